From an optimization exercise on the open Yosys and OpenROAD flow, aimed at small area; shortcuts taken in it are not production practice.
Where RTL was checked, it was by simulation tests only, not by an equivalence proof against the original.
Runs are listed by start time; runs that overlapped did not see each other's results, and the first one shown may already differ from the original design.
Some runs may be left out. An edit can pass the tests and still lose a function that they never use.
No functional check of the RTL was part of run 3.
In runs 5 to 13 the design's own scripts or RTL, not TritonCTS, make the clock network.
The clock port is modelled as an ideal driver, which makes a skipped or thinned clock tree look cheaper than it is; a real chip needs a root buffer or a tree.
No activity file was given, so power comes from the tool's default toggle rates.

**design/flow/run.sh**
```bash
#!/bin/bash
# synth_recipe.tcl (not shown) runs the flow's synth.tcl, then flattens the netlist and writes it again
# the make line also repeats each setting of config.mk as NAME=value (left out here)
make -C /OpenROAD-flow-scripts/flow DESIGN_CONFIG=/design/flow/config.mk WORK_HOME=/design/flow/orfs CLKGATE_MAP_FILE= SYNTH_SCRIPT=/design/flow/synth_recipe.tcl finish
```
**design/flow/config.mk**
```make
export PLATFORM = sky130hd
export DESIGN_NAME = top
export DESIGN_NICKNAME = top
export VERILOG_FILES = /design/flow/design.v
export SDC_FILE = /design/flow/constraint.sdc
export NUM_CORES = 4
export LEC_CHECK = 0
export CAP_MARGIN = 20
export CORE_MARGIN = 2
export CORE_UTILIZATION = 40
export SLEW_MARGIN = 20
```
**design/flow/constraint.sdc**
```tcl
create_clock -name core_clock -period 15.0 [get_ports {clk}]
set_input_delay 3.0000 -clock core_clock [delete_from_list [all_inputs] [get_ports {clk}]]
set_output_delay 3.0000 -clock core_clock [all_outputs]
set_load 0.01 [all_outputs]
```
**design/flow/design.v**
```verilog
module top(
    input clk,
    input push_switch1,
    input push_switch2,
    input push_switch3,
    input push_switch4,
    input push_switch5,
    input push_switch6,
    output [6:0] segment1,
    output [6:0] segment2,
    output [6:0] segment3,
    output [6:0] segment4,
    output [6:0] segment5,
    output [6:0] segment6,
	 input dip_switch1,
    input dip_switch2,
    input dip_switch3,
    input dip_switch4,
    input dip_switch5,
    input dip_switch6,
    input dip_switch7,
    input dip_switch8,
    input dip_switch9,
    input dip_switch10,
    output led1_red,
    output led2_yellow,	
    output led3_green,
    output led4_red,
    output led5_yellow,
    output led6_green
);
	 modeControl m1(
	 .mode(push_switch1),
    .clkBoard(clk),
	 .reset(push_switch6),
    .set(push_switch2),
    .up(push_switch3),
    .down(push_switch4),
    .d1(segment1),
    .d2(segment2),
    .d3(segment3),
    .d4(segment4),
    .d5(segment5),
    .d6(segment6),
	 .led1(led1_red),
	 .led2(led2_yellow),
	 .led3(led3_green),
	 .led4(led4_red),
	 .led5(led5_yellow),
	 .led6(led6_green)
	 );
endmodule
`timescale 1ns / 1ps
module modeControl(
	 input mode,
    input clkBoard,
	 input reset,
    input set,
    input up,
    input down,
    output reg [6:0] d1,
    output reg [6:0] d2,
    output reg [6:0] d3,
    output reg [6:0] d4,
    output reg [6:0] d5,
    output reg [6:0] d6,
	 output reg led1,
	 output reg led2,
	 output reg led3,
	 output reg led4,
	 output reg led5,
	 output reg led6
    );
	 reg [2:0] isUsing;  
	 wire is12;  
	 wire is12changed;
	 wire [5:0] sec;
	 wire [5:0] m;
	 wire [5:0] h;
	 wire alarmon;
	 wire alarmoff;
	 wire [6:0] clockd1;
	 wire [6:0] clockd2;
	 wire [6:0] clockd3;
	 wire [6:0] clockd4;
	 wire [6:0] clockd5;
	 wire [6:0] clockd6;
	 wire [6:0] calendard1;
	 wire [6:0] calendard2;
	 wire [6:0] calendard3;
	 wire [6:0] calendard4;
	 wire [6:0] calendard5;
	 wire [6:0] calendard6;
	 wire calendarled1,calendarled2,calendarled3,calendarled4,calendarled5,calendarled6;
	 wire [6:0] ad1;
	 wire [6:0] ad2;
	 wire [6:0] ad3;
	 wire [6:0] ad4;
	 wire [6:0] ad5;
	 wire [6:0] ad6;
	 wire [6:0] dcd1;
	 wire [6:0] dcd2;
	 wire [6:0] dcd3;
	 wire [6:0] dcd4;
	 wire [6:0] dcd5;
	 wire [6:0] dcd6;
	 clock c1( .alarmon(alarmon), .isUsing(isUsing), .clkBoard(clkBoard), .reset(reset), .set(set), .up(up), .down(down), .is12in(is12changed),
	 .is12out(is12),
    .d1(clockd1),
    .d2(clockd2),
    .d3(clockd3),
    .d4(clockd4),
    .d5(clockd5),
    .d6(clockd6),
	 .secout(sec),
	 .mout(m),
	 .hout(h),
	 .alarmoff(alarmoff)
	 );
	 displayControl dc1(.is12in(is12), .isUsing(isUsing), .clkBoard(clkBoard), .reset(reset), .set(set), .up(up), .down(down),
	 .is12out(is12changed),
	 .d1(dcd1),
    .d2(dcd2),
    .d3(dcd3),
    .d4(dcd4),
    .d5(dcd5),
    .d6(dcd6));
	 alarm a1(
	 .alarmoff(alarmoff),
	 .sec(sec),
	 .m(m),
	 .h(h),
	 .is12(is12changed),
	 .isUsing(isUsing),
    .clkBoard(clkBoard),
	 .reset(reset),
    .set(set),
    .up(up),
    .down(down),
    .d1(ad1),
    .d2(ad2),
    .d3(ad3),
    .d4(ad4),
    .d5(ad5),
    .d6(ad6),
	 .alarmonout(alarmon)	 
	 );
	 parameter buttonfreq = 70;
	 reg [6:0] modecounter;
	 reg [2:0] isUsingNext;
	 always @ (posedge clkBoard)
	 begin
	 isUsingNext = isUsing;
	 if(reset)
	 begin
		isUsingNext = 0;
		modecounter = 0;
	 end
		if( modecounter < buttonfreq )
		begin
				modecounter = modecounter + 1;
		end		
		else 
		begin
			modecounter = 0;
			if(mode==1)
				begin
					if(isUsingNext < 4)
						isUsingNext = isUsingNext + 2;
					else
						isUsingNext = 0;
				end
			else begin end	
		end
		case(isUsingNext)
		0:
		begin
			d1 = clockd1;
			d2 = clockd2;
			d3 = clockd3;
			d4 = clockd4;
			d5 = clockd5;
			d6 = clockd6;
			led1=0;
			led2=0;
			led3=0;
			led4=0;
			led5=0;
			led6=0;
		end
		2:
		begin
			d1 = ad1;
			d2 = ad2;
			d3 = ad3;
			d4 = ad4;
			d5 = ad5;
			d6 = ad6;
			led1=0;
			led2=0;
			led3=0;
			led4=0;
			led5=0;
			led6=0;
		end
		4:
		begin
			d1 = dcd1;
			d2 = dcd2;
			d3 = dcd3;
			d4 = dcd4;
			d5 = dcd5;
			d6 = dcd6;
			led1=0;
			led2=0;
			led3=0;
			led4=0;
			led5=0;
			led6=0;
		end
		default :
		begin
			d1 = 0;
			d2 = 0;
			d3 = 0;
			d4 = 0;
			d5 = 0;
			d6 = 0;
			led1=0;
			led2=0;
			led3=0;
			led4=0;
			led5=0;
			led6=0;
		end
		endcase
	 isUsing <= isUsingNext;
	 end
endmodule
`timescale 1ns / 1ps
module clock(
	 input alarmon,
	 input [2:0] isUsing,
    input clkBoard,
	 input reset,
    input set,
    input up,
    input down,
	 input is12in,
	 output reg is12out,
    output reg [6:0] d1,
    output reg [6:0] d2,
    output reg [6:0] d3,
    output reg [6:0] d4,
    output reg [6:0] d5,
    output reg [6:0] d6,
	 output reg [5:0] secout,
	 output reg [5:0] mout,
	 output reg [5:0] hout,
	 output reg alarmoff
    );
	 reg [5:0] blinkcounter;
	 reg blink;
	 reg[2:0] sec1;
	 reg[3:0] sec2;
	 reg[2:0] m1;
	 reg[3:0] m2;
	 reg[5:0] sec;
	 reg[5:0] m;
	 reg[5:0] h;
	 reg [8:0] counter1;  
	 reg [6:0] setcounter;
	 parameter secfreq = 500;	 
	 parameter buttonfreq = 70;
	 reg is12;
	 reg [1:0] setStatus;  
	 always @ (posedge clkBoard)
	 begin
	 if((alarmon==1)&&(up==1))
	 begin
		alarmoff<=1;
	 end
	 else
	 begin
		alarmoff<=0;
	 end
	 is12 = is12in;
	 is12out <= is12;
	 secout<=sec;
	 mout<=m;
	 hout<=h;	 
	 if(reset)
	 begin
		setcounter = 0;
		counter1 = 0;
		h=0;
		m=0;
		sec=0;
		setStatus=0;
		blinkcounter=0;
		blink=0;
	 end
	 else begin end
	 case(setStatus)
	 0:	 
	 begin
		if( setcounter < buttonfreq )
		begin
				setcounter = setcounter + 1;
		end		
		else 
		begin
				setcounter = 0;
				if( (set==1)&&(isUsing==0) )
				begin
						counter1 = 0;
						sec = 0;
						setStatus = 1;				
				end
				else begin end	
		end
		if( counter1 < secfreq )  
		begin
			counter1 = counter1 + 1;
		end
		else  
		begin
			sec = sec+1;
			counter1 = 0;
		end
	 end  
	 1:    
	 begin
	 	 if( setcounter < buttonfreq )
		 begin
					setcounter = setcounter + 1;
		 end		
		 else 
		 begin
				setcounter = 0;				
				if((set==1)&&(isUsing==0))
				begin
					setStatus = 2;
				end
				else begin end		
		 end
		 if(	counter1 < buttonfreq ) 
		 begin  
				counter1 = counter1 + 1;
		 end
		 else
		 begin
			 counter1 = 0;					  
			 if(up)
			 begin
				if(is12==0)  
				begin
					if(h<23)
						h=h+1;
					else
						h=0;
				end
				else	 
				begin 
					if( h > 11)
					begin
						h = h-12;
					end
					else
					begin
						h = h+12;
					end
				end
			 end 
			 else
			 begin
			 end	 
			 if(down)
			 begin
				if(is12==0)  
				begin
					if (h > 0) 
					begin
						h = h-1;
					end 
					else 
					begin
						h = 23;
					end
				end	 
				else	 
				begin
					if( h > 11)
					begin
						h = h-12;
					end
					else
					begin
						h = h+12;
					end		
				end	 
			 end	 
			 else begin end
		end
	 end  
	 2:    
	 begin
		 if( setcounter < buttonfreq )
			begin
					setcounter = setcounter + 1;
			end		
		 else 
		 begin
				setcounter = 0;
				if(set)
					begin
					if(isUsing==0)
					begin
							if(is12==0)  
								setStatus = 0;
							else
								setStatus = 3;  
					end
					else begin end
					end
				else begin end	
		 end			
		 if(	counter1 < buttonfreq ) 
		 begin  
				counter1 = counter1 + 1;
		 end
		 else
		 begin
			 counter1 = 0;				
			 if(up)
			 begin
				if(is12==0)  
				begin
					if(m<59)
						m=m+1;
					else
						m=0;
				end
				else	 
				begin 
					if(h<23)
						h=h+1;
					else
						h=0;
				end
			 end  
			 else
			 begin
			 end
			 if(down)
			 begin
				if(is12==0)  
				begin
					if(m>0)
					begin
						m=m-1;
					end
					else
					begin
						m=59;
					end
				end	 
				else	 
				begin
					if(h>0)
					begin
						h=h-1;
					end
					else
					begin
						h=23;
					end
				end	 
			 end	 
			 else begin end
		 end 
		 end
	 3:   
	 begin
				 if( setcounter < buttonfreq )
					begin
							setcounter = setcounter + 1;
					end		
				 else 
				 begin
						setcounter = 0;
						if(set)
							begin
							if(isUsing==0)
							begin
								setStatus = 0;
							end
							else begin end
							end
						else begin end	
				 end
		 if(	counter1 < buttonfreq ) 
		 begin  
				counter1 = counter1 + 1;
		 end
		 else
		 begin
			 counter1 = 0;				
			 if(up)	
			 begin
				if( m<59 )
					m=m+1;
				else
					m=0;
			 end
			 else
			 begin
			 end	 
			 if(down)	
			 begin
				if(m>0)
					m=m-1;
				else
					m=59;
			 end
			 else
			 begin
			 end	
		end
	 end  
	 endcase  
	 if (sec > 59) 
	 begin 
       sec = 0;
       m = m + 1;
    end 
	 else begin end
    if (m > 59) 
	 begin 
       m = 0;
       h = h + 1;
    end
	 else begin end
    if (h > 23) 
	 begin 
       h = 0;
    end
	 else begin end
	 if(m>49)
	 begin
		m1 = 5;
		m2 = m-50;
	 end
	 else if(m>39)
	 begin
		m1 = 4;
		m2 = m-40;
	 end
	 else if(m>29)
	 begin
		m1 = 3;
		m2 = m-30;
	 end
	 else if(m>19)
	 begin
		m1 = 2;
		m2 = m-20;
	 end
	 else if(m>9)
	 begin
		m1 = 1;
		m2 = m-10;
	 end
	 else  
	 begin
		m1 = 0;
		m2 = m;
	 end
	 if(sec>49)
	 begin
		sec1 = 5;
		sec2 = sec-50;
	 end
	 else if(sec>39)
	 begin
		sec1 = 4;
		sec2 = sec-40;
	 end
	 else if(sec>29)
	 begin
		sec1 = 3;
		sec2 = sec-30;
	 end
	 else if(sec>19)
	 begin
		sec1 = 2;
		sec2 = sec-20;
	 end
	 else if(sec>9)
	 begin
		sec1 = 1;
		sec2 = sec-10;
	 end
	 else  
	 begin
		sec1 = 0;
		sec2 = sec;
	 end
	 if( blinkcounter < (secfreq/10) )
	 begin
			blinkcounter = blinkcounter+1;
	 end
	 else
	 begin
			blinkcounter = 0;
			blink = ~blink;
	 end
	 if( ((setStatus==1) && (isUsing==0) && (blink==1))|| ((alarmon==1)&& (blink==1))	)
	 begin		
			d1<=0;
	 end
	 else 
	 begin
		 if(is12==0)  
		 begin
			  if(h<10)
			  begin
					d1 <= 7'b1111110;
			  end
			  else if(h<20)
			  begin
					d1 <= 7'b0110000;
			  end
			  else
			  begin
					d1 <= 7'b1101101;
			  end
		 end
		 else  
		 begin
			 if(h<12)  
			 begin
				d1<=7'b1110111;
			 end
			 else  
			 begin
			 d1<=7'b1100111;
			 end 
		 end
	 end
	 if( ((setStatus==1) && (isUsing==0) && (blink==1))  ||  ((alarmon==1)&& (blink==1)) )
	 begin		
			d2<=0;
	 end
	 else 
	 begin
	 if(is12==0)  
	 begin
		  if(h<10)
		  begin
			case(h)
				 4'b0000: d2<=7'b1111110;
				 4'b0001: d2<=7'b0110000;
				 4'b0010: d2<=7'b1101101;
				 4'b0011: d2<=7'b1111001;
				 4'b0100: d2<=7'b0110011;
				 4'b0101: d2<=7'b1011011;
				 4'b0110: d2<=7'b1011111;
				 4'b0111: d2<=7'b1110000;
				 4'b1000: d2<=7'b1111111;
				 4'b1001: d2<=7'b1111011; 
				 default: d2<=7'b0000000;
			 endcase
		  end
	  else if(h<20)
	  begin
		case(h-10)
          4'b0000: d2<=7'b1111110;
          4'b0001: d2<=7'b0110000;
          4'b0010: d2<=7'b1101101;
          4'b0011: d2<=7'b1111001;
          4'b0100: d2<=7'b0110011;
          4'b0101: d2<=7'b1011011;
          4'b0110: d2<=7'b1011111;
          4'b0111: d2<=7'b1110000;
          4'b1000: d2<=7'b1111111;
          4'b1001: d2<=7'b1111011; 
			 default: d2<=7'b0000000;
       endcase
	  end
	  else
	  begin
	  case(h-20)
          4'b0000: d2<=7'b1111110;
          4'b0001: d2<=7'b0110000;
          4'b0010: d2<=7'b1101101;
          4'b0011: d2<=7'b1111001;
			 default: d2<=7'b0000000;
       endcase
	  end 
	 end  
	 else  
	 begin 
	 d2<=0;
	 end 
	 end
	 if( ((setStatus==2) && (isUsing==0) && (blink==1))	|| ((alarmon==1)&& (blink==1))  )
	 begin		
			d3<=0;
	 end
	 else 
	 begin
	 if(is12==0)  
	 begin
      case(m1)
          4'b0000: d3<=7'b1111110;
          4'b0001: d3<=7'b0110000;
          4'b0010: d3<=7'b1101101;
          4'b0011: d3<=7'b1111001;
          4'b0100: d3<=7'b0110011;
          4'b0101: d3<=7'b1011011; 
			 default: d3<=7'b0000000;
        endcase
	 end
	 else  
	 begin
		if(h<12)
		begin
			if(h<10)
				d3 <= 7'b1111110;
			else
				d3 <= 7'b0110000;
		end
		else  
		begin
			if(h-12<10)
				d3 <= 7'b1111110;
			else
				d3 <= 7'b0110000;
		end
	 end
	 end
	 if( ((setStatus==2) && (isUsing==0) && (blink==1) )|| ((alarmon==1)&& (blink==1))	)
	 begin		
			d4<=0;
	 end
	 else 
	 begin
	 if(is12 ==0 )  
	 begin
      case(m2)
          4'b0000: d4<=7'b1111110;
          4'b0001: d4<=7'b0110000;
          4'b0010: d4<=7'b1101101;
          4'b0011: d4<=7'b1111001;
          4'b0100: d4<=7'b0110011;
          4'b0101: d4<=7'b1011011;
          4'b0110: d4<=7'b1011111;
          4'b0111: d4<=7'b1110000;
          4'b1000: d4<=7'b1111111;
          4'b1001: d4<=7'b1111011; 
			 default: d4<=7'b0000000;
        endcase
	 end
	 else  
	 begin
	 if(h<12)
	 begin
		 if(h<10)
		  begin
			case(h)
				 4'b0000: d4<=7'b1111110;
				 4'b0001: d4<=7'b0110000;
				 4'b0010: d4<=7'b1101101;
				 4'b0011: d4<=7'b1111001;
				 4'b0100: d4<=7'b0110011;
				 4'b0101: d4<=7'b1011011;
				 4'b0110: d4<=7'b1011111;
				 4'b0111: d4<=7'b1110000;
				 4'b1000: d4<=7'b1111111;
				 4'b1001: d4<=7'b1111011; 
				 default: d4<=7'b0000000;
			 endcase
		  end
		  else  
		  begin
			case(h-10)
				 4'b0000: d4<=7'b1111110;
				 4'b0001: d4<=7'b0110000; 
				 default: d4<=7'b0000000;
			 endcase
		  end
	 end
	 else	 
	 begin
		 if(h-12<10)  
		  begin
			case(h-12)
				 4'b0000: d4<=7'b1111110;
				 4'b0001: d4<=7'b0110000;
				 4'b0010: d4<=7'b1101101;
				 4'b0011: d4<=7'b1111001;
				 4'b0100: d4<=7'b0110011;
				 4'b0101: d4<=7'b1011011;
				 4'b0110: d4<=7'b1011111;
				 4'b0111: d4<=7'b1110000;
				 4'b1000: d4<=7'b1111111;
				 4'b1001: d4<=7'b1111011; 
				 default: d4<=7'b0000000;
			 endcase
		  end
		  else  
		  begin
			case(h-22)
				 4'b0000: d4<=7'b1111110;
				 4'b0001: d4<=7'b0110000; 
				 default: d4<=7'b0000000;
			 endcase
		  end
	 end
	 end
	 end
	 if( ((setStatus==3) && (isUsing==0) && (blink==1) )|| ((alarmon==1)&& (blink==1))	)
	 begin		
			d5<=0;
	 end
	 else 
	 begin
	 if(is12==0)  
	 begin
      case(sec1)
          4'b0000: d5<=7'b1111110;
          4'b0001: d5<=7'b0110000;
          4'b0010: d5<=7'b1101101;
          4'b0011: d5<=7'b1111001;
          4'b0100: d5<=7'b0110011;
          4'b0101: d5<=7'b1011011;
			 default: d5<=7'b0000000;
        endcase
	 end
	 else  
	 begin
		 case(m1)
          4'b0000: d5<=7'b1111110;
          4'b0001: d5<=7'b0110000;
          4'b0010: d5<=7'b1101101;
          4'b0011: d5<=7'b1111001;
          4'b0100: d5<=7'b0110011;
          4'b0101: d5<=7'b1011011; 
			 default: d5<=7'b0000000;
        endcase
	 end
	 end
	 if( ((setStatus==3) && (isUsing==0) && (blink==1)	)||  ((alarmon==1)&& (blink==1)) )
	 begin		
			d6<=0;
	 end
	 else 
	 begin
	 if(is12==0)  
    begin
      case(sec2)
          4'b0000: d6<=7'b1111110;
          4'b0001: d6<=7'b0110000;
          4'b0010: d6<=7'b1101101;
          4'b0011: d6<=7'b1111001;
          4'b0100: d6<=7'b0110011;
          4'b0101: d6<=7'b1011011;
          4'b0110: d6<=7'b1011111;
          4'b0111: d6<=7'b1110000;
          4'b1000: d6<=7'b1111111;
          4'b1001: d6<=7'b1111011; 
			 default: d6<=7'b0000000;
        endcase
    end
	 else  
	 begin
		 case(m2)
          4'b0000: d6<=7'b1111110;
          4'b0001: d6<=7'b0110000;
          4'b0010: d6<=7'b1101101;
          4'b0011: d6<=7'b1111001;
          4'b0100: d6<=7'b0110011;
          4'b0101: d6<=7'b1011011;
          4'b0110: d6<=7'b1011111;
          4'b0111: d6<=7'b1110000;
          4'b1000: d6<=7'b1111111;
          4'b1001: d6<=7'b1111011; 
			 default: d6<=7'b0000000;
        endcase	
	 end
	 end
	 end  
endmodule
`timescale 1ns / 1ps
module alarm(
	 input alarmoff,
	 input [5:0] sec,
	 input [5:0] m,
	 input [5:0] h,
	 input is12,
	 input [2:0] isUsing,
    input clkBoard,
	 input reset,
    input set,
    input up,
    input down,
    output reg [6:0] d1,
    output reg [6:0] d2,
    output reg [6:0] d3,
    output reg [6:0] d4,
    output reg [6:0] d5,
    output reg [6:0] d6,
	 output reg alarmonout
    );
	 reg [6:0] setcounter;
	 reg [5:0] blinkcounter;
	 reg blink;
	 reg[2:0] sec1;
	 reg[3:0] sec2;
	 reg[2:0] m1;
	 reg[3:0] m2;
	 reg [8:0] counter1;  
	 parameter secfreq = 500;	 
	 parameter buttonfreq = 70;
	 reg [1:0] setStatus;  
	 reg hasalarm;  
	 reg alarmon;  
	 reg [5:0] ah;  
	 reg [5:0] am;  
	 reg [5:0] asec;  
	 always @ (posedge clkBoard)
	 begin
		if( (hasalarm==1)&&(m==am)&&(h==ah) )
		begin
			alarmon=1;
		end
		else begin end
		if( alarmoff==1 )
		begin
			alarmon=0;
		end
		else begin end
		alarmonout <= alarmon;
		 if(reset)
		 begin
			counter1 = 0;
			setStatus = 0;
			hasalarm = 0;
			alarmon = 0;
			ah=0;
			am=0;
			asec=0;
			setcounter=0;
			blinkcounter=0;
			blink=0;
		 end
		 else begin end
		 case(setStatus)
		 0:
		 begin
		 	 if( setcounter < buttonfreq )
				begin
						setcounter = setcounter + 1;
				end		
			 else 
			 begin
					setcounter = 0;
					if(set)
						begin
						if(isUsing==2)
							begin
								counter1 = 0;
								hasalarm=1;
								setStatus = 1;
							end
						else begin end
						end
					else begin end	
			 end
			if( counter1 < secfreq ) 
				counter1 = counter1 + 1;
			else  
			begin
				counter1 = 0;
			end		
		 end  
		 1:    
			 begin
			 	 if( setcounter < buttonfreq )
					begin
							setcounter = setcounter + 1;
					end		
				 else 
				 begin
						setcounter = 0;
						if(set)
							begin
							if(isUsing==2)
							begin
								hasalarm=1;
								setStatus = 2;
							end
							else begin end
							end
						else begin end	
				 end
			 if(	counter1 < buttonfreq ) 
			 begin  
					counter1 = counter1 + 1;
			 end
			 else
			 begin
				 counter1 = 0;					  
				 if(up)
				 begin
					if(is12==0)  
					begin
						if(ah<23)
							ah=ah+1;
						else
							ah=0;
					end
					else	 
					begin 
						if( ah > 11)
						begin
							ah = ah-12;
						end
						else
						begin
							ah = ah+12;
						end
					end
				 end 
				 else
				 begin
				 end	 
				 if(down)
				 begin
					if(is12==0)  
					begin
						if (ah > 0) 
						begin
							ah = ah-1;
						end 
						else 
						begin
							ah = 23;
						end
					end	 
					else	 
					begin
						if( ah > 11)
						begin
							ah = ah-12;
						end
						else
						begin
							ah = ah+12;
						end		
					end	 
				 end	 
				 else begin end
			end			 
		 end  
		 2:    
		 begin
				 if( setcounter < buttonfreq )
					begin
							setcounter = setcounter + 1;
					end		
				 else 
				 begin
						setcounter = 0;
						if(set)
							begin
							if(isUsing==2)
							begin
									if(is12==0)  
									begin
										hasalarm = 1;
										setStatus = 0;
									end
									else begin
										setStatus = 3;  
									end
							end
							else begin end
							end
						else begin end	
				 end
		 if(	counter1 < buttonfreq ) 
		 begin  
				counter1 = counter1 + 1;
		 end
		 else
		 begin
			 counter1 = 0;				
			 if(up)
			 begin
				if(is12==0)  
				begin
					if(am<59)
						am=am+1;
					else
						am=0;
				end
				else	 
				begin 
					if(ah<23)
						ah=ah+1;
					else
						ah=0;
				end
			 end  
			 else
			 begin
			 end
			 if(down)
			 begin
				if(is12==0)  
				begin
					if(am>0)
					begin
						am=am-1;
					end
					else
					begin
						am=59;
					end
				end	 
				else	 
				begin
					if(ah>0)
					begin
						ah=ah-1;
					end
					else
					begin
						ah=23;
					end
				end	 
			 end	 
			 else begin end
		 end 
		 end
	 3:   
	 begin
		 	 if( setcounter < buttonfreq )
				begin
						setcounter = setcounter + 1;
				end		
			 else 
			 begin
					setcounter = 0;
					if(set)
						begin
						if(isUsing==2)
						begin
							hasalarm = 1;
							setStatus = 0;
						end
						else begin end
						end
					else begin end	
			 end
		 if(	counter1 < buttonfreq ) 
		 begin  
				counter1 = counter1 + 1;
		 end
		 else
		 begin
			 counter1 = 0;				
			 if(up)	
			 begin
				if( am<59 )
					am=am+1;
				else
					am=0;
			 end
			 else
			 begin
			 end	 
			 if(down)	
			 begin
				if(am>0)
					am=am-1;
				else
					am=59;
			 end
			 else
			 begin
			 end	
		end	 
		end  
		endcase
		 if (asec > 59) 
		 begin 
			 asec = 0;
		 end 
		 else begin end
		 if (am > 59) 
		 begin 
			 am = 0;			 
		 end
		 else begin end
		 if (ah > 23) 
		 begin 
			 ah = 0;
		 end
		 else begin end
	 if( (setStatus==0)&&(up==1) )
	 begin
		hasalarm = 0;
	 end
	 else begin end
	 if(am>49)
	 begin
		m1 = 5;
		m2 = am-50;
	 end
	 else if(am>39)
	 begin
		m1 = 4;
		m2 = am-40;
	 end
	 else if(am>29)
	 begin
		m1 = 3;
		m2 = am-30;
	 end
	 else if(am>19)
	 begin
		m1 = 2;
		m2 = am-20;
	 end
	 else if(am>9)
	 begin
		m1 = 1;
		m2 = am-10;
	 end
	 else  
	 begin
		m1 = 0;
		m2 = am;
	 end
	 if(asec>49)
	 begin
		sec1 = 5;
		sec2 = asec-50;
	 end
	 else if(asec>39)
	 begin
		sec1 = 4;
		sec2 = asec-40;
	 end
	 else if(asec>29)
	 begin
		sec1 = 3;
		sec2 = asec-30;
	 end
	 else if(asec>19)
	 begin
		sec1 = 2;
		sec2 = asec-20;
	 end
	 else if(asec>9)
	 begin
		sec1 = 1;
		sec2 = asec-10;
	 end
	 else  
	 begin
		sec1 = 0;
		sec2 = asec;
	 end
	 if( blinkcounter < (secfreq/10) )
	 begin
			blinkcounter = blinkcounter+1;
	 end
	 else
	 begin
			blinkcounter = 0;
			blink = ~blink;
	 end
	 if(hasalarm==1)
	 begin
		 if( (setStatus==1) && (isUsing==2) && (blink==1)	)
		 begin		
				d1<=0;
		 end
		 else 
		 begin
		 if(is12==0)  
		 begin
			  if(ah<10)
			  begin
					d1 <= 7'b1111110;
			  end
			  else if(ah<20)
			  begin
					d1 <= 7'b0110000;
			  end
			  else
			  begin
					d1 <= 7'b1101101;
			  end
		 end
		 else  
		 begin
			 if(ah<12)  
			 begin
				d1<=7'b1110111;
			 end
			 else  
			 begin
			 d1<=7'b1100111;
			 end 
		 end
		 end
	end
	else
	begin
		d1<=7'b0000001;
	end
	if(hasalarm==1)
	 begin
	 if( (setStatus==1) && (isUsing==2) && (blink==1)	)
	 begin		
			d2<=0;
	 end
	 else 
	 begin
	 if(is12==0)  
	 begin
		  if(ah<10)
		  begin
			case(ah)
				 4'b0000: d2<=7'b1111110;
				 4'b0001: d2<=7'b0110000;
				 4'b0010: d2<=7'b1101101;
				 4'b0011: d2<=7'b1111001;
				 4'b0100: d2<=7'b0110011;
				 4'b0101: d2<=7'b1011011;
				 4'b0110: d2<=7'b1011111;
				 4'b0111: d2<=7'b1110000;
				 4'b1000: d2<=7'b1111111;
				 4'b1001: d2<=7'b1111011; 
				 default: d2<=7'b0000000;
			 endcase
		  end
	  else if(ah<20)
	  begin
		case(ah-10)
          4'b0000: d2<=7'b1111110;
          4'b0001: d2<=7'b0110000;
          4'b0010: d2<=7'b1101101;
          4'b0011: d2<=7'b1111001;
          4'b0100: d2<=7'b0110011;
          4'b0101: d2<=7'b1011011;
          4'b0110: d2<=7'b1011111;
          4'b0111: d2<=7'b1110000;
          4'b1000: d2<=7'b1111111;
          4'b1001: d2<=7'b1111011; 
			 default: d2<=7'b0000000;
       endcase
	  end
	  else
	  begin
	  case(ah-20)
          4'b0000: d2<=7'b1111110;
          4'b0001: d2<=7'b0110000;
          4'b0010: d2<=7'b1101101;
          4'b0011: d2<=7'b1111001;
			 default: d2<=7'b0000000;
       endcase
	  end 
	 end  
	 else  
	 begin 
	 d2<=0;
	 end 
	 end	 
	end
	else
	begin
		d2<=7'b0000001;
	end
	if(hasalarm==1)
	 begin
	 if( (setStatus==2) && (isUsing==2) && (blink==1)	)
	 begin		
			d3<=0;
	 end
	 else 
	 begin
	 if(is12==0)  
	 begin
      case(m1)
          4'b0000: d3<=7'b1111110;
          4'b0001: d3<=7'b0110000;
          4'b0010: d3<=7'b1101101;
          4'b0011: d3<=7'b1111001;
          4'b0100: d3<=7'b0110011;
          4'b0101: d3<=7'b1011011; 
			 default: d3<=7'b0000000;
        endcase
	 end
	 else  
	 begin
		if(ah<12)
		begin
			if(ah<10)
				d3 <= 7'b1111110;
			else
				d3 <= 7'b0110000;
		end
		else  
		begin
			if(ah-12<10)
				d3 <= 7'b1111110;
			else
				d3 <= 7'b0110000;
		end
	 end
	 end
	end
	else
	begin
		d3<=7'b0000001;
	end
	if(hasalarm==1)
	 begin
	 if( (setStatus==2) && (isUsing==2) && (blink==1)	)
	 begin		
			d4<=0;
	 end
	 else 
	 begin
	 if(is12 ==0 )  
	 begin
      case(m2)
          4'b0000: d4<=7'b1111110;
          4'b0001: d4<=7'b0110000;
          4'b0010: d4<=7'b1101101;
          4'b0011: d4<=7'b1111001;
          4'b0100: d4<=7'b0110011;
          4'b0101: d4<=7'b1011011;
          4'b0110: d4<=7'b1011111;
          4'b0111: d4<=7'b1110000;
          4'b1000: d4<=7'b1111111;
          4'b1001: d4<=7'b1111011; 
			 default: d4<=7'b0000000;
        endcase
	 end
	 else  
	 begin
	 if(ah<12)
	 begin
		 if(ah<10)
		  begin
			case(ah)
				 4'b0000: d4<=7'b1111110;
				 4'b0001: d4<=7'b0110000;
				 4'b0010: d4<=7'b1101101;
				 4'b0011: d4<=7'b1111001;
				 4'b0100: d4<=7'b0110011;
				 4'b0101: d4<=7'b1011011;
				 4'b0110: d4<=7'b1011111;
				 4'b0111: d4<=7'b1110000;
				 4'b1000: d4<=7'b1111111;
				 4'b1001: d4<=7'b1111011; 
				 default: d4<=7'b0000000;
			 endcase
		  end
		  else  
		  begin
			case(ah-10)
				 4'b0000: d4<=7'b1111110;
				 4'b0001: d4<=7'b0110000; 
				 default: d4<=7'b0000000;
			 endcase
		  end
	 end
	 else	 
	 begin
		 if(ah-12<10)  
		  begin
			case(ah-12)
				 4'b0000: d4<=7'b1111110;
				 4'b0001: d4<=7'b0110000;
				 4'b0010: d4<=7'b1101101;
				 4'b0011: d4<=7'b1111001;
				 4'b0100: d4<=7'b0110011;
				 4'b0101: d4<=7'b1011011;
				 4'b0110: d4<=7'b1011111;
				 4'b0111: d4<=7'b1110000;
				 4'b1000: d4<=7'b1111111;
				 4'b1001: d4<=7'b1111011; 
				 default: d4<=7'b0000000;
			 endcase
		  end
		  else  
		  begin
			case(ah-22)
				 4'b0000: d4<=7'b1111110;
				 4'b0001: d4<=7'b0110000; 
				 default: d4<=7'b0000000;
			 endcase
		  end
	 end
	 end
	 end
	end
	else
	begin
		d4<=7'b0000001;
	end
	if(hasalarm==1)
	 begin
	 if( (setStatus==3) && (isUsing==2) && (blink==1)	)
	 begin		
			d5<=0;
	 end
	 else 
	 begin
	 if(is12==0)  
	 begin
      case(sec1)
          4'b0000: d5<=7'b1111110;
          4'b0001: d5<=7'b0110000;
          4'b0010: d5<=7'b1101101;
          4'b0011: d5<=7'b1111001;
          4'b0100: d5<=7'b0110011;
          4'b0101: d5<=7'b1011011;
			 default: d5<=7'b0000000;
        endcase
	 end
	 else  
	 begin
		 case(m1)
          4'b0000: d5<=7'b1111110;
          4'b0001: d5<=7'b0110000;
          4'b0010: d5<=7'b1101101;
          4'b0011: d5<=7'b1111001;
          4'b0100: d5<=7'b0110011;
          4'b0101: d5<=7'b1011011; 
			 default: d5<=7'b0000000;
        endcase
	 end
	 end
	end
	else
	begin
		d5<=7'b0000001;
	end
	if(hasalarm==1)
	 begin
	 if( (setStatus==3) && (isUsing==2) && (blink==1)	)
	 begin		
			d6<=0;
	 end
	 else 
	 begin
	 if(is12==0)  
    begin
      case(sec2)
          4'b0000: d6<=7'b1111110;
          4'b0001: d6<=7'b0110000;
          4'b0010: d6<=7'b1101101;
          4'b0011: d6<=7'b1111001;
          4'b0100: d6<=7'b0110011;
          4'b0101: d6<=7'b1011011;
          4'b0110: d6<=7'b1011111;
          4'b0111: d6<=7'b1110000;
          4'b1000: d6<=7'b1111111;
          4'b1001: d6<=7'b1111011; 
			 default: d6<=7'b0000000;
        endcase
    end
	 else  
	 begin
		 case(m2)
          4'b0000: d6<=7'b1111110;
          4'b0001: d6<=7'b0110000;
          4'b0010: d6<=7'b1101101;
          4'b0011: d6<=7'b1111001;
          4'b0100: d6<=7'b0110011;
          4'b0101: d6<=7'b1011011;
          4'b0110: d6<=7'b1011111;
          4'b0111: d6<=7'b1110000;
          4'b1000: d6<=7'b1111111;
          4'b1001: d6<=7'b1111011; 
			 default: d6<=7'b0000000;
        endcase	
	 end
	 end
	end
	else
	begin
		d6<=7'b0000001;
	end
	 end  
endmodule
`timescale 1ns / 1ps
module displayControl(
	 input is12in,
	 input [2:0] isUsing,
    input clkBoard,
	 input reset,
    input set,
    input up,
    input down,
	 output reg is12out,
    output reg [6:0] d1,
    output reg [6:0] d2,
    output reg [6:0] d3,
    output reg [6:0] d4,
    output reg [6:0] d5,
    output reg [6:0] d6
    );
	 reg [6:0] setcounter;
	 parameter buttonfreq = 70;
	 always @ (posedge clkBoard)
	 begin
	 if(reset)
	 begin
		setcounter = 0;
		is12out <= 0;
	 end
	 if( setcounter < buttonfreq )
		begin
				setcounter = setcounter + 1;
		end		
	 else 
	 begin
	 setcounter = 0;
		if(set)
		begin
			if(isUsing == 4)
			begin
				is12out <= ~is12in;
			end
			else
			begin
			end
		end
		else begin end	
	 end
		d1 = 7'b0111101;
		d2 = 7'b1001110;
		d3 = 7'b0000000;
		d4 = 7'b0000000;
		d5 = 7'b0000000;
		d6 = 7'b0000000;
	 end
endmodule
```
==> results of run 1 <==
[cells by family after synthesis]
kind of cell / share of synthesized area [%]
compound gates: 29.5
xor+xnor: 3.83
fa+ha+maj: 9.12
buf+inv: 5.75
flops: 25.6
mux: 2.71
other cells: 0.0201
simple gates: 23.5
[metrics by stage]
step | hold WS (ns) | util, % | area (um2) | total power, W | setup WS, ns
6_report | 0.400 | 44.3 | 20500 | 0.00146 | 4.39
5_1_grt | 0.413 | 44.3 | 20500 | 0.00151 | 3.91
4_1_cts | 0.397 | 44.3 | 20500 | 0.00148 | 4.60
3_5_place_dp | 0.388 | 42.1 | 19500 | 0.000750 | 3.95
3_3_place_gp | 0.385 | 42.1 | 19500 | 0.000748 | 4.11
2_1_floorplan | 0.329 | - | 18700 | 0.000729 | 4.59
[report_power, final]
part | switching, W | leakage [nW] | internal, W
Combinational | 0.0000532 | 6.13 | 0.0000313
Clock | 0.000302 | 0.466 | 0.000425
Sequential | 0.00000945 | 1.94 | 0.000644
Total | 0.000364 | 8.54 | 0.00110
[final cells by class]
| cell class | count | share of cell area, % |
|---|---|---|
| clock buffer | 35 | 3.79 |
| inverter | 127 | 2.33 |
| multi-input combinational | 1924 | 62.7 |
| timing repair buffer | 71 | 3.13 |
| clock inverter | 17 | 1.00 |
| tap | 607 | 3.70 |
| sequential | 239 | 23.3 |
[layout by cell type (no fill, tap or decap), types with 14 or more instances in the layout]
cell type,netlist,layout
a21o_1,21,21
ha_1,129,129
nand3_1,67,67
a21oi_1,155,155
xnor2_1,55,55
nand4_1,19,19
nor4_1,14,14
inv_1,119,119
a22o_1,40,40
or3_1,14,14
xor2_1,23,23
o22ai_1,24,24
and3_1,42,42
nand2_1,215,215
a31oi_1,57,57
nor2b_1,62,61
buf_4,12,25
a211oi_1,34,34
o21bai_1,14,14
o21a_1,23,23
o21ai_0,142,142
clkbuf_16,0,29
o31ai_1,16,16
clkdlybuf4s50_1,0,45
mux2i_1,36,36
and2_1,30,30
dfxtp_1,239,238
nand2b_1,36,36
nor2_1,217,215
nor3_1,69,68
o211ai_1,35,35
[worst max-delay path: cells and delay by family]
kind | cells | cell delay [ns]
buffers and inverters | 5 | 1.26
and+or+nand+nor | 11 | 2.68
xor gates and xnor gates | 1 | 0.51
adders and majority gates | 4 | 1.23
AOI/OAI and AO/OA | 9 | 2.37
[per-layer routing]
metal | GRT usage, % | wire [um] | vias to the layer above
met1 | 32.6 | 26900 | 8821
met5 | 0 | 13 | -
met4 | 8.34 | 2140 | 2
met2 | 40.3 | 27500 | 697
li1 | - | - | 8830
met3 | 2.66 | 3910 | 132
[worst max-delay path by stage]
stage                      start          end  cells past startpoint  slack (ns)
floorplan           push_switch6  m1.a1.d4[3]                     34        4.59
global placement    push_switch6  m1.c1.d4[2]                     30        4.11
detailed placement  push_switch6  m1.c1.d4[2]                     30        3.95
CTS                 push_switch6  m1.c1.d4[2]                     30        4.60
global route        push_switch6  m1.a1.d4[3]                     30        3.91
finish              push_switch6  m1.c1.d4[2]                     30        4.39
==> key figures, run 1 <==
Clock network
  • CTS tree: built
  • Clk buf depth: 3
  • TritonCTS Buffers: 29
  • H-tree Lvls: 1
  • Post_cts resized: 0
  • Root Driver: clkbuf_16
  • Clk sink count: 239
  • Setup Buffers After CTS: 0
  • CTS Hold Bufs: 0
  • Clock Pin Slew Worst Setup and Hold Paths: 0.06 ns
  • Clk latency of the worst-skew pair: 0.60 ns

Power and ir drop
  • VDD IR max: 0.101 mV
  • Pwr/cell area: 71.4 nW/um2
  • P_leak: 8.54 nW

Global route
  • Overall Global Routing Usage: 24.3%
  • Largest net degree at the start of global routing: 59
  • Gr ovfl total: 0
  • Vias in the first global route: 17200
  • Initial antenna violation count: 2
  • Wire length of the first global-routing pass: 94400 um

Min path
  • Hold path endpoint: m1.dc1.is12out
  • Hold Path Cell Cnt: 1
  • Worst hold start: m1.c1.is12out
  • HP Class: flip-flop to flip-flop

Setup path
  • Critical path's largest stage delay: 0.71 ns
  • Worst R2R Path Depth: 29
  • Worst reg2reg startpoint: m1.c1.m[1]
  • Most Frequent Cell on Critical Path: ha_1
  • WP data required: 15.46 ns
  • Startpoint types: input port
  • Worst Path Max Fanout: 43
  • Worst Path Arrival: 11.07 ns
  • R2R Setup Slk: 6.75 ns
  • Worst reg2reg path endpoint: m1.c1.d4[2]
  • Setup crit end kind: flip-flop
  • Crit path max-delay cell type: nand3_1
  • CP Class: input port to flip-flop

Detailed routing
  • Routed Antenna Nets: 0
  • Routed len/inst: 20.0 um
  • First-pass DRT Iterations: 5
  • Via count: 18500
  • Drt drc: 0
  • Total Wirelength: 60400 um
  • Vias per cell: 6.12
  • 1st-iter DRT viols: 1679

STA
  • Max Fclk: 94.3 MHz
  • Final hold vios: 0
  • Slew Viols, Final: 0
  • Setup TNS Final: 0 ns
  • Final period utilization: 70.7%
  • Worst rel slew slack: 28.1%
  • Setup repair after global routing missed its margin: false
  • Min Tclk post-route: 10.61 ns
  • Final number of setup-violating endpoints: 0
  • Worst-Margin Slew: 1.07 ns
  • Setup Skew: 0.0396 ns

Placed design
  • Number of I/O port buffers: 47
  • DP Cell Count: 2968
  • GPL Wtd Cong: 0.941
  • HPWL Detailed: 44800 um

Finish
  • Synth-to-Final Area Change: 9.82%
  • FILL cells: 4609
  • Non-Filler Instances: 3020
  • Post-layout nets: 2542
  • Multi-input gate area: 12900 um2
  • Register area: 4790 um2
  • Layout cells sized above 1: 6.76%
  • ANT cells: 0

Synthesis
  • Synth warnings: 4
  • EDFF count, synth: 0
  • Cell taking the most area after synthesis: dfxtp_1
  • Top-count cell post-synth: dfxtp_1
  • Post-synth cell types: 119
  • Average size of a mapped cell: 7.73 um2
  • Post-synthesis async set-or-reset flop share: 0%
  • Seq cells post-synth: 239
  • Area share of the largest cell type after synthesis: 25.6%
  • Seq/Total Area, Yosys: 25.6%
  • Post-synth top cells: dfxtp_1, nor2_1, nand2_1, a21oi_1, o21ai_0
  • Gate Count Post-Synth: 2417
  • Main area contributors after synthesis: dfxtp_1, ha_1, nor2_1
  • Post-synth top flop: dfxtp_1
  • Mapped cell area: 18700 um2

Floorplan
  • Die Ht: 220 um
  • Die area: 48500 um2
  • I/O pins: 65
  • FP Rows: 79
  • Core region area: 46400 um2
  • Initial Utilization: 40.3%
  • Die span in x: 220 um

Outcome
  • Status: finished clean

Flow run
  • Max cap viols: 0
==> run 2: changes to the inputs <==
==> design/flow/design.v (replaced) <==
module top(
    input clk,
    input push_switch1,
    input push_switch2,
    input push_switch3,
    input push_switch4,
    input push_switch5,
    input push_switch6,
    output [6:0] segment1,
    output [6:0] segment2,
    output [6:0] segment3,
    output [6:0] segment4,
    output [6:0] segment5,
    output [6:0] segment6,
    input dip_switch1,
    input dip_switch2,
    input dip_switch3,
    input dip_switch4,
    input dip_switch5,
    input dip_switch6,
    input dip_switch7,
    input dip_switch8,
    input dip_switch9,
    input dip_switch10,
    output led1_red,
    output led2_yellow,
    output led3_green,
    output led4_red,
    output led5_yellow,
    output led6_green
);
  assign led1_red = 1'b0;
  assign led2_yellow = 1'b0;
  assign led3_green = 1'b0;
  assign led4_red = 1'b0;
  assign led5_yellow = 1'b0;
  assign led6_green = 1'b0;
  reg r_rst, r_mode, r_set, r_up, r_down;
  always @(posedge clk) begin
    r_rst  <= push_switch6;
    r_mode <= push_switch1;
    r_set  <= push_switch2;
    r_up   <= push_switch3;
    r_down <= push_switch4;
  end
  reg [6:0] c;           
  reg [1:0] iu;          
  reg       is12;        
  reg [5:0] bc;          
  reg       blink;
  reg [8:0] cnt1;        
  reg [2:0] st;          
  reg [3:0] su;          
  reg [2:0] mt;          
  reg [3:0] mu;          
  reg       pm;          
  reg [3:0] hh;          
  reg [1:0] css;         
  reg       aoff;        
  reg [1:0] ass;         
  reg       has;         
  reg       aon;         
  reg       eq;          
  reg       apm;
  reg [3:0] ahh;
  reg [2:0] amt;
  reg [3:0] amu;
  reg [1:0] iu_d;        
  reg       aon_d;
  reg       is12_d;
  wire tick  = (c == 7'd70) & ~r_rst;
  wire pre   = (c == 7'd69);
  wire s_up  = pre & r_up & ~r_down;
  wire s_dn  = pre & r_down & ~r_up;
  wire btn   = tick & r_set;
  wire c_set = btn & (iu == 2'd0);
  wire a_set = btn & (iu == 2'd1);
  wire d_set = btn & (iu == 2'd2);
  reg [1:0] iu_n;
  always @* begin
    iu_n = iu;
    if (tick & r_mode) iu_n = (iu == 2'd0) ? 2'd1 : (iu == 2'd1) ? 2'd2 : 2'd0;
    if (r_rst) iu_n = 2'd0;
  end
  function [6:0] m_inc(input [6:0] v);
    if (v[3:0] == 4'd9) m_inc = {(v[6:4] == 3'd5) ? 3'd0 : v[6:4] + 3'd1, 4'd0};
    else m_inc = {v[6:4], v[3:0] + 4'd1};
  endfunction
  function [6:0] m_dec(input [6:0] v);
    if (v[3:0] == 4'd0) m_dec = {(v[6:4] == 3'd0) ? 3'd5 : v[6:4] - 3'd1, 4'd9};
    else m_dec = {v[6:4], v[3:0] - 4'd1};
  endfunction
  function [4:0] h_inc(input [4:0] v);
    if (v[3:0] == 4'd11) h_inc = {~v[4], 4'd0};
    else h_inc = {v[4], v[3:0] + 4'd1};
  endfunction
  function [4:0] h_dec(input [4:0] v);
    if (v[3:0] == 4'd0) h_dec = {~v[4], 4'd11};
    else h_dec = {v[4], v[3:0] - 4'd1};
  endfunction
  wire c_sec   = (css == 2'd0) & ~c_set & (cnt1 == 9'd500);
  wire c_mcar  = c_sec & ({st, su} == {3'd5, 4'd9});
  wire c_hcar  = c_mcar & ({mt, mu} == {3'd5, 4'd9});
  wire c_mfld  = ((css == 2'd2) & ~is12) | (css == 2'd3);
  wire c_hfld  = ((css == 2'd1) & ~is12) | ((css == 2'd2) & is12);
  wire c_hpm   = (css == 2'd1) & is12;
  wire c_minc  = c_mcar | (s_up & c_mfld);
  wire c_mdec  = s_dn & c_mfld;
  wire c_hinc  = c_hcar | (s_up & c_hfld);
  wire c_hdec  = s_dn & c_hfld;
  wire c_htog  = (s_up | s_dn) & c_hpm;
  wire a_mfld  = ((ass == 2'd2) & ~is12) | (ass == 2'd3);
  wire a_hfld  = ((ass == 2'd1) & ~is12) | ((ass == 2'd2) & is12);
  wire a_hpm   = (ass == 2'd1) & is12;
  wire a_minc  = s_up & a_mfld;
  wire a_mdec  = s_dn & a_mfld;
  wire a_hinc  = s_up & a_hfld;
  wire a_hdec  = s_dn & a_hfld;
  wire a_htog  = (s_up | s_dn) & a_hpm;
  reg [1:0] ass_n;
  always @* begin
    ass_n = ass;
    if (a_set)
      case (ass)
        2'd0: ass_n = 2'd1;
        2'd1: ass_n = 2'd2;
        2'd2: ass_n = is12 ? 2'd3 : 2'd0;
        2'd3: ass_n = 2'd0;
      endcase
    if (r_rst) ass_n = 2'd0;
  end
  reg [4:0] ah_n;
  reg [6:0] am_n;
  always @* begin
    ah_n = {apm, ahh};
    am_n = {amt, amu};
    if (a_hinc) ah_n = h_inc({apm, ahh});
    if (a_hdec) ah_n = h_dec({apm, ahh});
    if (a_htog) ah_n = {~apm, ahh};
    if (a_minc) am_n = m_inc({amt, amu});
    if (a_mdec) am_n = m_dec({amt, amu});
    if (r_rst) begin
      ah_n = 5'd0;
      am_n = 7'd0;
    end
  end
  always @(posedge clk) begin
    c <= (r_rst) ? 7'd1 : (c == 7'd70) ? 7'd0 : c + 7'd1;
    iu <= iu_n;
    is12 <= r_rst ? 1'b0 : d_set ? ~is12 : is12;
    bc <= (r_rst) ? 6'd1 : (bc == 6'd50) ? 6'd0 : bc + 6'd1;
    blink <= r_rst ? 1'b0 : (bc == 6'd50) ? ~blink : blink;
    aoff <= aon & r_up;
    cnt1 <= (r_rst | (css != 2'd0)) ? 9'd1 : (cnt1 == 9'd500) ? 9'd0 : cnt1 + 9'd1;
    if (r_rst | c_set & (css == 2'd0)) {st, su} <= 7'd0;
    else if (c_sec) {st, su} <= m_inc({st, su});
    if (r_rst) {mt, mu} <= 7'd0;
    else if (c_minc) {mt, mu} <= m_inc({mt, mu});
    else if (c_mdec) {mt, mu} <= m_dec({mt, mu});
    if (r_rst) {pm, hh} <= 5'd0;
    else if (c_hinc) {pm, hh} <= h_inc({pm, hh});
    else if (c_hdec) {pm, hh} <= h_dec({pm, hh});
    else if (c_htog) pm <= ~pm;
    if (r_rst) css <= 2'd0;
    else if (c_set)
      case (css)
        2'd0: css <= 2'd1;
        2'd1: css <= 2'd2;
        2'd2: css <= is12 ? 2'd3 : 2'd0;
        2'd3: css <= 2'd0;
      endcase
    aon <= r_rst ? 1'b0 : (aon | (has & eq)) & ~aoff;
    ass <= ass_n;
    has <= r_rst ? 1'b0 : ((has | a_set) & ~((ass_n == 2'd0) & r_up));
    {apm, ahh} <= ah_n;
    {amt, amu} <= am_n;
    eq <= ({pm, hh} == ah_n) & ({mt, mu} == am_n);
    iu_d <= iu;
    aon_d <= aon;
    is12_d <= is12;
  end
  function [6:0] seg(input [3:0] d);    
    case (d)
      4'd0: seg = 7'b1111110;
      4'd1: seg = 7'b0110000;
      4'd2: seg = 7'b1101101;
      4'd3: seg = 7'b1111001;
      4'd4: seg = 7'b0110011;
      4'd5: seg = 7'b1011011;
      4'd6: seg = 7'b1011111;
      4'd7: seg = 7'b1110000;
      4'd8: seg = 7'b1111111;
      4'd9: seg = 7'b1111011;
      default: seg = 7'b0000000;
    endcase
  endfunction
  wire       sa = (iu_n == 2'd1);
  wire       sd = (iu_n == 2'd2);
  wire       Hp = sa ? apm : pm;
  wire [3:0] Hh = sa ? ahh : hh;
  wire [2:0] Mt = sa ? amt : mt;
  wire [3:0] Mu = sa ? amu : mu;
  wire [2:0] St = sa ? 3'd0 : st;
  wire [3:0] Su = sa ? 4'd0 : su;
  wire b1 = blink & (sa ? ((ass == 2'd1) & (iu_d == 2'd1)) : (((css == 2'd1) & (iu_d == 2'd0)) | aon_d));
  wire b2 = blink & (sa ? ((ass == 2'd2) & (iu_d == 2'd1)) : (((css == 2'd2) & (iu_d == 2'd0)) | aon_d));
  wire b3 = blink & (sa ? ((ass == 2'd3) & (iu_d == 2'd1)) : (((css == 2'd3) & (iu_d == 2'd0)) | aon_d));
  wire dash = sa & ~has;
  reg [1:0] h24t;
  reg [3:0] h24u;
  always @* begin
    if (~Hp) begin
      h24t = (Hh >= 4'd10) ? 2'd1 : 2'd0;
      h24u = (Hh >= 4'd10) ? Hh - 4'd10 : Hh;
    end else begin
      h24t = (Hh >= 4'd8) ? 2'd2 : 2'd1;
      h24u = (Hh >= 4'd8) ? Hh - 4'd8 : Hh + 4'd2;
    end
  end
  wire       h12t = (Hh >= 4'd10);
  wire [3:0] h12u = h12t ? Hh - 4'd10 : Hh;
  wire [6:0] d1 = is12_d ? (Hp ? 7'b1100111 : 7'b1110111) : seg({2'b00, h24t});
  wire [6:0] d2 = is12_d ? 7'b0000000 : seg(h24u);
  wire [6:0] d3 = seg(is12_d ? {3'b000, h12t} : {1'b0, Mt});
  wire [6:0] d4 = seg(is12_d ? h12u : Mu);
  wire [6:0] d5 = seg(is12_d ? {1'b0, Mt} : {1'b0, St});
  wire [6:0] d6 = seg(is12_d ? Mu : Su);
  function [6:0] pick(input sd, input dash, input [6:0] dc, input blank, input [6:0] d);
    pick = sd ? dc : dash ? 7'b0000001 : blank ? 7'b0000000 : d;
  endfunction
  assign segment1 = pick(sd, dash, 7'b0111101, b1, d1);
  assign segment2 = pick(sd, dash, 7'b1001110, b1, d2);
  assign segment3 = pick(sd, dash, 7'b0000000, b2, d3);
  assign segment4 = pick(sd, dash, 7'b0000000, b2, d4);
  assign segment5 = pick(sd, dash, 7'b0000000, b3, d5);
  assign segment6 = pick(sd, dash, 7'b0000000, b3, d6);
endmodule
--- a/design/flow/config.mk
+++ b/design/flow/config.mk
@@ -5,6 +5,7 @@
 export SDC_FILE = /design/flow/constraint.sdc
 export NUM_CORES = 4
 export LEC_CHECK = 0
+export ABC_AREA = 1
 export CAP_MARGIN = 20
 export CORE_MARGIN = 2
 export CORE_UTILIZATION = 40
==> key figures, run 2 <==
Outcome
  • Status: finished clean

Clock network
  • Clock Pin Slew Worst Setup and Hold Paths: 0.06 ns (about the same)
  • Post_cts resized: 0 (unchanged)
  • Clk latency of the worst-skew pair: 0.34 ns (-0.26 ns)
  • CTS Hold Bufs: 0 (unchanged)
  • Root Driver: clkbuf_16
  • TritonCTS Buffers: 9 (-69%)
  • Clk sink count: 74 (-69%)
  • Setup Buffers After CTS: 0 (unchanged)
  • H-tree Lvls: 3 (+2)
  • CTS tree: built
  • Clk buf depth: 2 (-1)

Detailed routing
  • Via count: 5625 (-70%)
  • First-pass DRT Iterations: 7 (+2)
  • Routed len/inst: 12.4 um (-38%)
  • 1st-iter DRT viols: 319 (-81%)
  • Vias per cell: 4.94 (-19%)
  • Total Wirelength: 14100 um (-77%)
  • Routed Antenna Nets: 0 (unchanged)
  • Drt drc: 0 (unchanged)

Setup path
  • Worst Path Max Fanout: 29 (-33%)
  • Crit path max-delay cell type: nor2_4
  • Most Frequent Cell on Critical Path: nand2_1
  • CP Class: flip-flop to output pin
  • Startpoint types: flip-flop
  • Critical path's largest stage delay: 0.62 ns (-0.09 ns)
  • Setup crit end kind: output pin
  • Worst path cell trace: buf_4 > inv_2 > nand3_2 > nand2_1 > nand3_2 > nor2_4 > nand2_1 > o21ai_1 > inv_1 > o21ai_0 > inv_1 > ha_1 > nand2_1 > o211ai_1 > a21oi_1 > clkdlybuf4s50_1
  • WP data required: 12.00 ns (-3.46 ns)
  • Worst Path Arrival: 4.36 ns (-6.71 ns)

Synthesis
  • Main area contributors after synthesis: dfxtp_1, nand2_1, ha_1
  • Seq/Total Area, Yosys: 25.5% (-0.079 points)
  • Cell taking the most area after synthesis: dfxtp_1
  • Post-synth cell types: 46 (-61%)
  • Post-synth top cells: nand2_1, inv_1, nor2_1, dfxtp_1, nand3_1
  • Top-count cell post-synth: nand2_1
  • Area share of the largest cell type after synthesis: 25.5% (-0.079 points)
  • Mapped cell area: 5800 um2 (-69%)
  • Seq cells post-synth: 74 (-69%)
  • Post-synthesis async set-or-reset flop share: 0% (unchanged)
  • Post-synth top flop: dfxtp_1
  • EDFF count, synth: 0 (unchanged)
  • Synth warnings: 1 (-3)
  • Gate Count Post-Synth: 906 (-63%)
  • Average size of a mapped cell: 6.41 um2 (-17%)

Floorplan
  • I/O pins: 65 (unchanged)
  • Core region area: 14400 um2 (-69%)
  • Die area: 15500 um2 (-68%)
  • Die Ht: 124 um (-43%)
  • Die span in x: 124 um (-43%)
  • FP Rows: 44 (-44%)
  • Initial Utilization: 40.4% (+0.083 points)

STA
  • Max Fclk: 136 MHz (+44%)
  • Worst rel slew slack: 48.6% (+20 points)
  • Setup repair after global routing missed its margin: false
  • Worst-Margin Slew: 0.770 ns (-0.305 ns)
  • Final hold vios: 0 (unchanged)
  • Min Tclk post-route: 7.36 ns (-3.25 ns)
  • Final number of setup-violating endpoints: 0 (unchanged)
  • Slew Viols, Final: 0 (unchanged)
  • Final period utilization: 49.1% (-22 points)
  • Setup Skew: 0.00712 ns (-0.0325 ns)
  • Setup TNS Final: 0 ns (unchanged)

Global route
  • GR peak layer: met2
  • Wire length of the first global-routing pass: 23600 um (-75%)
  • Grt met3 use: 2.41% (-0.26 points)
  • Vias in the first global route: 5019 (-71%)
  • Largest net degree at the start of global routing: 30 (-49%)
  • Gr ovfl total: 0 (unchanged)
  • Initial antenna violation count: 0 (-2)
  • M2 GR Usage: 30.2% (-10 points)
  • Met1 Use GR: 24.0% (-8.5 points)
  • Overall Global Routing Usage: 18.3% (-5.9 points)

Placed design
  • GPL Wtd Cong: 0.874 (-7.1%)
  • Number of I/O port buffers: 47 (unchanged)
  • HPWL Detailed: 11200 um (-75%)
  • DP Cell Count: 1122 (-62%)

Flow run
  • Max cap viols: 0 (unchanged)

Finish
  • Non-Filler Instances: 1138 (-62%)
  • ANT cells: 0 (unchanged)
  • Largest register FFs: 9
  • Largest reg by FF count: cnt1
  • Post-layout nets: 1009 (-60%)
  • Layout cells sized above 1: 8.60% (+1.8 points)
  • Synth-to-Final Area Change: 16.0%
  • Most frequent cells in the layout: nand2_1, inv_1, nor2_1, dfxtp_1, nand3_1
  • FILL cells: 1502 (-67%)
  • Commonest non-fill, non-tap cell in the layout: nand2_1

Min path
  • HP Class: flip-flop to flip-flop

Power and ir drop
  • VDD IR max: 0.0421 mV (-58%)
  • Pwr/cell area: 66.6 nW/um2 (-6.7%)
  • P_leak: 3.13 nW (-63%)
## run 2: final timing paths
kind          from           to  slack [ns]  cells past startpoint
min          iu[0]      iu_d[0]        0.36                      0
min reg2reg  iu[0]      iu_d[0]        0.36                      0
max reg2reg   c[0]           eq       12.14                     15
max          r_rst  segment5[0]        7.64                     16
## run 2: cells by family after synthesis
logic type	after synthesis	synth area share [%]
buffers and inverters	174	11.9
other	1	0.0646
AOI/OAI and AO/OA	179	18.1
DFF	74	25.5
xor gates and xnor gates	13	1.96
adders and majority gates	43	9.27
and+or+nand+nor	422	33.1
## run 2: worst max-delay path, delay by kind of cell (launching register included)
family	cells	cell delay, ns
AOI/OAI and AO/OA	4	0.89
DFF	1	0.29
adders and majority gates	1	0.23
and+or+nand+nor	6	1.19
buffers and inverters	5	1.41
## run 2: metrics by stage
step / hold WS (ns) / utilization (%) / area (um2) / total power [W] / setup WS, ns
floorplan: 0.331 / - / 5820 / 0.000218 / 9.28
global placement: 0.335 / 44.6 / 6410 / 0.000221 / 8.00
detailed placement: 0.345 / 44.6 / 6410 / 0.000221 / 8.01
CTS: 0.355 / 46.8 / 6730 / 0.000455 / 7.63
global route: 0.359 / 46.8 / 6730 / 0.000465 / 7.26
finish: 0.355 / 46.8 / 6730 / 0.000449 / 7.64
## run 2: area by class of cell
class	count	area, um2	area share, %
clock buffers	11	243	3.61
clock inverters	5	77.6	1.15
inverters	153	574	8.53
multi-input cells	663	3650	54.2
flip-flops and latches	74	1480	22.0
well taps	184	230	3.42
repair buffers	48	478	7.10
## run 2: where the power goes
group	total [W]	switching, W	internal, W
Clock	0.000232	0.0000821	0.000150
Combinational	0.0000136	0.00000834	0.00000523
Sequential	0.000203	0.00000315	0.000200
Total	0.000449	0.0000936	0.000355
## run 2: routing by layer
metal	wire [um]	vias up	part of all wire, %
met5	0	-	0
met4	346	0	2.4
met3	647	20	4.6
met2	6360	135	45
met1	6780	2462	48
li1	-	3008	-
==> run 3: changes to the inputs <==
--- a/design/flow/design.v
+++ b/design/flow/design.v
@@ -35,9 +35,9 @@
   assign led4_red = 1'b0;
   assign led5_yellow = 1'b0;
   assign led6_green = 1'b0;
-  reg r_rst, r_mode, r_set, r_up, r_down;
+  wire rst = push_switch6;
+  reg r_mode, r_set, r_up, r_down;
   always @(posedge clk) begin
-    r_rst  <= push_switch6;
     r_mode <= push_switch1;
     r_set  <= push_switch2;
     r_up   <= push_switch3;
@@ -68,8 +68,10 @@
   reg [1:0] iu_d;        
   reg       aon_d;
   reg       is12_d;
-  wire tick  = (c == 7'd70) & ~r_rst;
-  wire pre   = (c == 7'd69);
+  wire tick  = (c == 7'b1110110);           
+  wire pre   = (c == 7'b0111011);           
+  wire bterm = (bc == 6'b010011);           
+  wire sterm = (cnt1 == 9'b001000011);      
   wire s_up  = pre & r_up & ~r_down;
   wire s_dn  = pre & r_down & ~r_up;
   wire btn   = tick & r_set;
@@ -79,28 +81,41 @@
   reg [1:0] iu_n;
   always @* begin
     iu_n = iu;
-    if (tick & r_mode) iu_n = (iu == 2'd0) ? 2'd1 : (iu == 2'd1) ? 2'd2 : 2'd0;
-    if (r_rst) iu_n = 2'd0;
-  end
+    if (tick & r_mode) iu_n = {iu == 2'd1, iu == 2'd0};
+  end
+  function [2:0] t_inc(input [2:0] t);
+    t_inc = {(t[1] & t[0]) | (t[2] & ~t[0]), (t[1] ^ t[0]) & ~t[2], ~t[0]};
+  endfunction
+  function [2:0] t_dec(input [2:0] t);
+    t_dec = {~t[1] & ~(t[0] ^ t[2]), (t[1] & t[0]) | (t[2] & ~t[0]), ~t[0]};
+  endfunction
+  function [3:0] u_inc(input [3:0] u);
+    u_inc = {(u[3] & ~u[0]) | (u[2] & u[1] & u[0]), u[2] ^ (u[1] & u[0]),
+             u[1] ^ (u[0] & ~u[3]), ~u[0]};
+  endfunction
+  function [3:0] u_dec(input [3:0] u);
+    u_dec = {(~u[3] & ~u[2] & ~u[1] & ~u[0]) | (u[3] & u[0]),
+             (u[2] & (u[1] | u[0])) | (u[3] & ~u[0]),
+             (u[1] & u[0]) | (u[2] & ~u[1] & ~u[0]) | (u[3] & ~u[0]),
+             ~u[0]};
+  endfunction
   function [6:0] m_inc(input [6:0] v);
-    if (v[3:0] == 4'd9) m_inc = {(v[6:4] == 3'd5) ? 3'd0 : v[6:4] + 3'd1, 4'd0};
-    else m_inc = {v[6:4], v[3:0] + 4'd1};
+    m_inc = {(v[3] & v[0]) ? t_inc(v[6:4]) : v[6:4], u_inc(v[3:0])};
   endfunction
   function [6:0] m_dec(input [6:0] v);
-    if (v[3:0] == 4'd0) m_dec = {(v[6:4] == 3'd0) ? 3'd5 : v[6:4] - 3'd1, 4'd9};
-    else m_dec = {v[6:4], v[3:0] - 4'd1};
+    m_dec = {(v[3:0] == 4'd0) ? t_dec(v[6:4]) : v[6:4], u_dec(v[3:0])};
   endfunction
   function [4:0] h_inc(input [4:0] v);
-    if (v[3:0] == 4'd11) h_inc = {~v[4], 4'd0};
-    else h_inc = {v[4], v[3:0] + 4'd1};
+    if (v[3] & v[1] & v[0]) h_inc = {~v[4], 4'd0};
+    else h_inc = {v[4], v[3] ^ (v[2] & v[1] & v[0]), v[2] ^ (v[1] & v[0]), v[1] ^ v[0], ~v[0]};
   endfunction
   function [4:0] h_dec(input [4:0] v);
     if (v[3:0] == 4'd0) h_dec = {~v[4], 4'd11};
-    else h_dec = {v[4], v[3:0] - 4'd1};
-  endfunction
-  wire c_sec   = (css == 2'd0) & ~c_set & (cnt1 == 9'd500);
-  wire c_mcar  = c_sec & ({st, su} == {3'd5, 4'd9});
-  wire c_hcar  = c_mcar & ({mt, mu} == {3'd5, 4'd9});
+    else h_dec = {v[4], v[3] & (v[2] | v[1] | v[0]), v[2] ^ (~v[1] & ~v[0]), ~(v[1] ^ v[0]), ~v[0]};
+  endfunction
+  wire c_sec   = (css == 2'd0) & ~c_set & sterm;
+  wire c_mcar  = c_sec & st[2] & st[0] & su[3] & su[0];
+  wire c_hcar  = c_mcar & mt[2] & mt[0] & mu[3] & mu[0];
   wire c_mfld  = ((css == 2'd2) & ~is12) | (css == 2'd3);
   wire c_hfld  = ((css == 2'd1) & ~is12) | ((css == 2'd2) & is12);
   wire c_hpm   = (css == 2'd1) & is12;
@@ -127,7 +142,6 @@
         2'd2: ass_n = is12 ? 2'd3 : 2'd0;
         2'd3: ass_n = 2'd0;
       endcase
-    if (r_rst) ass_n = 2'd0;
   end
   reg [4:0] ah_n;
   reg [6:0] am_n;
@@ -139,29 +153,28 @@
     if (a_htog) ah_n = {~apm, ahh};
     if (a_minc) am_n = m_inc({amt, amu});
     if (a_mdec) am_n = m_dec({amt, amu});
-    if (r_rst) begin
-      ah_n = 5'd0;
-      am_n = 7'd0;
-    end
   end
   always @(posedge clk) begin
-    c <= (r_rst) ? 7'd1 : (c == 7'd70) ? 7'd0 : c + 7'd1;
-    iu <= iu_n;
-    is12 <= r_rst ? 1'b0 : d_set ? ~is12 : is12;
-    bc <= (r_rst) ? 6'd1 : (bc == 6'd50) ? 6'd0 : bc + 6'd1;
-    blink <= r_rst ? 1'b0 : (bc == 6'd50) ? ~blink : blink;
+    c <= (rst | tick) ? 7'd0 : {c[5:0], ~(c[6] ^ c[5])};
+    bc <= (rst | bterm) ? 6'd0 : {bc[4:0], ~(bc[5] ^ bc[4])};
+    blink <= rst ? 1'b0 : blink ^ bterm;
+    iu <= rst ? 2'd0 : iu_n;
+    is12 <= rst ? 1'b0 : is12 ^ d_set;
     aoff <= aon & r_up;
-    cnt1 <= (r_rst | (css != 2'd0)) ? 9'd1 : (cnt1 == 9'd500) ? 9'd0 : cnt1 + 9'd1;
-    if (r_rst | c_set & (css == 2'd0)) {st, su} <= 7'd0;
+    if (rst) cnt1 <= 9'd0;
+    else if (css != 2'd0) cnt1 <= 9'd1;
+    else if (sterm) cnt1 <= 9'd0;
+    else cnt1 <= {cnt1[7:0], ~(cnt1[8] ^ cnt1[4])};
+    if (rst | c_set & (css == 2'd0)) {st, su} <= 7'd0;
     else if (c_sec) {st, su} <= m_inc({st, su});
-    if (r_rst) {mt, mu} <= 7'd0;
+    if (rst) {mt, mu} <= 7'd0;
     else if (c_minc) {mt, mu} <= m_inc({mt, mu});
     else if (c_mdec) {mt, mu} <= m_dec({mt, mu});
-    if (r_rst) {pm, hh} <= 5'd0;
+    if (rst) {pm, hh} <= 5'd0;
     else if (c_hinc) {pm, hh} <= h_inc({pm, hh});
     else if (c_hdec) {pm, hh} <= h_dec({pm, hh});
     else if (c_htog) pm <= ~pm;
-    if (r_rst) css <= 2'd0;
+    if (rst) css <= 2'd0;
     else if (c_set)
       case (css)
         2'd0: css <= 2'd1;
@@ -169,30 +182,24 @@
         2'd2: css <= is12 ? 2'd3 : 2'd0;
         2'd3: css <= 2'd0;
       endcase
-    aon <= r_rst ? 1'b0 : (aon | (has & eq)) & ~aoff;
-    ass <= ass_n;
-    has <= r_rst ? 1'b0 : ((has | a_set) & ~((ass_n == 2'd0) & r_up));
-    {apm, ahh} <= ah_n;
-    {amt, amu} <= am_n;
+    aon <= rst ? 1'b0 : (aon | (has & eq)) & ~aoff;
+    ass <= rst ? 2'd0 : ass_n;
+    has <= rst ? 1'b0 : ((has | a_set) & ~((ass_n == 2'd0) & r_up));
+    {apm, ahh} <= rst ? 5'd0 : ah_n;
+    {amt, amu} <= rst ? 7'd0 : am_n;
     eq <= ({pm, hh} == ah_n) & ({mt, mu} == am_n);
-    iu_d <= iu;
-    aon_d <= aon;
-    is12_d <= is12;
-  end
-  function [6:0] seg(input [3:0] d);    
-    case (d)
-      4'd0: seg = 7'b1111110;
-      4'd1: seg = 7'b0110000;
-      4'd2: seg = 7'b1101101;
-      4'd3: seg = 7'b1111001;
-      4'd4: seg = 7'b0110011;
-      4'd5: seg = 7'b1011011;
-      4'd6: seg = 7'b1011111;
-      4'd7: seg = 7'b1110000;
-      4'd8: seg = 7'b1111111;
-      4'd9: seg = 7'b1111011;
-      default: seg = 7'b0000000;
-    endcase
+    iu_d <= rst ? 2'd0 : iu;
+    aon_d <= rst ? 1'b0 : aon;
+    is12_d <= rst ? 1'b0 : is12;
+  end
+  function [6:0] seg(input [3:0] d);
+    seg = {d[3] | d[1] | ~(d[2] ^ d[0]),
+           ~d[2] | ~(d[1] ^ d[0]),
+           d[2] | ~d[1] | d[0],
+           d[3] | (~d[2] & ~d[0]) | (d[1] & ~d[0]) | (~d[2] & d[1]) | (d[2] & ~d[1] & d[0]),
+           ~d[0] & (~d[2] | d[1]),
+           d[3] | (~d[1] & ~d[0]) | (d[2] & ~d[1]) | (d[2] & ~d[0]),
+           d[3] | (d[2] ^ d[1]) | (d[1] & ~d[0])};
   endfunction
   wire       sa = (iu_n == 2'd1);
   wire       sd = (iu_n == 2'd2);
@@ -209,16 +216,36 @@
   reg [1:0] h24t;
   reg [3:0] h24u;
   always @* begin
-    if (~Hp) begin
-      h24t = (Hh >= 4'd10) ? 2'd1 : 2'd0;
-      h24u = (Hh >= 4'd10) ? Hh - 4'd10 : Hh;
-    end else begin
-      h24t = (Hh >= 4'd8) ? 2'd2 : 2'd1;
-      h24u = (Hh >= 4'd8) ? Hh - 4'd8 : Hh + 4'd2;
-    end
-  end
-  wire       h12t = (Hh >= 4'd10);
-  wire [3:0] h12u = h12t ? Hh - 4'd10 : Hh;
+    case ({Hp, Hh})
+      5'd0:  {h24t, h24u} = {2'd0, 4'd0};
+      5'd1:  {h24t, h24u} = {2'd0, 4'd1};
+      5'd2:  {h24t, h24u} = {2'd0, 4'd2};
+      5'd3:  {h24t, h24u} = {2'd0, 4'd3};
+      5'd4:  {h24t, h24u} = {2'd0, 4'd4};
+      5'd5:  {h24t, h24u} = {2'd0, 4'd5};
+      5'd6:  {h24t, h24u} = {2'd0, 4'd6};
+      5'd7:  {h24t, h24u} = {2'd0, 4'd7};
+      5'd8:  {h24t, h24u} = {2'd0, 4'd8};
+      5'd9:  {h24t, h24u} = {2'd0, 4'd9};
+      5'd10: {h24t, h24u} = {2'd1, 4'd0};
+      5'd11: {h24t, h24u} = {2'd1, 4'd1};
+      5'd16: {h24t, h24u} = {2'd1, 4'd2};
+      5'd17: {h24t, h24u} = {2'd1, 4'd3};
+      5'd18: {h24t, h24u} = {2'd1, 4'd4};
+      5'd19: {h24t, h24u} = {2'd1, 4'd5};
+      5'd20: {h24t, h24u} = {2'd1, 4'd6};
+      5'd21: {h24t, h24u} = {2'd1, 4'd7};
+      5'd22: {h24t, h24u} = {2'd1, 4'd8};
+      5'd23: {h24t, h24u} = {2'd1, 4'd9};
+      5'd24: {h24t, h24u} = {2'd2, 4'd0};
+      5'd25: {h24t, h24u} = {2'd2, 4'd1};
+      5'd26: {h24t, h24u} = {2'd2, 4'd2};
+      5'd27: {h24t, h24u} = {2'd2, 4'd3};
+      default: {h24t, h24u} = {2'd0, 4'd0};
+    endcase
+  end
+  wire       h12t = Hh[3] & Hh[1];
+  wire [3:0] h12u = {Hh[3] & ~Hh[1], Hh[2], Hh[1] & ~Hh[3], Hh[0]};
   wire [6:0] d1 = is12_d ? (Hp ? 7'b1100111 : 7'b1110111) : seg({2'b00, h24t});
   wire [6:0] d2 = is12_d ? 7'b0000000 : seg(h24u);
   wire [6:0] d3 = seg(is12_d ? {3'b000, h12t} : {1'b0, Mt});
==> design/flow/flow/run.sh (new file) <==
#!/bin/bash
# Own layout flow: the standard ORFS flow (standard.sh) with
#  - synthesis from flow/synth.tcl (standard synthesis, no adder cells, area abc script),
#  - port buffers of the smallest buffer cell,
#  - a clock tree of clkbuf_8 cells without dummy loads.
# make's full output goes to flow_make.log; ORFS keeps each step's log under orfs/logs.
set -euo pipefail
W=$(pwd)
export FLOW_WORK_DIR=$W
export FLOW_FLOW_DIR=$W/flow
bash standard.sh \
  SYNTH_SCRIPT=$W/flow/synth.tcl \
  ABC_AREA=1 \
  "BUFFER_PORTS_ARGS=-buffer_cell sky130_fd_sc_hd__buf_1" \
  "CTS_ARGS=-sink_clustering_enable -repair_clock_nets -dont_use_dummy_load -buf_list sky130_fd_sc_hd__clkbuf_8 -root_buf sky130_fd_sc_hd__clkbuf_8 -sink_clustering_size 40 -sink_clustering_max_diameter 100" \
  finish > $W/flow_make.log 2>&1
==> design/flow/flow/area.abc (new file) <==
strash
&get -n
&deepsyn -T 60
&put
dch -f
amap
topo
dnsize -c
==> design/flow/flow/synth.tcl (new file) <==
# The standard synthesis (synth_recipe.tcl, sourced below) with two changes:
#  - no adder-cell extraction (ADDER_MAP_FILE empty), so abc sees all the logic;
#  - abc runs the area script flow/area.abc instead of ORFS's.
# Registers, their names and cell types are those of the standard synthesis.
set ::env(ADDER_MAP_FILE) ""
proc abc {args} {
  set i [lsearch -exact $args -script]
  if {$i >= 0} {
    set args [lreplace $args [expr {$i + 1}] [expr {$i + 1}] $::env(FLOW_FLOW_DIR)/area.abc]
  }
  yosys abc {*}$args
}
source $::env(FLOW_WORK_DIR)/synth_recipe.tcl
==> design/flow/standard.sh (new file) <==
#!/bin/bash
# synth_recipe.tcl (not shown) runs the flow's synth.tcl, then flattens the netlist and writes it again
# the make line also repeats each setting of config.mk as NAME=value (left out here)
make -C /OpenROAD-flow-scripts/flow DESIGN_CONFIG=/design/flow/config.mk WORK_HOME=/design/flow/orfs CLKGATE_MAP_FILE= SYNTH_SCRIPT=/design/flow/synth_recipe.tcl "${@:-finish}"
removed: design/flow/run.sh
==> key figures, run 3 <==
Synthesis
  • Average size of a mapped cell: 6.81 um2 (+6.3%)
  • Gate Count Post-Synth: 572 (-37%)
  • Main area contributors after synthesis: dfxtp_1, nor2_1, clkinv_1
  • Cell taking the most area after synthesis: dfxtp_1
  • Post-synthesis async set-or-reset flop share: 0% (unchanged)
  • Seq/Total Area, Yosys: 37.5% (+12 points)
  • EDFF count, synth: 0 (unchanged)
  • Top-count cell post-synth: nor2_1
  • Mapped cell area: 3890 um2 (-33%)
  • Post-synth top flop: dfxtp_1
  • Seq cells post-synth: 73 (-1.4%)
  • Area share of the largest cell type after synthesis: 37.5% (+12 points)
  • Post-synth cell types: 39 (-15%)
  • Post-synth top cells: nor2_1, clkinv_1, dfxtp_1, nand2_1, o21ai_0
  • Synth warnings: 1 (unchanged)

Finish
  • Most frequent cells in the layout: nor2_1, clkinv_1, dfxtp_1, buf_1, nand2_1
  • Post-layout nets: 647 (-36%)
  • Largest reg by FF count: cnt1
  • Layout cells sized above 1: 1.75% (-6.8 points)
  • ANT cells: 0 (unchanged)
  • Largest register FFs: 9 (unchanged)
  • Synth-to-Final Area Change: 11.6%
  • FILL cells: 1004 (-33%)
  • Commonest non-fill, non-tap cell in the layout: nor2_1

Min path
  • Hold Path Cell Cnt: 1 (+1)
  • Worst hold start: aoff
  • HP Class: flip-flop to flip-flop
  • Hold path endpoint: aon

Clock network
  • Root Driver: clkbuf_8
  • Clk buf depth: 2 (unchanged)
  • Clock Pin Slew Worst Setup and Hold Paths: 0.07 ns (about the same)
  • Setup Buffers After CTS: 0 (unchanged)
  • H-tree Lvls: 3 (unchanged)
  • CTS tree: built
  • Clk latency of the worst-skew pair: 0.34 ns (about the same)
  • CTS Hold Bufs: 0 (unchanged)
  • TritonCTS Buffers: 9 (unchanged)
  • Clk sink count: 73 (-1.4%)
  • Post_cts resized: 0 (unchanged)

STA
  • Max Fclk: 122 MHz (-10%)
  • Final hold vios: 0 (unchanged)
  • Worst rel slew slack: 37.9% (-11 points)
  • Worst Hold Slack: 0.390 ns (+0.0349 ns)
  • Final number of setup-violating endpoints: 0 (unchanged)
  • Min Tclk post-route: 8.20 ns (+0.836 ns)
  • Setup repair after global routing missed its margin: false
  • Slew Viols, Final: 0 (unchanged)
  • Final period utilization: 54.6% (+5.6 points)
  • Setup Skew: 0.0265 ns (+0.0193 ns)
  • Setup TNS Final: 0 ns (unchanged)
  • Worst-Margin Slew: 0.922 ns (+0.152 ns)

Detailed routing
  • First-pass DRT Iterations: 7 (unchanged)
  • Drt drc: 0 (unchanged)
  • Total Wirelength: 10500 um (-26%)
  • 1st-iter DRT viols: 178 (-44%)
  • Routed len/inst: 13.7 um (+11%)
  • Vias per cell: 5.32 (+7.6%)
  • Routed Antenna Nets: 0 (unchanged)
  • Via count: 4046 (-28%)

Floorplan
  • Core region area: 9590 um2 (-33%)
  • Initial Utilization: 40.6% (+0.21 points)
  • Die area: 10500 um2 (-32%)
  • FP Rows: 36 (-18%)
  • I/O pins: 65 (unchanged)
  • Die span in x: 103 um (-17%)
  • Die Ht: 103 um (-17%)

Setup path
  • Worst Path Max Fanout: 18 (-38%)
  • Worst reg2reg startpoint: cnt1[4]
  • CP Class: flip-flop to output pin
  • WP data required: 12.00 ns (about the same)
  • Setup crit end kind: output pin
  • Worst Path Arrival: 5.20 ns (+0.84 ns)
  • Worst reg2reg path endpoint: mt[1]
  • Startpoint types: flip-flop
  • R2R Setup Slk: 10.84 ns (-1.30 ns)
  • Worst R2R Path Depth: 20 (+5)

Global route
  • Largest net degree at the start of global routing: 40 (+33%)
  • GR peak layer: met2
  • M2 GR Usage: 33.7% (+3.5 points)
  • Initial antenna violation count: 0 (unchanged)
  • Overall Global Routing Usage: 20.7% (+2.4 points)
  • Wire length of the first global-routing pass: 17100 um (-28%)
  • Vias in the first global route: 3606 (-28%)
  • Grt met3 use: 3.59% (+1.2 points)
  • Met1 Use GR: 27.7% (+3.7 points)
  • Gr ovfl total: 0 (unchanged)

Placed design
  • GPL Wtd Cong: 0.865 (-0.97%)
  • Number of I/O port buffers: 47 (unchanged)
  • HPWL Detailed: 8120 um (-28%)

Power and ir drop
  • Pwr/cell area: 73.8 nW/um2 (+11%)
  • P_leak: 1.47 nW (-53%)
  • VDD IR max: 0.0525 mV (+25%)

Outcome
  • Status: finished clean

Flow run
  • Max cap viols: 0 (unchanged)
-- run 3: stage by stage --
| step | instance area (um2) | power, W | std cells | util (%) | setup WS, ns |
|---|---|---|---|---|---|
| global placement | 4220 | 0.000210 | 752 | 44.0 | 6.81 |
| detailed placement | 4220 | 0.000210 | 752 | 44.0 | 6.70 |
| floorplan | 3910 | 0.000207 | 577 | - | 8.12 |
| global route | 4350 | 0.000335 | 761 | 45.3 | 6.18 |
| finish | 4350 | 0.000321 | 761 | 45.3 | 6.80 |
| CTS | 4340 | 0.000326 | 761 | 45.3 | 6.28 |
-- run 3: worst max path at each step --
stage,from,endpoint,cells past startpoint
global placement,c[5],segment2[5],16
global route,c[5],segment2[5],18
detailed placement,c[5],segment2[5],18
CTS,c[5],segment2[5],18
floorplan,c[5],segment4[3],15
finish,c[5],segment2[5],18
-- run 3: power breakdown --
| group | switching, W | leakage (nW) | internal, W |
|---|---|---|---|
| clock | 0.0000616 | 0.0647 | 0.0000535 |
| sequential | 0.00000131 | 0.592 | 0.000196 |
| combinational | 0.00000601 | 0.811 | 0.00000212 |
-- run 3: worst max-delay path, stage by stage (launching register included) --
cell	delay (ns)
dfxtp_1	0.37
nand3_1	0.10
or3_1	0.30
nor3_1	0.36
nand2_1	0.18
nor2_1	0.13
a21oi_1	0.07
nor2_2	0.54
clkinv_1	0.67
o22ai_1	0.64
clkinv_1	0.25
nor2_1	0.13
o21ai_0	0.13
o21a_1	0.21
nor2_1	0.16
o21ai_0	0.20
clkinv_1	0.11
o21a_1	0.13
buf_1	0.16
-- run 3: cells by family (layout without fill, tap and decap cells) --
kind of cell,after synthesis,count (layout),synth area share (%)
buffers and inverters,103,154,10.5
flip-flops,73,73,37.5
other,1,6,0.0963
AND/OR/NAND/NOR,240,240,26.1
AO/OA/AOI/OAI,155,155,25.7
-- run 3: final cells by class --
class	count	area (um2)	area share (%)
flip-flops and latches	73	1460	33.6
inverters	97	364	8.38
clock buffers	9	124	2.85
repair buffers	48	184	4.23
well taps	133	166	3.83
multi-input cells	401	2050	47.1
-- run 3: layer usage --
layer | vias to the layer above | share of wire [%]
li1 | 2090 | -
met1 | 1837 | 48
met2 | 112 | 46
met3 | 7 | 5.3
met4 | 0 | 0.69
met5 | - | 0
==> run 4: changes to the inputs <==
--- a/design/flow/design.v
+++ b/design/flow/design.v
@@ -84,17 +84,17 @@
     if (tick & r_mode) iu_n = {iu == 2'd1, iu == 2'd0};
   end
   function [2:0] t_inc(input [2:0] t);
-    t_inc = {(t[1] & t[0]) | (t[2] & ~t[0]), (t[1] ^ t[0]) & ~t[2], ~t[0]};
+    t_inc = {t[1], t[0], ~t[2]};
   endfunction
   function [2:0] t_dec(input [2:0] t);
-    t_dec = {~t[1] & ~(t[0] ^ t[2]), (t[1] & t[0]) | (t[2] & ~t[0]), ~t[0]};
+    t_dec = {~t[0], t[2], t[1]};
   endfunction
   function [3:0] u_inc(input [3:0] u);
-    u_inc = {(u[3] & ~u[0]) | (u[2] & u[1] & u[0]), u[2] ^ (u[1] & u[0]),
+    u_inc = {u[3] ^ (u[0] & (u[3] | (u[2] & u[1]))), u[2] ^ (u[1] & u[0]),
              u[1] ^ (u[0] & ~u[3]), ~u[0]};
   endfunction
   function [3:0] u_dec(input [3:0] u);
-    u_dec = {(~u[3] & ~u[2] & ~u[1] & ~u[0]) | (u[3] & u[0]),
+    u_dec = {u[3] ^ (~u[2] & ~u[1] & ~u[0]),
              (u[2] & (u[1] | u[0])) | (u[3] & ~u[0]),
              (u[1] & u[0]) | (u[2] & ~u[1] & ~u[0]) | (u[3] & ~u[0]),
              ~u[0]};
@@ -114,8 +114,8 @@
     else h_dec = {v[4], v[3] & (v[2] | v[1] | v[0]), v[2] ^ (~v[1] & ~v[0]), ~(v[1] ^ v[0]), ~v[0]};
   endfunction
   wire c_sec   = (css == 2'd0) & ~c_set & sterm;
-  wire c_mcar  = c_sec & st[2] & st[0] & su[3] & su[0];
-  wire c_hcar  = c_mcar & mt[2] & mt[0] & mu[3] & mu[0];
+  wire c_mcar  = c_sec & st[2] & ~st[1] & su[3] & su[0];
+  wire c_hcar  = c_mcar & mt[2] & ~mt[1] & mu[3] & mu[0];
   wire c_mfld  = ((css == 2'd2) & ~is12) | (css == 2'd3);
   wire c_hfld  = ((css == 2'd1) & ~is12) | ((css == 2'd2) & is12);
   wire c_hpm   = (css == 2'd1) & is12;
@@ -201,6 +201,10 @@
            d[3] | (~d[1] & ~d[0]) | (d[2] & ~d[1]) | (d[2] & ~d[0]),
            d[3] | (d[2] ^ d[1]) | (d[1] & ~d[0])};
   endfunction
+  function [6:0] segt(input [2:0] t);
+    segt = {~(t[1] ^ t[0]), ~t[2] | t[1], t[2] | ~t[1], ~(t[1] ^ t[0]),
+            ~t[2] & ~(t[1] ^ t[0]), ~t[0], t[1] | t[2]};
+  endfunction
   wire       sa = (iu_n == 2'd1);
   wire       sd = (iu_n == 2'd2);
   wire       Hp = sa ? apm : pm;
@@ -248,9 +252,9 @@
   wire [3:0] h12u = {Hh[3] & ~Hh[1], Hh[2], Hh[1] & ~Hh[3], Hh[0]};
   wire [6:0] d1 = is12_d ? (Hp ? 7'b1100111 : 7'b1110111) : seg({2'b00, h24t});
   wire [6:0] d2 = is12_d ? 7'b0000000 : seg(h24u);
-  wire [6:0] d3 = seg(is12_d ? {3'b000, h12t} : {1'b0, Mt});
+  wire [6:0] d3 = segt(is12_d ? {2'b00, h12t} : Mt);
   wire [6:0] d4 = seg(is12_d ? h12u : Mu);
-  wire [6:0] d5 = seg(is12_d ? {1'b0, Mt} : {1'b0, St});
+  wire [6:0] d5 = segt(is12_d ? Mt : St);
   wire [6:0] d6 = seg(is12_d ? Mu : Su);
   function [6:0] pick(input sd, input dash, input [6:0] dc, input blank, input [6:0] d);
     pick = sd ? dc : dash ? 7'b0000001 : blank ? 7'b0000000 : d;
==> key figures, run 4 <==
Synthesis
  • Seq cells post-synth: 73 (unchanged)
  • Gate Count Post-Synth: 549 (-4.0%)
  • EDFF count, synth: 0 (unchanged)
  • Post-synth top flop: dfxtp_1
  • Post-synthesis async set-or-reset flop share: 0% (unchanged)
  • Area share of the largest cell type after synthesis: 38.5% (+0.99 points)
  • Mapped cell area: 3790 um2 (-2.6%)
  • Top-count cell post-synth: nor2_1
  • Cell taking the most area after synthesis: dfxtp_1
  • Seq/Total Area, Yosys: 38.5% (+0.99 points)
  • Synth warnings: 1 (unchanged)
  • Main area contributors after synthesis: dfxtp_1, nor2_1, clkinv_1
  • Average size of a mapped cell: 6.91 um2 (+1.5%)
  • Post-synth cell types: 37 (-5.1%)
  • Post-synth top cells: nor2_1, clkinv_1, dfxtp_1, nand2_1, o21ai_0

Floorplan
  • FP Rows: 35 (-2.8%)
  • I/O pins: 65 (unchanged)
  • Initial Utilization: 41.1% (+0.47 points)
  • Die area: 10300 um2 (-2.5%)
  • Die span in x: 101 um (-1.2%)
  • Core region area: 9240 um2 (-3.7%)
  • Die Ht: 101 um (-1.2%)

Setup path
  • Setup crit end kind: output pin
  • Startpoint types: flip-flop
  • Most Frequent Cell on Critical Path: clkinv_1
  • Worst reg2reg path endpoint: eq
  • Worst Path Arrival: 5.13 ns (-0.07 ns)
  • Worst Path Max Fanout: 16 (-2)
  • Worst reg2reg startpoint: r_up
  • Critical path's largest stage delay: 0.71 ns (+0.04 ns)
  • Crit path max-delay cell type: o22ai_1
  • CP Class: flip-flop to output pin
  • R2R Setup Slk: 10.84 ns (about the same)
  • Worst R2R Path Depth: 12 (-40%)
  • Worst path cell trace: clkinv_1 > nor4_1 > nand2_1 > clkinv_1 > o21ai_0 > o21ai_0 > buf_4 > clkinv_1 > o22ai_1 > clkinv_1 > o32ai_1 > clkinv_1 > or2_0 > nor2_1 > o21ai_0 > nor2_1 > o31ai_1 > buf_1
  • CP Launch Point: c[4]
  • Crit path to: segment4[0]
  • WP data required: 12.00 ns (about the same)

Detailed routing
  • Via count: 3871 (-4.3%)
  • Drt drc: 0 (unchanged)
  • Total Wirelength: 10100 um (-3.5%)
  • Routed Antenna Nets: 0 (unchanged)
  • 1st-iter DRT viols: 190 (+6.7%)
  • Routed len/inst: 13.8 um (+0.16%)
  • Vias per cell: 5.28 (-0.67%)
  • First-pass DRT Iterations: 5 (-2)
  • Routed metal-1 wire length: 4970 um (-0.10%)
  • Highest metal used: met4
  • WL met2: 4250 um (-12%)
  • Routed wl met3: 569 um (+1.8%)

STA
  • Worst rel slew slack: 28.7% (-9.1 points)
  • Slew Viols, Final: 0 (unchanged)
  • Setup Skew: 0.0229 ns (-0.00358 ns)
  • Min Tclk post-route: 8.13 ns (-0.0629 ns)
  • Setup repair after global routing missed its margin: false
  • Max Fclk: 123 MHz (+0.77%)
  • Worst-Margin Slew: 1.04 ns (+0.120 ns)
  • Final period utilization: 54.2% (-0.42 points)
  • Setup TNS Final: 0 ns (unchanged)
  • Final hold vios: 0 (unchanged)
  • Final number of setup-violating endpoints: 0 (unchanged)

Power and ir drop
  • Clk pwr share: 36.6% (+0.7 points)
  • Register share of total power: 60.9% (-0.7 points)
  • VDD IR max: 0.0391 mV (-26%)
  • Psw: 0.0000726 W (+5.3%)
  • Sw frac: 22.4% (+0.87 points)
  • P_leak: 1.44 nW (-1.8%)
  • Pint: 0.000252 W (about the same)
  • Pwr/cell area: 76.7 nW/um2 (+3.9%)
  • Gate power share: 2.5% (about the same)

Finish
  • ANT cells: 0 (unchanged)
  • Post-layout nets: 623 (-3.7%)
  • Largest reg by FF count: cnt1
  • FILL cells: 992 (-1.2%)
  • Largest register FFs: 9 (unchanged)
  • Synth-to-Final Area Change: 11.5% (about the same)
  • Fin util: 45.8% (+0.50 points)
  • Most frequent cells in the layout: nor2_1, clkinv_1, dfxtp_1, buf_1, nand2_1
  • Layout cells sized above 1: 1.99% (+0.24 points)
  • Commonest non-fill, non-tap cell in the layout: nor2_1

Clock network
  • Post_cts resized: 0 (unchanged)
  • Clk buf depth: 2 (unchanged)
  • CTS Hold Bufs: 0 (unchanged)
  • Setup Buffers After CTS: 0 (unchanged)
  • H-tree Lvls: 3 (unchanged)
  • Clk sink count: 73 (unchanged)
  • CTS tree: built
  • Clock Pin Slew Worst Setup and Hold Paths: 0.08 ns (about the same)
  • Root Driver: clkbuf_8
  • Clk latency of the worst-skew pair: 0.35 ns (about the same)
  • TritonCTS Buffers: 9 (unchanged)

Placed design
  • HPWL Detailed: 7710 um (-5.1%)
  • GPL Wtd Cong: 0.855 (-1.2%)
  • Number of I/O port buffers: 47 (unchanged)

Global route
  • Gr ovfl total: 0 (unchanged)
  • Largest net degree at the start of global routing: 43 (+7.5%)
  • Overall Global Routing Usage: 20.5% (-0.23 points)
  • Vias in the first global route: 3533 (-2.0%)
  • Initial antenna violation count: 0 (unchanged)
  • Wire length of the first global-routing pass: 16700 um (-2.3%)

Flow run
  • Max cap viols: 0 (unchanged)

Outcome
  • Status: finished clean

Min path
  • HP Class: flip-flop to flip-flop
run 4: cell count changes after synthesis, sizes merged, moves of 3 or more:
cell	previous run	this run
nand3	8	4
clkinv	97	77
and3	0	7
o211ai	5	2
nor3	31	21
a221oi	8	5
or2	4	13
nand4	3	6
nor2	135	132
run 4: through the flow:
stage | cell area, um2 | setup WS [ns] | power (W) | hold WS, ns | cells
final | 4230 | 6.87 | 0.000325 | 0.391 | 733
after global routing | 4230 | 6.28 | 0.000337 | 0.404 | 733
after CTS | 4230 | 6.90 | 0.000329 | 0.393 | 733
after detailed placement | 4110 | 7.34 | 0.000210 | 0.384 | 724
after global placement | 4110 | 7.43 | 0.000210 | 0.385 | 724
after floorplan | 3810 | 7.82 | 0.000207 | 0.373 | 554
run 4: logic make-up (layout without fill, tap and decap cells):
logic type / Yosys count / in the layout / synth area share, %
buf+inv: 85 / 135 / 9.20
simple gates: 246 / 246 / 28.4
other cells: 1 / 6 / 0.0988
compound gates: 144 / 144 / 23.8
flops: 73 / 73 / 38.5
run 4: critical path: cells and delay by family (launching register included):
kind                   cells  cell delay (ns)
AND/OR/NAND/NOR            5             1.20
buffers and inverters      7             1.53
AO/OA/AOI/OAI              6             1.70
flip-flops                 1             0.35
run 4: worst min path at each step:
stage                     start   to  slack [ns]  depth (start not counted)
after floorplan            aoff  aon        0.37                          1
after global placement     aoff  aon        0.38                          1
after detailed placement   aoff  aon        0.38                          1
after CTS                  aoff  aon        0.39                          1
after global routing       aoff  aon        0.40                          1
final                      aoff  aon        0.39                          1
run 4: power groups by stage:
stage / Combinational (W) / Sequential (W) / Clock [W]
after CTS: 0.00000802 / 0.000198 / 0.000123
after global placement: 0.00000774 / 0.000202 / 0
after detailed placement: 0.00000802 / 0.000202 / 0
after global routing: 0.00000920 / 0.000198 / 0.000130
after floorplan: 0.00000564 / 0.000202 / 0
final: 0.00000799 / 0.000198 / 0.000119
run 4: cell type report:
class                      count  area [um2]  area share (%)
clock buffer                   9         124            2.93
inverter                      77         289            6.83
multi-input combinational    396        2000            47.3
tap                          129         161            3.81
sequential                    73        1460            34.5
timing repair buffer          49         193            4.55
run 4: metal layers:
| metal | up-vias | global-route usage [%] |
|---|---|---|
| met5 | - | 0 |
| met4 | 0 | 8.42 |
| met3 | 24 | 4.76 |
| met2 | 125 | 32.0 |
| met1 | 1724 | 27.3 |
| li1 | 1998 | - |
==> run 5: changes to the inputs <==
==> design/flow/flow/run.sh (replaced) <==
#!/bin/bash
# Own layout flow: the standard ORFS flow (standard.sh) with
#  - synthesis from flow/synth.tcl (standard synthesis, no adder cells, area abc script),
#  - port buffers of the smallest buffer cell,
#  - a one-level clock tree built by flow/manual_cts.tcl (ORFS's PRE_CTS_TCL hook):
#    the clock port drives FLOW_CTS_LEAVES buffers, each driving one group of flip-flops.
# make's full output goes to flow_make.log; ORFS keeps each step's log under orfs/logs.
set -euo pipefail
W=$(pwd)
export FLOW_WORK_DIR=$W
export FLOW_FLOW_DIR=$W/flow
export FLOW_CTS_LEAVES=4
export FLOW_CTS_BUF=sky130_fd_sc_hd__clkbuf_8
bash standard.sh \
  SYNTH_SCRIPT=$W/flow/synth.tcl \
  ABC_AREA=1 \
  "BUFFER_PORTS_ARGS=-buffer_cell sky130_fd_sc_hd__buf_1" \
  PRE_CTS_TCL=$W/flow/manual_cts.tcl \
  finish > $W/flow_make.log 2>&1
==> design/flow/flow/manual_cts.tcl (new file) <==
set block [ord::get_db_block]
set db [ord::get_db]
set nleaf $::env(FLOW_CTS_LEAVES)
set master [$db findMaster $::env(FLOW_CTS_BUF)]
set clk [$block findNet clk]
set sinks {}
foreach it [$clk getITerms] {
  set inst [$it getInst]
  set bb [$inst getBBox]
  set x [expr {([$bb xMin] + [$bb xMax]) / 2}]
  set y [expr {([$bb yMin] + [$bb yMax]) / 2}]
  lappend sinks [list $it $x $y]
}
set n [llength $sinks]
puts "manual CTS: $n sinks, $nleaf leaf buffers of [$master getName]"
# split into nleaf groups of nearly equal size: recursively halve the largest
# group along its longer side (by position)
proc split_groups {sinks k} {
  if {$k <= 1} { return [list $sinks] }
  set xs [lmap s $sinks {lindex $s 1}]; set ys [lmap s $sinks {lindex $s 2}]
  set dx [expr {[tcl::mathfunc::max {*}$xs] - [tcl::mathfunc::min {*}$xs]}]
  set dy [expr {[tcl::mathfunc::max {*}$ys] - [tcl::mathfunc::min {*}$ys]}]
  set idx [expr {$dx >= $dy ? 1 : 2}]
  set sorted [lsort -integer -index $idx $sinks]
  set k1 [expr {$k / 2}]; set k2 [expr {$k - $k1}]
  set n [llength $sorted]
  set cut [expr {($n * $k1) / $k}]
  return [concat [split_groups [lrange $sorted 0 [expr {$cut - 1}]] $k1] \
                 [split_groups [lrange $sorted $cut end] $k2]]
}
set groups [split_groups $sinks $nleaf]
for {set g 0} {$g < $nleaf} {incr g} {
  set grp [lindex $groups $g]
  set sx 0; set sy 0
  foreach s $grp { incr sx [lindex $s 1]; incr sy [lindex $s 2] }
  set cx [expr {$sx / [llength $grp]}]
  set cy [expr {$sy / [llength $grp]}]
  set buf [odb::dbInst_create $block $master "clkbuf_leaf_$g"]
  set net [odb::dbNet_create $block "clk_leaf_$g"]
  $net setSigType CLOCK
  foreach s $grp {
    set it [lindex $s 0]
    $it disconnect
    $it connect $net
  }
  foreach it [$buf getITerms] {
    set m [$it getMTerm]
    if {[$m getSigType] eq "POWER" || [$m getSigType] eq "GROUND"} { continue }
    if {[$m getIoType] eq "INPUT"} { $it connect $clk }
    if {[$m getIoType] eq "OUTPUT"} { $it connect $net }
  }
  $buf setLocation $cx $cy
  $buf setPlacementStatus PLACED
  puts "  leaf $g: [llength $grp] sinks at ($cx, $cy)"
}
proc clock_tree_synthesis {args} { puts "clock_tree_synthesis skipped: manual clock tree" }
set_propagated_clock [all_clocks]
--- a/design/flow/config.mk
+++ b/design/flow/config.mk
@@ -8,5 +8,5 @@
 export ABC_AREA = 1
 export CAP_MARGIN = 20
 export CORE_MARGIN = 2
-export CORE_UTILIZATION = 40
+export CORE_UTILIZATION = 65
 export SLEW_MARGIN = 20
==> key figures, run 5 <==
Outcome
  • Status: finished clean

Detailed routing
  • First-pass DRT Iterations: 6 (+1)
  • Via count: 3953 (+2.1%)
  • 1st-iter DRT viols: 272 (+43%)
  • Routed len/inst: 14.2 um (+3.5%)
  • Total Wirelength: 9550 um (-5.3%)
  • Vias per cell: 5.89 (+12%)
  • Drt drc: 0 (unchanged)
  • Routed Antenna Nets: 0 (unchanged)

STA
  • Setup repair after global routing missed its margin: false
  • Final hold vios: 0 (unchanged)
  • Setup TNS Final: 0 ns (unchanged)
  • Worst rel slew slack: 42.3% (+14 points)
  • Min Tclk post-route: 7.28 ns (-0.855 ns)
  • Final period utilization: 48.5% (-5.7 points)
  • Worst-Margin Slew: 0.857 ns (-0.185 ns)
  • Final number of setup-violating endpoints: 0 (unchanged)
  • Slew Viols, Final: 0 (unchanged)
  • Max Fclk: 137 MHz (+12%)
  • Setup Skew: 0.0108 ns (-0.0121 ns)

Placed design
  • GPL Wtd Cong: 0.855 (unchanged)
  • HPWL Detailed: 7360 um (-4.6%)
  • Number of I/O port buffers: 47 (unchanged)

Floorplan
  • I/O pins: 65 (unchanged)
  • Die span in x: 80.3 um (-21%)
  • Core region area: 5570 um2 (-40%)
  • Die Ht: 80.3 um (-21%)
  • Initial Utilization: 68.0% (+27 points)
  • FP Rows: 27 (-23%)
  • Die area: 6460 um2 (-37%)

Synthesis
  • Mapped cell area: 3790 um2 (-0.16%)
  • Post-synth top cells: nor2_1, clkinv_1, dfxtp_1, o21ai_0, nand2_1
  • Top-count cell post-synth: nor2_1
  • Gate Count Post-Synth: 548 (-0.18%)
  • Average size of a mapped cell: 6.91 um2 (about the same)
  • Seq/Total Area, Yosys: 38.6% (+0.064 points)
  • EDFF count, synth: 0 (unchanged)
  • Seq cells post-synth: 73 (unchanged)
  • Cell taking the most area after synthesis: dfxtp_1
  • Main area contributors after synthesis: dfxtp_1, nor2_1, clkinv_1
  • Post-synthesis async set-or-reset flop share: 0% (unchanged)
  • Post-synth cell types: 39 (+5.4%)
  • Post-synth top flop: dfxtp_1
  • Synth warnings: 1 (unchanged)
  • Area share of the largest cell type after synthesis: 38.6% (+0.064 points)

Setup path
  • Worst Path Max Fanout: 19 (+3)
  • Startpoint types: flip-flop
  • WP data required: 12.00 ns (about the same)
  • Worst reg2reg startpoint: r_up
  • Crit path to: segment2[5]
  • CP Launch Point: c[4]
  • Worst Path Arrival: 4.28 ns (-0.85 ns)
  • Worst reg2reg path endpoint: eq
  • Worst R2R Path Depth: 13 (+1)
  • Setup crit end kind: output pin
  • R2R Setup Slk: 11.05 ns (+0.21 ns)
  • CP Class: flip-flop to output pin

Clock network
  • Setup Buffers After CTS: 0 (unchanged)
  • Post_cts resized: 0 (unchanged)
  • CTS Hold Bufs: 0 (unchanged)
  • Clock Pin Slew Worst Setup and Hold Paths: 0.11 ns (+0.03 ns)
  • Clk latency of the worst-skew pair: 0.16 ns (-0.19 ns)

Finish
  • Post-layout nets: 618 (-0.80%)
  • ANT cells: 0 (unchanged)
  • Layout cells sized above 1: 1.17% (-0.82 points)
  • FILL cells: 478 (-52%)
  • Synth-to-Final Area Change: 7.99%
  • Most frequent cells in the layout: nor2_1, clkinv_1, dfxtp_1, buf_1, o21ai_0
  • Largest register FFs: 9 (unchanged)
  • Commonest non-fill, non-tap cell in the layout: nor2_1
  • Largest reg by FF count: cnt1

Power and ir drop
  • P_leak: 1.40 nW (-3.1%)
  • VDD IR max: 0.0679 mV (+74%)
  • Pwr/cell area: 67.7 nW/um2 (-12%)
  • Final Power: 0.000277 W (-15%)

Global route
  • Overall Global Routing Usage: 30.1% (+9.6 points)
  • Largest net degree at the start of global routing: 39 (-9.3%)
  • Initial antenna violation count: 0 (unchanged)
  • Vias in the first global route: 3541 (+0.23%)
  • Gr ovfl total: 0 (unchanged)
  • Wire length of the first global-routing pass: 15800 um (-5.0%)

Min path
  • Hold Path Cell Cnt: 1 (unchanged)
  • HP Class: flip-flop to flip-flop

Flow run
  • Max cap viols: 0 (unchanged)
-- run 5: kinds of logic (layout without fill, tap and decap cells) --
family          Yosys count  in the layout  share of synthesized area (%)
simple gates            237            237                           27.2
xor+xnor                  1              1                          0.231
other cells               1              6                         0.0990
buf+inv                  87            133                           9.41
flops                    73             73                           38.6
compound gates          149            149                           24.5
-- run 5: through the flow --
| step | setup slack [ns] | util, % | cells | hold WS, ns | cell area [um2] |
|---|---|---|---|---|---|
| 2_1_floorplan | 8.14 | - | 553 | 0.373 | 3810 |
| 3_3_place_gp | 7.96 | 72.4 | 667 | 0.379 | 4040 |
| 3_5_place_dp | 7.96 | 72.4 | 667 | 0.393 | 4040 |
| 4_1_cts | 7.75 | 73.4 | 671 | 0.406 | 4090 |
| 5_1_grt | 7.21 | 73.4 | 671 | 0.414 | 4090 |
| 6_report | 7.72 | 73.4 | 671 | 0.403 | 4090 |
-- run 5: area by class of cell --
type / instances / area (um2) / area share [%]
Timing Repair Buffer: 50 / 199 / 4.86
Tap cell: 72 / 90.1 / 2.20
Buffer: 4 / 55.1 / 1.35
Multi-Input combinational cell: 393 / 1990 / 48.6
Inverter: 79 / 297 / 7.25
Sequential cell: 73 / 1460 / 35.7
-- run 5: how the worst min path moves through the flow --
stage | startpoint | to | slack, ns
3_3_place_gp | aoff | aon | 0.38
2_1_floorplan | aoff | aon | 0.37
6_report | aoff | aon | 0.40
3_5_place_dp | aoff | aon | 0.39
5_1_grt | aoff | aon | 0.41
4_1_cts | aoff | aon | 0.41
-- run 5: layer usage --
layer	track usage, %	share of wire, %	vias to the layer above
met5	0	0	-
met3	4.04	7.4	32
met2	52.3	46	164
met1	39.3	44	1766
li1	-	-	1991
met4	7.80	3.0	0
-- run 5: power by group --
| group | switching, W | total (W) | internal (W) |
|---|---|---|---|
| registers | 0.00000168 | 0.000198 | 0.000196 |
| logic | 0.00000584 | 0.00000797 | 0.00000213 |
| clock network | 0.0000463 | 0.0000712 | 0.0000249 |
| total | 0.0000539 | 0.000277 | 0.000223 |
-- run 5: worst max-delay path, cell delays in order, from the launching register on --
cell      delay (ns)
dfxtp_1         0.35
clkinv_1        0.08
nor4_1          0.42
nand2_1         0.18
nor2_1          0.13
a21oi_1         0.06
nor2_1          0.09
buf_4           0.22
clkinv_1        0.49
and3_1          0.39
nor2_1          0.10
o21ai_0         0.19
nor2_1          0.25
nand2_1         0.17
nor2_1          0.17
nand3_1         0.13
o21ai_0         0.25
clkinv_1        0.13
o21a_1          0.18
buf_1           0.12
==> run 6: changes to the inputs <==
--- a/design/flow/flow/run.sh
+++ b/design/flow/flow/run.sh
@@ -9,8 +9,8 @@
 W=$(pwd)
 export FLOW_WORK_DIR=$W
 export FLOW_FLOW_DIR=$W/flow
-export FLOW_CTS_LEAVES=4
-export FLOW_CTS_BUF=sky130_fd_sc_hd__clkbuf_8
+export FLOW_CTS_LEAVES=3
+export FLOW_CTS_BUF=sky130_fd_sc_hd__clkbuf_16
 bash standard.sh \
   SYNTH_SCRIPT=$W/flow/synth.tcl \
   ABC_AREA=1 \
--- a/design/flow/config.mk
+++ b/design/flow/config.mk
@@ -8,5 +8,5 @@
 export ABC_AREA = 1
 export CAP_MARGIN = 20
 export CORE_MARGIN = 2
-export CORE_UTILIZATION = 65
+export CORE_UTILIZATION = 40
 export SLEW_MARGIN = 20
==> key figures, run 6 <==
Outcome
  • Status: finished clean

Global route
  • Grt met3 use: 1.31% (-2.7 points)
  • Met1 Use GR: 27.6% (-12 points)
  • GR peak layer: met2
  • Vias in the first global route: 3525 (-0.45%)
  • M2 GR Usage: 31.9% (-20 points)
  • Initial antenna violation count: 0 (unchanged)
  • Gr ovfl total: 0 (unchanged)
  • Overall Global Routing Usage: 19.6% (-11 points)
  • Largest net degree at the start of global routing: 39 (unchanged)
  • Wire length of the first global-routing pass: 16600 um (+5.0%)

Clock network
  • Clk latency of the worst-skew pair: 0.16 ns (about the same)
  • Clock Pin Slew Worst Setup and Hold Paths: 0.10 ns (about the same)
  • CTS Hold Bufs: 0 (unchanged)
  • Setup Buffers After CTS: 0 (unchanged)
  • Post_cts resized: 0 (unchanged)

Placed design
  • DP Worst Slack: 7.83 ns (-0.134 ns)
  • GPL Wtd Cong: 0.910 (+6.4%)
  • Number of I/O port buffers: 47 (unchanged)
  • HPWL Detailed: 7820 um (+6.4%)
  • Area post-placement: 4090 um2 (+1.4%)

Finish
  • Most frequent cells in the layout: nor2_1, clkinv_1, dfxtp_1, buf_1, o21ai_0
  • Largest reg by FF count: cnt1
  • Multi-input gate area: 1990 um2 (unchanged)
  • Register area: 1460 um2 (unchanged)
  • FILL cells: 970 (+100%)
  • ANT cells: 0 (unchanged)
  • Layout cells sized above 1: 1.17% (unchanged)
  • Synth-to-Final Area Change: 10.0%
  • Fin area: 4170 um2 (+1.9%)
  • Commonest non-fill, non-tap cell in the layout: nor2_1
  • Largest register FFs: 9 (unchanged)
  • Post-layout nets: 618 (unchanged)

STA
  • PnR worst setup slack: 7.57 ns (-0.150 ns)
  • Worst-Margin Slew: 0.692 ns (-0.165 ns)
  • Worst rel slew slack: 53.4% (+11 points)
  • Setup Skew: 0.0166 ns (+0.00585 ns)
  • Min Tclk post-route: 7.43 ns (+0.150 ns)
  • Final number of setup-violating endpoints: 0 (unchanged)
  • Final period utilization: 49.5% (+1.0 points)
  • Max Fclk: 135 MHz (-2.0%)
  • Setup repair after global routing missed its margin: false
  • Final hold vios: 0 (unchanged)
  • Setup TNS Final: 0 ns (unchanged)
  • Worst Hold Slack: 0.400 ns (-0.00258 ns)
  • Slew Viols, Final: 0 (unchanged)

Detailed routing
  • Via count: 3908 (-1.1%)
  • Routed Antenna Nets: 0 (unchanged)
  • Drt drc: 0 (unchanged)
  • Routed len/inst: 14.2 um (about the same)
  • 1st-iter DRT viols: 233 (-14%)
  • Vias per cell: 5.50 (-6.6%)
  • First-pass DRT Iterations: 5 (-1)
  • Total Wirelength: 10100 um (+5.9%)

Synthesis
  • Mapped cell area: 3790 um2 (unchanged)
  • Cell taking the most area after synthesis: dfxtp_1
  • Seq/Total Area, Yosys: 38.6% (unchanged)
  • Post-synth cell types: 39 (unchanged)
  • Synth warnings: 1 (unchanged)
  • Main area contributors after synthesis: dfxtp_1, nor2_1, clkinv_1
  • Post-synth top flop: dfxtp_1
  • Top-count cell post-synth: nor2_1
  • Average size of a mapped cell: 6.91 um2 (unchanged)
  • Post-synth top cells: nor2_1, clkinv_1, dfxtp_1, o21ai_0, nand2_1
  • Post-synthesis async set-or-reset flop share: 0% (unchanged)
  • Seq cells post-synth: 73 (unchanged)
  • EDFF count, synth: 0 (unchanged)
  • Gate Count Post-Synth: 548 (unchanged)
  • Area share of the largest cell type after synthesis: 38.6% (unchanged)

Floorplan
  • I/O pins: 65 (unchanged)
  • Die Ht: 101 um (+26%)
  • Core region area: 9200 um2 (+65%)
  • Initial Utilization: 41.2% (-27 points)
  • FP Rows: 35 (+30%)
  • Die span in x: 101 um (+26%)
  • Die area: 10300 um2 (+59%)

Power and ir drop
  • P_leak: 1.41 nW (+0.93%)
  • Register share of total power: 67.8% (-3.6 points)
  • Sw frac: 19.4% (about the same)
  • Gate power share: 2.8% (about the same)
  • Pint: 0.000235 W (+5.4%)
  • VDD IR max: 0.0738 mV (+8.7%)
  • Clk pwr share: 29.5% (+3.8 points)
  • Psw: 0.0000567 W (+5.3%)
  • Pwr/cell area: 70.0 nW/um2 (+3.5%)

Setup path
  • WP data required: 12.00 ns (about the same)
  • Worst R2R Path Depth: 13 (unchanged)
  • Crit path max-delay cell type: o22ai_1
  • CP Launch Point: c[4]
  • Worst Path Arrival: 4.43 ns (+0.15 ns)
  • CP Class: flip-flop to output pin
  • Levels on crit path: 18 (-1)
  • R2R Setup Slk: 11.12 ns (+0.07 ns)
  • Worst reg2reg path endpoint: eq
  • Setup crit end kind: output pin
  • Crit path max-delay family: buffers and inverters
  • Critical path's largest stage delay: 0.69 ns (+0.20 ns)
  • Startpoint types: flip-flop
  • Worst Path Buf+Inv: 6 (+1)
  • Worst reg2reg startpoint: r_up
  • Crit path to: segment2[5]
  • Worst path cell trace: clkinv_1 > nor4_1 > nand2_1 > nor2_1 > a21oi_1 > nor2_1 > buf_4 > clkinv_1 > o22ai_1 > clkinv_1 > nor2_1 > a32oi_1 > o21a_1 > nor2_1 > o21ai_0 > clkinv_1 > o21a_1 > buf_1
  • Worst Path Max Fanout: 19 (unchanged)

Flow run
  • Max cap viols: 0 (unchanged)

Min path
  • HP Class: flip-flop to flip-flop
==> run 6: worst min-delay path by stage <==
stage	cells after the start	end	slack (ns)	startpoint
after floorplan	1	aon	0.37	aoff
after global placement	1	aon	0.38	aoff
after detailed placement	1	aon	0.39	aoff
after CTS	1	aon	0.40	aoff
after global routing	1	aon	0.42	aoff
final	1	aon	0.40	aoff
==> run 6: kinds of logic (layout without fill, tap and decap cells) <==
kind of cell | Yosys count | in the layout | share of synthesized area, %
simple gates | 237 | 237 | 27.2
buf+inv | 87 | 133 | 9.41
xor+xnor | 1 | 1 | 0.231
flops | 73 | 73 | 38.6
other cells | 1 | 6 | 0.0990
compound gates | 149 | 149 | 24.5
==> run 6: layout make-up <==
class | instances | share of cell area [%]
Inverter | 79 | 7.11
Sequential cell | 73 | 35.1
Tap cell | 111 | 3.33
Multi-Input combinational cell | 393 | 47.7
Timing Repair Buffer | 51 | 4.95
Buffer | 3 | 1.80
==> run 6: stage by stage <==
step / instances / util (%) / power, W
after floorplan: 553 / - / 0.000207
after global placement: 707 / 44.5 / 0.000210
after detailed placement: 707 / 44.5 / 0.000210
after CTS: 710 / 45.3 / 0.000295
after global routing: 710 / 45.3 / 0.000304
final: 710 / 45.3 / 0.000292
==> run 6: worst register-to-register path: cells and delay by family (launching register included) <==
family                 cells  cell delay, ns
AOI/OAI and AO/OA          6            1.63
buffers and inverters      3            0.47
DFF                        1            0.63
and+or+nand+nor            4            1.09
==> run 6: metal layers <==
layer	share of wire, %	up-vias
met5	0	-
met3	5.3	23
met4	3.5	0
met2	45	131
li1	-	2001
met1	46	1753
==> run 6: power by group through the flow <==
stage	clock [W]	combinational (W)	sequential [W]
floorplan	0	0.00000565	0.000202
global placement	0	0.00000803	0.000202
detailed placement	0	0.00000813	0.000202
CTS	0.0000894	0.00000817	0.000198
global route	0.0000970	0.00000919	0.000198
finish	0.0000860	0.00000808	0.000198
==> run 7: changes to the inputs <==
--- a/design/flow/design.v
+++ b/design/flow/design.v
@@ -65,8 +65,8 @@
   reg [3:0] ahh;
   reg [2:0] amt;
   reg [3:0] amu;
-  reg [1:0] iu_d;        
-  reg       aon_d;
+  reg       iu_chg;      
+  reg       aon_d;       
   reg       is12_d;
   wire tick  = (c == 7'b1110110);           
   wire pre   = (c == 7'b0111011);           
@@ -188,7 +188,7 @@
     {apm, ahh} <= rst ? 5'd0 : ah_n;
     {amt, amu} <= rst ? 7'd0 : am_n;
     eq <= ({pm, hh} == ah_n) & ({mt, mu} == am_n);
-    iu_d <= rst ? 2'd0 : iu;
+    iu_chg <= ~rst & tick & r_mode;
     aon_d <= rst ? 1'b0 : aon;
     is12_d <= rst ? 1'b0 : is12;
   end
@@ -213,9 +213,11 @@
   wire [3:0] Mu = sa ? amu : mu;
   wire [2:0] St = sa ? 3'd0 : st;
   wire [3:0] Su = sa ? 4'd0 : su;
-  wire b1 = blink & (sa ? ((ass == 2'd1) & (iu_d == 2'd1)) : (((css == 2'd1) & (iu_d == 2'd0)) | aon_d));
-  wire b2 = blink & (sa ? ((ass == 2'd2) & (iu_d == 2'd1)) : (((css == 2'd2) & (iu_d == 2'd0)) | aon_d));
-  wire b3 = blink & (sa ? ((ass == 2'd3) & (iu_d == 2'd1)) : (((css == 2'd3) & (iu_d == 2'd0)) | aon_d));
+  wire iu_d0 = iu_chg ? (iu == 2'd1) : (iu == 2'd0);
+  wire iu_d1 = iu_chg ? (iu == 2'd2) : (iu == 2'd1);
+  wire b1 = blink & (sa ? ((ass == 2'd1) & iu_d1) : (((css == 2'd1) & iu_d0) | aon_d));
+  wire b2 = blink & (sa ? ((ass == 2'd2) & iu_d1) : (((css == 2'd2) & iu_d0) | aon_d));
+  wire b3 = blink & (sa ? ((ass == 2'd3) & iu_d1) : (((css == 2'd3) & iu_d0) | aon_d));
   wire dash = sa & ~has;
   reg [1:0] h24t;
   reg [3:0] h24u;
--- a/design/flow/flow/run.sh
+++ b/design/flow/flow/run.sh
@@ -9,8 +9,8 @@
 W=$(pwd)
 export FLOW_WORK_DIR=$W
 export FLOW_FLOW_DIR=$W/flow
-export FLOW_CTS_LEAVES=3
-export FLOW_CTS_BUF=sky130_fd_sc_hd__clkbuf_16
+export FLOW_CTS_LEAVES=4
+export FLOW_CTS_BUF=sky130_fd_sc_hd__clkbuf_8
 bash standard.sh \
   SYNTH_SCRIPT=$W/flow/synth.tcl \
   ABC_AREA=1 \
--- a/design/flow/config.mk
+++ b/design/flow/config.mk
@@ -8,5 +8,5 @@
 export ABC_AREA = 1
 export CAP_MARGIN = 20
 export CORE_MARGIN = 2
-export CORE_UTILIZATION = 40
+export CORE_UTILIZATION = 65
 export SLEW_MARGIN = 20
==> key figures, run 7 <==
Placed design
  • Number of I/O port buffers: 47 (unchanged)
  • DP Cell Count: 661 (-6.5%)
  • GPL Wtd Cong: 0.945 (+3.9%)
  • DP Worst Slack: 7.53 ns (-0.299 ns)
  • HPWL Detailed: 7130 um (-8.9%)

Synthesis
  • Post-synth top cells: nor2_1, clkinv_1, dfxtp_1, nand2_1
  • Post-Synth XOR/XNOR Area: 0% (-0.23 points)
  • Main area contributors after synthesis: dfxtp_1, nor2_1, clkinv_1
  • Post-Synth Adder-Cell Area: 0% (unchanged)
  • Multiplexer share of the synthesized area: 0% (unchanged)
  • Post-synth cell types: 38 (-2.6%)
  • Gate Count Post-Synth: 544 (-0.73%)
  • Synth warnings: 1 (unchanged)
  • Main combinational cell family by area after synthesis: simple AND/OR/NAND/NOR gates
  • EDFF count, synth: 0 (unchanged)
  • Mapped cell area: 3760 um2 (-0.79%)
  • Top-count cell post-synth: nor2_1
  • Post-synth top flop: dfxtp_1
  • Seq cells post-synth: 72 (-1.4%)
  • Post-Synth Simple-Gate Area: 25.7% (-1.5 points)
  • Average size of a mapped cell: 6.91 um2 (about the same)
  • Post-synthesis compound-gate area fraction: 25.4% (+0.93 points)
  • Area share of the largest cell type after synthesis: 38.3% (-0.22 points)
  • Post-synthesis async set-or-reset flop share: 0% (unchanged)
  • Seq/Total Area, Yosys: 38.3% (-0.22 points)
  • Cell taking the most area after synthesis: dfxtp_1

Floorplan
  • FP Rows: 27 (-23%)
  • I/O pins: 65 (unchanged)
  • Core region area: 5540 um2 (-40%)
  • Die Ht: 80.0 um (-21%)
  • Die area: 6410 um2 (-38%)
  • Initial Utilization: 67.8% (+27 points)
  • Die span in x: 80.0 um (-21%)

STA
  • Slew Viols, Final: 0 (unchanged)
  • Setup TNS Final: 0 ns (unchanged)
  • Min Tclk post-route: 7.81 ns (+0.378 ns)
  • Final period utilization: 52.0% (+2.5 points)
  • Setup Skew: 0.0134 ns (-0.00323 ns)
  • Final hold vios: 0 (unchanged)
  • PnR worst setup slack: 7.19 ns (-0.378 ns)
  • Worst-Margin Slew: 0.754 ns (+0.0623 ns)
  • Final number of setup-violating endpoints: 0 (unchanged)
  • Setup repair after global routing missed its margin: false
  • Worst rel slew slack: 49.7% (-3.7 points)
  • Max Fclk: 128 MHz (-4.8%)

Setup path
  • Startpoint types: flip-flop
  • Setup crit end kind: output pin
  • WP data required: 12.00 ns (about the same)
  • Worst Path Max Fanout: 18 (-1)
  • Worst Path Arrival: 4.81 ns (+0.38 ns)
  • CP Class: flip-flop to output pin

Min path
  • HP Class: flip-flop to flip-flop

Finish
  • Non-Filler Instances: 665 (-6.3%)
  • Post-layout nets: 612 (-0.97%)
  • ANT cells: 0 (unchanged)
  • Synth-to-Final Area Change: 7.66%
  • Register area: 1440 um2 (-1.4%)
  • Fin util: 73.0% (+28 points)
  • Multi-input gate area: 1940 um2 (-2.4%)
  • Largest reg by FF count: cnt1
  • FILL cells: 493 (-49%)
  • Layout cells sized above 1: 0.843% (-0.33 points)
  • Most frequent cells in the layout: nor2_1, clkinv_1, dfxtp_1, buf_1, nand2_1
  • Largest register FFs: 9 (unchanged)
  • Commonest non-fill, non-tap cell in the layout: nor2_1

Detailed routing
  • Via count: 3944 (+0.92%)
  • Routed len/inst: 13.8 um (-3.1%)
  • 1st-iter DRT viols: 313 (+34%)
  • Total Wirelength: 9180 um (-9.3%)
  • Routed Antenna Nets: 0 (unchanged)
  • First-pass DRT Iterations: 5 (unchanged)
  • Drt drc: 0 (unchanged)
  • Vias per cell: 5.93 (+7.8%)

Global route
  • M2 GR Usage: 48.8% (+17 points)
  • Met1 Use GR: 39.9% (+12 points)
  • GR peak layer: met2
  • Gr ovfl total: 0 (unchanged)
  • Vias in the first global route: 3370 (-4.4%)
  • Wire length of the first global-routing pass: 15200 um (-8.8%)
  • Largest net degree at the start of global routing: 40 (+2.6%)
  • Grt met3 use: 2.04% (+0.72 points)
  • Overall Global Routing Usage: 28.7% (+9.1 points)
  • Initial antenna violation count: 0 (unchanged)

Clock network
  • Post_cts resized: 0 (unchanged)
  • CTS Hold Bufs: 0 (unchanged)
  • Clock Pin Slew Worst Setup and Hold Paths: 0.11 ns (about the same)
  • Setup Buffers After CTS: 0 (unchanged)
  • Clk latency of the worst-skew pair: 0.17 ns (about the same)

Flow run
  • Max cap viols: 0 (unchanged)

Power and ir drop
  • P_leak: 1.40 nW (-0.92%)
  • Final Power: 0.000274 W (-6.1%)
  • Pwr/cell area: 67.7 nW/um2 (-3.3%)
  • VDD IR max: 0.0834 mV (+13%)

Outcome
  • Status: finished clean
==> run 7: cell types whose count changed after synthesis, sizes merged, moves of 3 or more <==
cell / change
a211oi: -3
a21oi: +8
a22oi: -3
a31oi: +4
and3: -4
clkinv: +10
nand2: -9
nand4: -5
nor3: +10
o21ai: -14
o221ai: +3
o22ai: -3
o32ai: -3
or2: -3
==> run 7: kinds of logic (layout without fill, tap and decap cells) <==
family,count (synthesis),in the layout
compound gates,148,148
buf+inv,97,141
flops,72,72
other cells,1,6
simple gates,226,226
==> run 7: worst paths after layout <==
path	start	end	slack, ns	depth (start not counted)
setup / recovery	c[6]	segment4[1]	7.19	17
hold reg to reg	aoff	aon	0.40	1
hold / removal	aoff	aon	0.40	1
setup reg to reg	c[5]	eq	11.45	14
==> run 7: final cells by class <==
cell class	count	share of cell area, %
multi-input combinational	380	48.0
sequential	72	35.6
inverter	89	8.26
timing repair buffer	48	4.55
tap	72	2.23
buffer	4	1.36
==> run 7: layer usage <==
metal	part of all wire [%]	vias up
met2	45	169
li1	-	1990
met1	45	1763
met5	0	-
met3	6.6	22
met4	2.7	0
==> run 7: metrics by stage <==
| step | hold WS [ns] | cell area [um2] |
|---|---|---|
| final | 0.404 | 4050 |
| after detailed placement | 0.391 | 3990 |
| after CTS | 0.406 | 4050 |
| after global placement | 0.379 | 3990 |
| after global routing | 0.440 | 4050 |
| after floorplan | 0.373 | 3780 |
==> run 7: power breakdown <==
| part | total (W) | internal [W] | leakage [nW] | switching, W |
|---|---|---|---|---|
| clock | 0.0000717 | 0.0000249 | 0.0288 | 0.0000468 |
| sequential | 0.000195 | 0.000193 | 0.584 | 0.00000122 |
| combinational | 0.00000768 | 0.00000218 | 0.784 | 0.00000550 |
==> run 7: worst max-delay path: stages (launching register included) <==
cell and delay (ns):
dfxtp_1 0.38, nand4_1 0.12, nor2_1 0.15, nand2_1 0.16, o21ai_0 0.28, clkinv_1 0.13, nand2_1 0.52, clkinv_1 0.54
o22ai_1 0.54, clkinv_1 0.33, o32ai_1 0.58, clkinv_1 0.19, nand2_1 0.09, nor2_1 0.06, nor2_1 0.16, nand2_1 0.08
a31oi_1 0.18, buf_1 0.17
==> run 8: changes to the inputs <==
--- a/design/flow/flow/run.sh
+++ b/design/flow/flow/run.sh
@@ -16,4 +16,5 @@
   ABC_AREA=1 \
   "BUFFER_PORTS_ARGS=-buffer_cell sky130_fd_sc_hd__buf_1" \
   PRE_CTS_TCL=$W/flow/manual_cts.tcl \
+  SKIP_REPAIR_TIE_FANOUT=1 \
   finish > $W/flow_make.log 2>&1
==> key figures, run 8 <==
Min path
  • HP Class: flip-flop to flip-flop

Floorplan
  • FP Rows: 27 (unchanged)
  • Die span in x: 80.0 um (unchanged)
  • I/O pins: 65 (unchanged)
  • Initial Utilization: 67.8% (unchanged)
  • Die area: 6410 um2 (unchanged)
  • Die Ht: 80.0 um (unchanged)
  • Core region area: 5540 um2 (unchanged)

Detailed routing
  • Total Wirelength: 9130 um (-0.54%)
  • Routed Antenna Nets: 0 (unchanged)
  • Highest metal used: met4
  • Via count: 3866 (-2.0%)
  • Routed wl met3: 542 um (-10%)
  • 1st-iter DRT viols: 239 (-24%)
  • Vias per cell: 5.86 (-1.2%)
  • Routed len/inst: 13.8 um (+0.21%)
  • First-pass DRT Iterations: 5 (unchanged)
  • Routed metal-1 wire length: 4240 um (+1.9%)
  • Drt drc: 0 (unchanged)
  • WL met2: 4230 um (+1.5%)

STA
  • Setup Skew: 0.0144 ns (+0.000972 ns)
  • Final hold vios: 0 (unchanged)
  • PnR worst setup slack: 7.35 ns (+0.156 ns)
  • Min Tclk post-route: 7.65 ns (-0.156 ns)
  • Slew Viols, Final: 0 (unchanged)
  • Worst-Margin Slew: 0.640 ns (-0.114 ns)
  • Max Fclk: 131 MHz (+2.0%)
  • Final number of setup-violating endpoints: 0 (unchanged)
  • Setup repair after global routing missed its margin: false
  • Worst Hold Slack: 0.407 ns (+0.00321 ns)
  • Worst rel slew slack: 56.9% (+7.2 points)
  • Final period utilization: 51.0% (-1.0 points)
  • Setup TNS Final: 0 ns (unchanged)

Synthesis
  • EDFF count, synth: 0 (unchanged)
  • Post-synth top flop: dfxtp_1
  • Cell taking the most area after synthesis: dfxtp_1
  • Seq cells post-synth: 72 (unchanged)
  • Top-count cell post-synth: nor2_1
  • Average size of a mapped cell: 6.91 um2 (unchanged)
  • Post-synth top cells: nor2_1, clkinv_1, dfxtp_1, nand2_1
  • Synth warnings: 1 (unchanged)
  • Gate Count Post-Synth: 544 (unchanged)
  • Seq/Total Area, Yosys: 38.3% (unchanged)
  • Main area contributors after synthesis: dfxtp_1, nor2_1, clkinv_1
  • Post-synthesis async set-or-reset flop share: 0% (unchanged)
  • Mapped cell area: 3760 um2 (unchanged)
  • Area share of the largest cell type after synthesis: 38.3% (unchanged)
  • Post-synth cell types: 38 (unchanged)

Clock network
  • Clock Pin Slew Worst Setup and Hold Paths: 0.12 ns (about the same)
  • CTS Hold Bufs: 0 (unchanged)
  • Clk latency of the worst-skew pair: 0.17 ns (about the same)
  • Post_cts resized: 0 (unchanged)
  • Setup Buffers After CTS: 0 (unchanged)

Setup path
  • CP Launch Point: c[6]
  • Crit path to: segment4[1]
  • Worst Path Buf+Inv: 5 (unchanged)
  • Worst reg2reg path endpoint: eq
  • Worst reg2reg startpoint: c[5]
  • Crit path max-delay family: compound AO/OA/AOI/OAI gates
  • Levels on crit path: 17 (unchanged)
  • Worst path cell trace: nand4_1 > nor2_1 > nand2_1 > o21ai_0 > clkinv_1 > nand2_1 > clkinv_1 > o22ai_1 > clkinv_1 > o32ai_1 > clkinv_1 > nand2_1 > nor2_1 > nor2_1 > nand2_1 > a31oi_1 > buf_1
  • Worst Path Max Fanout: 18 (unchanged)
  • Worst R2R Path Depth: 14 (unchanged)
  • Startpoint types: flip-flop
  • Crit path max-delay cell type: o32ai_1
  • R2R Setup Slk: 11.43 ns (-0.02 ns)
  • WP data required: 12.00 ns (about the same)
  • Worst Path Arrival: 4.65 ns (-0.16 ns)
  • Setup crit end kind: output pin
  • Critical path's largest stage delay: 0.53 ns (-0.05 ns)
  • CP Class: flip-flop to output pin

Placed design
  • GPL Wtd Cong: 0.948 (+0.30%)
  • HPWL Detailed: 7140 um (about the same)
  • Number of I/O port buffers: 47 (unchanged)
  • DP Worst Slack: 7.67 ns (+0.144 ns)

Finish
  • Post-layout nets: 607 (-0.82%)
  • Layout cells sized above 1: 0.850% (+0.0072 points)
  • Largest register FFs: 9 (unchanged)
  • Most frequent cells in the layout: nor2_1, clkinv_1, dfxtp_1, buf_1, nand2_1
  • Commonest non-fill, non-tap cell in the layout: nor2_1
  • Synth-to-Final Area Change: 7.16%
  • ANT cells: 0 (unchanged)
  • FILL cells: 484 (-1.8%)
  • Largest reg by FF count: cnt1

Power and ir drop
  • VDD IR max: 0.0826 mV (-1.0%)
  • P_leak: 1.38 nW (-1.2%)
  • Pwr/cell area: 68.6 nW/um2 (+1.4%)

Outcome
  • Status: finished clean

Global route
  • Gr ovfl total: 0 (unchanged)
  • Initial antenna violation count: 0 (unchanged)
  • Vias in the first global route: 3430 (+1.8%)
  • Overall Global Routing Usage: 28.6% (-0.13 points)
  • Wire length of the first global-routing pass: 15200 um (+0.13%)
  • Largest net degree at the start of global routing: 40 (unchanged)

Flow run
  • Max cap viols: 0 (unchanged)
run 8: kinds of logic (layout without fill, tap and decap cells):
family | count (synthesis) | in the layout | share of synthesized area [%]
flip-flops | 72 | 72 | 38.3
AND/OR/NAND/NOR | 226 | 226 | 25.7
buffers and inverters | 97 | 141 | 10.5
AO/OA/AOI/OAI | 148 | 148 | 25.4
other | 1 | 1 | 0.0998
run 8: area by class of cell:
class / instances / area, um2 / area share [%]
Buffer: 4 / 55.1 / 1.37
Sequential cell: 72 / 1440 / 35.8
Timing Repair Buffer: 48 / 184 / 4.57
Tap cell: 72 / 90.1 / 2.24
Inverter: 89 / 334 / 8.29
Multi-Input combinational cell: 375 / 1920 / 47.7
run 8: per-stage QoR:
stage                     power [W]  area (um2)  util [%]  instances
after floorplan            0.000204        3760         -        544
after global placement     0.000206        3970      71.7        656
after detailed placement   0.000207        3970      71.7        656
after CTS                  0.000277        4030      72.7        660
after global routing       0.000285        4030      72.7        660
final                      0.000276        4030      72.7        660
run 8: where the power goes:
part | leakage, nW | switching (W) | internal [W]
Clock | 0.0288 | 0.0000491 | 0.0000249
Combinational | 0.768 | 0.00000549 | 0.00000218
Sequential | 0.584 | 0.00000128 | 0.000193
Total | 1.38 | 0.0000559 | 0.000221
run 8: routing by layer:
layer / GRT usage [%] / vias to the layer above
met5: 0 / -
met2: 48.3 / 125
met3: 2.38 / 11
li1: - / 1972
met1: 40.4 / 1758
met4: 4.75 / 0
run 8: worst min path at each step:
stage | slack (ns) | start | cells after the start | endpoint
floorplan | 0.37 | aoff | 1 | aon
CTS | 0.41 | aoff | 1 | aon
finish | 0.41 | aoff | 1 | aon
global placement | 0.38 | aoff | 1 | aon
detailed placement | 0.39 | aoff | 1 | aon
global route | 0.42 | aoff | 1 | aon
==> run 9: changes to the inputs <==
--- a/design/flow/design.v
+++ b/design/flow/design.v
@@ -188,9 +188,9 @@
     {apm, ahh} <= rst ? 5'd0 : ah_n;
     {amt, amu} <= rst ? 7'd0 : am_n;
     eq <= ({pm, hh} == ah_n) & ({mt, mu} == am_n);
-    iu_chg <= ~rst & tick & r_mode;
-    aon_d <= rst ? 1'b0 : aon;
-    is12_d <= rst ? 1'b0 : is12;
+    iu_chg <= tick & r_mode;
+    aon_d <= aon;
+    is12_d <= is12;
   end
   function [6:0] seg(input [3:0] d);
     seg = {d[3] | d[1] | ~(d[2] ^ d[0]),
==> design/flow/flow/run.sh (replaced) <==
#!/bin/bash
# Own layout flow: the standard ORFS flow (standard.sh) with
#  - synthesis from flow/synth.tcl (standard synthesis, no adder cells, area abc script),
#  - port buffers of the smallest buffer cell, one tie cell for the constant outputs,
#  - a one-level clock tree built by flow/manual_cts.tcl (ORFS's PRE_CTS_TCL hook):
#    the clock port drives FLOW_CTS_LEAVES buffers, each driving one group of flip-flops.
# make's full output goes to flow_make.log; ORFS keeps each step's log under orfs/logs.
set -euo pipefail
W=$(pwd)
export FLOW_WORK_DIR=$W
export FLOW_FLOW_DIR=$W/flow
export FLOW_CTS_LEAVES=3
export FLOW_CTS_BUF=sky130_fd_sc_hd__clkbuf_16
bash standard.sh \
  SYNTH_SCRIPT=$W/flow/synth.tcl \
  ABC_AREA=1 \
  "BUFFER_PORTS_ARGS=-buffer_cell sky130_fd_sc_hd__buf_1" \
  PRE_CTS_TCL=$W/flow/manual_cts.tcl \
  SKIP_REPAIR_TIE_FANOUT=1 \
  finish > $W/flow_make.log 2>&1
==> key figures, run 9 <==
Outcome
  • Status: finished clean

Synthesis
  • EDFF count, synth: 0 (unchanged)
  • Post-synthesis async set-or-reset flop share: 0% (unchanged)
  • Post-Synth Simple-Gate Area: 25.0% (-0.69 points)
  • Gate Count Post-Synth: 536 (-1.5%)
  • Mapped cell area: 3750 um2 (-0.17%)
  • Post-Synth Adder-Cell Area: 0% (unchanged)
  • Post-synthesis compound-gate area fraction: 26.6% (+1.2 points)
  • Post-synth top flop: dfxtp_1
  • Area share of the largest cell type after synthesis: 38.4% (+0.064 points)
  • Post-Synth XOR/XNOR Area: 0% (unchanged)
  • Synth warnings: 1 (unchanged)
  • Cell taking the most area after synthesis: dfxtp_1
  • Main area contributors after synthesis: dfxtp_1, nor2_1, clkinv_1
  • Seq/Total Area, Yosys: 38.4% (+0.064 points)
  • Main combinational cell family by area after synthesis: compound AO/OA/AOI/OAI gates
  • Post-synth cell types: 37 (-2.6%)
  • Top-count cell post-synth: nor2_1
  • Multiplexer share of the synthesized area: 0% (unchanged)
  • Seq cells post-synth: 72 (unchanged)
  • Average size of a mapped cell: 7.00 um2 (+1.3%)
  • Post-synth top cells: nor2_1, clkinv_1, dfxtp_1, nand2_1, o21ai_0

Detailed routing
  • Routed Antenna Nets: 0 (unchanged)
  • Total Wirelength: 9060 um (-0.73%)
  • 1st-iter DRT viols: 233 (-2.5%)
  • Highest metal used: met4
  • Routed metal-1 wire length: 4080 um (-3.7%)
  • Routed wl met3: 571 um (+5.4%)
  • WL met2: 4190 um (-1.0%)
  • First-pass DRT Iterations: 6 (+1)
  • Via count: 3836 (-0.78%)
  • Drt drc: 0 (unchanged)
  • Vias per cell: 5.88 (+0.44%)
  • Routed len/inst: 13.9 um (+0.48%)

Setup path
  • Most Frequent Cell on Critical Path: clkinv_1
  • CP Class: flip-flop to output pin
  • WP data required: 12.00 ns (about the same)
  • Worst Path Max Fanout: 21 (+3)
  • Startpoint types: flip-flop
  • Worst Path Buf+Inv: 6 (+1)
  • Crit path max-delay cell type: o22ai_1
  • Setup crit end kind: output pin
  • Crit path max-delay family: simple AND/OR/NAND/NOR gates
  • Worst Path Arrival: 4.48 ns (-0.17 ns)
  • Worst path cell trace: clkinv_1 > nor4_1 > nand2_1 > clkinv_1 > o22ai_1 > nor2_1 > buf_4 > clkinv_1 > o22ai_1 > clkinv_1 > o22ai_1 > nor2_1 > or2_0 > nor2_1 > nand2_1 > a31o_1 > buf_1
  • Critical path's largest stage delay: 0.54 ns (about the same)

Power and ir drop
  • Final Power: 0.000286 W (+3.6%)
  • P_leak: 1.34 nW (-2.6%)
  • Pwr/cell area: 70.7 nW/um2 (+3.0%)
  • VDD IR max: 0.0868 mV (+5.1%)

Placed design
  • HPWL Detailed: 7030 um (-1.5%)
  • Number of I/O port buffers: 47 (unchanged)
  • GPL Wtd Cong: 0.864 (-8.9%)

Clock network
  • Post_cts resized: 0 (unchanged)
  • Clk latency of the worst-skew pair: 0.16 ns (about the same)
  • Clock Pin Slew Worst Setup and Hold Paths: 0.10 ns (-0.02 ns)
  • CTS Hold Bufs: 0 (unchanged)
  • Setup Buffers After CTS: 0 (unchanged)

STA
  • Max Fclk: 134 MHz (+2.2%)
  • Worst rel slew slack: 44.4% (-13 points)
  • Worst-Margin Slew: 0.826 ns (+0.186 ns)
  • Final period utilization: 49.9% (-1.1 points)
  • Final number of setup-violating endpoints: 0 (unchanged)
  • Min Tclk post-route: 7.48 ns (-0.166 ns)
  • Slew Viols, Final: 0 (unchanged)
  • Final hold vios: 0 (unchanged)
  • Setup TNS Final: 0 ns (unchanged)
  • Setup repair after global routing missed its margin: false
  • Setup Skew: 0.00902 ns (-0.00537 ns)

Floorplan
  • FP Rows: 27 (unchanged)
  • Core region area: 5540 um2 (unchanged)
  • Die Ht: 80.0 um (about the same)
  • Die span in x: 80.0 um (about the same)
  • Die area: 6400 um2 (-0.15%)
  • I/O pins: 65 (unchanged)
  • Initial Utilization: 67.7% (-0.11 points)

Finish
  • Layout cells sized above 1: 0.862% (+0.012 points)
  • Largest reg by FF count: cnt1
  • Most frequent cells in the layout: nor2_1, clkinv_1, dfxtp_1, buf_1, nand2_1
  • Synth-to-Final Area Change: 7.90%
  • Largest register FFs: 9 (unchanged)
  • ANT cells: 0 (unchanged)
  • Post-layout nets: 599 (-1.3%)
  • Commonest non-fill, non-tap cell in the layout: nor2_1

Global route
  • Largest net degree at the start of global routing: 38 (-5.0%)
  • Wire length of the first global-routing pass: 15500 um (+1.9%)
  • Vias in the first global route: 3564 (+3.9%)
  • Overall Global Routing Usage: 29.2% (+0.68 points)
  • Gr ovfl total: 0 (unchanged)
  • Initial antenna violation count: 0 (unchanged)

Flow run
  • Max cap viols: 0 (unchanged)

Min path
  • HP Class: flip-flop to flip-flop
## run 9: cell count changes in the layout (fill, tap and decap cells not counted), moves of 6 or more
cell	previous run	this run
nand2_1	33	39
clkinv_1	89	83
o21ai_0	29	38
a31oi_1	11	5
nor2_1	127	114
nor3_1	28	17
## run 9: cell type report
cell class	instances	area, um2
multi-input cells	373	1940
fillers	455	1490
flip-flops and latches	72	1440
inverters	83	312
repair buffers	49	191
well taps	72	90.1
plain buffers	3	75.1
## run 9: kinds of logic after synthesis
logic type	after synthesis
buffers and inverters	91
AO/OA/AOI/OAI	156
other	1
AND/OR/NAND/NOR	216
flip-flops	72
## run 9: worst register-to-register path, cell delays in order (launching register included)
cell,delay [ns]
dfxtp_1,0.35
nor2_1,0.23
clkinv_1,0.13
or4_1,0.47
nor4_1,0.32
clkinv_1,0.19
nor2_1,0.24
clkinv_1,0.13
nor2_1,0.29
clkinv_1,0.19
nor2_1,0.16
nand3_1,0.15
o22ai_1,0.25
nand2_1,0.13
nor2_1,0.23
nor2_1,0.08
o32ai_1,0.18
nor2_1,0.07
a211oi_1,0.15
## run 9: per-layer routing
metal | GRT usage, % | vias to the layer above
met4 | 8.47 | 0
met2 | 51.2 | 152
li1 | - | 1954
met3 | 1.36 | 23
met5 | 0 | -
met1 | 39.0 | 1707
## run 9: worst paths after layout
kind	cells after the start	end	slack, ns	start
setup / recovery	17	segment4[0]	7.52	c[6]
setup reg to reg	18	pm	11.00	css[0]
hold / removal	0	aon_d	0.37	aon
hold reg to reg	0	aon_d	0.37	aon
## run 9: stage by stage
step / utilization (%) / setup slack [ns] / instance area (um2) / instances / hold WS (ns)
6_report: 73.1 / 7.52 / 4050 / 652 / 0.367
5_1_grt: 73.1 / 7.13 / 4050 / 652 / 0.388
4_1_cts: 73.1 / 7.58 / 4050 / 652 / 0.370
3_5_place_dp: 71.7 / 7.80 / 3970 / 649 / 0.362
3_3_place_gp: 71.7 / 7.83 / 3970 / 649 / 0.356
2_1_floorplan: - / 8.11 / 3750 / 536 / 0.345
## run 9: where the power goes
group | switching (W) | internal, W
Sequential | 0.00000113 | 0.000193
Combinational | 0.00000507 | 0.00000185
Clock | 0.0000482 | 0.0000367
Total | 0.0000543 | 0.000232
==> run 10: changes to the inputs <==
--- a/design/flow/flow/run.sh
+++ b/design/flow/flow/run.sh
@@ -1,6 +1,7 @@
 #!/bin/bash
 # Own layout flow: the standard ORFS flow (standard.sh) with
-#  - synthesis from flow/synth.tcl (standard synthesis, no adder cells, area abc script),
+#  - synthesis from flow/synth.tcl (standard synthesis, no adder cells, area abc script
+#    tried with the deepsyn seeds in FLOW_ABC_SEEDS, smallest result kept),
 #  - port buffers of the smallest buffer cell, one tie cell for the constant outputs,
 #  - a one-level clock tree built by flow/manual_cts.tcl (ORFS's PRE_CTS_TCL hook):
 #    the clock port drives FLOW_CTS_LEAVES buffers, each driving one group of flip-flops.
@@ -9,6 +10,7 @@
 W=$(pwd)
 export FLOW_WORK_DIR=$W
 export FLOW_FLOW_DIR=$W/flow
+export FLOW_ABC_SEEDS="0 1 2 3"
 export FLOW_CTS_LEAVES=3
 export FLOW_CTS_BUF=sky130_fd_sc_hd__clkbuf_16
 bash standard.sh \
==> design/flow/flow/area.abc (replaced) <==
strash
&get -n
&deepsyn -T 60 -S @SEED@
&put
dch -f
amap
topo
dnsize -c
==> design/flow/flow/synth.tcl (replaced) <==
# The standard synthesis (synth_recipe.tcl, sourced below) with two changes:
#  - no adder-cell extraction (ADDER_MAP_FILE empty), so abc sees all the logic;
#  - the final abc mapping runs the area script flow/area.abc with each of the
#    seeds in FLOW_ABC_SEEDS and keeps the smallest result.
# Registers, their names and cell types are those of the standard synthesis.
set ::env(ADDER_MAP_FILE) ""
proc abc {args} {
  set i [lsearch -exact $args -script]
  set lib [lindex $args [expr {[lsearch -exact $args -liberty] + 1}]]
  set tmp $::env(FLOW_WORK_DIR)/abc_tmp
  file mkdir $tmp
  set fh [open $::env(FLOW_FLOW_DIR)/area.abc r]; set tmpl [read $fh]; close $fh
  yosys design -save my_pre_abc
  set best ""
  foreach seed $::env(FLOW_ABC_SEEDS) {
    yosys design -load my_pre_abc
    set sc $tmp/area_$seed.abc
    set fh [open $sc w]; puts -nonewline $fh [string map [list @SEED@ $seed] $tmpl]; close $fh
    set a [lreplace $args [expr {$i + 1}] [expr {$i + 1}] $sc]
    yosys abc {*}$a
    yosys tee -q -o $tmp/stat_$seed.txt stat -liberty $lib
    set fh [open $tmp/stat_$seed.txt r]; set st [read $fh]; close $fh
    regexp {Chip area for module[^:]*:\s*([0-9.]+)} $st -> area
    puts "abc seed $seed: area $area"
    if {$best eq "" || $area < $best} {
      set best $area
      yosys design -save my_best_abc
    }
  }
  puts "abc: keeping area $best"
  yosys design -load my_best_abc
}
source $::env(FLOW_WORK_DIR)/synth_recipe.tcl
==> key figures, run 10 <==
Outcome
  • Status: finished clean

Floorplan
  • Die Ht: 79.7 um (-0.32%)
  • FP Rows: 27 (unchanged)
  • Die span in x: 79.7 um (-0.32%)
  • Initial Utilization: 67.7% (about the same)
  • Core region area: 5510 um2 (-0.61%)
  • Die area: 6360 um2 (-0.64%)
  • I/O pins: 65 (unchanged)

Synthesis
  • Post-Synth Simple-Gate Area: 26.3% (+1.3 points)
  • Post-Synth XOR/XNOR Area: 0% (unchanged)
  • Post-synth top cells: nor2_1, clkinv_1, dfxtp_1, o21ai_0, o22ai_1
  • Average size of a mapped cell: 7.05 um2 (+0.65%)
  • Gate Count Post-Synth: 529 (-1.3%)
  • Cell taking the most area after synthesis: dfxtp_1
  • Area share of the largest cell type after synthesis: 38.7% (+0.26 points)
  • Main combinational cell family by area after synthesis: simple AND/OR/NAND/NOR gates
  • Multiplexer share of the synthesized area: 0% (unchanged)
  • Main area contributors after synthesis: dfxtp_1, nor2_1, clkinv_1
  • Seq/Total Area, Yosys: 38.7% (+0.26 points)
  • Seq cells post-synth: 72 (unchanged)
  • EDFF count, synth: 0 (unchanged)
  • Mapped cell area: 3730 um2 (-0.67%)
  • Post-synth cell types: 37 (unchanged)
  • Post-synthesis async set-or-reset flop share: 0% (unchanged)
  • Top-count cell post-synth: nor2_1
  • Post-synth top flop: dfxtp_1
  • Post-synthesis compound-gate area fraction: 25.5% (-1.1 points)
  • Post-Synth Adder-Cell Area: 0% (unchanged)
  • Synth warnings: 1 (unchanged)

STA
  • Final hold vios: 0 (unchanged)
  • Setup TNS Final: 0 ns (unchanged)
  • Worst rel slew slack: 49.3% (+4.9 points)
  • Max Fclk: 127 MHz (-5.2%)
  • Worst Hold Slack: 0.374 ns (+0.00733 ns)
  • Worst-Margin Slew: 0.754 ns (-0.0721 ns)
  • Setup repair after global routing missed its margin: false
  • Final number of setup-violating endpoints: 0 (unchanged)
  • Final period utilization: 52.6% (+2.7 points)
  • Slew Viols, Final: 0 (unchanged)
  • Setup Skew: 0.0158 ns (+0.00682 ns)
  • Min Tclk post-route: 7.89 ns (+0.410 ns)

Global route
  • Overall Global Routing Usage: 27.9% (-1.3 points)
  • Wire length of the first global-routing pass: 14600 um (-5.6%)
  • Largest net degree at the start of global routing: 36 (-5.3%)
  • Vias in the first global route: 3263 (-8.4%)
  • Gr ovfl total: 0 (unchanged)
  • Initial antenna violation count: 0 (unchanged)

Setup path
  • Levels on crit path: 20 (+3)
  • Crit path max-delay cell type: o22ai_1
  • Worst Path Max Fanout: 18 (-14%)
  • Startpoint types: flip-flop
  • Worst Path Buf+Inv: 7 (+1)
  • Worst path cell trace: clkinv_1 > nor4_1 > nand2_1 > clkinv_1 > o22ai_1 > nor2_1 > buf_4 > clkinv_1 > o22ai_1 > clkinv_1 > nor2_1 > clkinv_1 > nand2_1 > nand2_1 > a21oi_1 > nor3_1 > a2111oi_0 > a21oi_1 > o21ai_0 > buf_1
  • Most Frequent Cell on Critical Path: clkinv_1
  • Worst R2R Path Depth: 13 (-5)
  • CP Class: flip-flop to output pin
  • WP data required: 12.00 ns (about the same)
  • Critical path's largest stage delay: 0.58 ns (+0.04 ns)
  • Crit path max-delay family: compound AO/OA/AOI/OAI gates
  • Worst Path Arrival: 4.89 ns (+0.41 ns)
  • Setup crit end kind: output pin

Detailed routing
  • 1st-iter DRT viols: 232 (-0.43%)
  • Routed len/inst: 14.1 um (+1.4%)
  • Vias per cell: 5.99 (+1.9%)
  • First-pass DRT Iterations: 5 (-1)
  • Drt drc: 0 (unchanged)
  • Total Wirelength: 9090 um (+0.30%)
  • Routed Antenna Nets: 0 (unchanged)
  • Via count: 3866 (+0.78%)

Finish
  • Largest reg by FF count: cnt1
  • Synth-to-Final Area Change: 7.96% (about the same)
  • Commonest non-fill, non-tap cell in the layout: nor2_1
  • ANT cells: 0 (unchanged)
  • Largest register FFs: 9 (unchanged)
  • Most frequent cells in the layout: nor2_1, clkinv_1, dfxtp_1, buf_1, o21ai_0
  • FILL cells: 460 (+1.1%)
  • Post-layout nets: 592 (-1.2%)
  • Layout cells sized above 1: 0.873% (+0.011 points)

Power and ir drop
  • Gate power share: 2.5% (about the same)
  • Pwr/cell area: 71.2 nW/um2 (+0.68%)
  • Register share of total power: 68.0% (about the same)
  • Psw: 0.0000545 W (+0.23%)
  • P_leak: 1.33 nW (-1.4%)
  • Final Power: 0.000286 W (about the same)
  • Pint: 0.000232 W (about the same)
  • VDD IR max: 0.0810 mV (-6.7%)
  • Clk pwr share: 29.5% (about the same)
  • Sw frac: 19.0% (+0.032 points)

Flow run
  • Max cap viols: 0 (unchanged)

Clock network
  • Setup Buffers After CTS: 0 (unchanged)
  • CTS Hold Bufs: 0 (unchanged)
  • Clk latency of the worst-skew pair: 0.16 ns (about the same)
  • Post_cts resized: 0 (unchanged)
  • Clock Pin Slew Worst Setup and Hold Paths: 0.08 ns (-0.02 ns)

Min path
  • Hold Path Cell Cnt: 0 (unchanged)
  • HP Class: flip-flop to flip-flop

Placed design
  • Number of I/O port buffers: 47 (unchanged)
  • GPL Wtd Cong: 1.00 (+16%)
  • HPWL Detailed: 6980 um (-0.64%)
-- run 10: cell types whose count changed in the layout (fill, tap and decap cells not counted), moves of 5 or more --
| cell | change |
|---|---|
| a31oi_1 | +7 |
| clkinv_1 | -5 |
| o21bai_1 | -5 |
| nor2_1 | -7 |
| nor3_1 | +5 |
| nand2_1 | -8 |
| nand3_1 | +5 |
| o21a_1 | -5 |
-- run 10: power groups by stage --
| stage | sequential, W | combinational (W) | clock (W) |
|---|---|---|---|
| 3_5_place_dp | 0.000199 | 0.00000700 | 0 |
| 6_report | 0.000195 | 0.00000714 | 0.0000845 |
| 2_1_floorplan | 0.000199 | 0.00000512 | 0 |
| 5_1_grt | 0.000195 | 0.00000797 | 0.0000907 |
| 4_1_cts | 0.000195 | 0.00000705 | 0.0000855 |
| 3_3_place_gp | 0.000199 | 0.00000683 | 0 |
-- run 10: per-layer routing --
metal	routed length, um	global-route usage (%)	vias to the layer above	share of wire, %
li1	-	-	1956	-
met4	140	5.17	0	1.5
met2	4180	48.3	152	46
met3	565	2.49	13	6.2
met5	0	0	-	0
met1	4210	38.3	1745	46
-- run 10: area by class of cell --
type                       instances  area [um2]  share of cell area (%)
timing repair buffer              49         191                    4.76
buffer                             3        75.1                    1.87
multi-input combinational        371        1930                    48.0
sequential                        72        1440                    35.8
inverter                          78         293                    7.28
tap                               72        90.1                    2.24
-- run 10: kinds of logic (layout without fill, tap and decap cells) --
family	after synthesis	count (layout)
compound gates	151	151
buf+inv	86	130
flops	72	72
other cells	1	1
simple gates	219	219
-- run 10: worst paths after layout --
| kind | slack (ns) | endpoint | start |
|---|---|---|---|
| max | 7.11 | segment2[6] | c[6] |
| min | 0.37 | aon_d | aon |
| max reg2reg | 11.12 | eq | r_up |
| min reg2reg | 0.37 | aon_d | aon |
-- run 10: per-stage QoR --
stage | cells | cell area (um2) | util, % | worst slack (ns)
2_1_floorplan | 529 | 3730 | - | 8.06
3_3_place_gp | 642 | 3950 | 71.7 | 7.45
3_5_place_dp | 642 | 3950 | 71.7 | 7.43
5_1_grt | 645 | 4020 | 73.1 | 6.62
4_1_cts | 645 | 4020 | 73.1 | 7.21
6_report | 645 | 4020 | 73.1 | 7.11
==> run 11: changes to the inputs <==
--- a/design/flow/design.v
+++ b/design/flow/design.v
@@ -68,10 +68,10 @@
   reg       iu_chg;      
   reg       aon_d;       
   reg       is12_d;
-  wire tick  = (c == 7'b1110110);           
-  wire pre   = (c == 7'b0111011);           
-  wire bterm = (bc == 6'b010011);           
-  wire sterm = (cnt1 == 9'b001000011);      
+  wire tick  = (c == 7'b0001001);           
+  wire pre   = (c == 7'b1000100);           
+  wire bterm = (bc == 6'b101100);           
+  wire sterm = (cnt1 == 9'b110111100);      
   wire s_up  = pre & r_up & ~r_down;
   wire s_dn  = pre & r_down & ~r_up;
   wire btn   = tick & r_set;
@@ -155,16 +155,16 @@
     if (a_mdec) am_n = m_dec({amt, amu});
   end
   always @(posedge clk) begin
-    c <= (rst | tick) ? 7'd0 : {c[5:0], ~(c[6] ^ c[5])};
-    bc <= (rst | bterm) ? 6'd0 : {bc[4:0], ~(bc[5] ^ bc[4])};
+    c <= (rst | tick) ? 7'h7f : {c[5:0], c[6] ^ c[5]};
+    bc <= (rst | bterm) ? 6'h3f : {bc[4:0], bc[5] ^ bc[4]};
     blink <= rst ? 1'b0 : blink ^ bterm;
     iu <= rst ? 2'd0 : iu_n;
     is12 <= rst ? 1'b0 : is12 ^ d_set;
     aoff <= aon & r_up;
-    if (rst) cnt1 <= 9'd0;
-    else if (css != 2'd0) cnt1 <= 9'd1;
-    else if (sterm) cnt1 <= 9'd0;
-    else cnt1 <= {cnt1[7:0], ~(cnt1[8] ^ cnt1[4])};
+    if (rst) cnt1 <= 9'h1ff;
+    else if (css != 2'd0) cnt1 <= 9'h1fe;
+    else if (sterm) cnt1 <= 9'h1ff;
+    else cnt1 <= {cnt1[7:0], cnt1[8] ^ cnt1[4]};
     if (rst | c_set & (css == 2'd0)) {st, su} <= 7'd0;
     else if (c_sec) {st, su} <= m_inc({st, su});
     if (rst) {mt, mu} <= 7'd0;
==> key figures, run 11 <==
Outcome
  • Status: finished clean

Power and ir drop
  • VDD IR max: 0.0761 mV (-6.0%)
  • Psw: 0.0000558 W (+2.5%)
  • Pwr/cell area: 71.9 nW/um2 (+0.98%)
  • Clk pwr share: 30.0% (+0.5 points)
  • Register share of total power: 67.6% (-0.4 points)
  • Sw frac: 19.4% (+0.36 points)
  • P_leak: 1.31 nW (-1.6%)
  • Gate power share: 2.4% (about the same)
  • Pint: 0.000232 W (about the same)

Finish
  • Layout cells sized above 1: 0.699% (-0.17 points)
  • Largest register FFs: 9 (unchanged)
  • Largest reg by FF count: cnt1
  • Fin area: 4010 um2 (-0.44%)
  • Synth-to-Final Area Change: 7.78%
  • Post-layout nets: 591 (-0.17%)
  • Commonest non-fill, non-tap cell in the layout: nor2_1
  • Non-Filler Instances: 644 (-0.16%)
  • Most frequent cells in the layout: nor2_1, clkinv_1, dfxtp_1, buf_1, nand2_1
  • ANT cells: 0 (unchanged)

Setup path
  • Most Frequent Cell on Critical Path: clkinv_1
  • Critical path's largest stage delay: 0.90 ns (+0.32 ns)
  • Worst reg2reg path endpoint: eq
  • Startpoint types: flip-flop
  • R2R Setup Slk: 10.57 ns (-0.55 ns)
  • WP data required: 12.00 ns (about the same)
  • Crit path max-delay cell type: clkinv_1
  • Worst reg2reg startpoint: c[4]
  • CP Class: flip-flop to output pin
  • CP Launch Point: c[4]
  • Worst R2R Path Depth: 18 (+5)
  • Setup crit end kind: output pin
  • Worst Path Arrival: 6.16 ns (+1.27 ns)
  • Worst Path Max Fanout: 21 (+3)
  • Worst path cell trace: or2_0 > nor4_1 > nand2_1 > clkinv_1 > o22ai_1 > nor2_1 > clkinv_1 > o22ai_1 > clkinv_1 > o32ai_1 > clkinv_1 > nor2_1 > or2_0 > nor2_1 > o32ai_1 > buf_1

Placed design
  • HPWL Detailed: 7220 um (+3.4%)
  • Number of I/O port buffers: 47 (unchanged)
  • GPL Wtd Cong: 0.911 (-9.1%)
  • DP Cell Count: 641 (-0.16%)
  • Area post-placement: 3930 um2 (-0.44%)

STA
  • Setup TNS Final: 0 ns (unchanged)
  • Final period utilization: 61.1% (+8.4 points)
  • Slew Viols, Final: 0 (unchanged)
  • Min Tclk post-route: 9.16 ns (+1.27 ns)
  • Setup repair after global routing missed its margin: false
  • Setup Skew: 0.0109 ns (-0.00490 ns)
  • Worst rel slew slack: 27.6% (-22 points)
  • Max Fclk: 109 MHz (-14%)
  • Worst-Margin Slew: 1.08 ns (+0.329 ns)
  • Final hold vios: 0 (unchanged)
  • Final number of setup-violating endpoints: 0 (unchanged)

Detailed routing
  • Vias per cell: 6.05 (+0.88%)
  • First-pass DRT Iterations: 5 (unchanged)
  • Via count: 3894 (+0.72%)
  • Routed Antenna Nets: 0 (unchanged)
  • Total Wirelength: 9560 um (+5.2%)
  • Routed len/inst: 14.9 um (+5.4%)
  • Drt drc: 0 (unchanged)
  • 1st-iter DRT viols: 389 (+68%)

Synthesis
  • Top-count cell post-synth: nor2_1
  • Post-synth cell types: 36 (-2.7%)
  • Area share of the largest cell type after synthesis: 38.8% (+0.10 points)
  • Post-synth top flop: dfxtp_1
  • Post-synth top cells: nor2_1, clkinv_1, dfxtp_1, nand2_1, o22ai_1
  • EDFF count, synth: 0 (unchanged)
  • Main area contributors after synthesis: dfxtp_1, nor2_1, clkinv_1
  • Mapped cell area: 3720 um2 (-0.27%)
  • Post-synthesis async set-or-reset flop share: 0% (unchanged)
  • Synth warnings: 1 (unchanged)
  • Gate Count Post-Synth: 529 (unchanged)
  • Cell taking the most area after synthesis: dfxtp_1
  • Seq cells post-synth: 72 (unchanged)
  • Seq/Total Area, Yosys: 38.8% (+0.10 points)
  • Average size of a mapped cell: 7.03 um2 (-0.27%)

Min path
  • Worst hold start: aoff
  • HP Class: flip-flop to flip-flop
  • Hold Path Cell Cnt: 1 (+1)
  • Hold path endpoint: aon

Global route
  • Overall Global Routing Usage: 30.2% (+2.2 points)
  • Wire length of the first global-routing pass: 15600 um (+7.1%)
  • Vias in the first global route: 3405 (+4.4%)
  • Largest net degree at the start of global routing: 44 (+22%)
  • Initial antenna violation count: 0 (unchanged)
  • Gr ovfl total: 0 (unchanged)

Floorplan
  • Die Ht: 79.6 um (-0.13%)
  • I/O pins: 65 (unchanged)
  • Core region area: 5510 um2 (unchanged)
  • Die area: 6340 um2 (-0.25%)
  • FP Rows: 27 (unchanged)
  • Die span in x: 79.6 um (-0.13%)
  • Initial Utilization: 67.5% (-0.18 points)

Clock network
  • CTS Hold Bufs: 0 (unchanged)
  • Post_cts resized: 0 (unchanged)
  • Setup Buffers After CTS: 0 (unchanged)
  • Clock Pin Slew Worst Setup and Hold Paths: 0.10 ns (+0.02 ns)
  • Clk latency of the worst-skew pair: 0.16 ns (about the same)

Flow run
  • Max cap viols: 0 (unchanged)
==> run 11: power groups by stage <==
| stage | clock network, W | logic, W | registers [W] |
|---|---|---|---|
| floorplan | 0 | 0.00000478 | 0.000199 |
| global placement | 0 | 0.00000659 | 0.000199 |
| detailed placement | 0 | 0.00000676 | 0.000199 |
| CTS | 0.0000879 | 0.00000679 | 0.000195 |
| global route | 0.0000941 | 0.00000771 | 0.000195 |
| finish | 0.0000865 | 0.00000681 | 0.000195 |
==> run 11: cell families (layout without fill, tap and decap cells) <==
family          Yosys count  count (layout)  share of synthesized area (%)
buf+inv                  85             128                           9.39
flops                    72              72                           38.8
other cells               1               1                          0.101
simple gates            222             222                           26.7
compound gates          149             149                           25.1
==> run 11: cell type report <==
| cell class | count | area [um2] |
|---|---|---|
| Tap cell | 72 | 90.1 |
| Multi-Input combinational cell | 372 | 1930 |
| Buffer | 3 | 75.1 |
| Inverter | 77 | 289 |
| Fill cell | 477 | 1500 |
| Sequential cell | 72 | 1440 |
| Timing Repair Buffer | 48 | 184 |
==> run 11: worst max path at each step <==
stage	depth (start not counted)	to	slack, ns
6_report	16	segment4[0]	5.84
5_1_grt	19	segment2[5]	5.25
4_1_cts	16	segment4[0]	6.02
3_5_place_dp	16	segment4[0]	6.24
3_3_place_gp	16	segment4[0]	6.33
2_1_floorplan	18	segment2[5]	7.58
==> run 11: stage by stage <==
stage	util (%)	setup WS, ns	power (W)	hold WS [ns]
6_report	72.8	5.84	0.000288	0.402
5_1_grt	72.8	5.25	0.000297	0.413
4_1_cts	72.8	6.02	0.000289	0.396
3_5_place_dp	71.4	6.24	0.000206	0.373
3_3_place_gp	71.4	6.33	0.000206	0.372
2_1_floorplan	-	7.58	0.000203	0.345
==> run 11: metal layers <==
| layer | vias up | share of wire [%] | routed length, um | track usage, % |
|---|---|---|---|---|
| met3 | 12 | 8.7 | 828 | 2.15 |
| met4 | 0 | 1.5 | 143 | 5.34 |
| met5 | - | 0 | 0 | 0 |
| met2 | 184 | 45 | 4310 | 51.4 |
| met1 | 1751 | 45 | 4280 | 42.4 |
| li1 | 1947 | - | - | - |
==> run 11: worst max-delay path, delay by kind of cell, from the launching register on <==
kind                   cells  cell delay [ns]
AND/OR/NAND/NOR            7             2.51
buffers and inverters      5             1.68
AO/OA/AOI/OAI              4             1.50
flip-flops                 1             0.31
==> run 12: changes to the inputs <==
--- a/design/flow/flow/run.sh
+++ b/design/flow/flow/run.sh
@@ -12,7 +12,7 @@
 export FLOW_FLOW_DIR=$W/flow
 export FLOW_ABC_SEEDS="0 1 2 3"
 export FLOW_CTS_LEAVES=3
-export FLOW_CTS_BUF=sky130_fd_sc_hd__clkbuf_16
+export FLOW_CTS_BUF=sky130_fd_sc_hd__buf_12
 bash standard.sh \
   SYNTH_SCRIPT=$W/flow/synth.tcl \
   ABC_AREA=1 \
==> key figures, run 12 <==
Setup path
  • Worst Path Max Fanout: 21 (unchanged)
  • Setup crit end kind: output pin
  • WP data required: 12.00 ns (about the same)
  • Startpoint types: flip-flop
  • Worst reg2reg path endpoint: eq
  • Worst reg2reg startpoint: c[4]
  • CP Class: flip-flop to output pin
  • Worst Path Arrival: 6.05 ns (-0.11 ns)
  • R2R Setup Slk: 10.58 ns (about the same)
  • Worst R2R Path Depth: 18 (unchanged)

Synthesis
  • Seq/Total Area, Yosys: 38.8% (unchanged)
  • Gate Count Post-Synth: 529 (unchanged)
  • Average size of a mapped cell: 7.03 um2 (unchanged)
  • Post-synthesis async set-or-reset flop share: 0% (unchanged)
  • EDFF count, synth: 0 (unchanged)
  • Post-synth top flop: dfxtp_1
  • Post-synth cell types: 36 (unchanged)
  • Seq cells post-synth: 72 (unchanged)
  • Post-synth top cells: nor2_1, clkinv_1, dfxtp_1, nand2_1, o22ai_1
  • Main area contributors after synthesis: dfxtp_1, nor2_1, clkinv_1
  • Mapped cell area: 3720 um2 (unchanged)
  • Area share of the largest cell type after synthesis: 38.8% (unchanged)
  • Synth warnings: 1 (unchanged)
  • Cell taking the most area after synthesis: dfxtp_1
  • Top-count cell post-synth: nor2_1

Finish
  • Most frequent cells in the layout: nor2_1, clkinv_1, dfxtp_1, buf_1, nand2_1
  • FILL cells: 474 (-0.63%)
  • Non-Filler Instances: 644 (unchanged)
  • Synth-to-Final Area Change: 7.37%
  • Largest register FFs: 9 (unchanged)
  • Commonest non-fill, non-tap cell in the layout: nor2_1
  • Layout cells sized above 1: 0.699% (unchanged)
  • Largest reg by FF count: cnt1
  • ANT cells: 0 (unchanged)
  • Post-layout nets: 591 (unchanged)

STA
  • Setup repair after global routing missed its margin: false
  • Final hold vios: 0 (unchanged)
  • Final period utilization: 60.4% (-0.71 points)
  • Final number of setup-violating endpoints: 0 (unchanged)
  • Worst-Margin Slew: 1.08 ns (-0.00387 ns)
  • Slew Viols, Final: 0 (unchanged)
  • Worst rel slew slack: 27.8% (+0.26 points)
  • Max Fclk: 110 MHz (+1.2%)
  • Setup Skew: 0.0145 ns (+0.00352 ns)
  • Min Tclk post-route: 9.05 ns (-0.106 ns)
  • Setup TNS Final: 0 ns (unchanged)

Floorplan
  • Die Ht: 79.6 um (unchanged)
  • I/O pins: 65 (unchanged)
  • Core region area: 5510 um2 (unchanged)
  • Die area: 6340 um2 (unchanged)
  • FP Rows: 27 (unchanged)
  • Die span in x: 79.6 um (unchanged)
  • Initial Utilization: 67.5% (unchanged)

Global route
  • Initial antenna violation count: 0 (unchanged)
  • Vias in the first global route: 3398 (-0.21%)
  • Gr ovfl total: 0 (unchanged)
  • Largest net degree at the start of global routing: 44 (unchanged)
  • Overall Global Routing Usage: 29.8% (-0.37 points)
  • Wire length of the first global-routing pass: 15500 um (-0.97%)

Clock network
  • CTS Hold Bufs: 0 (unchanged)
  • Post_cts resized: 0 (unchanged)
  • Setup Buffers After CTS: 0 (unchanged)
  • Clk latency of the worst-skew pair: 0.14 ns (-0.02 ns)
  • Clock Pin Slew Worst Setup and Hold Paths: 0.11 ns (about the same)

Power and ir drop
  • Clk pwr share: 29.1% (-0.9 points)
  • Gate power share: 2.4% (about the same)
  • Pwr/cell area: 71.2 nW/um2 (-0.91%)
  • P_leak: 1.30 nW (-0.67%)
  • VDD IR max: 0.0743 mV (-2.4%)
  • Sw frac: 19.8% (+0.41 points)
  • Register share of total power: 68.5% (+0.9 points)
  • Psw: 0.0000563 W (+0.82%)
  • Pint: 0.000228 W (-1.8%)

Placed design
  • GPL Wtd Cong: 0.911 (unchanged)
  • HPWL Detailed: 7220 um (unchanged)
  • DP Cell Count: 641 (unchanged)
  • Number of I/O port buffers: 47 (unchanged)

Detailed routing
  • Routed len/inst: 14.7 um (-1.2%)
  • Via count: 3912 (+0.46%)
  • Total Wirelength: 9450 um (-1.2%)
  • Drt drc: 0 (unchanged)
  • Vias per cell: 6.07 (+0.46%)
  • First-pass DRT Iterations: 5 (unchanged)
  • 1st-iter DRT viols: 351 (-9.8%)
  • Routed Antenna Nets: 0 (unchanged)

Min path
  • Hold Path Cell Cnt: 0 (-1)
  • Worst hold start: aon
  • Hold path endpoint: aon_d
  • HP Class: flip-flop to flip-flop

Flow run
  • Max cap viols: 0 (unchanged)

Outcome
  • Status: finished clean
## run 12: cell type report
class	count	area (um2)	share of cell area (%)
Sequential cell	72	1440	36.1
Multi-Input combinational cell	372	1930	48.3
Buffer	3	60.1	1.50
Timing Repair Buffer	48	184	4.61
Tap cell	72	90.1	2.26
Inverter	77	289	7.24
## run 12: metrics by stage
| stage | cell area [um2] | power (W) | setup slack (ns) | util [%] | hold slack, ns |
|---|---|---|---|---|---|
| after floorplan | 3720 | 0.000203 | 7.58 | - | 0.345 |
| after global placement | 3930 | 0.000206 | 6.33 | 71.4 | 0.372 |
| after detailed placement | 3930 | 0.000206 | 6.24 | 71.4 | 0.373 |
| after CTS | 3990 | 0.000285 | 6.05 | 72.5 | 0.395 |
| after global routing | 3990 | 0.000292 | 5.31 | 72.5 | 0.414 |
| final | 3990 | 0.000284 | 5.95 | 72.5 | 0.402 |
## run 12: power groups by stage
| stage | Combinational, W | Clock (W) | Sequential (W) |
|---|---|---|---|
| floorplan | 0.00000478 | 0 | 0.000199 |
| global placement | 0.00000659 | 0 | 0.000199 |
| detailed placement | 0.00000676 | 0 | 0.000199 |
| CTS | 0.00000676 | 0.0000840 | 0.000195 |
| global route | 0.00000769 | 0.0000890 | 0.000195 |
| finish | 0.00000680 | 0.0000828 | 0.000195 |
## run 12: critical path, stage by stage (launching register included)
cell and delay [ns]:
dfxtp_1 0.31, or2_0 0.23, nor4_1 0.78, nand2_1 0.23, clkinv_1 0.13, o22ai_1 0.13
nor2_1 0.85, clkinv_1 0.88, o22ai_1 0.78, nor2_1 0.15, nor2_1 0.16, nor2_1 0.07
o21ai_0 0.12, a21oi_1 0.10, o21ai_0 0.28, clkinv_1 0.13, nor2_1 0.11, nor2_1 0.06
a211oi_1 0.25, buf_1 0.18
## run 12: how the worst max path moves through the flow
stage | startpoint | to | slack [ns]
after floorplan | c[4] | segment2[5] | 7.58
after global placement | c[4] | segment4[0] | 6.33
after detailed placement | c[4] | segment4[0] | 6.24
after CTS | c[4] | segment4[0] | 6.05
after global routing | c[4] | segment2[5] | 5.31
final | c[4] | segment2[4] | 5.95
## run 12: per-layer routing
metal  track usage, %  vias up  wire, um
met4             5.69        0       174
met3             1.92       16       800
met2             50.7      185      4200
met5                0        -         0
li1                 -     1946         -
met1             42.0     1765      4280
## run 12: logic make-up after synthesis
family / share of synthesized area [%]
and+or+nand+nor: 26.7
AOI/OAI and AO/OA: 25.1
buffers and inverters: 9.39
DFF: 38.8
other: 0.101
==> run 13: changes to the inputs <==
--- a/design/flow/config.mk
+++ b/design/flow/config.mk
@@ -9,4 +9,5 @@
 export CAP_MARGIN = 20
 export CORE_MARGIN = 2
 export CORE_UTILIZATION = 65
+export GPL_TIMING_DRIVEN = 0
 export SLEW_MARGIN = 20
==> key figures, run 13 <==
Global route
  • Largest net degree at the start of global routing: 44 (unchanged)
  • Overall Global Routing Usage: 31.4% (+1.6 points)
  • Wire length of the first global-routing pass: 16200 um (+4.9%)
  • Initial antenna violation count: 0 (unchanged)
  • Gr ovfl total: 0 (unchanged)
  • Vias in the first global route: 3550 (+4.5%)

Placed design
  • Number of I/O port buffers: 47 (unchanged)
  • GPL Wtd Cong: 0.899 (-1.3%)
  • HPWL Detailed: 7320 um (+1.5%)

STA
  • Max Fclk: 114 MHz (+3.7%)
  • Slew Viols, Final: 0 (unchanged)
  • Min Tclk post-route: 8.74 ns (-0.319 ns)
  • Final number of setup-violating endpoints: 0 (unchanged)
  • Final period utilization: 58.2% (-2.1 points)
  • Setup repair after global routing missed its margin: false
  • Setup Skew: 0.0130 ns (-0.00147 ns)
  • Final hold vios: 0 (unchanged)
  • Worst-Margin Slew: 0.919 ns (-0.160 ns)
  • Worst rel slew slack: 38.2% (+10 points)
  • Setup TNS Final: 0 ns (unchanged)

Synthesis
  • Area share of the largest cell type after synthesis: 38.8% (unchanged)
  • EDFF count, synth: 0 (unchanged)
  • Main area contributors after synthesis: dfxtp_1, nor2_1, clkinv_1
  • Post-synthesis async set-or-reset flop share: 0% (unchanged)
  • Post-synth top cells: nor2_1, clkinv_1, dfxtp_1, nand2_1, o22ai_1
  • Top-count cell post-synth: nor2_1
  • Post-synth top flop: dfxtp_1
  • Cell taking the most area after synthesis: dfxtp_1
  • Average size of a mapped cell: 7.03 um2 (unchanged)
  • Mapped cell area: 3720 um2 (unchanged)
  • Gate Count Post-Synth: 529 (unchanged)
  • Seq/Total Area, Yosys: 38.8% (unchanged)
  • Synth warnings: 1 (unchanged)
  • Post-synth cell types: 36 (unchanged)
  • Seq cells post-synth: 72 (unchanged)

Power and ir drop
  • VDD IR max: 0.0862 mV (+16%)
  • Final Power: 0.000286 W (+0.53%)
  • P_leak: 1.33 nW (+3.0%)
  • Pwr/cell area: 70.6 nW/um2 (-0.87%)

Floorplan
  • Initial Utilization: 67.5% (unchanged)
  • Die span in x: 79.6 um (unchanged)
  • FP Rows: 27 (unchanged)
  • I/O pins: 65 (unchanged)
  • Die area: 6340 um2 (unchanged)
  • Die Ht: 79.6 um (unchanged)
  • Core region area: 5510 um2 (unchanged)

Setup path
  • Critical path's largest stage delay: 0.78 ns (-0.10 ns)
  • Setup crit end kind: output pin
  • WP data required: 12.00 ns (about the same)
  • Most Frequent Cell on Critical Path: nor2_1
  • CP Class: flip-flop to output pin
  • Startpoint types: flip-flop
  • Worst path cell trace: or2_0 > nor4_1 > nand2_1 > clkinv_1 > o22ai_1 > nor2_2 > clkinv_1 > o22ai_1 > nor2_1 > nor2_1 > nor2_1 > o21ai_0 > a21oi_1 > o21ai_0 > clkinv_1 > nor2_1 > nor2_1 > a211oi_1 > buf_1
  • Crit path max-delay cell type: clkinv_1
  • Worst Path Arrival: 5.74 ns (-0.31 ns)
  • Worst Path Max Fanout: 21 (unchanged)

Finish
  • Largest register FFs: 9 (unchanged)
  • Commonest non-fill, non-tap cell in the layout: nor2_1
  • Post-layout nets: 598 (+1.2%)
  • Synth-to-Final Area Change: 8.89%
  • FILL cells: 464 (-2.1%)
  • Layout cells sized above 1: 2.25% (+1.5 points)
  • Largest reg by FF count: cnt1
  • ANT cells: 0 (unchanged)
  • Most frequent cells in the layout: nor2_1, clkinv_1, dfxtp_1, buf_1, nand2_1

Detailed routing
  • Total Wirelength: 9770 um (+3.4%)
  • Via count: 3960 (+1.2%)
  • Routed Antenna Nets: 0 (unchanged)
  • 1st-iter DRT viols: 362 (+3.1%)
  • First-pass DRT Iterations: 5 (unchanged)
  • Routed len/inst: 15.0 um (+2.3%)
  • Vias per cell: 6.08 (+0.14%)
  • Drt drc: 0 (unchanged)

Flow run
  • Max cap viols: 0 (unchanged)

Clock network
  • Post_cts resized: 0 (unchanged)
  • CTS Hold Bufs: 0 (unchanged)
  • Clock Pin Slew Worst Setup and Hold Paths: 0.11 ns (about the same)
  • Setup Buffers After CTS: 0 (unchanged)
  • Clk latency of the worst-skew pair: 0.14 ns (about the same)

Outcome
  • Status: finished clean

Min path
  • HP Class: flip-flop to flip-flop
## run 13: cell counts after synthesis
Identical to the previous run, type by type.
## run 13: path summary, 6_finish.rpt
path | from | depth (start not counted) | slack [ns] | end
max | c[4] | 19 | 6.26 | segment2[4]
max reg2reg | c[4] | 18 | 10.51 | eq
min reg2reg | aon | 0 | 0.39 | aon_d
min | aon | 0 | 0.39 | aon_d
## run 13: critical path, delay by kind of cell, from the launching register on
kind | cells | cell delay, ns
buffers and inverters | 4 | 1.23
AO/OA/AOI/OAI | 6 | 1.70
AND/OR/NAND/NOR | 9 | 2.35
flip-flops | 1 | 0.31
## run 13: where the power goes
group / internal, W / switching [W] / leakage [nW]
combinational: 0.00000288 / 0.00000513 / 0.722
sequential: 0.000193 / 0.00000136 / 0.585
clock: 0.0000326 / 0.0000504 / 0.0282
## run 13: layout make-up
class                      instances  area (um2)  area share [%]
sequential                        72        1440            35.6
buffer                            11         120            2.97
tap                               72        90.1            2.23
inverter                          77         289            7.14
timing repair buffer              47         178            4.39
multi-input combinational        372        1930            47.7
## run 13: per-layer routing
| layer | vias to the layer above | part of all wire (%) | global-route usage, % | wire length [um] |
|---|---|---|---|---|
| met5 | - | 0 | 0 | 0 |
| met4 | 0 | 2.3 | 7.76 | 229 |
| met2 | 182 | 45 | 52.1 | 4360 |
| met1 | 1793 | 45 | 44.5 | 4390 |
| met3 | 25 | 8.1 | 2.38 | 787 |
| li1 | 1960 | - | - | - |
## run 13: cells by family after synthesis
kind of cell,Yosys count,synth area share [%]
and+or+nand+nor,222,26.7
other,1,0.101
DFF,72,38.8
AOI/OAI and AO/OA,149,25.1
buffers and inverters,85,9.39
## run 13: per-stage QoR
step	setup slack [ns]	area [um2]	instances	hold slack (ns)	util, %
after global routing	5.79	4050	651	0.401	73.5
after global placement	6.22	3980	648	0.373	72.3
final	6.26	4050	651	0.389	73.5
after floorplan	7.58	3720	529	0.345	-
after detailed placement	6.11	3990	648	0.373	72.4
after CTS	5.93	4050	651	0.390	73.5

-- separate check: timing with driven ports --
No port has a modelled driver above. Below, the same layouts with a new extraction and two added sets of constraints. Step 1: set_driving_cell puts a clkbuf_16 on clk and a buf_2 on each other input, an assumption about the parent block. Step 2 moves the port delays by t, midway between the first and last clock arrival at a register: inputs arrive t later, outputs are due t later. That takes back most of the time a late clock gives input paths. Three values: no drivers, after step 1, after step 2; two values: the first two.
run | shift t [ns] | setup WS [ns] | worst setup path after step 2
run 1 | 0.634 | 4.392 / 4.426 / 3.792 | input to register
run 2 | 0.374 | 7.640 / 7.601 / 7.976 | register to output
run 3 | 0.357 | 6.804 / 6.777 / 7.134 | register to output
run 4 | 0.370 | 6.867 / 6.836 / 7.206 | register to output
run 5 | 0.218 | 7.722 / 7.661 / 7.880 | register to output
run 6 | 0.221 | 7.573 / 7.506 / 7.727 | register to output
run 7 | 0.222 | 7.195 / 7.133 / 7.354 | register to output
run 8 | 0.227 | 7.350 / 7.285 / 7.513 | register to output
run 9 | 0.218 | 7.516 / 7.452 / 7.671 | register to output
run 10 | 0.210 | 7.107 / 7.048 / 7.258 | register to output
run 11 | 0.220 | 5.839 / 5.776 / 5.996 | register to output
run 12 | 0.204 | 5.946 / 5.874 / 6.078 | register to output
run 13 | 0.202 | 6.265 / 6.196 / 6.398 | register to output
After both steps every run listed still meets setup and hold. For run 1, which loses most, drivers alone change the setup slack by +0.034 ns; drivers and shift together by -0.600 ns.
